What follows belongs to an exercise in optimizing a design on an open flow for small area; a production flow would make more cautious choices. In this exercise RTL edits were held to simulation tests only and were not proved equivalent to the original. Order is by start time. A run may have started before the one above it ended, and the first run may already hold edits. Some runs may be left out. An edit can pass the tests and still lose a function that they never use.

==> design.v <==
module AudioADC
(
input rst,  
input AUD_BCLK,  
input AUD_ADCLRCK,  
input AUD_ADCDAT,  
output reg done,
output reg [31:0]digital_signal_out
);
parameter START = 3'd0, RECIEVE = 3'd1, DONE = 3'd2, ERROR = 3'd3;
reg [2:0]S, NS;
reg [4:0]bits_left;
reg [31:0]temp_data;
always @(posedge AUD_BCLK or negedge rst)
begin
	if(rst == 1'b0)
		S <= START;
	else
		S <= NS;
end
always @ (posedge AUD_BCLK or negedge rst)
begin
	if(rst == 0)
	begin
		done <= 1'b0;
		bits_left <= 5'd31;
		digital_signal_out <= 31'd0;
	end
	else		
		case(S)
			START: 
			begin
				done <= 1'b0;
				bits_left <= 5'd31;
			end
			RECIEVE:
			begin
				bits_left <= bits_left - 5'd1;
				temp_data[bits_left] <= AUD_ADCDAT;
			end	
			DONE:
			begin
				done <= 1'b1;
				bits_left <= 5'd31;			
				digital_signal_out <= temp_data;
			end	
		endcase
end
always @ (*)
begin
	case (S)
		START:
		begin
			if(AUD_ADCLRCK == 1'd1)
				NS = RECIEVE;
			else
				NS = START;
		end
		RECIEVE:
		begin
			if(bits_left == 5'd0)
				NS = DONE;
			else
				NS = RECIEVE;
		end
		DONE: NS = START;
		ERROR: NS = ERROR;
		default: NS = ERROR;
	endcase
end
endmodule
module AudioDAC
(
input rst,
input AUD_BCLK,  
input AUD_DACLRCK,  
input [31:0]digital_signal_in,
output reg done,
output reg AUD_DACDAT  
);
parameter START = 3'd0, SEND = 3'd1, DONE = 3'd2, ERROR = 3'd3;
reg [2:0]S, NS;
reg [4:0]bits_left;
reg [31:0]temp_data;
always @(posedge AUD_BCLK or negedge rst)
begin
	if(rst == 1'b0)
		S <= START;
	else
		S <= NS;
end
always @ (posedge AUD_BCLK or negedge rst)
begin
	if(rst == 0)
		begin
			done <= 1'b0;
			bits_left <= 5'd31;
			temp_data <= 32'd0;
		end
	else
		case(S)
			START:
			begin
				done <= 1'b0;
				bits_left <= 5'd31;
				temp_data <= digital_signal_in;
			end
			SEND: bits_left <= bits_left - 5'd1;
			DONE:
			begin
				done <= 1'b1;				
				bits_left <= 5'd31;
			end
		endcase
end
always @ (*)
begin
	AUD_DACDAT = temp_data[bits_left];
	case (S)
		START:
		begin
			if(AUD_DACLRCK == 1)
				NS = SEND;
			else
				NS = START;	
		end
		SEND:
		begin
			if(bits_left == 5'd0)
				NS = DONE;
			else
				NS = SEND;
		end
		DONE: NS = START;
		ERROR: NS = ERROR;
		default: NS = ERROR;
	endcase
end
endmodule
module LowPassFilter
(
input rst,
input AUDIO_CLK, 
input AUD_DACLRCK, 
input [31:0]currentADCData,
output reg [31:0]lowPassFilterOutput
);
reg [31:0]lastAudioIn;
reg [31:0]lastOutput;
wire signed [31:0]leftAudio = {{16{currentADCData[31]}}, currentADCData[31:16]};
wire signed [31:0]leftLastOutput = {{16{lastOutput[31]}}, lastOutput[31:16]};
reg signed [31:0]leftResult;
wire signed [31:0]rightAudio = { {16{currentADCData[15]}}, currentADCData[15:0]};
wire signed [31:0]rightLastOutput = {{16{lastOutput[15]}}, lastOutput[15:0]};
reg signed [31:0]rightResult;
always @ (*)
begin
	leftResult = (($signed(32'd16) * $signed(leftAudio)) / $signed(32'd141)) + (($signed(32'd125) * $signed(leftLastOutput)) / $signed(32'd141));
	rightResult = (($signed(32'd16) * $signed(rightAudio)) / $signed(32'd141)) + (($signed(32'd125) * $signed(rightLastOutput)) / $signed(32'd141));
	lowPassFilterOutput[31:16] = leftResult[15:0];
	lowPassFilterOutput[15:0] =  rightResult[15:0];
end
always @ (posedge AUDIO_CLK or negedge rst)
begin	
	if(rst == 0)
		lastOutput <= 32'd0;
	else 
		if(AUD_DACLRCK == 1'b1)
			lastOutput <= lowPassFilterOutput;
end
endmodule
module HighPassFilter
(
input rst,
input AUDIO_CLK, 
input AUD_DACLRCK,  
input [31:0]currentADCData,
output reg [31:0]highPassFilterOutput
);
reg [31:0]lastAudioIn;
reg [31:0]lastOutput;
wire signed [31:0]leftAudio = {{16{currentADCData[31]}}, currentADCData[31:16]};
wire signed [31:0]leftLastOutput = {{16{lastOutput[31]}}, lastOutput[31:16]};
wire signed [31:0]leftLastInput = { {16{lastAudioIn[31]}}, lastAudioIn[31:16]};
reg signed [31:0]leftResult;
wire signed [31:0]rightAudio = {{16{currentADCData[15]}}, currentADCData[15:0]};
wire signed [31:0]rightLastOutput = {{16{lastOutput[15]}}, lastOutput[15:0]};
wire signed [31:0]rightLastInput = {{16{lastAudioIn[15]}}, lastAudioIn[15:0]};
reg signed [31:0]rightResult;
always @ (*)
begin
	leftResult = (($signed(32'd16) * ($signed(leftLastOutput) + $signed(leftAudio) - $signed(leftLastInput))) / $signed(32'd141));
	rightResult = (($signed(32'd16) * ($signed(rightLastOutput) + $signed(rightAudio) - $signed(rightLastInput))) / $signed(32'd141));
	highPassFilterOutput[31:16] = leftResult[15:0];
	highPassFilterOutput[15:0] =  rightResult[15:0];
end
always @ (posedge AUDIO_CLK or negedge rst)
begin	
	if(rst == 0)
	begin
		lastOutput <= 32'd0;
		lastAudioIn <= 32'd0;
	end
	else 
		if(AUD_DACLRCK == 1'b1)
		begin
			lastOutput <= highPassFilterOutput;
			lastAudioIn <= currentADCData;
		end
end
endmodule
module EchoFilter
(
input rst,
input AUDIO_CLK, 
input AUD_DACLRCK, 
input [31:0]currentADCData,
output reg [31:0]echoFilterOutput
);
reg [31:0]lastAudioIn;
wire signed [31:0]leftAudio = {{16{currentADCData[31]}}, currentADCData[31:16]};
wire signed [31:0]leftLastInput = {{16{lastAudioIn[31]}}, lastAudioIn[31:16]};
reg signed [31:0]leftResult;
wire signed [31:0]rightAudio = {{16{currentADCData[15]}}, currentADCData[15:0]};
wire signed [31:0]rightLastInput = {{16{lastAudioIn[15]}}, lastAudioIn[15:0]};
reg signed [31:0]rightResult;
always @ (*)
begin
	leftResult = (($signed(32'd3) * $signed(leftLastInput)) / $signed(32'd4)) + $signed(leftAudio) ;
	rightResult = (($signed(32'd3) * $signed(rightLastInput)) / $signed(32'd4)) + $signed(rightAudio);
	echoFilterOutput[31:16] = leftResult[15:0];
	echoFilterOutput[15:0] =  rightResult[15:0];
end
always @ (posedge AUDIO_CLK or negedge rst)
begin	
	if(rst == 0)
		lastAudioIn <= 32'd0;
	else 
		if(AUD_DACLRCK == 1'b1)
			lastAudioIn <= currentADCData;
end
endmodule
module audio_core
(
	input AUD_BCLK,
	input rst,
	input [2:0]SW,
	input AUD_ADCLRCK,
	input AUD_ADCDAT,
	input AUD_DACLRCK,
	output AUD_DACDAT
);
wire DACDone;
wire ADCDone;
wire [31:0]currentADCData;
reg [31:0]currentDACData;
AudioDAC myDAC(
	rst,  
	AUD_BCLK,  
	AUD_DACLRCK,  
	currentDACData,  
	DACDone,  
	AUD_DACDAT  
);
AudioADC myADC(
	rst,  
	AUD_BCLK,  
	AUD_ADCLRCK,  
	AUD_ADCDAT,  
	ADCDone,  
	currentADCData  
);
wire [31:0]lowPassFilterOutput;
LowPassFilter lowpass(rst, AUD_BCLK, AUD_DACLRCK, currentADCData, lowPassFilterOutput);
wire [31:0]highPassFilterOutput;
HighPassFilter highpass(rst, AUD_BCLK, AUD_DACLRCK, currentADCData, highPassFilterOutput);
wire [31:0]echoFilterOutput;
EchoFilter echo(rst, AUD_BCLK, AUD_DACLRCK, currentADCData, echoFilterOutput);
always @(*)
begin
	case({SW[2], SW[1], SW[0]})
		3'b001: currentDACData = lowPassFilterOutput; 
		3'b010: currentDACData = highPassFilterOutput; 
		3'b100: currentDACData = echoFilterOutput; 
		default: currentDACData = currentADCData;
	endcase
end
endmodule
==> run.sh <==
#!/bin/bash
# synth_recipe.tcl (not shown) runs the flow's synth.tcl, then flattens the netlist and writes it again
# the make line also repeats each setting of config.mk as NAME=value (left out here)
make -C /OpenROAD-flow-scripts/flow DESIGN_CONFIG=/design/flow/config.mk WORK_HOME=/design/flow/orfs CLKGATE_MAP_FILE= SYNTH_SCRIPT=/design/flow/synth_recipe.tcl finish
==> config.mk <==
export PLATFORM = sky130hd
export DESIGN_NAME = audio_core
export DESIGN_NICKNAME = audio_core
export VERILOG_FILES = /design/flow/design.v
export SDC_FILE = /design/flow/constraint.sdc
export NUM_CORES = 4
export LEC_CHECK = 0
export CAP_MARGIN = 20
export CORE_MARGIN = 2
export CORE_UTILIZATION = 40
export SLEW_MARGIN = 20
==> constraint.sdc <==
create_clock -name core_clock -period 40.0 [get_ports {AUD_BCLK}]
set_input_delay 8.0000 -clock core_clock [delete_from_list [all_inputs] [get_ports {AUD_BCLK}]]
set_output_delay 8.0000 -clock core_clock [all_outputs]
set_load 0.01 [all_outputs]
==> results of run 1 <==
## Yosys cell counts (all sizes together), types with 125 or more instances
cell type	instances
a21o	125
a21oi	529
a31oi	133
clkbuf	166
dfrtp	164
fa	156
ha	331
inv	627
mux2i	145
nand2	706
nand3	232
nor2	599
nor3	196
o21ai	549
xnor2	496
xor2	161
## cell families after synthesis
family	synth area share
simple gates	0.226
xor+xnor	0.107
buf+inv	0.0672
mux	0.0532
fa+ha+maj	0.134
compound gates	0.317
flops	0.0955
## sequential cells by signal, summed over array words and instances, names as in the netlist
name                      cells
highpass.lastAudioIn         32
myADC.bits_left               5
myADC.S                       2
myDAC.S                       2
myADC.temp_data              32
lowpass.lastOutput           32
myDAC.bits_left               5
myADC.digital_signal_out     32
highpass.lastOutput          32
myDAC.temp_data              32
## final timing paths
kind | startpoint | endpoint | slack, ns
setup / recovery | lowpass.lastOutput[21] | myDAC.temp_data[31] | 14.32
hold / removal | myDAC.temp_data[4] | myDAC.temp_data[4] | 0.48
setup reg to reg | lowpass.lastOutput[21] | myDAC.temp_data[31] | 14.32
hold reg to reg | myDAC.temp_data[4] | myDAC.temp_data[4] | 0.48
max in group asynchronous | rst | myDAC.temp_data[28] | 30.71
min in group asynchronous | rst | lowpass.lastOutput[18] | 7.44
## metrics by stage
stage,hold slack [ns],utilization,cell area [sq um],std cells,setup slack (ns)
2_1_floorplan,0.438,-,55800,7504,18.60
3_3_place_gp,0.458,0.412,57200,9175,14.97
3_5_place_dp,0.466,0.412,57200,9175,14.66
4_1_cts,0.480,0.418,58100,9217,14.58
5_1_grt,0.497,0.418,58100,9217,12.43
6_report,0.478,0.418,58100,9217,14.32
## routing by layer
metal | track usage | vias to the layer above | wire (um)
li1 | - | 27300 | -
met5 | 0 | - | 54
met2 | 0.355 | 1218 | 72300
met4 | 0.0309 | 8 | 1930
met3 | 0.0103 | 143 | 5670
met1 | 0.307 | 26300 | 77900
## layout make-up
type,instances,area share
clock buffer,24,0.00997
multi-input combinational,6407,0.805
timing repair buffer,54,0.00735
inverter,632,0.0411
tap,1876,0.0404
sequential,206,0.0917
clock inverter,18,0.00403
## worst max-delay path: cells and delay by family (launching register included)
family,cells,cell delay (ns)
AOI/OAI and AO/OA,49,13.86
xor gates and xnor gates,7,1.76
adders and majority gates,8,3.23
buffers and inverters,5,0.38
DFF,1,0.46
muxes,3,1.45
and+or+nand+nor,18,4.41
==> out/qor.yml, run 1 <==
outcome: "finished clean"
die-area_sq_mm: 0.142
drt_iter0_drc: 4449
vias: 55000
tritoncts: "done"
grt_use_total: 0.213
seq_area_sq_mm: 0.00533
reg2regPathDepth: 90
postCtsSetupBuffers: 0
num_antenna_cells: 0
min_path_type: "register to register"
fill_cells: 14300
postCtsHoldBufs: 0
synth_cell_types: 197
crit_required_ns: 40.40
grt_pass1_wl_mm: 261
syn_inst: 7504
hpwl_mm: 127
crit_path_start_kind: "register"
portBuffers: 8
multi_input_area_sq_mm: 0.0468
gp_congestion: 0.891
max_freq_mhz: 38.9
synth_edf_count: 32
synth_area_sq_mm: 0.0558
cts_sinks: 206
final_common_cell: "nand2_1"
crit_type: "register to register"
relSlewSlack: 0.195
cts_buffers: 23
synth-seq-cells: 206
ys_seq_area_frac: 0.0955
cp_common_cell: "a21oi_1"
dr.pass1.iters: 6
tns_ns: 0
tightest_slew_ns: 1.18
cts_max_level: 1
crit_path_top_delay_cell: "o21ai_1"
area_growth_pct: 4.10
fin_skew_ns: 0.0176
antenna_found_initial: 5
cts_resized: 0
arrival_ns: 26.09
ioPinCount: 9
avgViaCountPerCell: 5.97
grt_pass1_vias: 51100
post-route-period-util: 0.642
clk_transition_reported_paths_ns: 0.07
report.final.slew_viol_count: 0
cts_max_path_buffers: 3
drc: 0
rsz0062_at_grt: "false"
maxCapViolCount: 0
worstPathMaxFanout: 24
grt_overflow: 0
die_width_um: 377
critPathMaxStageDelay_ns: 0.82
ant_nets: 0
final_cell_mix: "695 x nand2_1, 622 x inv_1, 589 x nor2_1"
ys_async_sr_fraction: 0.845
core_area_sq_mm: 0.139
setup_viol: 0
fin_crit_ns: 25.68
drive_gt1_frac: 0.0846
clock_latency_ns: 0.55
wl_per_cell_um: 17.1
die_h_um: 377
synth.top_cell.area_share: 0.0757
synth_area_leaders: "xnor2_1 7.6%, ha_1 7.4%, dfrtp_1 7.4%, fa_1 5.6%, nand2_1 4.7%"
finalHoldViolations: 0
grt_max_degree: 86
finalWirelength_mm: 158
yosysWarnings: 6
synth-main-ff-cell: "dfrtp_1"
end_kind: "register"
synth.largest_area_cell: "xnor2_1"
min_path_cells: 2
start_util: 0.401
num_rows: 137
nNetsFinal: 7819
syn_avg_cell_area_sq_um: 7.44
root_buffer: "clkbuf_16"
Power of run 1 is not shown: default switching activity piles up to over one toggle a cycle in this logic, so the estimate is an artifact.
==> run 2: changes to the inputs <==
==> design.v (replaced) <==
module AudioADC
(
input rst,
input AUD_BCLK,
input AUD_ADCLRCK,
input AUD_ADCDAT,
output reg [31:0] digital_signal_out
);
reg [5:0] cnt;
reg [31:0] shift;
always @(posedge AUD_BCLK)
	shift <= {shift[30:0], AUD_ADCDAT};
always @(posedge AUD_BCLK or negedge rst)
begin
	if (rst == 1'b0)
		cnt <= 6'd0;
	else if (cnt == 6'd33)
		cnt <= 6'd0;
	else if (cnt != 6'd0 || AUD_ADCLRCK)
		cnt <= cnt + 6'd1;
end
always @(posedge AUD_BCLK or negedge rst)
begin
	if (rst == 1'b0)
		digital_signal_out <= 32'd0;
	else if (cnt == 6'd33)
		digital_signal_out <= shift;
end
endmodule
module AudioDAC
(
input rst,
input AUD_BCLK,
input AUD_DACLRCK,
input [31:0] digital_signal_in,
output AUD_DACDAT
);
reg [5:0] cnt;
reg top;
reg [31:0] ring;
wire idle = (cnt == 6'd0);
always @(posedge AUD_BCLK or negedge rst)
begin
	if (rst == 1'b0)
		cnt <= 6'd0;
	else if (cnt == 6'd33)
		cnt <= 6'd0;
	else if (!idle || AUD_DACLRCK)
		cnt <= cnt + 6'd1;
end
always @(posedge AUD_BCLK or negedge rst)
begin
	if (rst == 1'b0)
		top <= 1'b0;
	else
		top <= idle ? digital_signal_in[31] : ring[31];
end
always @(posedge AUD_BCLK)
	ring <= idle ? {digital_signal_in[30:0], digital_signal_in[31]} : {ring[30:0], top};
assign AUD_DACDAT = top;
endmodule
module LowPassFilter
(
input rst,
input AUDIO_CLK,
input AUD_DACLRCK,
input [15:0] x,
output [15:0] y
);
reg [15:0] lastOutput;
wire [12:0] a;
wire [15:0] b;
div_t1 d1(x, a);
div_t2 d2(lastOutput, b);
assign y = {{3{a[12]}}, a} + b;
always @(posedge AUDIO_CLK or negedge rst)
begin
	if (rst == 1'b0)
		lastOutput <= 16'd0;
	else if (AUD_DACLRCK)
		lastOutput <= y;
end
endmodule
module div_t1(input signed [15:0] v, output signed [12:0] q);
wire signed [31:0] vp = v;
wire signed [31:0] vn = ~vp;
wire signed [31:0] r0 = (vn >>> 10);
wire signed [31:0] r1 = (vn >>> 7);
wire signed [31:0] r2 = (vp >>> 5);
wire signed [31:0] r3 = (vn >>> 3);
wire signed [31:0] r4 = (vp >>> 1);
wire signed [31:0] r5 = (vp <<< 3);
wire signed [31:0] r6 = (vn <<< 5);
wire signed [31:0] r7 = (vp <<< 8);
wire signed [31:0] s = r0 + r1 + r2 + r3 + r4 + r5 + r6 + r7 + (v[15] ? 32'sd2080 : 32'sd36);
wire signed [31:0] qq = s >>> 11;
assign q = qq[12:0];
endmodule
module div_t2(input signed [15:0] v, output signed [15:0] q);
wire signed [31:0] vp = v;
wire signed [31:0] vn = ~vp;
wire signed [31:0] r0 = (vp >>> 10);
wire signed [31:0] r1 = (vp >>> 7);
wire signed [31:0] r2 = (vn >>> 5);
wire signed [31:0] r3 = (vp >>> 3);
wire signed [31:0] r4 = (vn >>> 1);
wire signed [31:0] r5 = (vn <<< 3);
wire signed [31:0] r6 = (vp <<< 5);
wire signed [31:0] r7 = (vn <<< 8);
wire signed [31:0] r8 = (vp <<< 11);
wire signed [31:0] s = r0 + r1 + r2 + r3 + r4 + r5 + r6 + r7 + r8 + (v[15] ? 32'sd2302 : 32'sd278);
wire signed [31:0] qq = s >>> 11;
assign q = qq[15:0];
endmodule
module HighPassFilter
(
input rst,
input AUDIO_CLK,
input AUD_DACLRCK,
input [15:0] x,
input [15:0] xp,
output [15:0] y
);
reg [14:0] lastOutput;
wire signed [17:0] u = $signed(lastOutput) + $signed(x) - $signed(xp);
wire [14:0] q;
div_t3 d3(u, q);
assign y = {q[14], q};
always @(posedge AUDIO_CLK or negedge rst)
begin
	if (rst == 1'b0)
		lastOutput <= 15'd0;
	else if (AUD_DACLRCK)
		lastOutput <= q;
end
endmodule
module div_t3(input signed [17:0] v, output signed [14:0] q);
wire signed [31:0] vp = v;
wire signed [31:0] vn = ~vp;
wire signed [31:0] r0 = (vn >>> 13);
wire signed [31:0] r1 = (vn >>> 11);
wire signed [31:0] r2 = (vn >>> 8);
wire signed [31:0] r3 = (vp >>> 6);
wire signed [31:0] r4 = (vn >>> 4);
wire signed [31:0] r5 = (vp >>> 2);
wire signed [31:0] r6 = (vp <<< 2);
wire signed [31:0] r7 = (vn <<< 4);
wire signed [31:0] r8 = (vp <<< 7);
wire signed [31:0] s = r0 + r1 + r2 + r3 + r4 + r5 + r6 + r7 + r8 + (v[17] ? 32'sd1040 : 32'sd20);
wire signed [31:0] qq = s >>> 10;
assign q = qq[14:0];
endmodule
module EchoFilter
(
input [15:0] x,
input [15:0] xp,
output [15:0] y
);
wire signed [17:0] t = $signed(xp) * 3 + (xp[15] ? 18'sd3 : 18'sd0);
wire signed [17:0] q = t >>> 2;
assign y = q[15:0] + x;
endmodule
module audio_core
(
	input AUD_BCLK,
	input rst,
	input [2:0]SW,
	input AUD_ADCLRCK,
	input AUD_ADCDAT,
	input AUD_DACLRCK,
	output AUD_DACDAT
);
wire [31:0] x;
reg [31:0] currentDACData;
AudioADC myADC(rst, AUD_BCLK, AUD_ADCLRCK, AUD_ADCDAT, x);
reg [31:0] xp;
always @(posedge AUD_BCLK or negedge rst)
begin
	if (rst == 1'b0)
		xp <= 32'd0;
	else if (AUD_DACLRCK)
		xp <= x;
end
wire [31:0] lp, hp, ec;
LowPassFilter lpL(rst, AUD_BCLK, AUD_DACLRCK, x[31:16], lp[31:16]);
LowPassFilter lpR(rst, AUD_BCLK, AUD_DACLRCK, x[15:0], lp[15:0]);
HighPassFilter hpL(rst, AUD_BCLK, AUD_DACLRCK, x[31:16], xp[31:16], hp[31:16]);
HighPassFilter hpR(rst, AUD_BCLK, AUD_DACLRCK, x[15:0], xp[15:0], hp[15:0]);
EchoFilter ecL(x[31:16], xp[31:16], ec[31:16]);
EchoFilter ecR(x[15:0], xp[15:0], ec[15:0]);
always @(*)
begin
	case (SW)
		3'b001: currentDACData = lp;
		3'b010: currentDACData = hp;
		3'b100: currentDACData = ec;
		default: currentDACData = x;
	endcase
end
AudioDAC myDAC(rst, AUD_BCLK, AUD_DACLRCK, currentDACData, AUD_DACDAT);
endmodule
==> run 2 against run 1 <==
Still clean. Synthesized area is 38% lower. Clock-buffer cell count is 14 higher. Non-clock buffer count is 6 lower. Clock skew is 0.0061 ns higher. Critical endpoint is now myDAC.ring[12]. Wire length is 48% lower. Worst hold slack worse by 0.13 ns.
==> out/qor.yml, run 2 <==
num_antenna_cells: 0
drive_gt1_frac: 0.0498
rsz0062_at_grt: "false"
synth-seq-cells: 203
synth_common_cells: "793 x inv_1, 556 x ha_1, 524 x fa_1"
ys_seq_area_frac: 0.138
grt_pass1_wl_mm: 135
min_path_type: "register to register"
synth-main-ff-cell: "dfrtp_1"
drc: 0
ant_nets: 0
cts_buffers: 26
start_util: 0.404
setup_viol: 0
synth.largest_area_cell: "fa_1"
fin_skew_ns: 0.0237
synth_cell_types: 78
cts_resized: 0
worstHoldStart: "myADC.shift[5]"
area_growth_pct: 7.29
synth_edf_count: 0
ys_async_sr_fraction: 0.685
grt_overflow: 0
portBuffers: 8
r2r-start: "myADC.digital_signal_out[1]"
fin_crit_ns: 10.38
avgViaCountPerCell: 5.06
cts_max_level: 1
tns_ns: 0
syn_inst: 3528
tritoncts: "done"
crit_required_ns: 40.46
crit_path_start_kind: "input pin"
relSlewSlack: 0.237
min_path_cells: 0
hpwl_mm: 68.2
maxCapViolCount: 0
max_freq_mhz: 96.4
synth_area_leaders: "fa_1 31%, ha_1 20%, dfrtp_1 10%, inv_1 8.7%, xnor2_1 4.2%"
rr_endpoint: "myDAC.ring[11]"
root_buffer: "clkbuf_16"
gp_congestion: 0.876
cts_sinks: 203
finalHoldViolations: 0
die-area_sq_mm: 0.0883
die_width_um: 297
postCtsSetupBuffers: 0
arrival_ns: 10.83
syn_avg_cell_area_sq_um: 9.75
crit_type: "input pin to register"
postCtsHoldBufs: 0
clock_latency_ns: 0.56
report.final.slew_viol_count: 0
tightest_slew_ns: 1.14
grt_use_total: 0.191
grt_max_degree: 79
cts_max_path_buffers: 3
core_area_sq_mm: 0.0851
post-synth-top-count-cell: "inv_1"
clk_transition_reported_paths_ns: 0.07
nNetsFinal: 4645
die_h_um: 297
grt_pass1_vias: 24600
antenna_found_initial: 2
ioPinCount: 9
min_to: "myADC.shift[6]"
worstPathMaxFanout: 22
final_cell_mix: "793 x inv_1, 556 x ha_1, 524 x fa_1"
dr.pass1.iters: 5
final_common_cell: "inv_1"
yosysWarnings: 5
finalWirelength_mm: 81.9
post-route-period-util: 0.259
wl_per_cell_um: 17.3
end_kind: "register"
vias: 23900
synth.top_cell.area_share: 0.305
drt_iter0_drc: 1389
worst-r2r-setup-slack_ns: 30.49
num_rows: 107
outcome: "finished clean"
reg2regPathDepth: 31
synth_area_sq_mm: 0.0344
run 2: changes by cell type in the layout (fill, tap and decap cells not counted), sizes merged, moves of 187 or more:
cell and delta:
nor2 -446, ha +225, fa +368, nand3 -187, o21ai -382, nand2 -568
xnor2 -331, a21oi -375
run 2: final cells by class:
type | count | area, sq um
Tap cell | 1144 | 1430
Multi-Input combinational cell | 2484 | 26500
Timing Repair Buffer | 48 | 379
Clock inverter | 10 | 120
Sequential cell | 203 | 4760
Fill cell | 8455 | 48300
Clock buffer | 38 | 757
Inverter | 794 | 2980
run 2: logic make-up after synthesis:
family          synth area share
compound gates             0.107
xor+xnor                  0.0599
mux                       0.0245
buf+inv                   0.0919
simple gates              0.0707
fa+ha+maj                  0.507
flops                      0.138
run 2: through the flow:
step / instances / instance area (sq um) / hold slack, ns / setup WS [ns] / utilization
6_report: 4721 / 36900 / 0.346 / 29.62 / 0.433
5_1_grt: 4721 / 36900 / 0.352 / 29.49 / 0.433
4_1_cts: 4721 / 36900 / 0.346 / 29.71 / 0.433
3_5_place_dp: 4673 / 36000 / 0.333 / 29.12 / 0.423
3_3_place_gp: 4673 / 36000 / 0.332 / 29.21 / 0.423
2_1_floorplan: 3528 / 34400 / 0.327 / 30.42 / -
run 2: how the worst max path moves through the flow:
stage / endpoint / from / slack, ns / cells after the start
2_1_floorplan: myDAC.ring[12] / SW[2] / 30.42 / 10
3_3_place_gp: myDAC.ring[12] / SW[0] / 29.21 / 10
3_5_place_dp: myDAC.ring[12] / SW[0] / 29.12 / 10
4_1_cts: myDAC.ring[12] / SW[0] / 29.71 / 10
5_1_grt: myDAC.ring[12] / SW[0] / 29.49 / 10
6_report: myDAC.ring[12] / SW[0] / 29.62 / 10
run 2: per-layer routing:
metal  global-route usage  vias to the layer above  share of wire
li1                     -                    11500              -
met1                0.268                    11900           0.47
met2                0.312                      436           0.46
met3               0.0319                       98          0.056
met4               0.0351                        4          0.018
met5                    0                        -        0.00028
run 2: critical path, stage by stage:
cell             delay [ns]
clkdlybuf4s50_1        0.47
nor2_1                 0.41
nand2_1                0.62
o21ai_0                0.48
buf_4                  0.26
nand2_1                0.09
a21oi_1                0.13
o21ai_0                0.10
o21ai_0                0.20
nand2_1                0.07
Power of run 2 is left out for the same reason.
==> run 3: changes to the inputs <==
--- a/design.v
+++ b/design.v
@@ -4,7 +4,9 @@
 input AUD_BCLK,
 input AUD_ADCLRCK,
 input AUD_ADCDAT,
-output reg [31:0] digital_signal_out
+output reg [31:0] digital_signal_out,
+output reg [13:0] t1_left,   
+output reg [13:0] t1_right
 );
 reg [5:0] cnt;
 reg [31:0] shift;
@@ -19,12 +21,186 @@
 	else if (cnt != 6'd0 || AUD_ADCLRCK)
 		cnt <= cnt + 6'd1;
 end
-always @(posedge AUD_BCLK or negedge rst)
-begin
-	if (rst == 1'b0)
+reg [7:0] r;
+reg [8:0] q;
+wire sign_bit = (cnt == 6'd1) || (cnt == 6'd17);
+wire [8:0] t = {r, AUD_ADCDAT};
+wire ge = (t >= 9'd141);
+wire [8:0] tm = t - 9'd141;
+always @(posedge AUD_BCLK)
+begin
+	if (sign_bit) begin
+		r <= AUD_ADCDAT ? 8'd140 : 8'd0;
+		q <= {9{AUD_ADCDAT}};
+	end else begin
+		r <= ge ? tm[7:0] : t[7:0];
+		q <= {q[7:0], ge};
+	end
+end
+reg [3:0] g;
+always @(*)
+begin
+	case (r)
+		8'd0: g = 4'd0;
+		8'd1: g = 4'd0;
+		8'd2: g = 4'd0;
+		8'd3: g = 4'd0;
+		8'd4: g = 4'd0;
+		8'd5: g = 4'd0;
+		8'd6: g = 4'd0;
+		8'd7: g = 4'd0;
+		8'd8: g = 4'd0;
+		8'd9: g = 4'd1;
+		8'd10: g = 4'd1;
+		8'd11: g = 4'd1;
+		8'd12: g = 4'd1;
+		8'd13: g = 4'd1;
+		8'd14: g = 4'd1;
+		8'd15: g = 4'd1;
+		8'd16: g = 4'd1;
+		8'd17: g = 4'd1;
+		8'd18: g = 4'd2;
+		8'd19: g = 4'd2;
+		8'd20: g = 4'd2;
+		8'd21: g = 4'd2;
+		8'd22: g = 4'd2;
+		8'd23: g = 4'd2;
+		8'd24: g = 4'd2;
+		8'd25: g = 4'd2;
+		8'd26: g = 4'd2;
+		8'd27: g = 4'd3;
+		8'd28: g = 4'd3;
+		8'd29: g = 4'd3;
+		8'd30: g = 4'd3;
+		8'd31: g = 4'd3;
+		8'd32: g = 4'd3;
+		8'd33: g = 4'd3;
+		8'd34: g = 4'd3;
+		8'd35: g = 4'd3;
+		8'd36: g = 4'd4;
+		8'd37: g = 4'd4;
+		8'd38: g = 4'd4;
+		8'd39: g = 4'd4;
+		8'd40: g = 4'd4;
+		8'd41: g = 4'd4;
+		8'd42: g = 4'd4;
+		8'd43: g = 4'd4;
+		8'd44: g = 4'd4;
+		8'd45: g = 4'd5;
+		8'd46: g = 4'd5;
+		8'd47: g = 4'd5;
+		8'd48: g = 4'd5;
+		8'd49: g = 4'd5;
+		8'd50: g = 4'd5;
+		8'd51: g = 4'd5;
+		8'd52: g = 4'd5;
+		8'd53: g = 4'd6;
+		8'd54: g = 4'd6;
+		8'd55: g = 4'd6;
+		8'd56: g = 4'd6;
+		8'd57: g = 4'd6;
+		8'd58: g = 4'd6;
+		8'd59: g = 4'd6;
+		8'd60: g = 4'd6;
+		8'd61: g = 4'd6;
+		8'd62: g = 4'd7;
+		8'd63: g = 4'd7;
+		8'd64: g = 4'd7;
+		8'd65: g = 4'd7;
+		8'd66: g = 4'd7;
+		8'd67: g = 4'd7;
+		8'd68: g = 4'd7;
+		8'd69: g = 4'd7;
+		8'd70: g = 4'd7;
+		8'd71: g = 4'd8;
+		8'd72: g = 4'd8;
+		8'd73: g = 4'd8;
+		8'd74: g = 4'd8;
+		8'd75: g = 4'd8;
+		8'd76: g = 4'd8;
+		8'd77: g = 4'd8;
+		8'd78: g = 4'd8;
+		8'd79: g = 4'd8;
+		8'd80: g = 4'd9;
+		8'd81: g = 4'd9;
+		8'd82: g = 4'd9;
+		8'd83: g = 4'd9;
+		8'd84: g = 4'd9;
+		8'd85: g = 4'd9;
+		8'd86: g = 4'd9;
+		8'd87: g = 4'd9;
+		8'd88: g = 4'd9;
+		8'd89: g = 4'd10;
+		8'd90: g = 4'd10;
+		8'd91: g = 4'd10;
+		8'd92: g = 4'd10;
+		8'd93: g = 4'd10;
+		8'd94: g = 4'd10;
+		8'd95: g = 4'd10;
+		8'd96: g = 4'd10;
+		8'd97: g = 4'd11;
+		8'd98: g = 4'd11;
+		8'd99: g = 4'd11;
+		8'd100: g = 4'd11;
+		8'd101: g = 4'd11;
+		8'd102: g = 4'd11;
+		8'd103: g = 4'd11;
+		8'd104: g = 4'd11;
+		8'd105: g = 4'd11;
+		8'd106: g = 4'd12;
+		8'd107: g = 4'd12;
+		8'd108: g = 4'd12;
+		8'd109: g = 4'd12;
+		8'd110: g = 4'd12;
+		8'd111: g = 4'd12;
+		8'd112: g = 4'd12;
+		8'd113: g = 4'd12;
+		8'd114: g = 4'd12;
+		8'd115: g = 4'd13;
+		8'd116: g = 4'd13;
+		8'd117: g = 4'd13;
+		8'd118: g = 4'd13;
+		8'd119: g = 4'd13;
+		8'd120: g = 4'd13;
+		8'd121: g = 4'd13;
+		8'd122: g = 4'd13;
+		8'd123: g = 4'd13;
+		8'd124: g = 4'd14;
+		8'd125: g = 4'd14;
+		8'd126: g = 4'd14;
+		8'd127: g = 4'd14;
+		8'd128: g = 4'd14;
+		8'd129: g = 4'd14;
+		8'd130: g = 4'd14;
+		8'd131: g = 4'd14;
+		8'd132: g = 4'd14;
+		8'd133: g = 4'd15;
+		8'd134: g = 4'd15;
+		8'd135: g = 4'd15;
+		8'd136: g = 4'd15;
+		8'd137: g = 4'd15;
+		8'd138: g = 4'd15;
+		8'd139: g = 4'd15;
+		8'd140: g = 4'd15;
+		default: g = 4'd15;
+	endcase
+end
+wire [13:0] t1_now = {q, g, q[8] & (r != 8'd0)};
+reg [13:0] t1_saved;
+always @(posedge AUD_BCLK)
+	if (cnt == 6'd17)
+		t1_saved <= t1_now;
+always @(posedge AUD_BCLK or negedge rst)
+begin
+	if (rst == 1'b0) begin
 		digital_signal_out <= 32'd0;
-	else if (cnt == 6'd33)
+		t1_left <= 14'd0;
+		t1_right <= 14'd0;
+	end else if (cnt == 6'd33) begin
 		digital_signal_out <= shift;
+		t1_left <= t1_saved;
+		t1_right <= t1_now;
+	end
 end
 endmodule
 module AudioDAC
@@ -64,15 +240,11 @@
 input rst,
 input AUDIO_CLK,
 input AUD_DACLRCK,
-input [15:0] x,
+input [13:0] t1,
 output [15:0] y
 );
 reg [15:0] lastOutput;
-wire [12:0] a;
-wire [15:0] b;
-div_t1 d1(x, a);
-div_t2 d2(lastOutput, b);
-assign y = {{3{a[12]}}, a} + b;
+div_t2_acc d2(lastOutput, t1[13:1], t1[0], y);
 always @(posedge AUDIO_CLK or negedge rst)
 begin
 	if (rst == 1'b0)
@@ -81,22 +253,7 @@
 		lastOutput <= y;
 end
 endmodule
-module div_t1(input signed [15:0] v, output signed [12:0] q);
-wire signed [31:0] vp = v;
-wire signed [31:0] vn = ~vp;
-wire signed [31:0] r0 = (vn >>> 10);
-wire signed [31:0] r1 = (vn >>> 7);
-wire signed [31:0] r2 = (vp >>> 5);
-wire signed [31:0] r3 = (vn >>> 3);
-wire signed [31:0] r4 = (vp >>> 1);
-wire signed [31:0] r5 = (vp <<< 3);
-wire signed [31:0] r6 = (vn <<< 5);
-wire signed [31:0] r7 = (vp <<< 8);
-wire signed [31:0] s = r0 + r1 + r2 + r3 + r4 + r5 + r6 + r7 + (v[15] ? 32'sd2080 : 32'sd36);
-wire signed [31:0] qq = s >>> 11;
-assign q = qq[12:0];
-endmodule
-module div_t2(input signed [15:0] v, output signed [15:0] q);
+module div_t2_acc(input signed [15:0] v, input signed [12:0] e, input c, output signed [15:0] q);
 wire signed [31:0] vp = v;
 wire signed [31:0] vn = ~vp;
 wire signed [31:0] r0 = (vp >>> 10);
@@ -108,7 +265,9 @@
 wire signed [31:0] r6 = (vp <<< 5);
 wire signed [31:0] r7 = (vn <<< 8);
 wire signed [31:0] r8 = (vp <<< 11);
-wire signed [31:0] s = r0 + r1 + r2 + r3 + r4 + r5 + r6 + r7 + r8 + (v[15] ? 32'sd2302 : 32'sd278);
+wire signed [31:0] ex = e;
+wire [31:0] cx = c;
+wire signed [31:0] s = r0 + r1 + r2 + r3 + r4 + r5 + r6 + r7 + r8 + (ex <<< 11) + $signed(cx <<< 11) + (v[15] ? 32'sd2302 : 32'sd278);
 wire signed [31:0] qq = s >>> 11;
 assign q = qq[15:0];
 endmodule
@@ -172,7 +331,8 @@
 );
 wire [31:0] x;
 reg [31:0] currentDACData;
-AudioADC myADC(rst, AUD_BCLK, AUD_ADCLRCK, AUD_ADCDAT, x);
+wire [13:0] t1L, t1R;
+AudioADC myADC(rst, AUD_BCLK, AUD_ADCLRCK, AUD_ADCDAT, x, t1L, t1R);
 reg [31:0] xp;
 always @(posedge AUD_BCLK or negedge rst)
 begin
@@ -182,8 +342,8 @@
 		xp <= x;
 end
 wire [31:0] lp, hp, ec;
-LowPassFilter lpL(rst, AUD_BCLK, AUD_DACLRCK, x[31:16], lp[31:16]);
-LowPassFilter lpR(rst, AUD_BCLK, AUD_DACLRCK, x[15:0], lp[15:0]);
+LowPassFilter lpL(rst, AUD_BCLK, AUD_DACLRCK, t1L, lp[31:16]);
+LowPassFilter lpR(rst, AUD_BCLK, AUD_DACLRCK, t1R, lp[15:0]);
 HighPassFilter hpL(rst, AUD_BCLK, AUD_DACLRCK, x[31:16], xp[31:16], hp[31:16]);
 HighPassFilter hpR(rst, AUD_BCLK, AUD_DACLRCK, x[15:0], xp[15:0], hp[15:0]);
 EchoFilter ecL(x[31:16], xp[31:16], ec[31:16]);
==> run 3 against run 2 <==
Clock skew decreased by 0.011 ns. Final area fell by 8.9%. Core utilization increased by 0.071 points. Via count fell by 12%. Sequential cell count rose by 63. Wire length shrank 15%. Critical path type unchanged. Critical endpoint is now myADC.g[0].
==> out/qor.yml, run 3 <==
outcome: "finished clean"
dr.pass1.iters: 6
arrival_ns: 11.10
cts_buffers: 31
rsz0062_at_grt: "false"
cts_max_level: 1
syn_avg_cell_area_sq_um: 10.1
num_rows: 102
crit_type: "input pin to register"
die_width_um: 284
finalWirelength_mm: 69.8
synth_fa_ha_area_frac: 0.442
crit_required_ns: 40.50
worstPathMaxFanout: 11
grt_use_total: 0.179
post-synth-top-count-cell: "inv_1"
maxCapViolCount: 0
max_freq_mhz: 94.3
ys_async_sr_fraction: 0.628
synth_edf_count: 14
crit_chain: "clkdlybuf4s50_1 > ha_1 > o311ai_2 > a21boi_4 > o22ai_1 > or3_1 > xor2_1 > or2_1 > clkinv_1 > a21oi_1 > a211o_1 > o311ai_0 > a2bb2oi_1"
vias: 21000
synth_compound_area_frac: 0.105
tns_ns: 0
postCtsSetupBuffers: 0
report.final.slew_viol_count: 0
wl_met2_mm: 34.5
grt_pass1_vias: 21700
wl_per_cell_um: 16.6
crit_path_start_kind: "input pin"
final_common_cell: "inv_1"
root_buffer: "clkbuf_16"
crit_path_top_delay_cell: "clkdlybuf4s50_1"
fill_cells: 7475
relSlewSlack: 0.279
gp_congestion: 0.854
portBuffers: 8
setup_viol: 0
synth.largest_area_cell: "fa_1"
synth.top_cell.area_share: 0.267
nNetsFinal: 3991
synth_common_cells: "650 x inv_1, 438 x ha_1, 418 x fa_1"
end_kind: "register"
avgViaCountPerCell: 5.00
grt_overflow: 0
start_util: 0.405
synthMuxAreaShare: 0.0398
syn_inst: 3116
cts_max_path_buffers: 3
die_h_um: 284
clock_latency_ns: 0.57
area_growth_pct: 7.28
core_area_sq_mm: 0.0775
hpwl_mm: 57.5
synthSimpleGateAreaFrac: 0.0738
drive_gt1_frac: 0.0692
finalHoldViolations: 0
post-route-period-util: 0.265
synth-seq-cells: 266
ys_seq_area_frac: 0.201
ant_nets: 0
ioPinCount: 9
final_cell_mix: "650 x inv_1, 438 x ha_1, 418 x fa_1"
postCtsHoldBufs: 0
grt_pass1_wl_mm: 116
min_path_type: "register to register"
die-area_sq_mm: 0.0806
antenna_found_initial: 1
clk_transition_reported_paths_ns: 0.06
synth_top_family_by_area: "adder cells"
synth_area_sq_mm: 0.0313
synth_area_leaders: "fa_1 27%, ha_1 17%, dfrtp_1 13%, inv_1 7.8%, dfxtp_1 5.4%"
synth-main-ff-cell: "dfrtp_1"
cts_resized: 0
synth_cell_types: 102
drc: 0
cts_sinks: 266
wl_met3_mm: 2.23
wl_met1_mm: 32.0
yosysWarnings: 5
fin_crit_ns: 10.61
critPathMaxStageDelay_ns: 0.67
synthXorXnorAreaFrac: 0.0508
tightest_slew_ns: 1.07
drt_iter0_drc: 1079
tritoncts: "done"
topRoutingLayerUsed: "met4"
fin_skew_ns: 0.0128
grt_max_degree: 76
-- run 3: cell count changes after synthesis, moves of 21 or more --
cell,previous run,this run
ha_1,556,438
dfxtp_1,64,85
mux2_2,66,91
fa_1,524,418
o21ai_0,144,114
dfrtp_1,139,167
xnor2_1,164,111
inv_1,793,650
nor2_1,153,125
-- run 3: kinds of logic (layout without fill, tap and decap cells) --
group,Yosys count,in the layout
DFF,266,266
and+or+nand+nor,487,487
AOI/OAI and AO/OA,501,501
muxes,112,112
buffers and inverters,713,748
other,0,2
xor gates and xnor gates,181,181
adders and majority gates,856,856
-- run 3: final cells by class --
cell class	count	area (sq um)	share of cell area
clock buffer	45	888	0.0264
timing repair buffer	36	292	0.00867
multi-input combinational	2137	22300	0.663
clock inverter	12	80.1	0.00238
sequential	266	6300	0.187
inverter	655	2460	0.0731
tap	1040	1300	0.0387
antenna	2	5.00	0.000149
-- run 3: per-layer routing --
layer / global-route usage / vias up
met3: 0.0184 / 56
met4: 0.0291 / 0
met1: 0.242 / 10400
li1: - / 10200
met5: 0 / -
met2: 0.313 / 337
-- run 3: worst paths after layout --
kind | endpoint | slack [ns] | from | cells after the start
setup / recovery | myADC.g[0] | 29.39 | AUD_ADCDAT | 13
hold / removal | myADC.shift[29] | 0.34 | myADC.shift[28] | 0
setup reg to reg | myDAC.ring[16] | 30.67 | myADC.digital_signal_out[1] | 33
hold reg to reg | myADC.shift[29] | 0.34 | myADC.shift[28] | 0
max in group asynchronous | hpL.lastOutput[9] | 31.43 | rst | 2
min in group asynchronous | myADC.cnt[1] | 7.32 | rst | 1
-- run 3: stage by stage --
step	std cells	hold WS (ns)	setup WS [ns]	cell area, sq um	utilization
2_1_floorplan	3116	0.327	29.80	31300	-
3_3_place_gp	4133	0.331	28.88	32600	0.421
3_5_place_dp	4133	0.333	28.81	32600	0.421
4_1_cts	4190	0.346	29.43	33600	0.434
5_1_grt	4192	0.356	29.10	33600	0.434
6_report	4193	0.343	29.39	33600	0.434
-- run 3: critical path: cells and delay by family --
kind / cells / cell delay, ns
AO/OA/AOI/OAI: 7 / 1.16
XOR/XNOR: 1 / 0.12
adder cells (fa/ha/maj): 1 / 0.23
buffers and inverters: 2 / 0.94
AND/OR/NAND/NOR: 2 / 0.65
Power of run 3 is left out for the same reason.
==> run 4: changes to the inputs <==
--- a/design.v
+++ b/design.v
@@ -244,7 +244,7 @@
 output [15:0] y
 );
 reg [15:0] lastOutput;
-div_t2_acc d2(lastOutput, t1[13:1], t1[0], y);
+lp_ch d(lastOutput, t1[13:1], t1[0], y);
 always @(posedge AUDIO_CLK or negedge rst)
 begin
 	if (rst == 1'b0)
@@ -253,23 +253,280 @@
 		lastOutput <= y;
 end
 endmodule
-module div_t2_acc(input signed [15:0] v, input signed [12:0] e, input c, output signed [15:0] q);
-wire signed [31:0] vp = v;
-wire signed [31:0] vn = ~vp;
-wire signed [31:0] r0 = (vp >>> 10);
-wire signed [31:0] r1 = (vp >>> 7);
-wire signed [31:0] r2 = (vn >>> 5);
-wire signed [31:0] r3 = (vp >>> 3);
-wire signed [31:0] r4 = (vn >>> 1);
-wire signed [31:0] r5 = (vn <<< 3);
-wire signed [31:0] r6 = (vp <<< 5);
-wire signed [31:0] r7 = (vn <<< 8);
-wire signed [31:0] r8 = (vp <<< 11);
-wire signed [31:0] ex = e;
-wire [31:0] cx = c;
-wire signed [31:0] s = r0 + r1 + r2 + r3 + r4 + r5 + r6 + r7 + r8 + (ex <<< 11) + $signed(cx <<< 11) + (v[15] ? 32'sd2302 : 32'sd278);
-wire signed [31:0] qq = s >>> 11;
-assign q = qq[15:0];
+module lp_ch(input [15:0] y, input [12:0] t1, input c1, output [15:0] yn);
+wire pos = ~y[15];
+wire [7:0] uh = y[15:8];
+wire [7:0] ul = y[7:0];
+wire [13:0] m;
+wire a1 = ~uh[0] & 1'b1;
+wire a2 = ~uh[0] ^ 1'b1;
+wire a3 = ~uh[1] & a1;
+wire a4 = ~uh[1] ^ a1;
+wire a5 = ~uh[2] ^ pos ^ a3;
+wire a6 = (~uh[2] & pos) | (~uh[2] & a3) | (pos & a3);
+wire a7 = uh[0] ^ ~uh[3] ^ pos;
+wire a8 = (uh[0] & ~uh[3]) | (uh[0] & pos) | (~uh[3] & pos);
+wire a9 = a6 & a7;
+wire a10 = a6 ^ a7;
+wire a11 = uh[1] ^ ~uh[4] ^ ul[0];
+wire a12 = (uh[1] & ~uh[4]) | (uh[1] & ul[0]) | (~uh[4] & ul[0]);
+wire a13 = a8 ^ a9 ^ a11;
+wire a14 = (a8 & a9) | (a8 & a11) | (a9 & a11);
+wire a15 = uh[2] ^ ~uh[5] ^ ul[1];
+wire a16 = (uh[2] & ~uh[5]) | (uh[2] & ul[1]) | (~uh[5] & ul[1]);
+wire a17 = a12 ^ a14 ^ a15;
+wire a18 = (a12 & a14) | (a12 & a15) | (a14 & a15);
+wire a19 = uh[3] ^ ~uh[6] ^ ul[2];
+wire a20 = (uh[3] & ~uh[6]) | (uh[3] & ul[2]) | (~uh[6] & ul[2]);
+wire a21 = a16 ^ a18 ^ a19;
+wire a22 = (a16 & a18) | (a16 & a19) | (a18 & a19);
+wire a23 = uh[4] ^ uh[7] ^ ul[3];
+wire a24 = (uh[4] & uh[7]) | (uh[4] & ul[3]) | (uh[7] & ul[3]);
+wire a25 = pos ^ 1'b1 ^ a20;
+wire a26 = (pos & 1'b1) | (pos & a20) | (1'b1 & a20);
+wire a27 = a22 ^ a23 ^ a25;
+wire a28 = (a22 & a23) | (a22 & a25) | (a23 & a25);
+wire a29 = uh[5] ^ ul[4] ^ 1'b1;
+wire a30 = (uh[5] & ul[4]) | (uh[5] & 1'b1) | (ul[4] & 1'b1);
+wire a31 = a24 ^ a26 ^ a28;
+wire a32 = (a24 & a26) | (a24 & a28) | (a26 & a28);
+wire a33 = a29 & a31;
+wire a34 = a29 ^ a31;
+wire a35 = uh[6] ^ ul[5] ^ 1'b1;
+wire a36 = (uh[6] & ul[5]) | (uh[6] & 1'b1) | (ul[5] & 1'b1);
+wire a37 = a30 ^ a32 ^ a33;
+wire a38 = (a30 & a32) | (a30 & a33) | (a32 & a33);
+wire a39 = a35 & a37;
+wire a40 = a35 ^ a37;
+wire a41 = ~uh[7] ^ ul[6] ^ a36;
+wire a42 = (~uh[7] & ul[6]) | (~uh[7] & a36) | (ul[6] & a36);
+wire a43 = a38 ^ a39 ^ a41;
+wire a44 = (a38 & a39) | (a38 & a41) | (a39 & a41);
+wire a45 = ul[7] ^ 1'b1 ^ a42;
+wire a46 = (ul[7] & 1'b1) | (ul[7] & a42) | (1'b1 & a42);
+wire a47 = a44 & a45;
+wire a48 = a44 ^ a45;
+wire a49 = 1'b1 ^ a46 ^ a47;
+wire a50 = (1'b1 & a46) | (1'b1 & a47) | (a46 & a47);
+wire a51 = 1'b1 ^ a50;
+assign m[0] = a2;
+assign m[1] = a4;
+assign m[2] = a5;
+assign m[3] = a10;
+assign m[4] = a13;
+assign m[5] = a17;
+assign m[6] = a21;
+assign m[7] = a27;
+assign m[8] = a34;
+assign m[9] = a40;
+assign m[10] = a43;
+assign m[11] = a48;
+assign m[12] = a49;
+assign m[13] = a51;
+wire [6:0] mh = m[13:7];
+wire [6:0] ml = m[6:0];
+wire [9:0] p;
+wire b1 = ml[0] ^ ~mh[0] ^ 1'b1;
+wire b2 = (ml[0] & ~mh[0]) | (ml[0] & 1'b1) | (~mh[0] & 1'b1);
+wire b3 = ml[1] ^ ~mh[1] ^ b2;
+wire b4 = (ml[1] & ~mh[1]) | (ml[1] & b2) | (~mh[1] & b2);
+wire b5 = ml[2] ^ ~mh[0] ^ ~mh[2];
+wire b6 = (ml[2] & ~mh[0]) | (ml[2] & ~mh[2]) | (~mh[0] & ~mh[2]);
+wire b7 = 1'b1 ^ b4 ^ b5;
+wire b8 = (1'b1 & b4) | (1'b1 & b5) | (b4 & b5);
+wire b9 = ml[3] ^ ~mh[0] ^ ~mh[1];
+wire b10 = (ml[3] & ~mh[0]) | (ml[3] & ~mh[1]) | (~mh[0] & ~mh[1]);
+wire b11 = ~mh[3] ^ 1'b1 ^ b6;
+wire b12 = (~mh[3] & 1'b1) | (~mh[3] & b6) | (1'b1 & b6);
+wire b13 = b8 ^ b9 ^ b11;
+wire b14 = (b8 & b9) | (b8 & b11) | (b9 & b11);
+wire b15 = ml[4] ^ ~mh[1] ^ ~mh[2];
+wire b16 = (ml[4] & ~mh[1]) | (ml[4] & ~mh[2]) | (~mh[1] & ~mh[2]);
+wire b17 = ~mh[4] ^ b10 ^ b12;
+wire b18 = (~mh[4] & b10) | (~mh[4] & b12) | (b10 & b12);
+wire b19 = b14 ^ b15 ^ b17;
+wire b20 = (b14 & b15) | (b14 & b17) | (b15 & b17);
+wire b21 = ml[5] ^ ~mh[2] ^ ~mh[3];
+wire b22 = (ml[5] & ~mh[2]) | (ml[5] & ~mh[3]) | (~mh[2] & ~mh[3]);
+wire b23 = ~mh[5] ^ b16 ^ b18;
+wire b24 = (~mh[5] & b16) | (~mh[5] & b18) | (b16 & b18);
+wire b25 = b20 ^ b21 ^ b23;
+wire b26 = (b20 & b21) | (b20 & b23) | (b21 & b23);
+wire b27 = ml[6] ^ ~mh[3] ^ ~mh[4];
+wire b28 = (ml[6] & ~mh[3]) | (ml[6] & ~mh[4]) | (~mh[3] & ~mh[4]);
+wire b29 = mh[6] ^ 1'b1 ^ b22;
+wire b30 = (mh[6] & 1'b1) | (mh[6] & b22) | (1'b1 & b22);
+wire b31 = b24 ^ b26 ^ b27;
+wire b32 = (b24 & b26) | (b24 & b27) | (b26 & b27);
+wire b33 = b29 & b31;
+wire b34 = b29 ^ b31;
+wire b35 = ~mh[4] ^ ~mh[5] ^ 1'b1;
+wire b36 = (~mh[4] & ~mh[5]) | (~mh[4] & 1'b1) | (~mh[5] & 1'b1);
+wire b37 = b28 ^ b30 ^ b32;
+wire b38 = (b28 & b30) | (b28 & b32) | (b30 & b32);
+wire b39 = b33 ^ b35 ^ b37;
+wire b40 = (b33 & b35) | (b33 & b37) | (b35 & b37);
+wire b41 = ~mh[5] ^ mh[6] ^ b36;
+wire b42 = (~mh[5] & mh[6]) | (~mh[5] & b36) | (mh[6] & b36);
+wire b43 = b38 ^ b40 ^ b41;
+wire b44 = (b38 & b40) | (b38 & b41) | (b40 & b41);
+wire b45 = mh[6] ^ b42 ^ b44;
+assign p[0] = b1;
+assign p[1] = b3;
+assign p[2] = b7;
+assign p[3] = b13;
+assign p[4] = b19;
+assign p[5] = b25;
+assign p[6] = b34;
+assign p[7] = b39;
+assign p[8] = b43;
+assign p[9] = b45;
+wire g1 = $signed(p) >= 10'sd141;
+wire l0 = p[9];
+wire l1 = $signed(p) < -10'sd141;
+wire l2 = $signed(p) < -10'sd282;
+wire l3 = $signed(p) < -10'sd423;
+wire f1 = t1[0] ^ c1 ^ y[0];
+wire f2 = (t1[0] & c1) | (t1[0] & y[0]) | (c1 & y[0]);
+wire f3 = ~uh[0] ^ ~mh[0] ^ ~g1;
+wire f4 = (~uh[0] & ~mh[0]) | (~uh[0] & ~g1) | (~mh[0] & ~g1);
+wire f5 = l0 ^ l1 ^ l2;
+wire f6 = (l0 & l1) | (l0 & l2) | (l1 & l2);
+wire f7 = l3 ^ 1'b1 ^ f1;
+wire f8 = (l3 & 1'b1) | (l3 & f1) | (1'b1 & f1);
+wire f9 = f3 ^ f5 ^ f7;
+wire f10 = (f3 & f5) | (f3 & f7) | (f5 & f7);
+wire f11 = t1[1] ^ y[1] ^ ~uh[1];
+wire f12 = (t1[1] & y[1]) | (t1[1] & ~uh[1]) | (y[1] & ~uh[1]);
+wire f13 = ~mh[1] ^ f2 ^ f4;
+wire f14 = (~mh[1] & f2) | (~mh[1] & f4) | (f2 & f4);
+wire f15 = f6 ^ f8 ^ f10;
+wire f16 = (f6 & f8) | (f6 & f10) | (f8 & f10);
+wire f17 = f11 ^ f13 ^ f15;
+wire f18 = (f11 & f13) | (f11 & f15) | (f13 & f15);
+wire f19 = t1[2] ^ y[2] ^ uh[0];
+wire f20 = (t1[2] & y[2]) | (t1[2] & uh[0]) | (y[2] & uh[0]);
+wire f21 = ~uh[2] ^ ~mh[2] ^ f12;
+wire f22 = (~uh[2] & ~mh[2]) | (~uh[2] & f12) | (~mh[2] & f12);
+wire f23 = f14 ^ f16 ^ f18;
+wire f24 = (f14 & f16) | (f14 & f18) | (f16 & f18);
+wire f25 = f19 ^ f21 ^ f23;
+wire f26 = (f19 & f21) | (f19 & f23) | (f21 & f23);
+wire f27 = t1[3] ^ y[3] ^ uh[1];
+wire f28 = (t1[3] & y[3]) | (t1[3] & uh[1]) | (y[3] & uh[1]);
+wire f29 = ~uh[3] ^ ~mh[3] ^ f20;
+wire f30 = (~uh[3] & ~mh[3]) | (~uh[3] & f20) | (~mh[3] & f20);
+wire f31 = f22 ^ f24 ^ f26;
+wire f32 = (f22 & f24) | (f22 & f26) | (f24 & f26);
+wire f33 = f27 ^ f29 ^ f31;
+wire f34 = (f27 & f29) | (f27 & f31) | (f29 & f31);
+wire f35 = t1[4] ^ y[4] ^ uh[2];
+wire f36 = (t1[4] & y[4]) | (t1[4] & uh[2]) | (y[4] & uh[2]);
+wire f37 = ~uh[4] ^ ~mh[4] ^ f28;
+wire f38 = (~uh[4] & ~mh[4]) | (~uh[4] & f28) | (~mh[4] & f28);
+wire f39 = f30 ^ f32 ^ f34;
+wire f40 = (f30 & f32) | (f30 & f34) | (f32 & f34);
+wire f41 = f35 ^ f37 ^ f39;
+wire f42 = (f35 & f37) | (f35 & f39) | (f37 & f39);
+wire f43 = t1[5] ^ y[5] ^ ~uh[0];
+wire f44 = (t1[5] & y[5]) | (t1[5] & ~uh[0]) | (y[5] & ~uh[0]);
+wire f45 = uh[3] ^ ~uh[5] ^ ~mh[5];
+wire f46 = (uh[3] & ~uh[5]) | (uh[3] & ~mh[5]) | (~uh[5] & ~mh[5]);
+wire f47 = 1'b1 ^ f36 ^ f38;
+wire f48 = (1'b1 & f36) | (1'b1 & f38) | (f36 & f38);
+wire f49 = f40 ^ f42 ^ f43;
+wire f50 = (f40 & f42) | (f40 & f43) | (f42 & f43);
+wire f51 = f45 ^ f47 ^ f49;
+wire f52 = (f45 & f47) | (f45 & f49) | (f47 & f49);
+wire f53 = t1[6] ^ y[6] ^ ~uh[1];
+wire f54 = (t1[6] & y[6]) | (t1[6] & ~uh[1]) | (y[6] & ~uh[1]);
+wire f55 = uh[4] ^ ~uh[6] ^ mh[6];
+wire f56 = (uh[4] & ~uh[6]) | (uh[4] & mh[6]) | (~uh[6] & mh[6]);
+wire f57 = 1'b1 ^ f44 ^ f46;
+wire f58 = (1'b1 & f44) | (1'b1 & f46) | (f44 & f46);
+wire f59 = f48 ^ f50 ^ f52;
+wire f60 = (f48 & f50) | (f48 & f52) | (f50 & f52);
+wire f61 = f53 ^ f55 ^ f57;
+wire f62 = (f53 & f55) | (f53 & f57) | (f55 & f57);
+wire f63 = f59 & f61;
+wire f64 = f59 ^ f61;
+wire f65 = t1[7] ^ y[7] ^ ~uh[2];
+wire f66 = (t1[7] & y[7]) | (t1[7] & ~uh[2]) | (y[7] & ~uh[2]);
+wire f67 = uh[5] ^ uh[7] ^ f54;
+wire f68 = (uh[5] & uh[7]) | (uh[5] & f54) | (uh[7] & f54);
+wire f69 = f56 ^ f58 ^ f60;
+wire f70 = (f56 & f58) | (f56 & f60) | (f58 & f60);
+wire f71 = f62 ^ f63 ^ f65;
+wire f72 = (f62 & f63) | (f62 & f65) | (f63 & f65);
+wire f73 = f67 ^ f69 ^ f71;
+wire f74 = (f67 & f69) | (f67 & f71) | (f69 & f71);
+wire f75 = t1[8] ^ y[8] ^ ~uh[3];
+wire f76 = (t1[8] & y[8]) | (t1[8] & ~uh[3]) | (y[8] & ~uh[3]);
+wire f77 = uh[6] ^ 1'b1 ^ f66;
+wire f78 = (uh[6] & 1'b1) | (uh[6] & f66) | (1'b1 & f66);
+wire f79 = f68 ^ f70 ^ f72;
+wire f80 = (f68 & f70) | (f68 & f72) | (f70 & f72);
+wire f81 = f74 ^ f75 ^ f77;
+wire f82 = (f74 & f75) | (f74 & f77) | (f75 & f77);
+wire f83 = f79 & f81;
+wire f84 = f79 ^ f81;
+wire f85 = t1[9] ^ y[9] ^ ~uh[4];
+wire f86 = (t1[9] & y[9]) | (t1[9] & ~uh[4]) | (y[9] & ~uh[4]);
+wire f87 = ~uh[7] ^ f76 ^ f78;
+wire f88 = (~uh[7] & f76) | (~uh[7] & f78) | (f76 & f78);
+wire f89 = f80 ^ f82 ^ f83;
+wire f90 = (f80 & f82) | (f80 & f83) | (f82 & f83);
+wire f91 = f85 ^ f87 ^ f89;
+wire f92 = (f85 & f87) | (f85 & f89) | (f87 & f89);
+wire f93 = t1[10] ^ y[10] ^ ~uh[5];
+wire f94 = (t1[10] & y[10]) | (t1[10] & ~uh[5]) | (y[10] & ~uh[5]);
+wire f95 = 1'b1 ^ f86 ^ f88;
+wire f96 = (1'b1 & f86) | (1'b1 & f88) | (f86 & f88);
+wire f97 = f90 ^ f92 ^ f93;
+wire f98 = (f90 & f92) | (f90 & f93) | (f92 & f93);
+wire f99 = f95 & f97;
+wire f100 = f95 ^ f97;
+wire f101 = t1[11] ^ y[11] ^ ~uh[6];
+wire f102 = (t1[11] & y[11]) | (t1[11] & ~uh[6]) | (y[11] & ~uh[6]);
+wire f103 = 1'b1 ^ f94 ^ f96;
+wire f104 = (1'b1 & f94) | (1'b1 & f96) | (f94 & f96);
+wire f105 = f98 ^ f99 ^ f101;
+wire f106 = (f98 & f99) | (f98 & f101) | (f99 & f101);
+wire f107 = f103 & f105;
+wire f108 = f103 ^ f105;
+wire f109 = ~t1[12] ^ y[12] ^ uh[7];
+wire f110 = (~t1[12] & y[12]) | (~t1[12] & uh[7]) | (y[12] & uh[7]);
+wire f111 = 1'b1 ^ f102 ^ f104;
+wire f112 = (1'b1 & f102) | (1'b1 & f104) | (f102 & f104);
+wire f113 = f106 ^ f107 ^ f109;
+wire f114 = (f106 & f107) | (f106 & f109) | (f107 & f109);
+wire f115 = f111 & f113;
+wire f116 = f111 ^ f113;
+wire f117 = y[13] ^ f110 ^ f112;
+wire f118 = (y[13] & f110) | (y[13] & f112) | (f110 & f112);
+wire f119 = f114 ^ f115 ^ f117;
+wire f120 = (f114 & f115) | (f114 & f117) | (f115 & f117);
+wire f121 = y[14] ^ 1'b1 ^ f118;
+wire f122 = (y[14] & 1'b1) | (y[14] & f118) | (1'b1 & f118);
+wire f123 = f120 & f121;
+wire f124 = f120 ^ f121;
+wire f125 = ~y[15] ^ f122 ^ f123;
+assign yn[0] = f9;
+assign yn[1] = f17;
+assign yn[2] = f25;
+assign yn[3] = f33;
+assign yn[4] = f41;
+assign yn[5] = f51;
+assign yn[6] = f64;
+assign yn[7] = f73;
+assign yn[8] = f84;
+assign yn[9] = f91;
+assign yn[10] = f100;
+assign yn[11] = f108;
+assign yn[12] = f116;
+assign yn[13] = f119;
+assign yn[14] = f124;
+assign yn[15] = f125;
 endmodule
 module HighPassFilter
 (
@@ -281,9 +538,8 @@
 output [15:0] y
 );
 reg [14:0] lastOutput;
-wire signed [17:0] u = $signed(lastOutput) + $signed(x) - $signed(xp);
 wire [14:0] q;
-div_t3 d3(u, q);
+hp_ch d(lastOutput, x, xp, q);
 assign y = {q[14], q};
 always @(posedge AUDIO_CLK or negedge rst)
 begin
@@ -293,21 +549,356 @@
 		lastOutput <= q;
 end
 endmodule
-module div_t3(input signed [17:0] v, output signed [14:0] q);
-wire signed [31:0] vp = v;
-wire signed [31:0] vn = ~vp;
-wire signed [31:0] r0 = (vn >>> 13);
-wire signed [31:0] r1 = (vn >>> 11);
-wire signed [31:0] r2 = (vn >>> 8);
-wire signed [31:0] r3 = (vp >>> 6);
-wire signed [31:0] r4 = (vn >>> 4);
-wire signed [31:0] r5 = (vp >>> 2);
-wire signed [31:0] r6 = (vp <<< 2);
-wire signed [31:0] r7 = (vn <<< 4);
-wire signed [31:0] r8 = (vp <<< 7);
-wire signed [31:0] s = r0 + r1 + r2 + r3 + r4 + r5 + r6 + r7 + r8 + (v[17] ? 32'sd1040 : 32'sd20);
-wire signed [31:0] qq = s >>> 10;
-assign q = qq[14:0];
+module hp_ch(input [14:0] h, input [15:0] x, input [15:0] xp, output [14:0] q);
+wire [17:0] u;
+wire s1 = h[0] ^ x[0] ^ ~xp[0];
+wire s2 = (h[0] & x[0]) | (h[0] & ~xp[0]) | (x[0] & ~xp[0]);
+wire s3 = 1'b1 & s1;
+wire s4 = 1'b1 ^ s1;
+wire s5 = h[1] ^ x[1] ^ ~xp[1];
+wire s6 = (h[1] & x[1]) | (h[1] & ~xp[1]) | (x[1] & ~xp[1]);
+wire s7 = s2 ^ s3 ^ s5;
+wire s8 = (s2 & s3) | (s2 & s5) | (s3 & s5);
+wire s9 = h[2] ^ x[2] ^ ~xp[2];
+wire s10 = (h[2] & x[2]) | (h[2] & ~xp[2]) | (x[2] & ~xp[2]);
+wire s11 = s6 ^ s8 ^ s9;
+wire s12 = (s6 & s8) | (s6 & s9) | (s8 & s9);
+wire s13 = h[3] ^ x[3] ^ ~xp[3];
+wire s14 = (h[3] & x[3]) | (h[3] & ~xp[3]) | (x[3] & ~xp[3]);
+wire s15 = s10 ^ s12 ^ s13;
+wire s16 = (s10 & s12) | (s10 & s13) | (s12 & s13);
+wire s17 = h[4] ^ x[4] ^ ~xp[4];
+wire s18 = (h[4] & x[4]) | (h[4] & ~xp[4]) | (x[4] & ~xp[4]);
+wire s19 = s14 ^ s16 ^ s17;
+wire s20 = (s14 & s16) | (s14 & s17) | (s16 & s17);
+wire s21 = h[5] ^ x[5] ^ ~xp[5];
+wire s22 = (h[5] & x[5]) | (h[5] & ~xp[5]) | (x[5] & ~xp[5]);
+wire s23 = s18 ^ s20 ^ s21;
+wire s24 = (s18 & s20) | (s18 & s21) | (s20 & s21);
+wire s25 = h[6] ^ x[6] ^ ~xp[6];
+wire s26 = (h[6] & x[6]) | (h[6] & ~xp[6]) | (x[6] & ~xp[6]);
+wire s27 = s22 ^ s24 ^ s25;
+wire s28 = (s22 & s24) | (s22 & s25) | (s24 & s25);
+wire s29 = h[7] ^ x[7] ^ ~xp[7];
+wire s30 = (h[7] & x[7]) | (h[7] & ~xp[7]) | (x[7] & ~xp[7]);
+wire s31 = s26 ^ s28 ^ s29;
+wire s32 = (s26 & s28) | (s26 & s29) | (s28 & s29);
+wire s33 = h[8] ^ x[8] ^ ~xp[8];
+wire s34 = (h[8] & x[8]) | (h[8] & ~xp[8]) | (x[8] & ~xp[8]);
+wire s35 = s30 ^ s32 ^ s33;
+wire s36 = (s30 & s32) | (s30 & s33) | (s32 & s33);
+wire s37 = h[9] ^ x[9] ^ ~xp[9];
+wire s38 = (h[9] & x[9]) | (h[9] & ~xp[9]) | (x[9] & ~xp[9]);
+wire s39 = s34 ^ s36 ^ s37;
+wire s40 = (s34 & s36) | (s34 & s37) | (s36 & s37);
+wire s41 = h[10] ^ x[10] ^ ~xp[10];
+wire s42 = (h[10] & x[10]) | (h[10] & ~xp[10]) | (x[10] & ~xp[10]);
+wire s43 = s38 ^ s40 ^ s41;
+wire s44 = (s38 & s40) | (s38 & s41) | (s40 & s41);
+wire s45 = h[11] ^ x[11] ^ ~xp[11];
+wire s46 = (h[11] & x[11]) | (h[11] & ~xp[11]) | (x[11] & ~xp[11]);
+wire s47 = s42 ^ s44 ^ s45;
+wire s48 = (s42 & s44) | (s42 & s45) | (s44 & s45);
+wire s49 = h[12] ^ x[12] ^ ~xp[12];
+wire s50 = (h[12] & x[12]) | (h[12] & ~xp[12]) | (x[12] & ~xp[12]);
+wire s51 = s46 ^ s48 ^ s49;
+wire s52 = (s46 & s48) | (s46 & s49) | (s48 & s49);
+wire s53 = h[13] ^ x[13] ^ ~xp[13];
+wire s54 = (h[13] & x[13]) | (h[13] & ~xp[13]) | (x[13] & ~xp[13]);
+wire s55 = s50 ^ s52 ^ s53;
+wire s56 = (s50 & s52) | (s50 & s53) | (s52 & s53);
+wire s57 = ~h[14] ^ x[14] ^ ~xp[14];
+wire s58 = (~h[14] & x[14]) | (~h[14] & ~xp[14]) | (x[14] & ~xp[14]);
+wire s59 = 1'b1 ^ s54 ^ s56;
+wire s60 = (1'b1 & s54) | (1'b1 & s56) | (s54 & s56);
+wire s61 = s57 & s59;
+wire s62 = s57 ^ s59;
+wire s63 = ~x[15] ^ xp[15] ^ 1'b1;
+wire s64 = (~x[15] & xp[15]) | (~x[15] & 1'b1) | (xp[15] & 1'b1);
+wire s65 = s58 ^ s60 ^ s61;
+wire s66 = (s58 & s60) | (s58 & s61) | (s60 & s61);
+wire s67 = s63 & s65;
+wire s68 = s63 ^ s65;
+wire s69 = s64 ^ s66 ^ s67;
+wire s70 = (s64 & s66) | (s64 & s67) | (s66 & s67);
+wire s71 = 1'b1 ^ s70;
+assign u[0] = s4;
+assign u[1] = s7;
+assign u[2] = s11;
+assign u[3] = s15;
+assign u[4] = s19;
+assign u[5] = s23;
+assign u[6] = s27;
+assign u[7] = s31;
+assign u[8] = s35;
+assign u[9] = s39;
+assign u[10] = s43;
+assign u[11] = s47;
+assign u[12] = s51;
+assign u[13] = s55;
+assign u[14] = s62;
+assign u[15] = s68;
+assign u[16] = s69;
+assign u[17] = s71;
+wire neg = u[17];
+wire [9:0] uh = u[17:8];
+wire [7:0] ul = u[7:0];
+wire [13:0] m;
+wire a1 = ~uh[0] & 1'b1;
+wire a2 = ~uh[0] ^ 1'b1;
+wire a3 = ~uh[1] & a1;
+wire a4 = ~uh[1] ^ a1;
+wire a5 = ~uh[2] ^ neg ^ a3;
+wire a6 = (~uh[2] & neg) | (~uh[2] & a3) | (neg & a3);
+wire a7 = uh[0] ^ ~uh[3] ^ neg;
+wire a8 = (uh[0] & ~uh[3]) | (uh[0] & neg) | (~uh[3] & neg);
+wire a9 = a6 & a7;
+wire a10 = a6 ^ a7;
+wire a11 = uh[1] ^ ~uh[4] ^ ul[0];
+wire a12 = (uh[1] & ~uh[4]) | (uh[1] & ul[0]) | (~uh[4] & ul[0]);
+wire a13 = a8 ^ a9 ^ a11;
+wire a14 = (a8 & a9) | (a8 & a11) | (a9 & a11);
+wire a15 = uh[2] ^ ~uh[5] ^ ul[1];
+wire a16 = (uh[2] & ~uh[5]) | (uh[2] & ul[1]) | (~uh[5] & ul[1]);
+wire a17 = a12 ^ a14 ^ a15;
+wire a18 = (a12 & a14) | (a12 & a15) | (a14 & a15);
+wire a19 = uh[3] ^ ~uh[6] ^ ul[2];
+wire a20 = (uh[3] & ~uh[6]) | (uh[3] & ul[2]) | (~uh[6] & ul[2]);
+wire a21 = a16 ^ a18 ^ a19;
+wire a22 = (a16 & a18) | (a16 & a19) | (a18 & a19);
+wire a23 = uh[4] ^ ~uh[7] ^ ul[3];
+wire a24 = (uh[4] & ~uh[7]) | (uh[4] & ul[3]) | (~uh[7] & ul[3]);
+wire a25 = neg ^ a20 ^ a22;
+wire a26 = (neg & a20) | (neg & a22) | (a20 & a22);
+wire a27 = a23 & a25;
+wire a28 = a23 ^ a25;
+wire a29 = uh[5] ^ ~uh[8] ^ ul[4];
+wire a30 = (uh[5] & ~uh[8]) | (uh[5] & ul[4]) | (~uh[8] & ul[4]);
+wire a31 = a24 ^ a26 ^ a27;
+wire a32 = (a24 & a26) | (a24 & a27) | (a26 & a27);
+wire a33 = a29 & a31;
+wire a34 = a29 ^ a31;
+wire a35 = uh[6] ^ uh[9] ^ ul[5];
+wire a36 = (uh[6] & uh[9]) | (uh[6] & ul[5]) | (uh[9] & ul[5]);
+wire a37 = 1'b1 ^ a30 ^ a32;
+wire a38 = (1'b1 & a30) | (1'b1 & a32) | (a30 & a32);
+wire a39 = a33 ^ a35 ^ a37;
+wire a40 = (a33 & a35) | (a33 & a37) | (a35 & a37);
+wire a41 = uh[7] ^ ul[6] ^ 1'b1;
+wire a42 = (uh[7] & ul[6]) | (uh[7] & 1'b1) | (ul[6] & 1'b1);
+wire a43 = a36 ^ a38 ^ a40;
+wire a44 = (a36 & a38) | (a36 & a40) | (a38 & a40);
+wire a45 = a41 & a43;
+wire a46 = a41 ^ a43;
+wire a47 = uh[8] ^ ul[7] ^ 1'b1;
+wire a48 = (uh[8] & ul[7]) | (uh[8] & 1'b1) | (ul[7] & 1'b1);
+wire a49 = a42 ^ a44 ^ a45;
+wire a50 = (a42 & a44) | (a42 & a45) | (a44 & a45);
+wire a51 = a47 & a49;
+wire a52 = a47 ^ a49;
+wire a53 = ~uh[9] ^ a48 ^ a50;
+wire a54 = (~uh[9] & a48) | (~uh[9] & a50) | (a48 & a50);
+wire a55 = a51 & a53;
+wire a56 = a51 ^ a53;
+wire a57 = 1'b1 ^ a54 ^ a55;
+assign m[0] = a2;
+assign m[1] = a4;
+assign m[2] = a5;
+assign m[3] = a10;
+assign m[4] = a13;
+assign m[5] = a17;
+assign m[6] = a21;
+assign m[7] = a28;
+assign m[8] = a34;
+assign m[9] = a39;
+assign m[10] = a46;
+assign m[11] = a52;
+assign m[12] = a56;
+assign m[13] = a57;
+wire [6:0] mh = m[13:7];
+wire [6:0] ml = m[6:0];
+wire [10:0] p;
+wire b1 = ml[0] ^ ~mh[0] ^ 1'b1;
+wire b2 = (ml[0] & ~mh[0]) | (ml[0] & 1'b1) | (~mh[0] & 1'b1);
+wire b3 = ml[1] ^ ~mh[1] ^ b2;
+wire b4 = (ml[1] & ~mh[1]) | (ml[1] & b2) | (~mh[1] & b2);
+wire b5 = ml[2] ^ ~mh[0] ^ ~mh[2];
+wire b6 = (ml[2] & ~mh[0]) | (ml[2] & ~mh[2]) | (~mh[0] & ~mh[2]);
+wire b7 = 1'b1 ^ b4 ^ b5;
+wire b8 = (1'b1 & b4) | (1'b1 & b5) | (b4 & b5);
+wire b9 = ml[3] ^ ~mh[0] ^ ~mh[1];
+wire b10 = (ml[3] & ~mh[0]) | (ml[3] & ~mh[1]) | (~mh[0] & ~mh[1]);
+wire b11 = ~mh[3] ^ 1'b1 ^ b6;
+wire b12 = (~mh[3] & 1'b1) | (~mh[3] & b6) | (1'b1 & b6);
+wire b13 = b8 ^ b9 ^ b11;
+wire b14 = (b8 & b9) | (b8 & b11) | (b9 & b11);
+wire b15 = ml[4] ^ ~mh[1] ^ ~mh[2];
+wire b16 = (ml[4] & ~mh[1]) | (ml[4] & ~mh[2]) | (~mh[1] & ~mh[2]);
+wire b17 = ~mh[4] ^ b10 ^ b12;
+wire b18 = (~mh[4] & b10) | (~mh[4] & b12) | (b10 & b12);
+wire b19 = b14 ^ b15 ^ b17;
+wire b20 = (b14 & b15) | (b14 & b17) | (b15 & b17);
+wire b21 = ml[5] ^ ~mh[2] ^ ~mh[3];
+wire b22 = (ml[5] & ~mh[2]) | (ml[5] & ~mh[3]) | (~mh[2] & ~mh[3]);
+wire b23 = ~mh[5] ^ b16 ^ b18;
+wire b24 = (~mh[5] & b16) | (~mh[5] & b18) | (b16 & b18);
+wire b25 = b20 ^ b21 ^ b23;
+wire b26 = (b20 & b21) | (b20 & b23) | (b21 & b23);
+wire b27 = ml[6] ^ ~mh[3] ^ ~mh[4];
+wire b28 = (ml[6] & ~mh[3]) | (ml[6] & ~mh[4]) | (~mh[3] & ~mh[4]);
+wire b29 = mh[6] ^ 1'b1 ^ b22;
+wire b30 = (mh[6] & 1'b1) | (mh[6] & b22) | (1'b1 & b22);
+wire b31 = b24 ^ b26 ^ b27;
+wire b32 = (b24 & b26) | (b24 & b27) | (b26 & b27);
+wire b33 = b29 & b31;
+wire b34 = b29 ^ b31;
+wire b35 = ~mh[4] ^ ~mh[5] ^ 1'b1;
+wire b36 = (~mh[4] & ~mh[5]) | (~mh[4] & 1'b1) | (~mh[5] & 1'b1);
+wire b37 = b28 ^ b30 ^ b32;
+wire b38 = (b28 & b30) | (b28 & b32) | (b30 & b32);
+wire b39 = b33 ^ b35 ^ b37;
+wire b40 = (b33 & b35) | (b33 & b37) | (b35 & b37);
+wire b41 = ~mh[5] ^ mh[6] ^ b36;
+wire b42 = (~mh[5] & mh[6]) | (~mh[5] & b36) | (mh[6] & b36);
+wire b43 = b38 ^ b40 ^ b41;
+wire b44 = (b38 & b40) | (b38 & b41) | (b40 & b41);
+wire b45 = mh[6] ^ b42 ^ b44;
+wire b46 = (mh[6] & b42) | (mh[6] & b44) | (b42 & b44);
+wire b47 = 1'b1 ^ b46;
+assign p[0] = b1;
+assign p[1] = b3;
+assign p[2] = b7;
+assign p[3] = b13;
+assign p[4] = b19;
+assign p[5] = b25;
+assign p[6] = b34;
+assign p[7] = b39;
+assign p[8] = b43;
+assign p[9] = b45;
+assign p[10] = b47;
+wire g1 = $signed(p) >= 11'sd141;
+wire g2 = $signed(p) >= 11'sd282;
+wire g3 = $signed(p) >= 11'sd423;
+wire l0 = p[10];
+wire l1 = $signed(p) < -11'sd141;
+wire l2 = $signed(p) < -11'sd282;
+wire l3 = $signed(p) < -11'sd423;
+wire l4 = $signed(p) < -11'sd564;
+wire l5 = $signed(p) < -11'sd705;
+wire f1 = uh[0] ^ mh[0] ^ g1;
+wire f2 = (uh[0] & mh[0]) | (uh[0] & g1) | (mh[0] & g1);
+wire f3 = g2 ^ g3 ^ ~l0;
+wire f4 = (g2 & g3) | (g2 & ~l0) | (g3 & ~l0);
+wire f5 = ~l1 ^ ~l2 ^ ~l3;
+wire f6 = (~l1 & ~l2) | (~l1 & ~l3) | (~l2 & ~l3);
+wire f7 = ~l4 ^ ~l5 ^ f1;
+wire f8 = (~l4 & ~l5) | (~l4 & f1) | (~l5 & f1);
+wire f9 = f3 ^ f5 ^ f7;
+wire f10 = (f3 & f5) | (f3 & f7) | (f5 & f7);
+wire f11 = uh[1] ^ mh[1] ^ 1'b1;
+wire f12 = (uh[1] & mh[1]) | (uh[1] & 1'b1) | (mh[1] & 1'b1);
+wire f13 = f2 ^ f4 ^ f6;
+wire f14 = (f2 & f4) | (f2 & f6) | (f4 & f6);
+wire f15 = f8 ^ f10 ^ f11;
+wire f16 = (f8 & f10) | (f8 & f11) | (f10 & f11);
+wire f17 = f13 & f15;
+wire f18 = f13 ^ f15;
+wire f19 = ~uh[0] ^ uh[2] ^ mh[2];
+wire f20 = (~uh[0] & uh[2]) | (~uh[0] & mh[2]) | (uh[2] & mh[2]);
+wire f21 = 1'b1 ^ f12 ^ f14;
+wire f22 = (1'b1 & f12) | (1'b1 & f14) | (f12 & f14);
+wire f23 = f16 ^ f17 ^ f19;
+wire f24 = (f16 & f17) | (f16 & f19) | (f17 & f19);
+wire f25 = f21 & f23;
+wire f26 = f21 ^ f23;
+wire f27 = ~uh[1] ^ uh[3] ^ mh[3];
+wire f28 = (~uh[1] & uh[3]) | (~uh[1] & mh[3]) | (uh[3] & mh[3]);
+wire f29 = 1'b1 ^ f20 ^ f22;
+wire f30 = (1'b1 & f20) | (1'b1 & f22) | (f20 & f22);
+wire f31 = f24 ^ f25 ^ f27;
+wire f32 = (f24 & f25) | (f24 & f27) | (f25 & f27);
+wire f33 = f29 & f31;
+wire f34 = f29 ^ f31;
+wire f35 = ~uh[2] ^ uh[4] ^ mh[4];
+wire f36 = (~uh[2] & uh[4]) | (~uh[2] & mh[4]) | (uh[4] & mh[4]);
+wire f37 = 1'b1 ^ f28 ^ f30;
+wire f38 = (1'b1 & f28) | (1'b1 & f30) | (f28 & f30);
+wire f39 = f32 ^ f33 ^ f35;
+wire f40 = (f32 & f33) | (f32 & f35) | (f33 & f35);
+wire f41 = f37 & f39;
+wire f42 = f37 ^ f39;
+wire f43 = uh[0] ^ ~uh[3] ^ uh[5];
+wire f44 = (uh[0] & ~uh[3]) | (uh[0] & uh[5]) | (~uh[3] & uh[5]);
+wire f45 = mh[5] ^ 1'b1 ^ f36;
+wire f46 = (mh[5] & 1'b1) | (mh[5] & f36) | (1'b1 & f36);
+wire f47 = f38 ^ f40 ^ f41;
+wire f48 = (f38 & f40) | (f38 & f41) | (f40 & f41);
+wire f49 = f43 ^ f45 ^ f47;
+wire f50 = (f43 & f45) | (f43 & f47) | (f45 & f47);
+wire f51 = uh[1] ^ ~uh[4] ^ uh[6];
+wire f52 = (uh[1] & ~uh[4]) | (uh[1] & uh[6]) | (~uh[4] & uh[6]);
+wire f53 = ~mh[6] ^ f44 ^ f46;
+wire f54 = (~mh[6] & f44) | (~mh[6] & f46) | (f44 & f46);
+wire f55 = f48 ^ f50 ^ f51;
+wire f56 = (f48 & f50) | (f48 & f51) | (f50 & f51);
+wire f57 = f53 & f55;
+wire f58 = f53 ^ f55;
+wire f59 = uh[2] ^ ~uh[5] ^ uh[7];
+wire f60 = (uh[2] & ~uh[5]) | (uh[2] & uh[7]) | (~uh[5] & uh[7]);
+wire f61 = 1'b1 ^ f52 ^ f54;
+wire f62 = (1'b1 & f52) | (1'b1 & f54) | (f52 & f54);
+wire f63 = f56 ^ f57 ^ f59;
+wire f64 = (f56 & f57) | (f56 & f59) | (f57 & f59);
+wire f65 = f61 & f63;
+wire f66 = f61 ^ f63;
+wire f67 = uh[3] ^ ~uh[6] ^ uh[8];
+wire f68 = (uh[3] & ~uh[6]) | (uh[3] & uh[8]) | (~uh[6] & uh[8]);
+wire f69 = 1'b1 ^ f60 ^ f62;
+wire f70 = (1'b1 & f60) | (1'b1 & f62) | (f60 & f62);
+wire f71 = f64 ^ f65 ^ f67;
+wire f72 = (f64 & f65) | (f64 & f67) | (f65 & f67);
+wire f73 = f69 & f71;
+wire f74 = f69 ^ f71;
+wire f75 = uh[4] ^ ~uh[7] ^ ~uh[9];
+wire f76 = (uh[4] & ~uh[7]) | (uh[4] & ~uh[9]) | (~uh[7] & ~uh[9]);
+wire f77 = f68 ^ f70 ^ f72;
+wire f78 = (f68 & f70) | (f68 & f72) | (f70 & f72);
+wire f79 = f73 ^ f75 ^ f77;
+wire f80 = (f73 & f75) | (f73 & f77) | (f75 & f77);
+wire f81 = uh[5] ^ ~uh[8] ^ 1'b1;
+wire f82 = (uh[5] & ~uh[8]) | (uh[5] & 1'b1) | (~uh[8] & 1'b1);
+wire f83 = f76 ^ f78 ^ f80;
+wire f84 = (f76 & f78) | (f76 & f80) | (f78 & f80);
+wire f85 = f81 & f83;
+wire f86 = f81 ^ f83;
+wire f87 = uh[6] ^ uh[9] ^ f82;
+wire f88 = (uh[6] & uh[9]) | (uh[6] & f82) | (uh[9] & f82);
+wire f89 = f84 ^ f85 ^ f87;
+wire f90 = (f84 & f85) | (f84 & f87) | (f85 & f87);
+wire f91 = uh[7] ^ 1'b1 ^ f88;
+wire f92 = (uh[7] & 1'b1) | (uh[7] & f88) | (1'b1 & f88);
+wire f93 = f90 & f91;
+wire f94 = f90 ^ f91;
+wire f95 = uh[8] ^ 1'b1 ^ f92;
+wire f96 = (uh[8] & 1'b1) | (uh[8] & f92) | (1'b1 & f92);
+wire f97 = f93 & f95;
+wire f98 = f93 ^ f95;
+wire f99 = ~uh[9] ^ f96 ^ f97;
+assign q[0] = f9;
+assign q[1] = f18;
+assign q[2] = f26;
+assign q[3] = f34;
+assign q[4] = f42;
+assign q[5] = f49;
+assign q[6] = f58;
+assign q[7] = f66;
+assign q[8] = f74;
+assign q[9] = f79;
+assign q[10] = f86;
+assign q[11] = f89;
+assign q[12] = f94;
+assign q[13] = f98;
+assign q[14] = f99;
 endmodule
 module EchoFilter
 (
@@ -315,9 +906,94 @@
 input [15:0] xp,
 output [15:0] y
 );
-wire signed [17:0] t = $signed(xp) * 3 + (xp[15] ? 18'sd3 : 18'sd0);
-wire signed [17:0] q = t >>> 2;
-assign y = q[15:0] + x;
+ec_ch d(x, xp, y);
+endmodule
+module ec_ch(input [15:0] x, input [15:0] xp, output [15:0] y);
+wire [13:0] xq = ~xp[15:2];
+wire c = xp[15] | ~(xp[1] | xp[0]);
+wire s1 = x[0] ^ xp[0] ^ xq[0];
+wire s2 = (x[0] & xp[0]) | (x[0] & xq[0]) | (xp[0] & xq[0]);
+wire s3 = c & s1;
+wire s4 = c ^ s1;
+wire s5 = x[1] ^ xp[1] ^ xq[1];
+wire s6 = (x[1] & xp[1]) | (x[1] & xq[1]) | (xp[1] & xq[1]);
+wire s7 = s2 ^ s3 ^ s5;
+wire s8 = (s2 & s3) | (s2 & s5) | (s3 & s5);
+wire s9 = x[2] ^ xp[2] ^ xq[2];
+wire s10 = (x[2] & xp[2]) | (x[2] & xq[2]) | (xp[2] & xq[2]);
+wire s11 = s6 ^ s8 ^ s9;
+wire s12 = (s6 & s8) | (s6 & s9) | (s8 & s9);
+wire s13 = x[3] ^ xp[3] ^ xq[3];
+wire s14 = (x[3] & xp[3]) | (x[3] & xq[3]) | (xp[3] & xq[3]);
+wire s15 = s10 ^ s12 ^ s13;
+wire s16 = (s10 & s12) | (s10 & s13) | (s12 & s13);
+wire s17 = x[4] ^ xp[4] ^ xq[4];
+wire s18 = (x[4] & xp[4]) | (x[4] & xq[4]) | (xp[4] & xq[4]);
+wire s19 = s14 ^ s16 ^ s17;
+wire s20 = (s14 & s16) | (s14 & s17) | (s16 & s17);
+wire s21 = x[5] ^ xp[5] ^ xq[5];
+wire s22 = (x[5] & xp[5]) | (x[5] & xq[5]) | (xp[5] & xq[5]);
+wire s23 = s18 ^ s20 ^ s21;
+wire s24 = (s18 & s20) | (s18 & s21) | (s20 & s21);
+wire s25 = x[6] ^ xp[6] ^ xq[6];
+wire s26 = (x[6] & xp[6]) | (x[6] & xq[6]) | (xp[6] & xq[6]);
+wire s27 = s22 ^ s24 ^ s25;
+wire s28 = (s22 & s24) | (s22 & s25) | (s24 & s25);
+wire s29 = x[7] ^ xp[7] ^ xq[7];
+wire s30 = (x[7] & xp[7]) | (x[7] & xq[7]) | (xp[7] & xq[7]);
+wire s31 = s26 ^ s28 ^ s29;
+wire s32 = (s26 & s28) | (s26 & s29) | (s28 & s29);
+wire s33 = x[8] ^ xp[8] ^ xq[8];
+wire s34 = (x[8] & xp[8]) | (x[8] & xq[8]) | (xp[8] & xq[8]);
+wire s35 = s30 ^ s32 ^ s33;
+wire s36 = (s30 & s32) | (s30 & s33) | (s32 & s33);
+wire s37 = x[9] ^ xp[9] ^ xq[9];
+wire s38 = (x[9] & xp[9]) | (x[9] & xq[9]) | (xp[9] & xq[9]);
+wire s39 = s34 ^ s36 ^ s37;
+wire s40 = (s34 & s36) | (s34 & s37) | (s36 & s37);
+wire s41 = x[10] ^ xp[10] ^ xq[10];
+wire s42 = (x[10] & xp[10]) | (x[10] & xq[10]) | (xp[10] & xq[10]);
+wire s43 = s38 ^ s40 ^ s41;
+wire s44 = (s38 & s40) | (s38 & s41) | (s40 & s41);
+wire s45 = x[11] ^ xp[11] ^ xq[11];
+wire s46 = (x[11] & xp[11]) | (x[11] & xq[11]) | (xp[11] & xq[11]);
+wire s47 = s42 ^ s44 ^ s45;
+wire s48 = (s42 & s44) | (s42 & s45) | (s44 & s45);
+wire s49 = x[12] ^ xp[12] ^ xq[12];
+wire s50 = (x[12] & xp[12]) | (x[12] & xq[12]) | (xp[12] & xq[12]);
+wire s51 = s46 ^ s48 ^ s49;
+wire s52 = (s46 & s48) | (s46 & s49) | (s48 & s49);
+wire s53 = x[13] ^ xp[13] ^ ~xq[13];
+wire s54 = (x[13] & xp[13]) | (x[13] & ~xq[13]) | (xp[13] & ~xq[13]);
+wire s55 = 1'b1 ^ s50 ^ s52;
+wire s56 = (1'b1 & s50) | (1'b1 & s52) | (s50 & s52);
+wire s57 = s53 & s55;
+wire s58 = s53 ^ s55;
+wire s59 = x[14] ^ xp[14] ^ 1'b1;
+wire s60 = (x[14] & xp[14]) | (x[14] & 1'b1) | (xp[14] & 1'b1);
+wire s61 = s54 ^ s56 ^ s57;
+wire s62 = (s54 & s56) | (s54 & s57) | (s56 & s57);
+wire s63 = s59 & s61;
+wire s64 = s59 ^ s61;
+wire s65 = ~x[15] ^ ~xp[15] ^ 1'b1;
+wire s66 = s60 ^ s62 ^ s63;
+wire s67 = s65 ^ s66;
+assign y[0] = s4;
+assign y[1] = s7;
+assign y[2] = s11;
+assign y[3] = s15;
+assign y[4] = s19;
+assign y[5] = s23;
+assign y[6] = s27;
+assign y[7] = s31;
+assign y[8] = s35;
+assign y[9] = s39;
+assign y[10] = s43;
+assign y[11] = s47;
+assign y[12] = s51;
+assign y[13] = s58;
+assign y[14] = s64;
+assign y[15] = s67;
 endmodule
 module audio_core
 (
==> run 4 against run 3 <==
Sequential cell count unchanged. Final area shrank 26%. Clock skew grew 0.022 ns. Die area shrank 26%. Cell count down 30%. Sequential share of layout area rose by 6.5 points. Synthesized area down 26%. Fmax is 61% lower. Core utilization up 0.16 points. Global-route usage decreased by 0.33 points. Critical path type is now register to register.
==> out/qor.yml, run 4 <==
synth.top_cell.area_share: 0.338
synth-seq-cells: 266
top_usage_layer: "met2"
tritoncts: "done"
gr-usage-met3: 0.0198
cp.buffers_inverters: 23
end_kind: "register"
clk_transition_reported_paths_ns: 0.06
pre_cts_slack_ns: 12.66
die_h_um: 244
setup_viol: 0
fin_skew_ns: 0.0349
synth_area_sq_mm: 0.0231
cts_buffers: 31
die_width_um: 244
cts_resized: 0
synth_cell_types: 72
die-area_sq_mm: 0.0597
final_cells: 2932
clock_latency_ns: 0.60
arrival_ns: 27.61
report.final.slew_viol_count: 0
maxCapViolCount: 0
grt_max_degree: 76
syn_inst: 2153
fin_area_sq_mm: 0.0250
cts_sinks: 266
yosysWarnings: 5
dp.cells: 2874
cp_common_cell: "fa_1"
syn_avg_cell_area_sq_um: 10.7
root_buffer: "clkbuf_16"
portBuffers: 8
synth_edf_count: 14
dpl-instance-area_sq_mm: 0.0240
finalWirelength_mm: 49.2
synth_fa_ha_area_frac: 0.428
synth-main-ff-cell: "dfrtp_1"
cts_max_level: 1
synth_area_leaders: "fa_1 34%, dfrtp_1 18%, inv_1 9.0%, ha_1 8.9%, dfxtp_1 7.4%"
ant_nets: 0
drt_iter0_drc: 821
post-route-period-util: 0.678
min_path_cells: 0
cts_max_path_buffers: 3
postCtsSetupBuffers: 0
drive_gt1_frac: 0.0784
final_cell_mix: "555 x inv_1, 390 x fa_1, 167 x dfrtp_1"
reg2regPathDepth: 96
tns_ns: 0
crit_type: "register to register"
grt_pass1_wl_mm: 84.3
wl_per_cell_um: 16.8
synthSimpleGateAreaFrac: 0.0576
post-synth-top-count-cell: "inv_1"
grt_overflow: 0
grt_use_total: 0.175
finalHoldViolations: 0
fill_cells: 5433
tightest_slew_ns: 0.965
crit_path_start_kind: "register"
start_util: 0.402
synth_top_family_by_area: "adder cells"
min_path_type: "register to register"
num_rows: 88
synth.largest_area_cell: "fa_1"
min_to: "myADC.shift[7]"
worstHoldStart: "myADC.shift[6]"
area_growth_pct: 8.24
crit_family: "adder cells"
core_area_sq_mm: 0.0574
rr_endpoint: "myDAC.ring[0]"
met2_usage: 0.303
worstPathMaxFanout: 7
antenna_found_initial: 0
avgViaCountPerCell: 4.91
worst-r2r-setup-slack_ns: 12.86
vias: 14400
outcome: "finished clean"
synth_compound_area_frac: 0.0787
ys_async_sr_fraction: 0.628
drc: 0
rsz0062_at_grt: "false"
r2r-start: "myADC.digital_signal_out[16]"
num_antenna_cells: 0
critPathMaxStageDelay_ns: 0.58
ys_seq_area_frac: 0.273
ioPinCount: 9
nNetsFinal: 2705
relSlewSlack: 0.357
met1_usage: 0.233
final_common_cell: "inv_1"
postLayoutSetupSlackWorst_ns: 12.86
gp_congestion: 0.837
synthXorXnorAreaFrac: 0.0144
synthMuxAreaShare: 0.0464
crit_path_top_delay_cell: "fa_1"
max_freq_mhz: 36.9
grt_pass1_vias: 16000
synth_common_cells: "555 x inv_1, 390 x fa_1, 167 x dfrtp_1"
postCtsHoldBufs: 0
fin_crit_ns: 27.14
dr.pass1.iters: 5
crit_required_ns: 40.47
hpwl_mm: 39.7
==> run 4: cell types whose count changed in the layout (fill, tap and decap cells not counted), sizes merged, moves of 57 or more <==
cell   before  now
ha        438  165
nor2      127   65
inv       655  559
xor2       69   12
xnor2     112   26
a21oi     135   38
==> run 4: through the flow <==
step	utilization	hold WS, ns
after floorplan	-	0.327
after global placement	0.418	0.331
after detailed placement	0.418	0.333
after CTS	0.436	0.347
after global routing	0.436	0.356
final	0.436	0.347
==> run 4: worst max path at each step <==
stage	start	end	slack [ns]	cells after the start
after floorplan	myADC.digital_signal_out[16]	myDAC.top	13.94	96
after global placement	myADC.digital_signal_out[16]	myDAC.top	13.14	96
after detailed placement	myADC.digital_signal_out[16]	myDAC.ring[0]	12.66	96
after CTS	myADC.digital_signal_out[16]	myDAC.ring[0]	12.70	96
after global routing	myADC.digital_signal_out[16]	myDAC.ring[0]	11.33	96
final	myADC.digital_signal_out[16]	myDAC.ring[0]	12.86	96
==> run 4: logic make-up after synthesis <==
kind of cell	Yosys count
and+or+nand+nor	292
DFF	266
AOI/OAI and AO/OA	284
muxes	96
adders and majority gates	556
buffers and inverters	621
xor gates and xnor gates	38
==> run 4: final cells by class <==
| class | count | area (sq um) | share of cell area |
|---|---|---|---|
| clock buffers | 38 | 822 | 0.0329 |
| repair buffers | 20 | 169 | 0.00676 |
| multi-input cells | 1266 | 14400 | 0.578 |
| inverters | 557 | 2100 | 0.0839 |
| well taps | 765 | 957 | 0.0383 |
| clock inverters | 20 | 206 | 0.00826 |
| flip-flops and latches | 266 | 6300 | 0.252 |
==> run 4: routing by layer <==
metal,part of all wire,wire (um)
met1,0.44,21700
met2,0.50,24600
met3,0.030,1450
met4,0.029,1430
met5,0,0
==> run 4: worst register-to-register path, delay by kind of cell, from the launching register on <==
kind | cells | cell delay [ns]
AO/OA/AOI/OAI | 4 | 0.81
AND/OR/NAND/NOR | 1 | 0.09
adder cells (fa/ha/maj) | 66 | 23.92
flip-flops | 1 | 0.37
buffers and inverters | 23 | 1.44
XOR/XNOR | 2 | 0.38
Power of run 4 is left out for the same reason.
==> run 5: changes to the inputs <==
==> design.v (replaced) <==
module lp_ch(input [15:0] y, input [12:0] t1, input c1, output [15:0] yn);
wire pos = ~y[15];
wire [7:0] uh = y[15:8];
wire [7:0] ul = y[7:0];
wire [13:0] m;
wire a1 = uh[0] | 1'b0;
wire a2 = uh[0] ^ 1'b0;
wire a3, a4;
assign a3 = uh[1] ^ a1; assign a4 = uh[1] | a1;
wire a5, a6;
fa a5_c(uh[2], a4, ~pos, a5, a6);
wire a7, a8;
fa a7_c(uh[0], pos, ~uh[3], a7, a8);
wire a9 = ~a6 & a7;
wire a10 = a6 ^ a7;
wire a11, a12;
fa a11_c(uh[1], ul[0], a8, a11, a12);
wire a13, a14;
fa a13_c(a9, a11, ~uh[4], a13, a14);
wire a15, a16;
fa a15_c(uh[2], ul[1], a12, a15, a16);
wire a17, a18;
fa a17_c(a14, a15, ~uh[5], a17, a18);
wire a19, a20;
fa a19_c(uh[3], ul[2], a16, a19, a20);
wire a21, a22;
fa a21_c(a18, a19, ~uh[6], a21, a22);
wire a23, a24;
fa a23_c(uh[4], uh[7], ul[3], a23, a24);
wire a25, a26;
fa a25_c(pos, a20, a22, a25, a26);
wire a27, a28;
fa a27_c(a23, a25, ~1'b0, a27, a28);
wire a29, a30;
fa a29_c(uh[5], ul[4], a24, a29, a30);
wire a31, a32;
fa a31_c(a26, a28, a29, a31, a32);
wire a33 = ~1'b0 & a31;
wire a34 = 1'b0 ^ a31;
wire a35, a36;
fa a35_c(uh[6], ul[5], a30, a35, a36);
wire a37, a38;
fa a37_c(a32, a33, a35, a37, a38);
wire a39 = ~1'b0 & a37;
wire a40 = 1'b0 ^ a37;
wire a41, a42;
fa a41_c(ul[6], a36, a38, a41, a42);
wire a43, a44;
fa a43_c(a39, a41, ~uh[7], a43, a44);
wire a45, a46;
fa a45_c(ul[7], a42, a44, a45, a46);
wire a47 = ~1'b0 & a45;
wire a48 = 1'b0 ^ a45;
wire a49, a50;
fa a49_c(a46, a47, ~1'b0, a49, a50);
wire a51 = 1'b0 ^ a50;
assign m[0] = a2;
assign m[1] = a3;
assign m[2] = ~a5;
assign m[3] = ~a10;
assign m[4] = a13;
assign m[5] = a17;
assign m[6] = a21;
assign m[7] = a27;
assign m[8] = ~a34;
assign m[9] = ~a40;
assign m[10] = a43;
assign m[11] = ~a48;
assign m[12] = a49;
assign m[13] = ~a51;
wire [6:0] mh = m[13:7];
wire [6:0] ml = m[6:0];
wire [9:0] p;
wire b1, b2;
ha b1_c(mh[0], ~ml[0], b1, b2);
wire b3, b4;
fa b3_c(mh[1], b2, ~ml[1], b3, b4);
wire b5, b6;
ha b5_c(mh[0], mh[2], b5, b6);
wire b7, b8;
fa b7_c(b4, b5, ~ml[2], b7, b8);
wire b9, b10;
fa b9_c(mh[0], mh[1], mh[3], b9, b10);
wire b11, b12;
ha b11_c(b6, b8, b11, b12);
wire b13, b14;
fa b13_c(b9, b11, ~ml[3], b13, b14);
wire b15, b16;
fa b15_c(mh[1], mh[2], mh[4], b15, b16);
wire b17, b18;
fa b17_c(b10, b12, b14, b17, b18);
wire b19, b20;
fa b19_c(b15, b17, ~ml[4], b19, b20);
wire b21, b22;
fa b21_c(mh[2], mh[3], mh[5], b21, b22);
wire b23, b24;
fa b23_c(b16, b18, b20, b23, b24);
wire b25, b26;
fa b25_c(b21, b23, ~ml[5], b25, b26);
wire b27, b28;
ha b27_c(mh[3], mh[4], b27, b28);
wire b29, b30;
fa b29_c(b22, b24, b26, b29, b30);
wire b31, b32;
fa b31_c(ml[6], mh[6], ~b27, b31, b32);
wire b33 = ~b29 & b31;
wire b34 = b29 ^ b31;
wire b35, b36;
ha b35_c(mh[4], mh[5], b35, b36);
wire b37, b38;
fa b37_c(b28, b30, b35, b37, b38);
wire b39, b40;
fa b39_c(b32, b33, ~b37, b39, b40);
wire b41, b42;
fa b41_c(mh[5], b36, b38, b41, b42);
wire b43, b44;
fa b43_c(mh[6], b40, ~b41, b43, b44);
wire b45 = mh[6] ^ b44 ^ ~b42;
assign p[0] = ~b1;
assign p[1] = ~b3;
assign p[2] = ~b7;
assign p[3] = ~b13;
assign p[4] = ~b19;
assign p[5] = ~b25;
assign p[6] = ~b34;
assign p[7] = b39;
assign p[8] = b43;
assign p[9] = b45;
wire g1 = $signed(p) >= 10'sd141;
wire l0 = p[9];
wire l1 = $signed(p) < -10'sd141;
wire l2 = $signed(p) < -10'sd282;
wire l3 = $signed(p) < -10'sd423;
wire f1, f2;
fa f1_c(t1[0], c1, y[0], f1, f2);
wire f3, f4;
fa f3_c(l0, l1, l2, f3, f4);
wire f5, f6;
fa f5_c(l3, f1, f3, f5, f6);
wire f7, f8;
fa f7_c(uh[0], mh[0], g1, f7, f8);
wire f9, f10;
ha f9_c(f7, ~f5, f9, f10);
wire f11, f12;
fa f11_c(t1[1], y[1], f2, f11, f12);
wire f13, f14;
fa f13_c(f4, f6, f11, f13, f14);
wire f15, f16;
fa f15_c(uh[1], mh[1], f8, f15, f16);
wire f17, f18;
fa f17_c(f10, f15, ~f13, f17, f18);
wire f19, f20;
fa f19_c(t1[2], y[2], uh[0], f19, f20);
wire f21, f22;
fa f21_c(f12, f14, f19, f21, f22);
wire f23, f24;
fa f23_c(uh[2], mh[2], f16, f23, f24);
wire f25, f26;
fa f25_c(f18, f23, ~f21, f25, f26);
wire f27, f28;
fa f27_c(t1[3], y[3], uh[1], f27, f28);
wire f29, f30;
fa f29_c(f20, f22, f27, f29, f30);
wire f31, f32;
fa f31_c(uh[3], mh[3], f24, f31, f32);
wire f33, f34;
fa f33_c(f26, f31, ~f29, f33, f34);
wire f35, f36;
fa f35_c(t1[4], y[4], uh[2], f35, f36);
wire f37, f38;
fa f37_c(f28, f30, f35, f37, f38);
wire f39, f40;
fa f39_c(uh[4], mh[4], f32, f39, f40);
wire f41, f42;
fa f41_c(f34, f39, ~f37, f41, f42);
wire f43, f44;
fa f43_c(t1[5], y[5], uh[3], f43, f44);
wire f45, f46;
fa f45_c(f36, f38, f43, f45, f46);
wire f47, f48;
fa f47_c(uh[0], uh[5], mh[5], f47, f48);
wire f49, f50;
ha f49_c(f40, f42, f49, f50);
wire f51, f52;
fa f51_c(f47, f49, ~f45, f51, f52);
wire f53, f54;
fa f53_c(t1[6], y[6], uh[4], f53, f54);
wire f55, f56;
fa f55_c(mh[6], f44, f46, f55, f56);
wire f57, f58;
ha f57_c(uh[1], uh[6], f57, f58);
wire f59, f60;
fa f59_c(f48, f50, f52, f59, f60);
wire f61, f62;
fa f61_c(f53, f55, ~f57, f61, f62);
wire f63 = ~f59 & f61;
wire f64 = f59 ^ f61;
wire f65, f66;
fa f65_c(t1[7], y[7], uh[5], f65, f66);
wire f67, f68;
fa f67_c(uh[7], f54, f56, f67, f68);
wire f69, f70;
fa f69_c(f62, f63, f65, f69, f70);
wire f71, f72;
fa f71_c(uh[2], f58, f60, f71, f72);
wire f73, f74;
fa f73_c(f67, f69, ~f71, f73, f74);
wire f75, f76;
fa f75_c(t1[8], y[8], uh[6], f75, f76);
wire f77, f78;
fa f77_c(f66, f68, f70, f77, f78);
wire f79, f80;
fa f79_c(f74, f75, f77, f79, f80);
wire f81, f82;
ha f81_c(uh[3], f72, f81, f82);
wire f83 = f79 & ~f81;
wire f84 = f79 ^ f81;
wire f85, f86;
fa f85_c(t1[9], y[9], f76, f85, f86);
wire f87, f88;
fa f87_c(f78, f80, f83, f87, f88);
wire f89, f90;
fa f89_c(uh[4], uh[7], f82, f89, f90);
wire f91, f92;
fa f91_c(f85, f87, ~f89, f91, f92);
wire f93, f94;
fa f93_c(t1[10], y[10], f86, f93, f94);
wire f95, f96;
fa f95_c(f88, f92, f93, f95, f96);
wire f97, f98;
ha f97_c(uh[5], f90, f97, f98);
wire f99 = f95 & ~f97;
wire f100 = f95 ^ f97;
wire f101, f102;
fa f101_c(t1[11], y[11], f94, f101, f102);
wire f103, f104;
fa f103_c(f96, f99, f101, f103, f104);
wire f105, f106;
ha f105_c(uh[6], f98, f105, f106);
wire f107 = f103 & ~f105;
wire f108 = f103 ^ f105;
wire f109, f110;
fa f109_c(y[12], uh[7], f102, f109, f110);
wire f111, f112;
fa f111_c(f104, f107, f109, f111, f112);
wire f113, f114;
ha f113_c(t1[12], f106, f113, f114);
wire f115 = f111 & ~f113;
wire f116 = f111 ^ f113;
wire f117, f118;
fa f117_c(y[13], f110, f112, f117, f118);
wire f119, f120;
fa f119_c(f115, f117, ~f114, f119, f120);
wire f121, f122;
fa f121_c(y[14], f118, f120, f121, f122);
wire f123 = ~1'b0 & f121;
wire f124 = 1'b0 ^ f121;
wire f125 = f122 ^ f123 ^ ~y[15];
assign yn[0] = ~f9;
assign yn[1] = ~f17;
assign yn[2] = ~f25;
assign yn[3] = ~f33;
assign yn[4] = ~f41;
assign yn[5] = ~f51;
assign yn[6] = ~f64;
assign yn[7] = f73;
assign yn[8] = ~f84;
assign yn[9] = f91;
assign yn[10] = ~f100;
assign yn[11] = ~f108;
assign yn[12] = ~f116;
assign yn[13] = f119;
assign yn[14] = ~f124;
assign yn[15] = f125;
endmodule
module hp_ch(input [14:0] h, input [15:0] x, input [15:0] xp, output [14:0] q);
wire [17:0] u;
wire s1, s2;
fa s1_c(h[0], x[0], ~xp[0], s1, s2);
wire s3 = ~1'b0 & s1;
wire s4 = 1'b0 ^ s1;
wire s5, s6;
fa s5_c(h[1], x[1], s2, s5, s6);
wire s7, s8;
fa s7_c(s3, s5, ~xp[1], s7, s8);
wire s9, s10;
fa s9_c(h[2], x[2], s6, s9, s10);
wire s11, s12;
fa s11_c(s8, s9, ~xp[2], s11, s12);
wire s13, s14;
fa s13_c(h[3], x[3], s10, s13, s14);
wire s15, s16;
fa s15_c(s12, s13, ~xp[3], s15, s16);
wire s17, s18;
fa s17_c(h[4], x[4], s14, s17, s18);
wire s19, s20;
fa s19_c(s16, s17, ~xp[4], s19, s20);
wire s21, s22;
fa s21_c(h[5], x[5], s18, s21, s22);
wire s23, s24;
fa s23_c(s20, s21, ~xp[5], s23, s24);
wire s25, s26;
fa s25_c(h[6], x[6], s22, s25, s26);
wire s27, s28;
fa s27_c(s24, s25, ~xp[6], s27, s28);
wire s29, s30;
fa s29_c(h[7], x[7], s26, s29, s30);
wire s31, s32;
fa s31_c(s28, s29, ~xp[7], s31, s32);
wire s33, s34;
fa s33_c(h[8], x[8], s30, s33, s34);
wire s35, s36;
fa s35_c(s32, s33, ~xp[8], s35, s36);
wire s37, s38;
fa s37_c(h[9], x[9], s34, s37, s38);
wire s39, s40;
fa s39_c(s36, s37, ~xp[9], s39, s40);
wire s41, s42;
fa s41_c(h[10], x[10], s38, s41, s42);
wire s43, s44;
fa s43_c(s40, s41, ~xp[10], s43, s44);
wire s45, s46;
fa s45_c(h[11], x[11], s42, s45, s46);
wire s47, s48;
fa s47_c(s44, s45, ~xp[11], s47, s48);
wire s49, s50;
fa s49_c(h[12], x[12], s46, s49, s50);
wire s51, s52;
fa s51_c(s48, s49, ~xp[12], s51, s52);
wire s53, s54;
fa s53_c(h[13], x[13], s50, s53, s54);
wire s55, s56;
fa s55_c(s52, s53, ~xp[13], s55, s56);
wire s57, s58;
fa s57_c(x[14], s54, s56, s57, s58);
wire s59, s60;
ha s59_c(h[14], xp[14], s59, s60);
wire s61 = s57 & ~s59;
wire s62 = s57 ^ s59;
wire s63, s64;
fa s63_c(xp[15], s58, s61, s63, s64);
wire s65, s66;
ha s65_c(x[15], s60, s65, s66);
wire s67 = s63 & ~s65;
wire s68 = s63 ^ s65;
wire s69, s70;
fa s69_c(s64, s67, ~s66, s69, s70);
wire s71 = 1'b0 ^ s70;
assign u[0] = ~s4;
assign u[1] = s7;
assign u[2] = s11;
assign u[3] = s15;
assign u[4] = s19;
assign u[5] = s23;
assign u[6] = s27;
assign u[7] = s31;
assign u[8] = s35;
assign u[9] = s39;
assign u[10] = s43;
assign u[11] = s47;
assign u[12] = s51;
assign u[13] = s55;
assign u[14] = ~s62;
assign u[15] = ~s68;
assign u[16] = s69;
assign u[17] = ~s71;
wire neg = u[17];
wire [9:0] uh = u[17:8];
wire [7:0] ul = u[7:0];
wire [13:0] m;
wire a1 = uh[0] | 1'b0;
wire a2 = uh[0] ^ 1'b0;
wire a3, a4;
assign a3 = uh[1] ^ a1; assign a4 = uh[1] | a1;
wire a5, a6;
fa a5_c(uh[2], a4, ~neg, a5, a6);
wire a7, a8;
fa a7_c(uh[0], neg, ~uh[3], a7, a8);
wire a9 = ~a6 & a7;
wire a10 = a6 ^ a7;
wire a11, a12;
fa a11_c(uh[1], ul[0], a8, a11, a12);
wire a13, a14;
fa a13_c(a9, a11, ~uh[4], a13, a14);
wire a15, a16;
fa a15_c(uh[2], ul[1], a12, a15, a16);
wire a17, a18;
fa a17_c(a14, a15, ~uh[5], a17, a18);
wire a19, a20;
fa a19_c(uh[3], ul[2], a16, a19, a20);
wire a21, a22;
fa a21_c(a18, a19, ~uh[6], a21, a22);
wire a23, a24;
fa a23_c(uh[4], ul[3], neg, a23, a24);
wire a25, a26;
fa a25_c(a20, a22, a23, a25, a26);
wire a27 = ~uh[7] & a25;
wire a28 = uh[7] ^ a25;
wire a29, a30;
fa a29_c(uh[5], ul[4], a24, a29, a30);
wire a31, a32;
fa a31_c(a26, a27, a29, a31, a32);
wire a33 = ~uh[8] & a31;
wire a34 = uh[8] ^ a31;
wire a35, a36;
fa a35_c(uh[6], uh[9], ul[5], a35, a36);
wire a37, a38;
fa a37_c(a30, a32, a33, a37, a38);
wire a39, a40;
fa a39_c(a35, a37, ~1'b0, a39, a40);
wire a41, a42;
fa a41_c(uh[7], ul[6], a36, a41, a42);
wire a43, a44;
fa a43_c(a38, a40, a41, a43, a44);
wire a45 = ~1'b0 & a43;
wire a46 = 1'b0 ^ a43;
wire a47, a48;
fa a47_c(uh[8], ul[7], a42, a47, a48);
wire a49, a50;
fa a49_c(a44, a45, a47, a49, a50);
wire a51 = ~1'b0 & a49;
wire a52 = 1'b0 ^ a49;
wire a53, a54;
fa a53_c(a48, a50, a51, a53, a54);
wire a55 = ~uh[9] & a53;
wire a56 = uh[9] ^ a53;
wire a57 = a54 ^ a55 ^ ~1'b0;
assign m[0] = a2;
assign m[1] = a3;
assign m[2] = ~a5;
assign m[3] = ~a10;
assign m[4] = a13;
assign m[5] = a17;
assign m[6] = a21;
assign m[7] = ~a28;
assign m[8] = ~a34;
assign m[9] = a39;
assign m[10] = ~a46;
assign m[11] = ~a52;
assign m[12] = ~a56;
assign m[13] = a57;
wire [6:0] mh = m[13:7];
wire [6:0] ml = m[6:0];
wire [10:0] p;
wire b1, b2;
ha b1_c(mh[0], ~ml[0], b1, b2);
wire b3, b4;
fa b3_c(mh[1], b2, ~ml[1], b3, b4);
wire b5, b6;
ha b5_c(mh[0], mh[2], b5, b6);
wire b7, b8;
fa b7_c(b4, b5, ~ml[2], b7, b8);
wire b9, b10;
fa b9_c(mh[0], mh[1], mh[3], b9, b10);
wire b11, b12;
ha b11_c(b6, b8, b11, b12);
wire b13, b14;
fa b13_c(b9, b11, ~ml[3], b13, b14);
wire b15, b16;
fa b15_c(mh[1], mh[2], mh[4], b15, b16);
wire b17, b18;
fa b17_c(b10, b12, b14, b17, b18);
wire b19, b20;
fa b19_c(b15, b17, ~ml[4], b19, b20);
wire b21, b22;
fa b21_c(mh[2], mh[3], mh[5], b21, b22);
wire b23, b24;
fa b23_c(b16, b18, b20, b23, b24);
wire b25, b26;
fa b25_c(b21, b23, ~ml[5], b25, b26);
wire b27, b28;
ha b27_c(mh[3], mh[4], b27, b28);
wire b29, b30;
fa b29_c(b22, b24, b26, b29, b30);
wire b31, b32;
fa b31_c(ml[6], mh[6], ~b27, b31, b32);
wire b33 = ~b29 & b31;
wire b34 = b29 ^ b31;
wire b35, b36;
ha b35_c(mh[4], mh[5], b35, b36);
wire b37, b38;
fa b37_c(b28, b30, b35, b37, b38);
wire b39, b40;
fa b39_c(b32, b33, ~b37, b39, b40);
wire b41, b42;
fa b41_c(mh[5], b36, b38, b41, b42);
wire b43, b44;
fa b43_c(mh[6], b40, ~b41, b43, b44);
wire b45, b46;
fa b45_c(mh[6], b44, ~b42, b45, b46);
wire b47 = 1'b0 ^ b46;
assign p[0] = ~b1;
assign p[1] = ~b3;
assign p[2] = ~b7;
assign p[3] = ~b13;
assign p[4] = ~b19;
assign p[5] = ~b25;
assign p[6] = ~b34;
assign p[7] = b39;
assign p[8] = b43;
assign p[9] = b45;
assign p[10] = ~b47;
wire g1 = $signed(p) >= 11'sd141;
wire g2 = $signed(p) >= 11'sd282;
wire g3 = $signed(p) >= 11'sd423;
wire l0 = p[10];
wire l1 = $signed(p) < -11'sd141;
wire l2 = $signed(p) < -11'sd282;
wire l3 = $signed(p) < -11'sd423;
wire l4 = $signed(p) < -11'sd564;
wire l5 = $signed(p) < -11'sd705;
wire f1, f2;
fa f1_c(uh[0], mh[0], g1, f1, f2);
wire f3, f4;
fa f3_c(g2, g3, f1, f3, f4);
wire f5, f6;
fa f5_c(l0, l1, l2, f5, f6);
wire f7, f8;
fa f7_c(l3, l4, l5, f7, f8);
wire f9, f10;
fa f9_c(f5, f7, ~f3, f9, f10);
wire f11, f12;
fa f11_c(uh[1], mh[1], f2, f11, f12);
wire f13, f14;
ha f13_c(f6, f8, f13, f14);
wire f15, f16;
fa f15_c(f4, f11, ~f10, f15, f16);
wire f17 = ~f13 & f15;
wire f18 = f13 ^ f15;
wire f19, f20;
fa f19_c(uh[2], mh[2], f12, f19, f20);
wire f21, f22;
fa f21_c(f16, f17, f19, f21, f22);
wire f23, f24;
ha f23_c(uh[0], f14, f23, f24);
wire f25 = f21 & ~f23;
wire f26 = f21 ^ f23;
wire f27, f28;
fa f27_c(uh[3], mh[3], f20, f27, f28);
wire f29, f30;
fa f29_c(f22, f25, f27, f29, f30);
wire f31, f32;
ha f31_c(uh[1], f24, f31, f32);
wire f33 = f29 & ~f31;
wire f34 = f29 ^ f31;
wire f35, f36;
fa f35_c(uh[4], mh[4], f28, f35, f36);
wire f37, f38;
fa f37_c(f30, f33, f35, f37, f38);
wire f39, f40;
ha f39_c(uh[2], f32, f39, f40);
wire f41 = f37 & ~f39;
wire f42 = f37 ^ f39;
wire f43, f44;
fa f43_c(uh[0], uh[5], mh[5], f43, f44);
wire f45, f46;
fa f45_c(f36, f38, f41, f45, f46);
wire f47, f48;
ha f47_c(uh[3], f40, f47, f48);
wire f49, f50;
fa f49_c(f43, f45, ~f47, f49, f50);
wire f51, f52;
fa f51_c(uh[1], uh[6], f44, f51, f52);
wire f53, f54;
fa f53_c(f46, f50, f51, f53, f54);
wire f55, f56;
fa f55_c(uh[4], mh[6], f48, f55, f56);
wire f57 = f53 & ~f55;
wire f58 = f53 ^ f55;
wire f59, f60;
fa f59_c(uh[2], uh[7], f52, f59, f60);
wire f61, f62;
fa f61_c(f54, f57, f59, f61, f62);
wire f63, f64;
ha f63_c(uh[5], f56, f63, f64);
wire f65 = f61 & ~f63;
wire f66 = f61 ^ f63;
wire f67, f68;
fa f67_c(uh[3], uh[8], f60, f67, f68);
wire f69, f70;
fa f69_c(f62, f65, f67, f69, f70);
wire f71, f72;
ha f71_c(uh[6], f64, f71, f72);
wire f73 = f69 & ~f71;
wire f74 = f69 ^ f71;
wire f75, f76;
fa f75_c(uh[4], f68, f70, f75, f76);
wire f77, f78;
fa f77_c(uh[7], uh[9], f72, f77, f78);
wire f79, f80;
fa f79_c(f73, f75, ~f77, f79, f80);
wire f81, f82;
fa f81_c(uh[5], f76, f80, f81, f82);
wire f83, f84;
ha f83_c(uh[8], f78, f83, f84);
wire f85 = f81 & ~f83;
wire f86 = f81 ^ f83;
wire f87, f88;
fa f87_c(uh[6], uh[9], f82, f87, f88);
wire f89, f90;
fa f89_c(f85, f87, ~f84, f89, f90);
wire f91, f92;
fa f91_c(uh[7], f88, f90, f91, f92);
wire f93 = ~1'b0 & f91;
wire f94 = 1'b0 ^ f91;
wire f95, f96;
fa f95_c(uh[8], f92, f93, f95, f96);
wire f97 = ~1'b0 & f95;
wire f98 = 1'b0 ^ f95;
wire f99 = f96 ^ f97 ^ ~uh[9];
assign q[0] = ~f9;
assign q[1] = ~f18;
assign q[2] = ~f26;
assign q[3] = ~f34;
assign q[4] = ~f42;
assign q[5] = f49;
assign q[6] = ~f58;
assign q[7] = ~f66;
assign q[8] = ~f74;
assign q[9] = f79;
assign q[10] = ~f86;
assign q[11] = f89;
assign q[12] = ~f94;
assign q[13] = ~f98;
assign q[14] = f99;
endmodule
module ec_ch(input [15:0] x, input [15:0] xp, output [15:0] y);
wire [13:0] xq = ~xp[15:2];
wire c = xp[15] | ~(xp[1] | xp[0]);
wire s1, s2;
fa s1_c(x[0], xp[0], xq[0], s1, s2);
wire s3, s4;
ha s3_c(c, s1, s3, s4);
wire s5, s6;
fa s5_c(x[1], xp[1], xq[1], s5, s6);
wire s7, s8;
fa s7_c(s2, s4, s5, s7, s8);
wire s9, s10;
fa s9_c(x[2], xp[2], xq[2], s9, s10);
wire s11, s12;
fa s11_c(s6, s8, s9, s11, s12);
wire s13, s14;
fa s13_c(x[3], xp[3], xq[3], s13, s14);
wire s15, s16;
fa s15_c(s10, s12, s13, s15, s16);
wire s17, s18;
fa s17_c(x[4], xp[4], xq[4], s17, s18);
wire s19, s20;
fa s19_c(s14, s16, s17, s19, s20);
wire s21, s22;
fa s21_c(x[5], xp[5], xq[5], s21, s22);
wire s23, s24;
fa s23_c(s18, s20, s21, s23, s24);
wire s25, s26;
fa s25_c(x[6], xp[6], xq[6], s25, s26);
wire s27, s28;
fa s27_c(s22, s24, s25, s27, s28);
wire s29, s30;
fa s29_c(x[7], xp[7], xq[7], s29, s30);
wire s31, s32;
fa s31_c(s26, s28, s29, s31, s32);
wire s33, s34;
fa s33_c(x[8], xp[8], xq[8], s33, s34);
wire s35, s36;
fa s35_c(s30, s32, s33, s35, s36);
wire s37, s38;
fa s37_c(x[9], xp[9], xq[9], s37, s38);
wire s39, s40;
fa s39_c(s34, s36, s37, s39, s40);
wire s41, s42;
fa s41_c(x[10], xp[10], xq[10], s41, s42);
wire s43, s44;
fa s43_c(s38, s40, s41, s43, s44);
wire s45, s46;
fa s45_c(x[11], xp[11], xq[11], s45, s46);
wire s47, s48;
fa s47_c(s42, s44, s45, s47, s48);
wire s49, s50;
fa s49_c(x[12], xp[12], xq[12], s49, s50);
wire s51, s52;
fa s51_c(s46, s48, s49, s51, s52);
wire s53, s54;
fa s53_c(x[13], xp[13], s50, s53, s54);
wire s55, s56;
fa s55_c(s52, s53, ~xq[13], s55, s56);
wire s57 = ~1'b0 & s55;
wire s58 = 1'b0 ^ s55;
wire s59, s60;
fa s59_c(x[14], xp[14], s54, s59, s60);
wire s61, s62;
fa s61_c(s56, s57, s59, s61, s62);
wire s63 = ~1'b0 & s61;
wire s64 = 1'b0 ^ s61;
wire s65 = s60 ^ s62 ^ s63;
wire s66 = x[15] ^ xp[15] ^ 1'b0;
wire s67 = s65 ^ s66;
assign y[0] = s3;
assign y[1] = s7;
assign y[2] = s11;
assign y[3] = s15;
assign y[4] = s19;
assign y[5] = s23;
assign y[6] = s27;
assign y[7] = s31;
assign y[8] = s35;
assign y[9] = s39;
assign y[10] = s43;
assign y[11] = s47;
assign y[12] = s51;
assign y[13] = ~s58;
assign y[14] = ~s64;
assign y[15] = ~s67;
endmodule
module fa(input a, input b, input c, output s, output co);
assign s = a ^ b ^ c;
assign co = (a & b) | (a & c) | (b & c);
endmodule
module ha(input a, input b, output s, output co);
assign s = a ^ b;
assign co = a & b;
endmodule
module audio_core
(
	input AUD_BCLK,
	input rst,
	input [2:0]SW,
	input AUD_ADCLRCK,
	input AUD_ADCDAT,
	input AUD_DACLRCK,
	output AUD_DACDAT
);
reg [5:0] adc_cnt;
reg [31:0] adc_shift;
reg [31:0] x;
always @(posedge AUD_BCLK)
	adc_shift <= {adc_shift[30:0], AUD_ADCDAT};
always @(posedge AUD_BCLK or negedge rst)
begin
	if (rst == 1'b0)
		adc_cnt <= 6'd0;
	else if (adc_cnt == 6'd33)
		adc_cnt <= 6'd0;
	else if (adc_cnt != 6'd0 || AUD_ADCLRCK)
		adc_cnt <= adc_cnt + 6'd1;
end
reg [7:0] r;
reg [8:0] q;
wire sign_bit = (adc_cnt == 6'd1) || (adc_cnt == 6'd17);
wire [8:0] t = {r, AUD_ADCDAT};
wire ge = (t >= 9'd141);
wire [8:0] tm = t - 9'd141;
always @(posedge AUD_BCLK)
begin
	if (sign_bit) begin
		r <= AUD_ADCDAT ? 8'd140 : 8'd0;
		q <= {9{AUD_ADCDAT}};
	end else begin
		r <= ge ? tm[7:0] : t[7:0];
		q <= {q[7:0], ge};
	end
end
reg [3:0] g;
always @(*)
begin
	case (r)
		8'd0: g = 4'd0;
		8'd1: g = 4'd0;
		8'd2: g = 4'd0;
		8'd3: g = 4'd0;
		8'd4: g = 4'd0;
		8'd5: g = 4'd0;
		8'd6: g = 4'd0;
		8'd7: g = 4'd0;
		8'd8: g = 4'd0;
		8'd9: g = 4'd1;
		8'd10: g = 4'd1;
		8'd11: g = 4'd1;
		8'd12: g = 4'd1;
		8'd13: g = 4'd1;
		8'd14: g = 4'd1;
		8'd15: g = 4'd1;
		8'd16: g = 4'd1;
		8'd17: g = 4'd1;
		8'd18: g = 4'd2;
		8'd19: g = 4'd2;
		8'd20: g = 4'd2;
		8'd21: g = 4'd2;
		8'd22: g = 4'd2;
		8'd23: g = 4'd2;
		8'd24: g = 4'd2;
		8'd25: g = 4'd2;
		8'd26: g = 4'd2;
		8'd27: g = 4'd3;
		8'd28: g = 4'd3;
		8'd29: g = 4'd3;
		8'd30: g = 4'd3;
		8'd31: g = 4'd3;
		8'd32: g = 4'd3;
		8'd33: g = 4'd3;
		8'd34: g = 4'd3;
		8'd35: g = 4'd3;
		8'd36: g = 4'd4;
		8'd37: g = 4'd4;
		8'd38: g = 4'd4;
		8'd39: g = 4'd4;
		8'd40: g = 4'd4;
		8'd41: g = 4'd4;
		8'd42: g = 4'd4;
		8'd43: g = 4'd4;
		8'd44: g = 4'd4;
		8'd45: g = 4'd5;
		8'd46: g = 4'd5;
		8'd47: g = 4'd5;
		8'd48: g = 4'd5;
		8'd49: g = 4'd5;
		8'd50: g = 4'd5;
		8'd51: g = 4'd5;
		8'd52: g = 4'd5;
		8'd53: g = 4'd6;
		8'd54: g = 4'd6;
		8'd55: g = 4'd6;
		8'd56: g = 4'd6;
		8'd57: g = 4'd6;
		8'd58: g = 4'd6;
		8'd59: g = 4'd6;
		8'd60: g = 4'd6;
		8'd61: g = 4'd6;
		8'd62: g = 4'd7;
		8'd63: g = 4'd7;
		8'd64: g = 4'd7;
		8'd65: g = 4'd7;
		8'd66: g = 4'd7;
		8'd67: g = 4'd7;
		8'd68: g = 4'd7;
		8'd69: g = 4'd7;
		8'd70: g = 4'd7;
		8'd71: g = 4'd8;
		8'd72: g = 4'd8;
		8'd73: g = 4'd8;
		8'd74: g = 4'd8;
		8'd75: g = 4'd8;
		8'd76: g = 4'd8;
		8'd77: g = 4'd8;
		8'd78: g = 4'd8;
		8'd79: g = 4'd8;
		8'd80: g = 4'd9;
		8'd81: g = 4'd9;
		8'd82: g = 4'd9;
		8'd83: g = 4'd9;
		8'd84: g = 4'd9;
		8'd85: g = 4'd9;
		8'd86: g = 4'd9;
		8'd87: g = 4'd9;
		8'd88: g = 4'd9;
		8'd89: g = 4'd10;
		8'd90: g = 4'd10;
		8'd91: g = 4'd10;
		8'd92: g = 4'd10;
		8'd93: g = 4'd10;
		8'd94: g = 4'd10;
		8'd95: g = 4'd10;
		8'd96: g = 4'd10;
		8'd97: g = 4'd11;
		8'd98: g = 4'd11;
		8'd99: g = 4'd11;
		8'd100: g = 4'd11;
		8'd101: g = 4'd11;
		8'd102: g = 4'd11;
		8'd103: g = 4'd11;
		8'd104: g = 4'd11;
		8'd105: g = 4'd11;
		8'd106: g = 4'd12;
		8'd107: g = 4'd12;
		8'd108: g = 4'd12;
		8'd109: g = 4'd12;
		8'd110: g = 4'd12;
		8'd111: g = 4'd12;
		8'd112: g = 4'd12;
		8'd113: g = 4'd12;
		8'd114: g = 4'd12;
		8'd115: g = 4'd13;
		8'd116: g = 4'd13;
		8'd117: g = 4'd13;
		8'd118: g = 4'd13;
		8'd119: g = 4'd13;
		8'd120: g = 4'd13;
		8'd121: g = 4'd13;
		8'd122: g = 4'd13;
		8'd123: g = 4'd13;
		8'd124: g = 4'd14;
		8'd125: g = 4'd14;
		8'd126: g = 4'd14;
		8'd127: g = 4'd14;
		8'd128: g = 4'd14;
		8'd129: g = 4'd14;
		8'd130: g = 4'd14;
		8'd131: g = 4'd14;
		8'd132: g = 4'd14;
		8'd133: g = 4'd15;
		8'd134: g = 4'd15;
		8'd135: g = 4'd15;
		8'd136: g = 4'd15;
		8'd137: g = 4'd15;
		8'd138: g = 4'd15;
		8'd139: g = 4'd15;
		8'd140: g = 4'd15;
		default: g = 4'd15;
	endcase
end
wire [13:0] t1_now = {q, g, q[8] & (r != 8'd0)};
reg [13:0] t1_saved;
always @(posedge AUD_BCLK)
	if (adc_cnt == 6'd17)
		t1_saved <= t1_now;
reg [13:0] t1L, t1R;
always @(posedge AUD_BCLK or negedge rst)
begin
	if (rst == 1'b0) begin
		x <= 32'd0;
		t1L <= 14'd0;
		t1R <= 14'd0;
	end else if (adc_cnt == 6'd33) begin
		x <= adc_shift;
		t1L <= t1_saved;
		t1R <= t1_now;
	end
end
reg [31:0] xp;
reg [15:0] lpL, lpR;
reg [14:0] hpL, hpR;
wire [15:0] lpL_n, lpR_n, ecL, ecR;
wire [14:0] hpL_n, hpR_n;
lp_ch lp_left(lpL, t1L[13:1], t1L[0], lpL_n);
lp_ch lp_right(lpR, t1R[13:1], t1R[0], lpR_n);
hp_ch hp_left(hpL, x[31:16], xp[31:16], hpL_n);
hp_ch hp_right(hpR, x[15:0], xp[15:0], hpR_n);
ec_ch ec_left(x[31:16], xp[31:16], ecL);
ec_ch ec_right(x[15:0], xp[15:0], ecR);
always @(posedge AUD_BCLK or negedge rst)
begin
	if (rst == 1'b0) begin
		xp <= 32'd0;
		lpL <= 16'd0;
		lpR <= 16'd0;
		hpL <= 15'd0;
		hpR <= 15'd0;
	end else if (AUD_DACLRCK) begin
		xp <= x;
		lpL <= lpL_n;
		lpR <= lpR_n;
		hpL <= hpL_n;
		hpR <= hpR_n;
	end
end
reg [31:0] currentDACData;
always @(*)
begin
	case (SW)
		3'b001: currentDACData = {lpL_n, lpR_n};
		3'b010: currentDACData = {hpL_n[14], hpL_n, hpR_n[14], hpR_n};
		3'b100: currentDACData = {ecL, ecR};
		default: currentDACData = x;
	endcase
end
reg [5:0] dac_cnt;
reg dac_top;
reg [31:0] dac_ring;
wire dac_idle = (dac_cnt == 6'd0);
always @(posedge AUD_BCLK or negedge rst)
begin
	if (rst == 1'b0)
		dac_cnt <= 6'd0;
	else if (dac_cnt == 6'd33)
		dac_cnt <= 6'd0;
	else if (!dac_idle || AUD_DACLRCK)
		dac_cnt <= dac_cnt + 6'd1;
end
always @(posedge AUD_BCLK or negedge rst)
begin
	if (rst == 1'b0)
		dac_top <= 1'b0;
	else
		dac_top <= dac_idle ? currentDACData[31] : dac_ring[31];
end
always @(posedge AUD_BCLK)
	dac_ring <= dac_idle ? {currentDACData[30:0], currentDACData[31]} : {dac_ring[30:0], dac_top};
assign AUD_DACDAT = dac_top;
endmodule
--- a/config.mk
+++ b/config.mk
@@ -9,3 +9,5 @@
 export CORE_MARGIN = 2
 export CORE_UTILIZATION = 40
 export SLEW_MARGIN = 20
+export SYNTH_HIERARCHICAL = 1
+export SYNTH_MINIMUM_KEEP_SIZE = 0
==> run 5 against run 4 <==
Non-clock buffer count decreased by 2. Wire length down 6.8%. Final area shrank 3.6%. Sequential share of layout area is 0.93 points higher. Global-route usage decreased by 0.41 points. Critical path depth is 16 lower. Largest cell class unchanged. Highest routed layer unchanged.
==> out/qor.yml, run 5 <==
outcome: "finished clean"
syn_avg_cell_area_sq_um: 12.6
avgViaCountPerCell: 5.08
tns_ns: 0
grt_max_degree: 68
post-route-period-util: 0.783
clk_transition_reported_paths_ns: 0.06
synth.largest_area_cell: "fa_1"
final_cell_mix: "422 x fa_1, 247 x inv_1, 167 x dfrtp_1"
root_buffer: "clkbuf_16"
drc: 0
tightest_slew_ns: 0.989
die_h_um: 241
cp_common_cell: "fa_1"
min_to: "adc_shift[2]"
antenna_found_initial: 0
setup_viol: 0
cts_max_path_buffers: 3
rsz0062_at_grt: "false"
min_path_cells: 0
grt_use_total: 0.171
min_path_type: "register to register"
max_freq_mhz: 31.9
crit_path_start_kind: "register"
finalWirelength_mm: 45.9
dr.pass1.iters: 6
tritoncts: "done"
synth-seq-cells: 266
drt_iter0_drc: 654
maxCapViolCount: 0
seq_area_sq_mm: 0.00630
synth_edf_count: 14
fin_skew_ns: 0.0159
syn_inst: 1787
core_area_sq_mm: 0.0553
worst-r2r-setup-slack_ns: 8.69
multi_input_area_sq_mm: 0.0147
r2r-start: "x[16]"
yosysWarnings: 7
grt_pass1_vias: 14300
reg2regPathDepth: 80
finalHoldViolations: 0
ioPinCount: 9
synth_cell_types: 81
nNetsFinal: 2274
worstHoldStart: "adc_shift[1]"
end_kind: "register"
hpwl_mm: 36.0
relSlewSlack: 0.339
cts_sinks: 266
report.final.slew_viol_count: 0
synth_common_cells: "422 x fa_1, 247 x inv_1, 167 x dfrtp_1"
cts_max_level: 1
start_util: 0.407
fin_crit_ns: 31.31
wl_per_cell_um: 18.3
crit_start: "x[16]"
postCtsHoldBufs: 0
ys_seq_area_frac: 0.280
crit_required_ns: 40.51
crit_type: "register to register"
crit_path_top_delay_cell: "fa_1"
rr_endpoint: "dac_top"
die-area_sq_mm: 0.0582
num_rows: 86
cts_resized: 0
synth.top_cell.area_share: 0.375
area_growth_pct: 7.10
synth_area_sq_mm: 0.0225
synth_area_leaders: "fa_1 38%, dfrtp_1 19%, mux2_2 7.7%, dfxtp_1 7.6%, ha_1 6.2%"
final_common_cell: "fa_1"
grt_overflow: 0
clock_latency_ns: 0.58
arrival_ns: 31.83
num_antenna_cells: 0
drive_gt1_frac: 0.143
vias: 12700
ant_nets: 0
cts_buffers: 31
gp_congestion: 0.833
die_width_um: 241
synth-main-ff-cell: "dfrtp_1"
ys_async_sr_fraction: 0.628
worstPathMaxFanout: 11
portBuffers: 8
critPathMaxStageDelay_ns: 0.70
postCtsSetupBuffers: 0
post-synth-top-count-cell: "fa_1"
fill_cells: 5079
grt_pass1_wl_mm: 78.9
run 5: cell count changes after synthesis, moves of 12 or more:
cell,previous run,this run
o21ai_0,114,40
a21oi_1,38,22
inv_1,555,247
nor3_1,9,21
ha_1,165,112
fa_1,390,422
buf_4,0,48
mux2_2,88,154
nand2_1,142,72
run 5: cell type report:
class,count,area share
clock buffers,43,0.0357
clock inverters,15,0.00929
inverters,253,0.0396
multi-input cells,1162,0.609
flip-flops and latches,266,0.261
well taps,748,0.0388
repair buffers,18,0.00639
run 5: worst max path at each step:
stage,to,slack (ns),cells after the start
2_1_floorplan,dac_top,9.80,82
3_3_place_gp,dac_ring[0],8.79,80
3_5_place_dp,dac_top,8.51,80
4_1_cts,dac_top,8.45,80
5_1_grt,dac_top,7.24,80
6_report,dac_top,8.69,80
run 5: logic make-up after synthesis:
group,Yosys count,share of synthesized area
mux,160,0.0803
fa+ha+maj,534,0.438
other cells,4,0.000667
buf+inv,361,0.0698
compound gates,206,0.0690
flops,266,0.280
simple gates,230,0.0512
xor+xnor,26,0.0113
run 5: stage by stage:
stage	utilization	setup slack, ns	instances	cell area [sq um]	hold WS (ns)
2_1_floorplan	-	9.80	1789	22500	0.327
3_3_place_gp	0.416	8.79	2447	23000	0.335
3_5_place_dp	0.416	8.51	2447	23000	0.334
4_1_cts	0.436	8.45	2505	24100	0.349
5_1_grt	0.436	7.24	2505	24100	0.350
6_report	0.436	8.69	2505	24100	0.347
run 5: critical path, delay by kind of cell (launching register included):
family                   cells  cell delay, ns
AND/OR/NAND/NOR              2            0.39
buffers and inverters        4            0.46
AO/OA/AOI/OAI                3            0.81
flip-flops                   1            0.47
adder cells (fa/ha/maj)     69           28.67
XOR/XNOR                     2            0.41
run 5: per-layer routing:
metal	track usage	wire length, um
met5	0	0
met4	0.0389	892
met3	0.0199	1640
met2	0.273	21500
met1	0.252	21800
run 5: modules after synthesis (local to each module, per instance):
module / cells inside / area, sq um
audio_core: 845 / 10600
ec_ch: 32 / 201
fa: 1 / 20.0
ha: 1 / 12.5
hp_ch: 124 / 757
lp_ch: 76 / 437
Power of run 5 is left out for the same reason.
==> run 6: changes to the inputs <==
--- a/config.mk
+++ b/config.mk
@@ -7,7 +7,11 @@
 export LEC_CHECK = 0
 export CAP_MARGIN = 20
 export CORE_MARGIN = 2
-export CORE_UTILIZATION = 40
+export CORE_UTILIZATION = 65
+export CTS_BUF_LIST = sky130_fd_sc_hd__clkbuf_8
+export CTS_CLUSTER_DIAMETER = 60
+export CTS_CLUSTER_SIZE = 16
+export PLACE_DENSITY = 0.75
 export SLEW_MARGIN = 20
 export SYNTH_HIERARCHICAL = 1
 export SYNTH_MINIMUM_KEEP_SIZE = 0
==> run 6 against run 5 <==
Core utilization up 24 points. Critical path type unchanged. Largest cell class unchanged. Highest routed layer unchanged. Still clean. Die area down 38%. Global-route usage up 10 points. Fmax down 0.17%.
==> out/qor.yml, run 6 <==
synthMuxAreaShare: 0.0803
hpwl_mm: 35.3
synth_fa_ha_area_frac: 0.438
synthSimpleGateAreaFrac: 0.0512
drc: 0
root_buffer: "clkbuf_8"
num_antenna_cells: 0
area_growth_pct: 3.29
cp_common_cell: "fa_1"
postCtsHoldBufs: 0
cts_max_path_buffers: 3
finalHoldViolations: 0
synth.top_cell.area_share: 0.375
reg2regPathDepth: 80
arrival_ns: 31.89
clk_transition_reported_paths_ns: 0.11
worst-r2r-setup-slack_ns: 8.63
tightest_slew_ns: 1.06
portBuffers: 8
nNetsFinal: 2268
synth_top_family_by_area: "adder cells"
worstPathMaxFanout: 11
num_rows: 68
crit_required_ns: 40.52
ant_nets: 0
drt_iter0_drc: 719
dr.pass1.iters: 5
ys_async_sr_fraction: 0.628
gp_congestion: 0.887
cp.buffers_inverters: 4
synthXorXnorAreaFrac: 0.0113
tritoncts: "done"
crit_family: "adder cells"
synth_common_cells: "422 x fa_1, 247 x inv_1, 167 x dfrtp_1"
synth_area_leaders: "fa_1 38%, dfrtp_1 19%, mux2_2 7.7%, dfxtp_1 7.6%, ha_1 6.2%"
core_area_sq_mm: 0.0343
rr_endpoint: "dac_top"
avgViaCountPerCell: 5.87
grt_max_degree: 73
crit_cells: 80
vias: 12900
clock_latency_ns: 0.59
crit_type: "register to register"
cts_buffers: 26
report.final.slew_viol_count: 0
fin_crit_ns: 31.37
final_cell_mix: "422 x fa_1, 251 x inv_1, 167 x dfrtp_1"
min_path_type: "register to register"
post-route-period-util: 0.784
cts_resized: 0
max_freq_mhz: 31.9
post-synth-top-count-cell: "fa_1"
tns_ns: 0
synth.largest_area_cell: "fa_1"
grt_pass1_wl_mm: 76.8
synth-main-ff-cell: "dfrtp_1"
syn_avg_cell_area_sq_um: 12.6
synth_cell_types: 81
drive_gt1_frac: 0.140
crit_path_top_delay_cell: "fa_1"
wl_per_cell_um: 20.2
maxCapViolCount: 0
critPathMaxStageDelay_ns: 0.69
grt_overflow: 0
syn_inst: 1787
r2r-start: "x[16]"
cts_max_level: 1
ys_seq_area_frac: 0.280
postCtsSetupBuffers: 0
crit_path_start_kind: "register"
die_h_um: 190
cts_sinks: 266
end_kind: "register"
grt_pass1_vias: 14500
final_common_cell: "fa_1"
rsz0062_at_grt: "false"
start_util: 0.656
yosysWarnings: 7
crit_start: "x[16]"
antenna_found_initial: 0
outcome: "finished clean"
endpoint: "dac_top"
die-area_sq_mm: 0.0361
setup_viol: 0
ioPinCount: 9
fin_skew_ns: 0.0241
synth-seq-cells: 266
synth_compound_area_frac: 0.0690
synth_area_sq_mm: 0.0225
grt_use_total: 0.271
relSlewSlack: 0.296
die_width_um: 190
synth_edf_count: 14
finalWirelength_mm: 44.5
==> run 6: routing by layer <==
metal  wire (um)  vias to the layer above  track usage
met4         930                        0       0.0632
met2       22300                      275        0.452
met5           0                        -            0
met1       19400                     6847        0.384
li1            -                     5727            -
met3        1860                       59       0.0373
==> run 6: worst min-delay path by stage <==
stage / slack [ns] / cells after the start / endpoint / startpoint
final: 0.34 / 0 / adc_shift[30] / adc_shift[29]
after global routing: 0.36 / 0 / adc_shift[4] / adc_shift[3]
after CTS: 0.34 / 0 / adc_shift[30] / adc_shift[29]
after detailed placement: 0.34 / 0 / adc_shift[23] / adc_shift[22]
after global placement: 0.33 / 0 / adc_shift[2] / adc_shift[1]
after floorplan: 0.33 / 0 / adc_shift[10] / adc_shift[9]
==> run 6: cells by family after synthesis <==
logic type               Yosys count
AO/OA/AOI/OAI                    206
XOR/XNOR                          26
adder cells (fa/ha/maj)          534
buffers and inverters            361
flip-flops                       266
multiplexers                     160
other                              4
AND/OR/NAND/NOR                  230
==> run 6: final cells by class <==
class,instances,area [sq um]
Multi-Input combinational cell,1162,14700
Timing Repair Buffer,17,146
Inverter,253,953
Fill cell,2474,11000
Clock buffer,28,385
Sequential cell,266,6300
Clock inverter,19,221
Tap cell,455,569
==> run 6: metrics by stage <==
stage / hold WS [ns] / worst slack (ns) / utilization / cells / cell area (sq um)
2_1_floorplan: 0.327 / 9.80 / - / 1789 / 22500
3_3_place_gp: 0.332 / 8.98 / 0.660 / 2153 / 22600
3_5_place_dp: 0.336 / 8.53 / 0.660 / 2153 / 22600
4_1_cts: 0.342 / 8.50 / 0.678 / 2200 / 23200
5_1_grt: 0.362 / 7.30 / 0.678 / 2200 / 23200
6_report: 0.340 / 8.63 / 0.678 / 2200 / 23200
==> run 6: Yosys stat by module (local to each module, per instance) <==
module,times used,flip-flops and latches,cells
lp_ch,2,0,76
audio_core,1,266,845
fa,422,0,1
ha,56,0,1
hp_ch,2,0,124
ec_ch,2,0,32
Power of run 6 is left out for the same reason.
==> run 7: changes to the inputs <==
--- a/config.mk
+++ b/config.mk
@@ -8,9 +8,9 @@
 export CAP_MARGIN = 20
 export CORE_MARGIN = 2
 export CORE_UTILIZATION = 65
-export CTS_BUF_LIST = sky130_fd_sc_hd__clkbuf_8
-export CTS_CLUSTER_DIAMETER = 60
-export CTS_CLUSTER_SIZE = 16
+export CTS_BUF_LIST = sky130_fd_sc_hd__clkbuf_16
+export CTS_CLUSTER_DIAMETER = 100
+export CTS_CLUSTER_SIZE = 30
 export PLACE_DENSITY = 0.75
 export SLEW_MARGIN = 20
 export SYNTH_HIERARCHICAL = 1
==> run 7 against run 6 <==
Highest routed layer unchanged. Non-clock buffer count stayed put. Critical path depth is the same. Final area decreased by 0.60%. Cell count down 1.0%. Wire length down 0.59%. Fmax is 0.25% higher. Die area did not move. Core utilization fell by 0.41 points. Clock-buffer cell count is 13 lower. Synthesized cell count unchanged. Sequential share of layout area increased by 0.16 points. Sequential cell count unchanged. Still clean.
==> out/qor.yml, run 7 <==
ys_seq_area_frac: 0.280
final_common_cell: "fa_1"
synth_area_sq_mm: 0.0225
crit_type: "register to register"
num_antenna_cells: 0
relSlewSlack: 0.294
drive_gt1_frac: 0.129
core_area_sq_mm: 0.0343
r2r-start: "x[16]"
grt_overflow: 0
crit_path_top_delay_cell: "fa_1"
postCtsSetupBuffers: 0
fin_crit_ns: 31.29
crit_required_ns: 40.46
final_cell_mix: "422 x fa_1, 250 x inv_1, 167 x dfrtp_1"
dr.pass1.iters: 5
synth-seq-cells: 266
synth_common_cells: "422 x fa_1, 247 x inv_1, 167 x dfrtp_1"
die_h_um: 190
tightest_slew_ns: 1.06
tritoncts: "done"
maxCapViolCount: 0
postCtsHoldBufs: 0
crit_path_start_kind: "register"
final_cells: 2177
ant_nets: 0
num_rows: 68
synth.top_cell.area_share: 0.375
cp_common_cell: "fa_1"
min_to: "adc_shift[3]"
end_kind: "register"
gp_congestion: 0.887
outcome: "finished clean"
ioPinCount: 9
cts_max_path_buffers: 3
grt_pass1_wl_mm: 76.4
min_path_cells: 0
drc: 0
rsz0062_at_grt: "false"
cts_buffers: 14
rr_endpoint: "dac_ring[0]"
arrival_ns: 31.75
grt_use_total: 0.269
start_util: 0.656
cts_resized: 0
finalWirelength_mm: 44.3
fill_cells: 2479
hpwl_mm: 35.3
synth_cell_types: 81
reg2regPathDepth: 80
post-route-period-util: 0.782
antenna_found_initial: 0
syn_avg_cell_area_sq_um: 12.6
syn_inst: 1787
yosysWarnings: 7
worst-r2r-setup-slack_ns: 8.71
root_buffer: "clkbuf_16"
area_growth_pct: 2.67
clk_transition_reported_paths_ns: 0.12
synth_area_leaders: "fa_1 38%, dfrtp_1 19%, mux2_2 7.7%, dfxtp_1 7.6%, ha_1 6.2%"
min_path_type: "register to register"
dp.cells: 2153
clock_latency_ns: 0.51
cts_max_level: 1
setup_viol: 0
ys_async_sr_fraction: 0.628
report.final.slew_viol_count: 0
post-synth-top-count-cell: "fa_1"
synth-main-ff-cell: "dfrtp_1"
nNetsFinal: 2256
cts_sinks: 266
avgViaCountPerCell: 5.90
wl_per_cell_um: 20.3
max_freq_mhz: 32.0
synth.largest_area_cell: "fa_1"
tns_ns: 0
worstPathMaxFanout: 11
critPathMaxStageDelay_ns: 0.69
worstHoldStart: "adc_shift[2]"
portBuffers: 8
finalHoldViolations: 0
vias: 12800
synth_edf_count: 14
die-area_sq_mm: 0.0361
drt_iter0_drc: 718
grt_pass1_vias: 14400
die_width_um: 190
fin_skew_ns: 0.0359
grt_max_degree: 73
-- run 7: cell counts after synthesis --
No cell type changed its count.
-- run 7: metal layers --
metal,vias up,GRT usage,part of all wire
li1,5683,-,-
met1,6855,0.384,0.44
met2,249,0.451,0.51
met3,53,0.0328,0.037
met4,0,0.0561,0.018
met5,-,0,0
-- run 7: worst max-delay path by stage --
stage | startpoint | to | slack, ns | cells after the start
finish | x[16] | dac_ring[0] | 8.71 | 80
global route | xp[16] | dac_top | 7.35 | 81
CTS | x[16] | dac_ring[0] | 8.54 | 80
detailed placement | x[16] | dac_top | 8.53 | 80
global placement | x[16] | dac_top | 8.98 | 80
floorplan | x[16] | dac_top | 9.80 | 82
-- run 7: cell type report --
type / count / area [sq um] / share of cell area
timing repair buffer: 17 / 146 / 0.00634
multi-input combinational: 1162 / 14700 / 0.635
clock buffer: 15 / 375 / 0.0162
sequential: 266 / 6300 / 0.273
inverter: 253 / 953 / 0.0413
clock inverter: 9 / 92.6 / 0.00401
tap: 455 / 569 / 0.0246
-- run 7: metrics by stage --
step           instance area [sq um]  hold WS, ns   util  worst slack (ns)
6_report                       23100        0.355  0.674              8.71
5_1_grt                        23100        0.357  0.674              7.35
4_1_cts                        23100        0.356  0.674              8.54
3_5_place_dp                   22600        0.336  0.660              8.53
3_3_place_gp                   22600        0.332  0.660              8.98
2_1_floorplan                  22500        0.327      -              9.80
-- run 7: logic make-up after synthesis --
| kind of cell | synth area share |
|---|---|
| AO/OA/AOI/OAI | 0.0690 |
| XOR/XNOR | 0.0113 |
| adder cells (fa/ha/maj) | 0.438 |
| buffers and inverters | 0.0698 |
| flip-flops | 0.280 |
| multiplexers | 0.0803 |
| other | 0.000667 |
| AND/OR/NAND/NOR | 0.0512 |
-- run 7: per-module statistics from Yosys (local to each module, per instance) --
module,cells inside,area [sq um],times used,flops+latches
lp_ch,76,437,2,0
fa,1,20.0,422,0
ec_ch,32,201,2,0
ha,1,12.5,56,0
audio_core,845,10600,1,266
hp_ch,124,757,2,0
-- run 7: worst max-delay path, delay by kind of cell, from the launching register on --
kind,cells,cell delay (ns)
compound gates,3,0.78
simple gates,2,0.41
flops,1,0.47
buf+inv,4,0.46
fa+ha+maj,69,28.72
xor+xnor,2,0.43
Power of run 7 is left out for the same reason.
==> run 8: changes to the inputs <==
--- a/design.v
+++ b/design.v
@@ -502,37 +502,35 @@
 assign p[10] = ~b47;
 wire g1 = $signed(p) >= 11'sd141;
 wire g2 = $signed(p) >= 11'sd282;
-wire g3 = $signed(p) >= 11'sd423;
 wire l0 = p[10];
 wire l1 = $signed(p) < -11'sd141;
 wire l2 = $signed(p) < -11'sd282;
 wire l3 = $signed(p) < -11'sd423;
 wire l4 = $signed(p) < -11'sd564;
-wire l5 = $signed(p) < -11'sd705;
 wire f1, f2;
 fa f1_c(uh[0], mh[0], g1, f1, f2);
 wire f3, f4;
-fa f3_c(g2, g3, f1, f3, f4);
+fa f3_c(l0, l1, l2, f3, f4);
 wire f5, f6;
-fa f5_c(l0, l1, l2, f5, f6);
+ha f5_c(l3, l4, f5, f6);
 wire f7, f8;
-fa f7_c(l3, l4, l5, f7, f8);
-wire f9, f10;
-fa f9_c(f5, f7, ~f3, f9, f10);
+fa f7_c(g2, f1, ~f3, f7, f8);
+wire f9 = ~f5 & f7;
+wire f10 = f5 ^ f7;
 wire f11, f12;
 fa f11_c(uh[1], mh[1], f2, f11, f12);
 wire f13, f14;
-ha f13_c(f6, f8, f13, f14);
+fa f13_c(f8, f9, f11, f13, f14);
 wire f15, f16;
-fa f15_c(f4, f11, ~f10, f15, f16);
-wire f17 = ~f13 & f15;
+ha f15_c(f4, f6, f15, f16);
+wire f17 = f13 & ~f15;
 wire f18 = f13 ^ f15;
 wire f19, f20;
 fa f19_c(uh[2], mh[2], f12, f19, f20);
 wire f21, f22;
-fa f21_c(f16, f17, f19, f21, f22);
+fa f21_c(f14, f17, f19, f21, f22);
 wire f23, f24;
-ha f23_c(uh[0], f14, f23, f24);
+ha f23_c(uh[0], f16, f23, f24);
 wire f25 = f21 & ~f23;
 wire f26 = f21 ^ f23;
 wire f27, f28;
@@ -608,7 +606,7 @@
 wire f97 = ~1'b0 & f95;
 wire f98 = 1'b0 ^ f95;
 wire f99 = f96 ^ f97 ^ ~uh[9];
-assign q[0] = ~f9;
+assign q[0] = ~f10;
 assign q[1] = ~f18;
 assign q[2] = ~f26;
 assign q[3] = ~f34;
@@ -625,91 +623,89 @@
 assign q[14] = f99;
 endmodule
 module ec_ch(input [15:0] x, input [15:0] xp, output [15:0] y);
-wire [13:0] xq = ~xp[15:2];
-wire c = xp[15] | ~(xp[1] | xp[0]);
-wire s1, s2;
-fa s1_c(x[0], xp[0], xq[0], s1, s2);
-wire s3, s4;
-ha s3_c(c, s1, s3, s4);
+wire s1 = xp[0] & xp[15];
+wire s2, s3;
+fa s2_c(xp[0], xp[1], xp[15], s2, s3);
+wire s4 = s1 & s2;
 wire s5, s6;
-fa s5_c(x[1], xp[1], xq[1], s5, s6);
+fa s5_c(xp[1], xp[2], x[0], s5, s6);
 wire s7, s8;
-fa s7_c(s2, s4, s5, s7, s8);
+fa s7_c(s3, s4, s5, s7, s8);
 wire s9, s10;
-fa s9_c(x[2], xp[2], xq[2], s9, s10);
+fa s9_c(xp[2], xp[3], x[1], s9, s10);
 wire s11, s12;
 fa s11_c(s6, s8, s9, s11, s12);
 wire s13, s14;
-fa s13_c(x[3], xp[3], xq[3], s13, s14);
+fa s13_c(xp[3], xp[4], x[2], s13, s14);
 wire s15, s16;
 fa s15_c(s10, s12, s13, s15, s16);
 wire s17, s18;
-fa s17_c(x[4], xp[4], xq[4], s17, s18);
+fa s17_c(xp[4], xp[5], x[3], s17, s18);
 wire s19, s20;
 fa s19_c(s14, s16, s17, s19, s20);
 wire s21, s22;
-fa s21_c(x[5], xp[5], xq[5], s21, s22);
+fa s21_c(xp[5], xp[6], x[4], s21, s22);
 wire s23, s24;
 fa s23_c(s18, s20, s21, s23, s24);
 wire s25, s26;
-fa s25_c(x[6], xp[6], xq[6], s25, s26);
+fa s25_c(xp[6], xp[7], x[5], s25, s26);
 wire s27, s28;
 fa s27_c(s22, s24, s25, s27, s28);
 wire s29, s30;
-fa s29_c(x[7], xp[7], xq[7], s29, s30);
+fa s29_c(xp[7], xp[8], x[6], s29, s30);
 wire s31, s32;
 fa s31_c(s26, s28, s29, s31, s32);
 wire s33, s34;
-fa s33_c(x[8], xp[8], xq[8], s33, s34);
+fa s33_c(xp[8], xp[9], x[7], s33, s34);
 wire s35, s36;
 fa s35_c(s30, s32, s33, s35, s36);
 wire s37, s38;
-fa s37_c(x[9], xp[9], xq[9], s37, s38);
+fa s37_c(xp[9], xp[10], x[8], s37, s38);
 wire s39, s40;
 fa s39_c(s34, s36, s37, s39, s40);
 wire s41, s42;
-fa s41_c(x[10], xp[10], xq[10], s41, s42);
+fa s41_c(xp[10], xp[11], x[9], s41, s42);
 wire s43, s44;
 fa s43_c(s38, s40, s41, s43, s44);
 wire s45, s46;
-fa s45_c(x[11], xp[11], xq[11], s45, s46);
+fa s45_c(xp[11], xp[12], x[10], s45, s46);
 wire s47, s48;
 fa s47_c(s42, s44, s45, s47, s48);
 wire s49, s50;
-fa s49_c(x[12], xp[12], xq[12], s49, s50);
+fa s49_c(xp[12], xp[13], x[11], s49, s50);
 wire s51, s52;
 fa s51_c(s46, s48, s49, s51, s52);
 wire s53, s54;
-fa s53_c(x[13], xp[13], s50, s53, s54);
+fa s53_c(xp[13], xp[14], x[12], s53, s54);
 wire s55, s56;
-fa s55_c(s52, s53, ~xq[13], s55, s56);
-wire s57 = ~1'b0 & s55;
-wire s58 = 1'b0 ^ s55;
+fa s55_c(s50, s52, s53, s55, s56);
+wire s57, s58;
+fa s57_c(xp[14], x[13], s54, s57, s58);
 wire s59, s60;
-fa s59_c(x[14], xp[14], s54, s59, s60);
-wire s61, s62;
-fa s61_c(s56, s57, s59, s61, s62);
-wire s63 = ~1'b0 & s61;
-wire s64 = 1'b0 ^ s61;
-wire s65 = s60 ^ s62 ^ s63;
-wire s66 = x[15] ^ xp[15] ^ 1'b0;
-wire s67 = s65 ^ s66;
-assign y[0] = s3;
-assign y[1] = s7;
-assign y[2] = s11;
-assign y[3] = s15;
-assign y[4] = s19;
-assign y[5] = s23;
-assign y[6] = s27;
-assign y[7] = s31;
-assign y[8] = s35;
-assign y[9] = s39;
-assign y[10] = s43;
-assign y[11] = s47;
-assign y[12] = s51;
-assign y[13] = ~s58;
-assign y[14] = ~s64;
-assign y[15] = ~s67;
+fa s59_c(s56, s57, ~xp[15], s59, s60);
+wire s61 = ~1'b0 & s59;
+wire s62 = 1'b0 ^ s59;
+wire s63, s64;
+fa s63_c(x[14], s58, s60, s63, s64);
+wire s65, s66;
+fa s65_c(s61, s63, ~xp[15], s65, s66);
+wire s67 = s64 ^ s66 ^ ~x[15];
+assign y[0] = s7;
+assign y[1] = s11;
+assign y[2] = s15;
+assign y[3] = s19;
+assign y[4] = s23;
+assign y[5] = s27;
+assign y[6] = s31;
+assign y[7] = s35;
+assign y[8] = s39;
+assign y[9] = s43;
+assign y[10] = s47;
+assign y[11] = s51;
+assign y[12] = s55;
+assign y[13] = ~s62;
+assign y[14] = s65;
+assign y[15] = s67;
 endmodule
 module fa(input a, input b, input c, output s, output co);
 assign s = a ^ b ^ c;
==> run 8 against run 7 <==
Still clean on timing, DRC and antenna. Wire length decreased by 2.8%. Critical endpoint unchanged. Largest cell class unchanged. Clock-buffer cell count increased by 1. Final area decreased by 1.0%.
==> out/qor.yml, run 8 <==
outcome: "finished clean"
clock_latency_ns: 0.53
multi_input_area_sq_mm: 0.0145
fill_cells: 2372
crit_path_top_delay_cell: "fa_1"
vias: 12600
arrival_ns: 31.63
final_common_cell: "fa_1"
synth.largest_area_cell: "fa_1"
fin_area_sq_mm: 0.0229
cts_resized: 0
crit_path_start_kind: "register"
synth.top_cell.area_share: 0.381
tightest_slew_ns: 1.02
synth_area_leaders: "fa_1 38%, dfrtp_1 19%, mux2_2 7.8%, dfxtp_1 7.7%, ha_1 6.4%"
rsz0062_at_grt: "false"
synth_cell_types: 80
critPathMaxStageDelay_ns: 0.69
crit_type: "register to register"
antenna_found_initial: 2
tritoncts: "done"
die_width_um: 189
fin_util: 0.680
maxCapViolCount: 0
hpwl_mm: 33.6
die_h_um: 189
fin_skew_ns: 0.0496
syn_inst: 1727
grt_pass1_wl_mm: 74.2
min_path_type: "register to register"
finalHoldViolations: 0
yosysWarnings: 7
drc: 0
post-route-period-util: 0.779
post-synth-top-count-cell: "fa_1"
seq_area_sq_mm: 0.00630
root_buffer: "clkbuf_16"
drive_gt1_frac: 0.135
report.final.slew_viol_count: 0
die-area_sq_mm: 0.0356
cts_sinks: 266
syn_avg_cell_area_sq_um: 12.9
relSlewSlack: 0.320
fin_crit_ns: 31.15
ys_seq_area_frac: 0.284
ant_nets: 0
max_freq_mhz: 32.1
synth-seq-cells: 266
ys_async_sr_fraction: 0.628
drt_iter0_drc: 570
gp_congestion: 0.888
clk_transition_reported_paths_ns: 0.11
synth_common_cells: "422 x fa_1, 221 x inv_1, 167 x dfrtp_1"
num_rows: 67
dr.pass1.iters: 6
portBuffers: 8
area_growth_pct: 3.00
final_cell_mix: "422 x fa_1, 224 x inv_1, 167 x dfrtp_1"
ioPinCount: 9
postCtsHoldBufs: 0
avgViaCountPerCell: 5.96
finalWirelength_mm: 43.1
synth_area_sq_mm: 0.0222
cts_max_level: 1
tns_ns: 0
cts_max_path_buffers: 3
cts_buffers: 15
cp_common_cell: "fa_1"
setup_viol: 0
nNetsFinal: 2203
end_kind: "register"
grt_max_degree: 67
crit_required_ns: 40.48
core_area_sq_mm: 0.0336
start_util: 0.660
synth_edf_count: 14
wl_per_cell_um: 20.3
synth-main-ff-cell: "dfrtp_1"
num_antenna_cells: 0
grt_pass1_vias: 14100
dpl-instance-area_sq_mm: 0.0224
postCtsSetupBuffers: 0
worstPathMaxFanout: 8
grt_overflow: 0
grt_use_total: 0.265
## run 8: metrics by stage
step / hold slack (ns) / std cells / setup WS [ns]
3_5_place_dp: 0.339 / 2090 / 8.71
3_3_place_gp: 0.331 / 2090 / 9.20
5_1_grt: 0.336 / 2116 / 7.60
2_1_floorplan: 0.327 / 1729 / 10.09
6_report: 0.330 / 2116 / 8.85
4_1_cts: 0.327 / 2116 / 8.64
## run 8: critical path: cells and delay by family, from the launching register on
kind,cells,cell delay (ns)
fa+ha+maj,69,28.69
compound gates,3,1.03
xor+xnor,2,0.48
flops,1,0.47
buf+inv,2,0.35
simple gates,1,0.09
## run 8: per-module statistics from Yosys, one instance, submodules excluded
module | cells | times used | flip-flops and latches
hp_ch | 107 | 2 | 0
ha | 1 | 56 | 0
fa | 1 | 422 | 0
audio_core | 845 | 1 | 266
lp_ch | 76 | 2 | 0
ec_ch | 19 | 2 | 0
## run 8: final cells by class
class                           count  share of cell area
Multi-Input combinational cell   1132               0.634
Sequential cell                   266               0.276
Inverter                          227              0.0374
Tap cell                          448              0.0245
Clock buffer                       16              0.0175
Timing Repair Buffer               17             0.00640
Clock inverter                     10             0.00498
## run 8: per-layer routing
layer  wire length, um  vias to the layer above  GRT usage
li1                  -                     5515          -
met1             17900                     6742      0.370
met2             22100                      291      0.446
met3              1820                       70     0.0346
met4              1220                        2     0.0712
met5                13                        -          0
## run 8: final timing paths
check | startpoint | endpoint | slack (ns) | cells after the start
min in group asynchronous | rst | xp[16] | 7.47 | 1
worst max-delay path | x[16] | dac_ring[0] | 8.85 | 77
worst max register to register | x[16] | dac_ring[0] | 8.85 | 77
max in group asynchronous | rst | adc_cnt[4] | 30.54 | 3
worst min register to register | adc_shift[29] | adc_shift[30] | 0.33 | 0
worst min-delay path | adc_shift[29] | adc_shift[30] | 0.33 | 0
## run 8: logic make-up after synthesis
| group | after synthesis | share of synthesized area |
|---|---|---|
| fa+ha+maj | 536 | 0.445 |
| buf+inv | 331 | 0.0651 |
| flops | 266 | 0.284 |
| simple gates | 208 | 0.0463 |
| compound gates | 200 | 0.0679 |
| mux | 160 | 0.0814 |
| xor+xnor | 22 | 0.00992 |
| other cells | 4 | 0.000676 |
Power of run 8 is left out for the same reason.
==> run 9: changes to the inputs <==
--- a/config.mk
+++ b/config.mk
@@ -9,8 +9,8 @@
 export CORE_MARGIN = 2
 export CORE_UTILIZATION = 65
 export CTS_BUF_LIST = sky130_fd_sc_hd__clkbuf_16
-export CTS_CLUSTER_DIAMETER = 100
-export CTS_CLUSTER_SIZE = 30
+export CTS_CLUSTER_DIAMETER = 120
+export CTS_CLUSTER_SIZE = 34
 export PLACE_DENSITY = 0.75
 export SLEW_MARGIN = 20
 export SYNTH_HIERARCHICAL = 1
==> run 9 against run 8 <==
Still clean on timing, DRC and antenna. Register-to-register slack improved by 0.04 ns. Sequential share of layout area increased by 0.074 points. Critical path depth unchanged. Critical endpoint unchanged. Highest routed layer unchanged.
==> out/qor.yml, run 9 <==
grt_pass1_vias: 14100
die-area_sq_mm: 0.0356
finalWirelength_mm: 42.8
ys_seq_area_frac: 0.284
clock_latency_ns: 0.52
cp.buffers_inverters: 2
crit_start: "x[16]"
crit_path_top_delay_cell: "fa_1"
reg2regPathDepth: 77
setup_viol: 0
portBuffers: 8
maxCapViolCount: 0
drt_iter0_drc: 638
root_buffer: "clkbuf_16"
syn_avg_cell_area_sq_um: 12.9
yosysWarnings: 7
critPathMaxStageDelay_ns: 0.70
cts_buffers: 13
antenna_found_initial: 4
min_to: "adc_shift[27]"
synth_common_cells: "422 x fa_1, 221 x inv_1, 167 x dfrtp_1"
dr.pass1.iters: 5
clk_transition_reported_paths_ns: 0.12
arrival_ns: 31.58
cts_max_level: 1
rsz0062_at_grt: "false"
cp_common_cell: "fa_1"
synth_area_leaders: "fa_1 38%, dfrtp_1 19%, mux2_2 7.8%, dfxtp_1 7.7%, ha_1 6.4%"
synth-seq-cells: 266
relSlewSlack: 0.318
crit_type: "register to register"
ant_nets: 0
finalHoldViolations: 0
grt_max_degree: 67
synth.largest_area_cell: "fa_1"
crit_path_start_kind: "register"
die_h_um: 189
worst-r2r-setup-slack_ns: 8.89
worstHoldStart: "adc_shift[26]"
syn_inst: 1727
nNetsFinal: 2201
max_freq_mhz: 32.1
report.final.slew_viol_count: 0
outcome: "finished clean"
hpwl_mm: 33.6
area_growth_pct: 2.73
synth_area_sq_mm: 0.0222
cts_max_path_buffers: 3
final_cell_mix: "422 x fa_1, 222 x inv_1, 167 x dfrtp_1"
crit_required_ns: 40.47
postLayoutSetupSlackWorst_ns: 8.89
postCtsHoldBufs: 0
synth_cell_types: 80
fill_cells: 2372
pre_cts_slack_ns: 8.71
vias: 12600
gp_congestion: 0.888
core_area_sq_mm: 0.0336
post-synth-top-count-cell: "fa_1"
cts_resized: 0
cts_sinks: 266
tns_ns: 0
dp.cells: 2090
worstPathMaxFanout: 8
start_util: 0.660
post-route-period-util: 0.778
min_path_type: "register to register"
num_antenna_cells: 0
end_kind: "register"
ioPinCount: 9
avgViaCountPerCell: 5.98
postCtsSetupBuffers: 0
grt_use_total: 0.263
final_cells: 2112
tritoncts: "done"
synth.top_cell.area_share: 0.381
crit_family: "adder cells"
grt_pass1_wl_mm: 73.8
synth_edf_count: 14
drc: 0
num_rows: 67
die_width_um: 189
ys_async_sr_fraction: 0.628
min_path_cells: 0
r2r-start: "x[16]"
drive_gt1_frac: 0.135
tightest_slew_ns: 1.02
fin_crit_ns: 31.11
grt_overflow: 0
wl_per_cell_um: 20.2
rr_endpoint: "dac_ring[0]"
fin_skew_ns: 0.0396
final_common_cell: "fa_1"
synth-main-ff-cell: "dfrtp_1"
-- run 9: cell counts after synthesis --
Identical to the previous run, type by type.
-- run 9: per-module statistics from Yosys, one instance, submodules excluded --
module | cell area (sq um) | copies in the design
lp_ch | 437 | 2
audio_core | 10600 | 1
ec_ch | 149 | 2
ha | 12.5 | 56
fa | 20.0 | 422
hp_ch | 658 | 2
-- run 9: layout make-up --
class | instances | area (sq um) | area share
clock buffers | 13 | 325 | 0.0143
well taps | 448 | 561 | 0.0246
repair buffers | 17 | 146 | 0.00642
clock inverters | 9 | 128 | 0.00560
flip-flops and latches | 266 | 6300 | 0.276
multi-input cells | 1132 | 14500 | 0.635
inverters | 227 | 856 | 0.0375
-- run 9: how the worst max path moves through the flow --
stage,end,slack (ns),cells past startpoint
after global placement,dac_top,9.20,77
final,dac_ring[0],8.89,77
after detailed placement,dac_top,8.71,77
after CTS,dac_top,8.71,77
after global routing,dac_ring[0],7.71,79
after floorplan,dac_top,10.09,80
-- run 9: kinds of logic (layout without fill, tap and decap cells) --
logic type | count (synthesis) | after routing | synth area share
other | 4 | 6 | 0.000676
multiplexers | 160 | 160 | 0.0814
buffers and inverters | 331 | 266 | 0.0651
flip-flops | 266 | 266 | 0.284
adder cells (fa/ha/maj) | 536 | 536 | 0.445
AND/OR/NAND/NOR | 208 | 208 | 0.0463
XOR/XNOR | 22 | 22 | 0.00992
AO/OA/AOI/OAI | 200 | 200 | 0.0679
-- run 9: stage by stage --
stage | util | instance area [sq um] | hold WS, ns
after floorplan | - | 22200 | 0.327
after global placement | 0.665 | 22400 | 0.331
after detailed placement | 0.665 | 22400 | 0.339
after CTS | 0.678 | 22800 | 0.333
after global routing | 0.678 | 22800 | 0.351
final | 0.678 | 22800 | 0.349
-- run 9: layer usage --
| layer | vias up | global-route usage | part of all wire |
|---|---|---|---|
| li1 | 5513 | - | - |
| met1 | 6758 | 0.368 | 0.42 |
| met2 | 282 | 0.446 | 0.52 |
| met3 | 67 | 0.0345 | 0.042 |
| met4 | 2 | 0.0607 | 0.025 |
| met5 | - | 0 | 0.00030 |
Power of run 9 is left out for the same reason.
==> run 10: changes to the inputs <==
--- a/config.mk
+++ b/config.mk
@@ -8,9 +8,9 @@
 export CAP_MARGIN = 20
 export CORE_MARGIN = 2
 export CORE_UTILIZATION = 65
-export CTS_BUF_LIST = sky130_fd_sc_hd__clkbuf_16
-export CTS_CLUSTER_DIAMETER = 120
-export CTS_CLUSTER_SIZE = 34
+export CTS_BUF_LIST = sky130_fd_sc_hd__clkbuf_8 sky130_fd_sc_hd__clkbuf_16
+export CTS_CLUSTER_DIAMETER = 100
+export CTS_CLUSTER_SIZE = 30
 export PLACE_DENSITY = 0.75
 export SLEW_MARGIN = 20
 export SYNTH_HIERARCHICAL = 1
==> run 10 against run 9 <==
Register-to-register slack got worse by 0.04 ns. Die area unchanged. Non-clock buffer count unchanged. Critical path type unchanged. Still clean. Highest routed layer unchanged. Worst hold slack worse by 0.019 ns. Core utilization rose by 0.18 points. Critical path depth unchanged.
==> out/qor.yml, run 10 <==
dr.pass1.iters: 6
grt_overflow: 0
postCtsHoldBufs: 0
synth.largest_area_cell: "fa_1"
arrival_ns: 31.63
tns_ns: 0
setup_viol: 0
grt_pass1_vias: 14100
relSlewSlack: 0.320
min_to: "adc_shift[30]"
worstHoldStart: "adc_shift[29]"
hpwl_mm: 33.6
grt_pass1_wl_mm: 74.2
finalWirelength_mm: 43.1
end_kind: "register"
portBuffers: 8
rsz0062_at_grt: "false"
r2r-start: "x[16]"
cts_max_path_buffers: 3
outcome: "finished clean"
crit_path_start_kind: "register"
reg2regPathDepth: 77
grt_max_degree: 67
cts_max_level: 1
synth-main-ff-cell: "dfrtp_1"
maxCapViolCount: 0
cp_common_cell: "fa_1"
syn_avg_cell_area_sq_um: 12.9
final_cells: 2116
core_area_sq_mm: 0.0336
cts_buffers: 15
num_rows: 67
crit_type: "register to register"
critPathMaxStageDelay_ns: 0.69
worstPathMaxFanout: 8
die_width_um: 189
yosysWarnings: 7
seq_area_sq_mm: 0.00630
final_common_cell: "fa_1"
synth.top_cell.area_share: 0.381
area_growth_pct: 3.00
die-area_sq_mm: 0.0356
syn_inst: 1727
antenna_found_initial: 2
post-synth-top-count-cell: "fa_1"
cts_resized: 0
vias: 12600
start_util: 0.660
ant_nets: 0
crit_required_ns: 40.48
ys_async_sr_fraction: 0.628
final_cell_mix: "422 x fa_1, 224 x inv_1, 167 x dfrtp_1"
synth_edf_count: 14
clock_latency_ns: 0.53
multi_input_area_sq_mm: 0.0145
grt_use_total: 0.265
num_antenna_cells: 0
tritoncts: "done"
max_freq_mhz: 32.1
report.final.slew_viol_count: 0
wl_per_cell_um: 20.3
gp_congestion: 0.888
fin_crit_ns: 31.15
synth-seq-cells: 266
rr_endpoint: "dac_ring[0]"
synth_common_cells: "422 x fa_1, 221 x inv_1, 167 x dfrtp_1"
fill_cells: 2372
crit_path_top_delay_cell: "fa_1"
ioPinCount: 9
fin_skew_ns: 0.0496
worst-r2r-setup-slack_ns: 8.85
nNetsFinal: 2203
synth_area_sq_mm: 0.0222
synth_cell_types: 80
die_h_um: 189
tightest_slew_ns: 1.02
post-route-period-util: 0.779
root_buffer: "clkbuf_16"
drt_iter0_drc: 570
drive_gt1_frac: 0.135
avgViaCountPerCell: 5.96
finalHoldViolations: 0
drc: 0
postCtsSetupBuffers: 0
synth_area_leaders: "fa_1 38%, dfrtp_1 19%, mux2_2 7.8%, dfxtp_1 7.7%, ha_1 6.4%"
clk_transition_reported_paths_ns: 0.11
dp.cells: 2090
cts_sinks: 266
min_path_type: "register to register"
ys_seq_area_frac: 0.284
min_path_cells: 0
## run 10: cell counts after synthesis
No cell type changed its count.
## run 10: how the worst max path moves through the flow
stage	endpoint	cells after the start	startpoint
2_1_floorplan	dac_top	80	x[16]
3_3_place_gp	dac_top	77	x[16]
3_5_place_dp	dac_top	77	x[16]
4_1_cts	dac_top	78	xp[16]
5_1_grt	dac_ring[0]	79	xp[16]
6_report	dac_ring[0]	77	x[16]
## run 10: kinds of logic after synthesis
| kind of cell | synth area share |
|---|---|
| compound gates | 0.0679 |
| xor+xnor | 0.00992 |
| fa+ha+maj | 0.445 |
| buf+inv | 0.0651 |
| flops | 0.284 |
| mux | 0.0814 |
| other cells | 0.000676 |
| simple gates | 0.0463 |
## run 10: routing by layer
layer  part of all wire  GRT usage  vias up
met2               0.51      0.446      291
met1               0.42      0.370     6742
met4              0.028     0.0712        2
met3              0.042     0.0346       70
met5            0.00030          0        -
li1                   -          -     5515
## run 10: modules after synthesis (local to each module, per instance)
module / flip-flops and latches / cells / copies in the design
audio_core: 266 / 845 / 1
hp_ch: 0 / 107 / 2
lp_ch: 0 / 76 / 2
ec_ch: 0 / 19 / 2
fa: 0 / 1 / 422
ha: 0 / 1 / 56
## run 10: through the flow
step	instance area (sq um)	utilization	setup WS, ns	hold WS, ns
final	22900	0.680	8.85	0.330
after detailed placement	22400	0.665	8.71	0.339
after global routing	22900	0.680	7.60	0.336
after floorplan	22200	-	10.09	0.327
after global placement	22400	0.665	9.20	0.331
after CTS	22900	0.680	8.64	0.327
## run 10: layout make-up
cell class | count | share of cell area
Clock buffer | 16 | 0.0175
Clock inverter | 10 | 0.00498
Inverter | 227 | 0.0374
Multi-Input combinational cell | 1132 | 0.634
Sequential cell | 266 | 0.276
Tap cell | 448 | 0.0245
Timing Repair Buffer | 17 | 0.00640
## run 10: worst max-delay path, delay by kind of cell (launching register included)
kind            cells  cell delay, ns
simple gates        1            0.09
xor+xnor            2            0.48
flops               1            0.47
fa+ha+maj          69           28.69
compound gates      3            1.03
buf+inv             2            0.35
Power of run 10 is left out for the same reason.
==> run 11: changes to the inputs <==
==> flow/run.sh (new file) <==
#!/bin/bash
# The standard layout, with the resizer's power recovery after global
# routing (it downsizes cells on paths with timing slack to spare).
set -o pipefail
export RECOVER_POWER=100
bash standard.sh finish > standard_flow.log 2>&1
==> standard.sh (new file) <==
#!/bin/bash
# synth_recipe.tcl (not shown) runs the flow's synth.tcl, then flattens the netlist and writes it again
# the make line also repeats each setting of config.mk as NAME=value (left out here)
make -C /OpenROAD-flow-scripts/flow DESIGN_CONFIG=/design/flow/config.mk WORK_HOME=/design/flow/orfs CLKGATE_MAP_FILE= SYNTH_SCRIPT=/design/flow/synth_recipe.tcl "${@:-finish}"
--- a/config.mk
+++ b/config.mk
@@ -8,7 +8,7 @@
 export CAP_MARGIN = 20
 export CORE_MARGIN = 2
 export CORE_UTILIZATION = 65
-export CTS_BUF_LIST = sky130_fd_sc_hd__clkbuf_8 sky130_fd_sc_hd__clkbuf_16
+export CTS_BUF_LIST = sky130_fd_sc_hd__clkbuf_16
 export CTS_CLUSTER_DIAMETER = 100
 export CTS_CLUSTER_SIZE = 30
 export PLACE_DENSITY = 0.75
removed: run.sh
==> run 11 against run 10 <==
Clock skew is essentially flat. Register-to-register slack is essentially flat. The layout now fails its checks (capacitance limit, slew limit). Non-clock buffer count is the same. Largest cell class unchanged. Critical endpoint unchanged. Highest routed layer unchanged. Sequential cell count is the same. Synthesized area is the same. Final area shrank 0.49%.
==> out/qor.yml, run 11 <==
portBuffers: 8
maxCapViolCount: 8
postCtsSetupBuffers: 0
die_h_um: 189
outcome: "failed layout checks"
critPathMaxStageDelay_ns: 0.69
cts_resized: 0
post-route-period-util: 0.779
num_antenna_cells: 0
drive_gt1_frac: 0.126
ys_seq_area_frac: 0.284
fin_crit_ns: 31.14
postCtsHoldBufs: 0
ys_async_sr_fraction: 0.628
multi_input_area_sq_mm: 0.0144
ioPinCount: 9
yosysWarnings: 7
worstPathMaxFanout: 8
grt_overflow: 0
die-area_sq_mm: 0.0356
crit_type: "register to register"
crit_required_ns: 40.48
synth_common_cells: "422 x fa_1, 221 x inv_1, 167 x dfrtp_1"
synth_cell_types: 80
ant_nets: 0
drc: 0
syn_inst: 1727
cp_common_cell: "fa_1"
finalWirelength_mm: 43.0
seq_area_sq_mm: 0.00630
cts_buffers: 15
dr.pass1.iters: 7
synth.top_cell.area_share: 0.381
root_buffer: "clkbuf_16"
synth_area_sq_mm: 0.0222
gp_congestion: 0.888
grt_max_degree: 67
cts_max_path_buffers: 3
setup_viol: 0
report.final.slew_viol_count: 358
final_common_cell: "fa_1"
final_cell_mix: "422 x fa_1, 224 x inv_1, 167 x dfrtp_1"
wl_per_cell_um: 20.3
clock_latency_ns: 0.52
syn_avg_cell_area_sq_um: 12.9
crit_path_top_delay_cell: "fa_1"
drt_iter0_drc: 583
antenna_found_initial: 2
tns_ns: 0
synth.largest_area_cell: "fa_1"
fin_skew_ns: 0.0496
post-synth-top-count-cell: "fa_1"
min_path_type: "register to register"
cts_max_level: 1
grt_pass1_wl_mm: 74.2
finalHoldViolations: 0
nNetsFinal: 2203
clk_transition_reported_paths_ns: 0.11
die_width_um: 189
core_area_sq_mm: 0.0336
vias: 12600
tightest_slew_ns: 3.37
relSlewSlack: -1.24
area_growth_pct: 2.50
synth_area_leaders: "fa_1 38%, dfrtp_1 19%, mux2_2 7.8%, dfxtp_1 7.7%, ha_1 6.4%"
arrival_ns: 31.62
synth-main-ff-cell: "dfrtp_1"
cp.buffers_inverters: 2
rsz0062_at_grt: "false"
cts_sinks: 266
fill_cells: 2390
check-failures: "capacitance limit, slew limit"
grt_use_total: 0.265
num_rows: 67
crit_path_start_kind: "register"
tritoncts: "done"
crit_family: "adder cells"
synth-seq-cells: 266
synth_edf_count: 14
max_freq_mhz: 32.1
start_util: 0.660
hpwl_mm: 33.6
grt_pass1_vias: 14100
avgViaCountPerCell: 5.96
end_kind: "register"
run 11: metal layers:
metal | GRT usage | up-vias | share of wire | routed length (um)
li1 | - | 5509 | - | -
met1 | 0.370 | 6733 | 0.41 | 17800
met2 | 0.446 | 302 | 0.51 | 22100
met3 | 0.0346 | 70 | 0.044 | 1900
met4 | 0.0712 | 2 | 0.028 | 1220
met5 | 0 | - | 0.00030 | 13
run 11: kinds of logic (layout without fill, tap and decap cells):
group,count (synthesis),after routing,share of synthesized area
muxes,160,160,0.0814
buffers and inverters,331,270,0.0651
xor gates and xnor gates,22,22,0.00992
adders and majority gates,536,536,0.445
other,4,6,0.000676
AOI/OAI and AO/OA,200,200,0.0679
and+or+nand+nor,208,208,0.0463
DFF,266,266,0.284
run 11: final timing paths:
| kind | start | cells after the start | to | slack (ns) |
|---|---|---|---|---|
| max | x[16] | 77 | dac_ring[0] | 8.86 |
| min in group asynchronous | rst | 1 | xp[16] | 8.58 |
| max in group asynchronous | rst | 3 | adc_cnt[4] | 24.61 |
| min | adc_shift[29] | 0 | adc_shift[30] | 0.33 |
| min reg2reg | adc_shift[29] | 0 | adc_shift[30] | 0.33 |
| max reg2reg | x[16] | 77 | dac_ring[0] | 8.86 |
run 11: area by class of cell:
| cell class | instances | share of cell area |
|---|---|---|
| multi-input cells | 1132 | 0.633 |
| flip-flops and latches | 266 | 0.277 |
| inverters | 227 | 0.0376 |
| well taps | 448 | 0.0246 |
| clock buffers | 16 | 0.0176 |
| repair buffers | 17 | 0.00544 |
| clock inverters | 10 | 0.00500 |
run 11: Yosys stat by module, one instance, submodules excluded:
| module | cell area, sq um | cells inside |
|---|---|---|
| audio_core | 10600 | 845 |
| ec_ch | 149 | 19 |
| fa | 20.0 | 1 |
| ha | 12.5 | 1 |
| hp_ch | 658 | 107 |
| lp_ch | 437 | 76 |
run 11: stage by stage:
| step | area (sq um) | setup slack [ns] | util | hold WS, ns | instances |
|---|---|---|---|---|---|
| detailed placement | 22400 | 8.71 | 0.665 | 0.339 | 2090 |
| floorplan | 22200 | 10.09 | - | 0.327 | 1729 |
| global route | 22800 | 7.60 | 0.677 | 0.336 | 2116 |
| CTS | 22900 | 8.64 | 0.680 | 0.327 | 2116 |
| global placement | 22400 | 9.20 | 0.665 | 0.331 | 2090 |
| finish | 22800 | 8.86 | 0.677 | 0.332 | 2116 |
Power of run 11 is left out for the same reason.
==> run 12: changes to the inputs <==
--- a/design.v
+++ b/design.v
@@ -68,65 +68,65 @@
 assign m[11] = ~a48;
 assign m[12] = a49;
 assign m[13] = ~a51;
-wire [6:0] mh = m[13:7];
-wire [6:0] ml = m[6:0];
+wire [5:0] mh = m[13:8];
+wire [7:0] ml = m[7:0];
 wire [9:0] p;
-wire b1, b2;
-ha b1_c(mh[0], ~ml[0], b1, b2);
+wire b1 = ~ml[1] & mh[0];
+wire b2 = ml[1] ^ mh[0];
 wire b3, b4;
-fa b3_c(mh[1], b2, ~ml[1], b3, b4);
+fa b3_c(mh[1], b1, ~ml[2], b3, b4);
 wire b5, b6;
-ha b5_c(mh[0], mh[2], b5, b6);
-wire b7, b8;
-fa b7_c(b4, b5, ~ml[2], b7, b8);
+fa b5_c(mh[0], mh[2], b4, b5, b6);
+wire b7 = ~ml[3] & b5;
+wire b8 = ml[3] ^ b5;
 wire b9, b10;
 fa b9_c(mh[0], mh[1], mh[3], b9, b10);
 wire b11, b12;
-ha b11_c(b6, b8, b11, b12);
-wire b13, b14;
-fa b13_c(b9, b11, ~ml[3], b13, b14);
+fa b11_c(b6, b7, b9, b11, b12);
+wire b13 = ~ml[4] & b11;
+wire b14 = ml[4] ^ b11;
 wire b15, b16;
 fa b15_c(mh[1], mh[2], mh[4], b15, b16);
 wire b17, b18;
-fa b17_c(b10, b12, b14, b17, b18);
+fa b17_c(b10, b12, b13, b17, b18);
 wire b19, b20;
-fa b19_c(b15, b17, ~ml[4], b19, b20);
+fa b19_c(b15, b17, ~ml[5], b19, b20);
 wire b21, b22;
-fa b21_c(mh[2], mh[3], mh[5], b21, b22);
+fa b21_c(mh[2], mh[3], b16, b21, b22);
 wire b23, b24;
-fa b23_c(b16, b18, b20, b23, b24);
+fa b23_c(b18, b20, b21, b23, b24);
 wire b25, b26;
-fa b25_c(b21, b23, ~ml[5], b25, b26);
-wire b27, b28;
-ha b27_c(mh[3], mh[4], b27, b28);
+ha b25_c(ml[6], mh[5], b25, b26);
+wire b27 = b23 & ~b25;
+wire b28 = b23 ^ b25;
 wire b29, b30;
-fa b29_c(b22, b24, b26, b29, b30);
+fa b29_c(mh[3], mh[4], b22, b29, b30);
 wire b31, b32;
-fa b31_c(ml[6], mh[6], ~b27, b31, b32);
-wire b33 = ~b29 & b31;
-wire b34 = b29 ^ b31;
-wire b35, b36;
-ha b35_c(mh[4], mh[5], b35, b36);
+fa b31_c(b24, b27, b29, b31, b32);
+wire b33, b34;
+ha b33_c(ml[7], b26, b33, b34);
+wire b35 = b31 & ~b33;
+wire b36 = b31 ^ b33;
 wire b37, b38;
-fa b37_c(b28, b30, b35, b37, b38);
+fa b37_c(mh[4], b30, b32, b37, b38);
 wire b39, b40;
-fa b39_c(b32, b33, ~b37, b39, b40);
+ha b39_c(mh[5], b34, b39, b40);
 wire b41, b42;
-fa b41_c(mh[5], b36, b38, b41, b42);
-wire b43, b44;
-fa b43_c(mh[6], b40, ~b41, b43, b44);
-wire b45 = mh[6] ^ b44 ^ ~b42;
-assign p[0] = ~b1;
-assign p[1] = ~b3;
-assign p[2] = ~b7;
-assign p[3] = ~b13;
-assign p[4] = ~b19;
-assign p[5] = ~b25;
-assign p[6] = ~b34;
-assign p[7] = b39;
-assign p[8] = b43;
-assign p[9] = b45;
+fa b41_c(b35, b37, ~b39, b41, b42);
+wire b43 = mh[5] ^ 1'b0 ^ b40;
+wire b44 = b38 ^ b42 ^ ~b43;
+assign p[0] = ml[0];
+assign p[1] = b2;
+assign p[2] = ~b3;
+assign p[3] = b8;
+assign p[4] = b14;
+assign p[5] = ~b19;
+assign p[6] = b28;
+assign p[7] = b36;
+assign p[8] = ~b41;
+assign p[9] = ~b44;
 wire g1 = $signed(p) >= 10'sd141;
+wire g2 = $signed(p) >= 10'sd282;
 wire l0 = p[9];
 wire l1 = $signed(p) < -10'sd141;
 wire l2 = $signed(p) < -10'sd282;
@@ -138,7 +138,7 @@
 wire f5, f6;
 fa f5_c(l3, f1, f3, f5, f6);
 wire f7, f8;
-fa f7_c(uh[0], mh[0], g1, f7, f8);
+fa f7_c(uh[0], g1, g2, f7, f8);
 wire f9, f10;
 ha f9_c(f7, ~f5, f9, f10);
 wire f11, f12;
@@ -146,7 +146,7 @@
 wire f13, f14;
 fa f13_c(f4, f6, f11, f13, f14);
 wire f15, f16;
-fa f15_c(uh[1], mh[1], f8, f15, f16);
+fa f15_c(uh[1], mh[0], f8, f15, f16);
 wire f17, f18;
 fa f17_c(f10, f15, ~f13, f17, f18);
 wire f19, f20;
@@ -154,7 +154,7 @@
 wire f21, f22;
 fa f21_c(f12, f14, f19, f21, f22);
 wire f23, f24;
-fa f23_c(uh[2], mh[2], f16, f23, f24);
+fa f23_c(uh[2], mh[1], f16, f23, f24);
 wire f25, f26;
 fa f25_c(f18, f23, ~f21, f25, f26);
 wire f27, f28;
@@ -162,7 +162,7 @@
 wire f29, f30;
 fa f29_c(f20, f22, f27, f29, f30);
 wire f31, f32;
-fa f31_c(uh[3], mh[3], f24, f31, f32);
+fa f31_c(uh[3], mh[2], f24, f31, f32);
 wire f33, f34;
 fa f33_c(f26, f31, ~f29, f33, f34);
 wire f35, f36;
@@ -170,7 +170,7 @@
 wire f37, f38;
 fa f37_c(f28, f30, f35, f37, f38);
 wire f39, f40;
-fa f39_c(uh[4], mh[4], f32, f39, f40);
+fa f39_c(uh[4], mh[3], f32, f39, f40);
 wire f41, f42;
 fa f41_c(f34, f39, ~f37, f41, f42);
 wire f43, f44;
@@ -178,7 +178,7 @@
 wire f45, f46;
 fa f45_c(f36, f38, f43, f45, f46);
 wire f47, f48;
-fa f47_c(uh[0], uh[5], mh[5], f47, f48);
+fa f47_c(uh[0], uh[5], mh[4], f47, f48);
 wire f49, f50;
 ha f49_c(f40, f42, f49, f50);
 wire f51, f52;
@@ -186,7 +186,7 @@
 wire f53, f54;
 fa f53_c(t1[6], y[6], uh[4], f53, f54);
 wire f55, f56;
-fa f55_c(mh[6], f44, f46, f55, f56);
+fa f55_c(mh[5], f44, f46, f55, f56);
 wire f57, f58;
 ha f57_c(uh[1], uh[6], f57, f58);
 wire f59, f60;
@@ -442,24 +442,24 @@
 wire [6:0] mh = m[13:7];
 wire [6:0] ml = m[6:0];
 wire [10:0] p;
-wire b1, b2;
-ha b1_c(mh[0], ~ml[0], b1, b2);
+wire b1 = ~ml[0] & mh[0];
+wire b2 = ml[0] ^ mh[0];
 wire b3, b4;
-fa b3_c(mh[1], b2, ~ml[1], b3, b4);
+fa b3_c(mh[1], b1, ~ml[1], b3, b4);
 wire b5, b6;
-ha b5_c(mh[0], mh[2], b5, b6);
-wire b7, b8;
-fa b7_c(b4, b5, ~ml[2], b7, b8);
+fa b5_c(mh[0], mh[2], b4, b5, b6);
+wire b7 = ~ml[2] & b5;
+wire b8 = ml[2] ^ b5;
 wire b9, b10;
 fa b9_c(mh[0], mh[1], mh[3], b9, b10);
 wire b11, b12;
-ha b11_c(b6, b8, b11, b12);
-wire b13, b14;
-fa b13_c(b9, b11, ~ml[3], b13, b14);
+fa b11_c(b6, b7, b9, b11, b12);
+wire b13 = ~ml[3] & b11;
+wire b14 = ml[3] ^ b11;
 wire b15, b16;
 fa b15_c(mh[1], mh[2], mh[4], b15, b16);
 wire b17, b18;
-fa b17_c(b10, b12, b14, b17, b18);
+fa b17_c(b10, b12, b13, b17, b18);
 wire b19, b20;
 fa b19_c(b15, b17, ~ml[4], b19, b20);
 wire b21, b22;
@@ -469,37 +469,37 @@
 wire b25, b26;
 fa b25_c(b21, b23, ~ml[5], b25, b26);
 wire b27, b28;
-ha b27_c(mh[3], mh[4], b27, b28);
+fa b27_c(mh[3], mh[4], b22, b27, b28);
 wire b29, b30;
-fa b29_c(b22, b24, b26, b29, b30);
+fa b29_c(b24, b26, b27, b29, b30);
 wire b31, b32;
-fa b31_c(ml[6], mh[6], ~b27, b31, b32);
-wire b33 = ~b29 & b31;
+ha b31_c(ml[6], mh[6], b31, b32);
+wire b33 = b29 & ~b31;
 wire b34 = b29 ^ b31;
 wire b35, b36;
-ha b35_c(mh[4], mh[5], b35, b36);
+fa b35_c(mh[4], mh[5], b28, b35, b36);
 wire b37, b38;
-fa b37_c(b28, b30, b35, b37, b38);
-wire b39, b40;
-fa b39_c(b32, b33, ~b37, b39, b40);
+fa b37_c(b30, b33, b35, b37, b38);
+wire b39 = ~b32 & b37;
+wire b40 = b32 ^ b37;
 wire b41, b42;
 fa b41_c(mh[5], b36, b38, b41, b42);
 wire b43, b44;
-fa b43_c(mh[6], b40, ~b41, b43, b44);
+fa b43_c(b39, b41, ~mh[6], b43, b44);
 wire b45, b46;
-fa b45_c(mh[6], b44, ~b42, b45, b46);
+fa b45_c(b42, b44, ~mh[6], b45, b46);
 wire b47 = 1'b0 ^ b46;
-assign p[0] = ~b1;
+assign p[0] = b2;
 assign p[1] = ~b3;
-assign p[2] = ~b7;
-assign p[3] = ~b13;
+assign p[2] = b8;
+assign p[3] = b14;
 assign p[4] = ~b19;
 assign p[5] = ~b25;
-assign p[6] = ~b34;
-assign p[7] = b39;
-assign p[8] = b43;
-assign p[9] = b45;
-assign p[10] = ~b47;
+assign p[6] = b34;
+assign p[7] = b40;
+assign p[8] = ~b43;
+assign p[9] = ~b45;
+assign p[10] = b47;
 wire g1 = $signed(p) >= 11'sd141;
 wire g2 = $signed(p) >= 11'sd282;
 wire l0 = p[10];
==> run.sh (new file) <==
#!/bin/bash
# synth_recipe.tcl (not shown) runs the flow's synth.tcl, then flattens the netlist and writes it again
# the make line also repeats each setting of config.mk as NAME=value (left out here)
make -C /OpenROAD-flow-scripts/flow DESIGN_CONFIG=/design/flow/config.mk WORK_HOME=/design/flow/orfs CLKGATE_MAP_FILE= SYNTH_SCRIPT=/design/flow/synth_recipe.tcl finish
removed: flow/run.sh
removed: standard.sh
==> run 12 against run 11 <==
The run now finishes clean. Non-clock buffer count stayed put. Register-to-register slack worse by 0.91 ns. Sequential share of layout area decreased by 0.15 points. Worst hold slack improved by 0.0096 ns. Largest cell class unchanged. Highest routed layer is now met4.
==> out/qor.yml, run 12 <==
synth-main-ff-cell: "dfrtp_1"
die_width_um: 189
portBuffers: 8
grt_overflow: 0
fin_area_sq_mm: 0.0229
critPathMaxStageDelay_ns: 0.58
relSlewSlack: 0.326
min_to: "adc_shift[12]"
area_growth_pct: 3.26
ys_seq_area_frac: 0.284
cts_max_path_buffers: 3
gp_congestion: 0.887
ant_nets: 0
post-route-period-util: 0.801
core_area_sq_mm: 0.0335
met1_usage: 0.377
met2_usage: 0.463
fin_crit_ns: 32.06
drt_iter0_drc: 606
final_cell_mix: "416 x fa_1, 212 x inv_1, 167 x dfrtp_1"
clock_latency_ns: 0.53
min_path_cells: 0
num_antenna_cells: 0
synth.top_cell.area_share: 0.376
synth-seq-cells: 266
r2r-start: "x[16]"
antenna_found_initial: 0
fin_skew_ns: 0.0361
synth_area_sq_mm: 0.0222
wl_per_cell_um: 20.6
crit_type: "register to register"
worstHoldStart: "adc_shift[11]"
setup_viol: 0
final_cells: 2122
worstPathMaxFanout: 8
syn_avg_cell_area_sq_um: 12.8
rsz0062_at_grt: "false"
outcome: "finished clean"
cts_sinks: 266
nNetsFinal: 2207
synth_area_leaders: "fa_1 38%, dfrtp_1 19%, mux2_2 7.8%, dfxtp_1 7.7%, ha_1 6.7%"
tightest_slew_ns: 1.01
yosysWarnings: 7
maxCapViolCount: 0
grt_max_degree: 99
fill_cells: 2384
gr-usage-met3: 0.0238
avgViaCountPerCell: 5.97
final_common_cell: "fa_1"
die-area_sq_mm: 0.0356
cts_resized: 0
synth_edf_count: 14
dr.pass1.iters: 5
min_path_type: "register to register"
crit_path_top_delay_cell: "fa_1"
tns_ns: 0
ys_async_sr_fraction: 0.628
synth_cell_types: 80
grt_pass1_wl_mm: 75.0
reg2regPathDepth: 80
dpl-instance-area_sq_mm: 0.0223
dp.cells: 2095
postCtsSetupBuffers: 0
grt_pass1_vias: 14100
drive_gt1_frac: 0.135
fin_util: 0.682
vias: 12700
syn_inst: 1731
tritoncts: "done"
arrival_ns: 32.52
worst-r2r-setup-slack_ns: 7.94
ioPinCount: 9
max_freq_mhz: 31.2
finalWirelength_mm: 43.8
end_kind: "register"
cts_buffers: 15
drc: 0
top_usage_layer: "met2"
cp_common_cell: "fa_1"
postCtsHoldBufs: 0
grt_use_total: 0.268
root_buffer: "clkbuf_16"
report.final.slew_viol_count: 0
crit_path_start_kind: "register"
finalHoldViolations: 0
num_rows: 67
rr_endpoint: "dac_ring[0]"
cts_max_level: 1
synth_common_cells: "416 x fa_1, 209 x inv_1, 167 x dfrtp_1"
clk_transition_reported_paths_ns: 0.11
synth.largest_area_cell: "fa_1"
start_util: 0.661
post-synth-top-count-cell: "fa_1"
crit_required_ns: 40.47
die_h_um: 189
hpwl_mm: 34.2
run 12: cell count changes after synthesis, sizes merged, moves of 6 or more:
cell    before  now
nand2       68   76
fa         422  416
o21ai       44   50
a21oi       18   30
o211ai      11    5
inv        226  212
run 12: worst max path at each step:
stage                from     endpoint  slack (ns)  cells past startpoint
detailed placement  x[16]      dac_top        7.84                     80
finish              x[16]  dac_ring[0]        7.94                     80
global placement    x[16]      dac_top        8.34                     80
global route        x[16]      dac_top        6.67                     80
floorplan           x[16]      dac_top        9.30                     81
CTS                 x[16]      dac_top        7.79                     80
run 12: critical path: cells and delay by family, from the launching register on:
family / cells / cell delay (ns)
AO/OA/AOI/OAI: 3 / 1.02
XOR/XNOR: 2 / 0.45
adder cells (fa/ha/maj): 70 / 29.03
buffers and inverters: 3 / 0.60
flip-flops: 1 / 0.46
AND/OR/NAND/NOR: 2 / 0.47
run 12: stage by stage:
| step | hold slack (ns) | setup slack (ns) |
|---|---|---|
| floorplan | 0.327 | 9.30 |
| global placement | 0.333 | 8.34 |
| detailed placement | 0.340 | 7.84 |
| CTS | 0.346 | 7.79 |
| global route | 0.345 | 6.67 |
| finish | 0.342 | 7.94 |
run 12: Yosys stat by module, one instance, submodules excluded:
module      cell area (sq um)  cells inside  times used
hp_ch                     691           108           2
lp_ch                     518            86           2
fa                       20.0             1         416
ec_ch                     149            19           2
audio_core              10600           845           1
ha                       12.5             1          44
run 12: metal layers:
layer  part of all wire  vias up
li1                   -     5557
met1               0.42     6773
met2               0.52      276
met3              0.038       65
met4              0.023        0
met5                  0        -
run 12: cells by family (layout without fill, tap and decap cells):
kind of cell	Yosys count	count (layout)	share of synthesized area
simple gates	220	220	0.0482
fa+ha+maj	534	534	0.442
flops	266	266	0.284
xor+xnor	24	24	0.0114
buf+inv	315	256	0.0625
compound gates	208	208	0.0687
other cells	4	6	0.000677
mux	160	160	0.0816
run 12: final cells by class:
type / count / area [sq um] / area share
inverter: 213 / 803 / 0.0351
multi-input combinational: 1152 / 14500 / 0.634
clock inverter: 11 / 168 / 0.00733
sequential: 266 / 6300 / 0.275
timing repair buffer: 17 / 166 / 0.00727
tap: 448 / 561 / 0.0245
clock buffer: 15 / 375 / 0.0164
Power of run 12 is left out for the same reason.
==> run 13: changes to the inputs <==
--- a/design.v
+++ b/design.v
@@ -726,6 +726,7 @@
 	output AUD_DACDAT
 );
 reg [5:0] adc_cnt;
+wire [5:0] adc_step = {adc_cnt[4:0], ~(adc_cnt[5] ^ adc_cnt[4])};
 reg [31:0] adc_shift;
 reg [31:0] x;
 always @(posedge AUD_BCLK)
@@ -734,14 +735,14 @@
 begin
 	if (rst == 1'b0)
 		adc_cnt <= 6'd0;
-	else if (adc_cnt == 6'd33)
+	else if (adc_cnt == 6'd49)
 		adc_cnt <= 6'd0;
 	else if (adc_cnt != 6'd0 || AUD_ADCLRCK)
-		adc_cnt <= adc_cnt + 6'd1;
+		adc_cnt <= adc_step;
 end
 reg [7:0] r;
 reg [8:0] q;
-wire sign_bit = (adc_cnt == 6'd1) || (adc_cnt == 6'd17);
+wire sign_bit = (adc_cnt == 6'd1) || (adc_cnt == 6'd29);
 wire [8:0] t = {r, AUD_ADCDAT};
 wire ge = (t >= 9'd141);
 wire [8:0] tm = t - 9'd141;
@@ -906,7 +907,7 @@
 wire [13:0] t1_now = {q, g, q[8] & (r != 8'd0)};
 reg [13:0] t1_saved;
 always @(posedge AUD_BCLK)
-	if (adc_cnt == 6'd17)
+	if (adc_cnt == 6'd29)
 		t1_saved <= t1_now;
 reg [13:0] t1L, t1R;
 always @(posedge AUD_BCLK or negedge rst)
@@ -915,7 +916,7 @@
 		x <= 32'd0;
 		t1L <= 14'd0;
 		t1R <= 14'd0;
-	end else if (adc_cnt == 6'd33) begin
+	end else if (adc_cnt == 6'd49) begin
 		x <= adc_shift;
 		t1L <= t1_saved;
 		t1R <= t1_now;
@@ -966,10 +967,10 @@
 begin
 	if (rst == 1'b0)
 		dac_cnt <= 6'd0;
-	else if (dac_cnt == 6'd33)
+	else if (dac_cnt == 6'd49)
 		dac_cnt <= 6'd0;
 	else if (!dac_idle || AUD_DACLRCK)
-		dac_cnt <= dac_cnt + 6'd1;
+		dac_cnt <= {dac_cnt[4:0], ~(dac_cnt[5] ^ dac_cnt[4])};
 end
 always @(posedge AUD_BCLK or negedge rst)
 begin
==> run 13 against run 12 <==
Cell count increased by 3.7%. Core utilization is 0.63 points lower. Worst hold slack got worse by 0.0034 ns. Final area down 1.4%. Fmax down 0.17%. Register-to-register slack got worse by 0.05 ns. Synthesized cell count grew 4.8%. Via count up 2.2%. Largest cell class unchanged. First-iteration DRC count grew 24%. Sequential cell count stayed put. Still clean on timing, DRC and antenna. Global-route usage grew 0.46 points. Critical path type unchanged. Die area decreased by 1.1%.
==> out/qor.yml, run 13 <==
outcome: "finished clean"
fill_cells: 2507
tightest_slew_ns: 1.07
drc: 0
tns_ns: 0
syn_inst: 1814
synth-seq-cells: 266
setup_viol: 0
final_cell_mix: "416 x fa_1, 246 x nand2_1, 205 x inv_1"
ioPinCount: 9
clock_latency_ns: 0.51
clk_transition_reported_paths_ns: 0.12
nNetsFinal: 2285
wl_per_cell_um: 20.0
crit_type: "register to register"
portBuffers: 8
report.final.slew_viol_count: 0
crit_required_ns: 40.44
die_h_um: 188
synth_cell_types: 75
arrival_ns: 32.55
cts_buffers: 14
core_area_sq_mm: 0.0334
drive_gt1_frac: 0.0913
cts_max_path_buffers: 3
crit_start: "x[16]"
postLayoutSetupSlackWorst_ns: 7.89
grt_pass1_vias: 14600
worstPathMaxFanout: 8
max_freq_mhz: 31.1
postCtsHoldBufs: 0
worstHoldStart: "adc_shift[14]"
cts_resized: 0
tritoncts: "done"
fin_area_sq_mm: 0.0226
fin_crit_ns: 32.11
root_buffer: "clkbuf_16"
relSlewSlack: 0.288
r2r-start: "x[16]"
rsz0062_at_grt: "false"
avgViaCountPerCell: 5.89
grt_overflow: 0
num_rows: 67
post-route-period-util: 0.803
synth_common_cells: "416 x fa_1, 246 x nand2_1, 203 x inv_1"
num_antenna_cells: 0
cts_sinks: 266
synth.top_cell.area_share: 0.380
post-synth-top-count-cell: "fa_1"
grt_use_total: 0.273
end_kind: "register"
synth_area_sq_mm: 0.0219
syn_avg_cell_area_sq_um: 12.1
min_path_type: "register to register"
ys_seq_area_frac: 0.288
synth_area_leaders: "fa_1 38%, dfrtp_1 19%, dfxtp_1 7.8%, ha_1 6.7%, mux2_2 4.9%"
maxCapViolCount: 0
final_common_cell: "fa_1"
antenna_found_initial: 1
synth_edf_count: 14
die_width_um: 188
multi_input_area_sq_mm: 0.0143
seq_area_sq_mm: 0.00630
top_usage_layer: "met2"
vias: 12900
grt_max_degree: 73
ys_async_sr_fraction: 0.628
finalHoldViolations: 0
synth-main-ff-cell: "dfrtp_1"
grt_pass1_wl_mm: 76.5
cts_max_level: 1
cp_common_cell: "fa_1"
die-area_sq_mm: 0.0352
finalWirelength_mm: 44.0
met2_usage: 0.457
fin_skew_ns: 0.0235
drt_iter0_drc: 751
hpwl_mm: 34.9
gr-usage-met3: 0.0264
postCtsSetupBuffers: 0
crit_path_top_delay_cell: "a2111oi_0"
yosysWarnings: 7
dpl-instance-area_sq_mm: 0.0221
gp_congestion: 0.891
synth.largest_area_cell: "fa_1"
area_growth_pct: 2.99
crit_path_start_kind: "register"
met1_usage: 0.393
start_util: 0.656
pre_cts_slack_ns: 7.92
ant_nets: 0
hold_slack_ns: 0.339
critPathMaxStageDelay_ns: 0.67
dr.pass1.iters: 6
run 13: cell count changes after synthesis, moves of 6 or more:
cell      previous run  this run
a21oi_1             30        20
buf_2                9         2
clkbuf_1            40        52
inv_1              209       203
mux2_2             154        96
nand2_1             74       246
nor2_1              54        41
nor3_1              25        18
run 13: cell families after synthesis:
kind of cell | share of synthesized area
fa+ha+maj | 0.447
other cells | 0.000685
buf+inv | 0.0618
xor+xnor | 0.0107
compound gates | 0.0673
flops | 0.288
simple gates | 0.0744
mux | 0.0503
run 13: path summary, 6_finish.rpt:
path                            endpoint  slack, ns  cells after the start
max reg2reg                  dac_ring[0]       7.89                     80
min reg2reg                adc_shift[15]       0.34                      0
min                        adc_shift[15]       0.34                      0
max in group asynchronous         xp[31]      30.70                      3
min in group asynchronous     adc_cnt[4]       7.45                      1
max                          dac_ring[0]       7.89                     80
run 13: routing by layer:
layer | vias to the layer above | routed length [um]
li1 | 5715 | -
met1 | 6873 | 19200
met3 | 52 | 1710
met5 | - | 13
met4 | 2 | 992
met2 | 307 | 22000
run 13: worst max-delay path, delay by kind of cell, from the launching register on:
kind	cells	cell delay (ns)
compound gates	3	1.12
xor+xnor	2	0.42
fa+ha+maj	70	29.08
buf+inv	4	0.57
flops	1	0.46
simple gates	1	0.38
run 13: area by class of cell:
class / count / area share
tap: 448 / 0.0249
timing repair buffer: 19 / 0.00716
clock inverter: 9 / 0.00499
sequential: 266 / 0.279
inverter: 206 / 0.0343
multi-input combinational: 1237 / 0.633
clock buffer: 15 / 0.0166
run 13: per-module statistics from Yosys, one instance, submodules excluded:
module | times used | cells inside | area (sq um)
audio_core | 1 | 928 | 10300
ec_ch | 2 | 19 | 149
fa | 416 | 1 | 20.0
ha | 44 | 1 | 12.5
hp_ch | 2 | 108 | 691
lp_ch | 2 | 86 | 518
run 13: stage by stage:
stage / util / instances
CTS: 0.676 / 2199
floorplan: - / 1816
global placement: 0.661 / 2175
finish: 0.676 / 2200
global route: 0.676 / 2200
detailed placement: 0.661 / 2175
Power of run 13 is left out for the same reason.
==> run 14: changes to the inputs <==
--- a/config.mk
+++ b/config.mk
@@ -13,5 +13,3 @@
 export CTS_CLUSTER_SIZE = 30
 export PLACE_DENSITY = 0.75
 export SLEW_MARGIN = 20
-export SYNTH_HIERARCHICAL = 1
-export SYNTH_MINIMUM_KEEP_SIZE = 0
==> run 14 against run 13 <==
Still clean on timing, DRC and antenna. First-iteration DRC count grew 40%. Cell count up 25%. Worst hold slack improved by 0.0097 ns. Sequential share of layout area shrank 1.5 points. Register-to-register slack worse by 0.08 ns. Synthesized cell count increased by 28%. Via count increased by 16%. Core utilization up 1.3 points. Fmax is 0.26% lower. Worst setup slack got worse by 0.083 ns. Clock-buffer cell count did not move. Critical path type unchanged.
==> out/qor.yml, run 14 <==
outcome: "finished clean"
cts_max_path_buffers: 3
multi_input_area_sq_mm: 0.0141
postCtsSetupBuffers: 0
antenna_found_initial: 0
arrival_ns: 32.59
end_kind: "register"
crit_path_top_delay_cell: "fa_1"
syn_avg_cell_area_sq_um: 9.86
fill_cells: 2597
finalWirelength_mm: 48.2
tightest_slew_ns: 0.997
synth_area_sq_mm: 0.0229
vias: 15000
worstPathMaxFanout: 11
yosysWarnings: 1
tns_ns: 0
fin_skew_ns: 0.0392
min_path_type: "register to register"
clock_latency_ns: 0.53
tritoncts: "done"
drt_iter0_drc: 1054
grt_pass1_vias: 16100
cts_buffers: 15
seq_area_sq_mm: 0.00630
drc: 0
synth_top_family_by_area: "adder cells"
hpwl_mm: 37.7
synth.largest_area_cell: "fa_1"
num_antenna_cells: 0
synthMuxAreaShare: 0.00759
ant_nets: 0
synth_area_leaders: "fa_1 32%, dfrtp_1 18%, inv_1 9.5%, ha_1 7.7%, dfxtp_1 7.4%"
report.final.slew_viol_count: 0
die_h_um: 192
max_freq_mhz: 31.1
fin_crit_ns: 32.19
num_rows: 68
ioPinCount: 9
synth_cell_types: 73
start_util: 0.662
cts_resized: 0
ys_seq_area_frac: 0.275
postCtsHoldBufs: 0
final_common_cell: "inv_1"
core_area_sq_mm: 0.0346
synthXorXnorAreaFrac: 0.0287
synth-seq-cells: 266
synth_compound_area_frac: 0.101
grt_max_degree: 102
crit_type: "register to register"
dr.pass1.iters: 6
root_buffer: "clkbuf_16"
synth_fa_ha_area_frac: 0.402
dp.cells: 2720
fin_area_sq_mm: 0.0239
synth_edf_count: 14
synth.top_cell.area_share: 0.323
maxCapViolCount: 0
relSlewSlack: 0.334
critPathMaxStageDelay_ns: 0.81
post-synth-top-count-cell: "inv_1"
area_growth_pct: 4.16
final_cell_mix: "583 x inv_1, 370 x fa_1, 248 x nand2_1"
grt_pass1_wl_mm: 82.4
post-route-period-util: 0.805
grt_use_total: 0.285
clk_transition_reported_paths_ns: 0.12
die-area_sq_mm: 0.0368
synth-main-ff-cell: "dfrtp_1"
crit_required_ns: 40.40
syn_inst: 2325
fin_util: 0.690
dpl-instance-area_sq_mm: 0.0233
rsz0062_at_grt: "false"
avgViaCountPerCell: 5.48
setup_viol: 0
synthSimpleGateAreaFrac: 0.0772
gp_congestion: 0.904
grt_overflow: 0
portBuffers: 8
die_width_um: 192
synth_common_cells: "581 x inv_1, 370 x fa_1, 248 x nand2_1"
nNetsFinal: 2802
ys_async_sr_fraction: 0.628
cts_sinks: 266
crit_path_start_kind: "register"
cts_max_level: 1
finalHoldViolations: 0
wl_per_cell_um: 17.6
cp_common_cell: "fa_1"
final_cells: 2746
drive_gt1_frac: 0.0279
[run 14: cell count changes in the layout (fill, tap and decap cells not counted), moves of 10 or more]
cell | before | now
a21oi_1 | 20 | 59
nor2_1 | 40 | 89
ha_1 | 117 | 141
fa_1 | 416 | 370
mux2_2 | 96 | 3
o21ai_0 | 46 | 178
mux2i_1 | 2 | 14
a22oi_1 | 31 | 19
inv_1 | 205 | 583
xor2_1 | 3 | 13
xnor2_1 | 15 | 62
[run 14: cell families (layout without fill, tap and decap cells)]
logic type,Yosys count,in the layout
buf+inv,660,626
fa+ha+maj,515,515
mux,17,17
compound gates,373,373
flops,266,266
xor+xnor,75,75
simple gates,419,419
[run 14: final cells by class]
class	instances	area share
tap	455	0.0238
multi-input combinational	1399	0.593
sequential	266	0.264
clock buffer	15	0.0157
inverter	584	0.0918
clock inverter	10	0.00524
timing repair buffer	17	0.00697
[run 14: per-layer routing]
layer / vias to the layer above / routed length (um) / global-route usage
li1: 7037 / - / -
met1: 7502 / 20900 / 0.402
met2: 409 / 23600 / 0.475
met3: 95 / 2440 / 0.0362
met4: 0 / 1330 / 0.0707
met5: - / 0 / 0
[run 14: critical path, delay by kind of cell (launching register included)]
kind / cells / cell delay (ns)
compound gates: 3 / 0.37
xor+xnor: 4 / 1.02
fa+ha+maj: 67 / 27.15
buf+inv: 28 / 2.07
flops: 1 / 0.38
simple gates: 7 / 1.04
[run 14: path summary, 6_finish.rpt]
| check | slack (ns) | start | cells after the start | endpoint |
|---|---|---|---|---|
| setup / recovery | 7.81 | x[0] | 109 | dac_ring[16] |
| hold / removal | 0.35 | adc_shift[30] | 0 | adc_shift[31] |
| setup reg to reg | 7.81 | x[0] | 109 | dac_ring[16] |
| hold reg to reg | 0.35 | adc_shift[30] | 0 | adc_shift[31] |
| max in group asynchronous | 30.90 | rst | 3 | hpR[0] |
| min in group asynchronous | 7.41 | rst | 1 | lpL[8] |
[run 14: per-stage QoR]
| stage | hold WS [ns] | setup slack, ns |
|---|---|---|
| floorplan | 0.331 | 9.74 |
| CTS | 0.351 | 7.72 |
| finish | 0.348 | 7.81 |
| global route | 0.361 | 6.35 |
| detailed placement | 0.337 | 7.74 |
| global placement | 0.338 | 8.26 |
Power of run 14 is left out for the same reason.
==> run 15: changes to the inputs <==
--- a/config.mk
+++ b/config.mk
@@ -7,9 +7,11 @@
 export LEC_CHECK = 0
 export CAP_MARGIN = 20
 export CORE_MARGIN = 2
-export CORE_UTILIZATION = 65
+export CORE_UTILIZATION = 75
 export CTS_BUF_LIST = sky130_fd_sc_hd__clkbuf_16
 export CTS_CLUSTER_DIAMETER = 100
 export CTS_CLUSTER_SIZE = 30
-export PLACE_DENSITY = 0.75
+export PLACE_DENSITY = 0.85
 export SLEW_MARGIN = 20
+export SYNTH_HIERARCHICAL = 1
+export SYNTH_MINIMUM_KEEP_SIZE = 0
==> run 15 against run 14 <==
Worst hold slack lost 0.0066 ns. Still clean on timing, DRC and antenna. Worst setup slack gained 0.095 ns. First-iteration DRC count shrank 17%. Die area shrank 17%.
==> out/qor.yml, run 15 <==
outcome: "finished clean"
synth-main-ff-cell: "dfrtp_1"
grt_overflow: 0
post-synth-top-count-cell: "fa_1"
synth.largest_area_cell: "fa_1"
tns_ns: 0
fin_crit_ns: 32.10
cp.buffers_inverters: 4
postCtsSetupBuffers: 0
rr_endpoint: "dac_ring[0]"
cp_common_cell: "fa_1"
syn_avg_cell_area_sq_um: 12.1
worst-r2r-setup-slack_ns: 7.90
arrival_ns: 32.56
die_h_um: 175
maxCapViolCount: 0
start_util: 0.763
cts_sinks: 266
min_to: "adc_shift[15]"
grt_use_total: 0.327
crit_required_ns: 40.46
die-area_sq_mm: 0.0306
rsz0062_at_grt: "false"
crit_type: "register to register"
root_buffer: "clkbuf_16"
max_freq_mhz: 31.2
relSlewSlack: 0.396
crit_cells: 80
area_growth_pct: 2.51
gp_congestion: 0.876
fill_cells: 1692
drc: 0
synth_area_leaders: "fa_1 38%, dfrtp_1 19%, dfxtp_1 7.8%, ha_1 6.7%, mux2_2 4.9%"
avgViaCountPerCell: 6.25
crit_path_start_kind: "register"
ys_async_sr_fraction: 0.628
die_width_um: 175
synthSimpleGateAreaFrac: 0.0744
drt_iter0_drc: 877
synth_compound_area_frac: 0.0673
num_antenna_cells: 0
crit_path_top_delay_cell: "fa_1"
min_path_cells: 0
synth-seq-cells: 266
grt_pass1_vias: 15100
cts_max_path_buffers: 3
ant_nets: 0
synth_area_sq_mm: 0.0219
hpwl_mm: 35.1
finalHoldViolations: 0
ys_seq_area_frac: 0.288
reg2regPathDepth: 80
post-route-period-util: 0.802
synth_top_family_by_area: "adder cells"
yosysWarnings: 7
clock_latency_ns: 0.52
grt_max_degree: 71
cts_max_level: 1
crit_family: "adder cells"
fin_skew_ns: 0.0540
synthXorXnorAreaFrac: 0.0107
wl_per_cell_um: 21.6
synth_fa_ha_area_frac: 0.447
min_path_type: "register to register"
worstPathMaxFanout: 8
tritoncts: "done"
report.final.slew_viol_count: 0
final_common_cell: "fa_1"
synth_edf_count: 14
tightest_slew_ns: 0.906
finalWirelength_mm: 46.1
core_area_sq_mm: 0.0287
vias: 13400
ioPinCount: 9
dr.pass1.iters: 5
synth.top_cell.area_share: 0.380
grt_pass1_wl_mm: 77.9
setup_viol: 0
cts_buffers: 14
r2r-start: "x[16]"
synthMuxAreaShare: 0.0503
postCtsHoldBufs: 0
nNetsFinal: 2285
cts_resized: 0
drive_gt1_frac: 0.0908
synth_common_cells: "416 x fa_1, 246 x nand2_1, 203 x inv_1"
end_kind: "register"
clk_transition_reported_paths_ns: 0.12
critPathMaxStageDelay_ns: 0.59
synth_cell_types: 75
antenna_found_initial: 0
syn_inst: 1814
final_cell_mix: "416 x fa_1, 246 x nand2_1, 207 x inv_1"
num_rows: 62
worstHoldStart: "adc_shift[14]"
portBuffers: 8
run 15: metrics by stage:
step	cell area [sq um]	util	setup WS (ns)	cells	hold slack, ns
after global routing	22500	0.782	6.89	2136	0.362
after global placement	22000	0.766	8.67	2112	0.334
final	22500	0.782	7.90	2136	0.342
after detailed placement	22000	0.766	7.92	2112	0.335
after CTS	22400	0.782	7.82	2136	0.356
after floorplan	21900	-	9.32	1816	0.331
run 15: worst max-delay path by stage:
stage | from | endpoint | slack [ns]
detailed placement | x[16] | dac_top | 7.92
floorplan | x[16] | dac_top | 9.32
finish | x[16] | dac_ring[0] | 7.90
CTS | x[16] | dac_ring[0] | 7.82
global placement | x[16] | dac_top | 8.67
global route | x[16] | dac_ring[0] | 6.89
run 15: area by class of cell:
class | count | area [sq um] | area share
Multi-Input combinational cell | 1237 | 14300 | 0.636
Sequential cell | 266 | 6300 | 0.281
Inverter | 206 | 773 | 0.0344
Tap cell | 384 | 480 | 0.0214
Clock buffer | 15 | 375 | 0.0167
Timing Repair Buffer | 19 | 161 | 0.00719
Clock inverter | 9 | 90.1 | 0.00401
run 15: routing by layer:
layer / global-route usage / up-vias / routed length (um)
li1: - / 5724 / -
met1: 0.444 / 7091 / 18400
met2: 0.556 / 425 / 24000
met3: 0.0440 / 116 / 2350
met4: 0.112 / 0 / 1400
met5: 0 / - / 0
run 15: kinds of logic (layout without fill, tap and decap cells):
kind of cell    Yosys count  in the layout
other cells               4              6
fa+ha+maj               533            533
mux                      98             98
xor+xnor                 22             22
buf+inv                 313            249
compound gates          206            206
flops                   266            266
simple gates            372            372
run 15: Yosys stat by module, one instance, submodules excluded:
module,copies in the design,flip-flops and latches,cells
audio_core,1,266,928
fa,416,0,1
hp_ch,2,0,108
lp_ch,2,0,86
ec_ch,2,0,19
ha,44,0,1
Power of run 15 is left out for the same reason.

re-timing with driven ports:
In the flow no input, the clock included, has a driving cell. The finished layouts below were timed again as built, in two steps.
Step 1 assumes that a clkbuf_16 drives the clock port and a buf_2 every other input.
Step 2, shift: input delay + t, output delay - t, t = (earliest + latest rising clock arrival at the registers) / 2. This alone moves slack from input paths to output paths.
a / b / c = ideal ports / drivers / drivers and shift; a / b = the first two.
| run | t, ns | slack for setup (ns) | hold slack, ns | latest minus earliest clock arrival (ns) | worst register clock-pin slew, ns |
|---|---|---|---|---|---|
| run 1 | 0.598 | 14.316 / 14.316 / 14.316 | 0.478 / 0.478 / 0.478 | 0.020 / 0.020 | 0.07 / 0.07 |
| run 2 | 0.616 | 29.623 / 29.630 / 29.014 | 0.346 / 0.346 / 0.346 | 0.025 / 0.024 | 0.07 / 0.07 |
| run 3 | 0.615 | 29.393 / 29.426 / 28.810 | 0.343 / 0.343 / 0.343 | 0.013 / 0.013 | 0.06 / 0.06 |
| run 4 | 0.637 | 12.863 / 12.863 / 12.863 | 0.347 / 0.347 / 0.347 | 0.037 / 0.037 | 0.07 / 0.07 |
| run 5 | 0.631 | 8.688 / 8.688 / 8.688 | 0.347 / 0.347 / 0.347 | 0.016 / 0.016 | 0.07 / 0.07 |
| run 6 | 0.635 | 8.634 / 8.634 / 8.634 | 0.340 / 0.340 / 0.340 | 0.027 / 0.027 | 0.11 / 0.11 |
| run 7 | 0.546 | 8.713 / 8.713 / 8.713 | 0.355 / 0.355 / 0.355 | 0.036 / 0.036 | 0.12 / 0.12 |
| run 8 | 0.556 | 8.845 / 8.845 / 8.845 | 0.330 / 0.330 / 0.330 | 0.059 / 0.060 | 0.12 / 0.12 |
| run 9 | 0.556 | 8.885 / 8.885 / 8.885 | 0.349 / 0.349 / 0.349 | 0.046 / 0.046 | 0.12 / 0.12 |
| run 10 | 0.556 | 8.845 / 8.845 / 8.845 | 0.330 / 0.330 / 0.330 | 0.059 / 0.060 | 0.12 / 0.12 |
| run 11 | 0.555 | 8.859 / 8.859 / 8.859 | 0.332 / 0.332 / 0.332 | 0.058 / 0.058 | 0.12 / 0.12 |
| run 12 | 0.567 | 7.944 / 7.944 / 7.944 | 0.342 / 0.342 / 0.342 | 0.045 / 0.045 | 0.12 / 0.12 |
| run 13 | 0.551 | 7.890 / 7.890 / 7.890 | 0.339 / 0.339 / 0.339 | 0.025 / 0.025 | 0.12 / 0.12 |
| run 14 | 0.561 | 7.807 / 7.807 / 7.807 | 0.348 / 0.348 / 0.348 | 0.039 / 0.039 | 0.12 / 0.12 |
| run 15 | 0.552 | 7.901 / 7.901 / 7.901 | 0.342 / 0.342 / 0.342 | 0.055 / 0.054 | 0.12 / 0.12 |
The setup slack of run 2, which loses most, moves by +0.007 ns with the drivers and by -0.609 ns with both steps.
